Context: an optimization exercise on an open-source flow, tuned for small area. The choices shown serve that exercise and are no tape-out recipe.
At most, simulation tests tie the RTL to the original design; equivalence was not proved.
Runs are listed by start time; runs that overlapped did not see each other's results, and the first one shown may already differ from the original design.
The series may have gaps, and a smaller design here may also do less where the tests do not look.
Function not checked in runs 9 and 10: the RTL went through the layout flow alone.

==> design/flow/design.v <==
module Naddr(a,b,s,ci,co);
parameter N=8;
input[N-1:0] a;
input[N-1:0] b;
output[N-1:0] s;
input ci;
output co;
assign {co,s} = a + b + {{(N-1){1'b0}},ci};
endmodule
module boothEncode(A,d);
input[2:0] A;
output reg[2:0] d;
always @(*)
begin
	case(A)
		3'B000: d = 3'b000;
		3'B001: d = 3'b001;
		3'B010: d = 3'b001;
		3'B011: d = 3'b010;
		3'B100: d = 3'b110;
		3'B101: d = 3'b111;
		3'B110: d = 3'b111;
		3'B111: d = 3'b000;
	endcase
end
endmodule
module subMultiply(B,d,P);
input[15:0] B;
input[2:0] d;
output reg[17:0] P;
always @(*)
begin
	case(d)
		3'b000: P = 18'b0;
		default: P = 18'b0;
		3'b001: P = {B[15],B[15],B};
		3'b010: begin
			P = {B[15],B[15],B}<<1;
		end
		3'b110:begin
			P = ((~{B[15],B[15],B})+1)<<1;
		end
		3'b111:begin
			P = (~{B[15],B[15],B})+1;
		end
	endcase
end
endmodule
module subSum(P7,P6,P5,P4,P3,P2,P1,P0,P);
input[17:0] P7,P6,P5,P4,P3,P2,P1,P0;
output[31:0] P;
wire[19:0] P01,P23,P45,P67;
Naddr #(.N(20)) Naddr0(.a({P0[17],P0[17],P0}),.b({P1,2'b0}),.s(P01),.ci(1'b0),.co());
Naddr #(.N(20)) Naddr1(.a({P2[17],P2[17],P2}),.b({P3,2'b0}),.s(P23),.ci(1'b0),.co());
Naddr #(.N(20)) Naddr2(.a({P4[17],P4[17],P4}),.b({P5,2'b0}),.s(P45),.ci(1'b0),.co());
Naddr #(.N(20)) Naddr3(.a({P6[17],P6[17],P6}),.b({P7,2'b0}),.s(P67),.ci(1'b0),.co());
wire[23:0] P0123,P4567;
Naddr #(.N(24)) Naddr4(.a({P01[19],P01[19],P01[19],P01[19],P01}),.b({P23,4'b0}),.s(P0123),.ci(1'b0),.co());
Naddr #(.N(24)) Naddr5(.a({P45[19],P45[19],P45[19],P45[19],P45}),.b({P67,4'b0}),.s(P4567),.ci(1'b0),.co());
Naddr #(.N(32)) Naddr6(.a({{8{P0123[23]}},P0123}),.b({P4567,8'b0}),.s(P),.ci(1'b0),.co());
endmodule
module booth_multiplier(A,B,P);
	input[15:0] A,B;
	output[31:0] P;
	wire[2:0] d0,d1,d2,d3,d4,d5,d6,d7;
	boothEncode boothEncode0(.A({A[1],A[0],1'b0}),.d(d0));
	boothEncode boothEncode1(.A({A[3],A[2],A[1]}),.d(d1));
	boothEncode boothEncode2(.A({A[5],A[4],A[3]}),.d(d2));
	boothEncode boothEncode3(.A({A[7],A[6],A[5]}),.d(d3));
	boothEncode boothEncode4(.A({A[9],A[8],A[7]}),.d(d4));
	boothEncode boothEncode5(.A({A[11],A[10],A[9]}),.d(d5));
	boothEncode boothEncode6(.A({A[13],A[12],A[11]}),.d(d6));
	boothEncode boothEncode7(.A({A[15],A[14],A[13]}),.d(d7));
	wire[17:0] P7,P6,P5,P4,P3,P2,P1,P0;
	subMultiply subMultiply0(.B(B),.d(d0),.P(P0));
	subMultiply subMultiply1(.B(B),.d(d1),.P(P1));
	subMultiply subMultiply2(.B(B),.d(d2),.P(P2));
	subMultiply subMultiply3(.B(B),.d(d3),.P(P3));
	subMultiply subMultiply4(.B(B),.d(d4),.P(P4));
	subMultiply subMultiply5(.B(B),.d(d5),.P(P5));
	subMultiply subMultiply6(.B(B),.d(d6),.P(P6));
	subMultiply subMultiply7(.B(B),.d(d7),.P(P7));
	subSum subSum0(.P7(P7),.P6(P6),.P5(P5),.P4(P4),.P3(P3),.P2(P2),.P1(P1),.P0(P0),.P(P));
endmodule
module counterT(clk,en,r,q,co);
parameter n=2;
parameter counter_bits = 1;
input clk,en,r;
output reg[counter_bits:1] q;
output co;
assign co = (q==(n-1))&&en;
always @(posedge clk)
begin
	if(r) q<=0;
	else if(en)
	begin
		if(q==(n-1)) q<=0;
		else q<=q+1;
	end
	else q<=q;
end
endmodule
module dffre(d,en,r,clk,q);
parameter WIDTH = 1;
input en,r,clk;
input[WIDTH-1:0] d;
output reg[WIDTH-1:0] q;
always @(posedge clk)
begin
	if(r) q <= {WIDTH{1'b0}};
	else if(en) q<=d;
	else q <= q;
end
endmodule
module firControl(sample,reset,co,clk,oe,clr);
input sample,reset,clk,co;
output reg clr,oe;
parameter RESET = 0,MAC= 1,DATAOUT=2;
reg[2:0] state,nextstate;
always @(posedge clk) if(reset) state <= RESET;else state <= nextstate;
always @(*)begin
	clr = 0;oe = 0;
	case(state)
		RESET :begin
			clr = 1;
			oe = 0;
			if(sample)
			begin
				nextstate = MAC;
			end
			else begin
				nextstate = RESET;
			end
		end
		MAC: begin
			clr = 0;
			oe = 0;
			if(co) begin
				nextstate = DATAOUT;
			end
			else begin
				nextstate = MAC;
			end
		end
		DATAOUT : begin
			clr = 0;
			oe = 1;
			nextstate = RESET;
		end
		default : begin
			clr = 0;
			oe = 0;
			nextstate = RESET;
		end
	endcase
end
endmodule
module h_rom_h(addr,dout,mode);
input mode;
input[4:0] addr;
output reg[15:0] dout;
always @(*)begin
		if(mode) begin
		case(addr)
		5'b00000: dout = 16'b1111111111110010;
                    5'b00001: dout = 16'b0000000000010001;
                    5'b00010: dout = 16'b0000000001000000;
                    5'b00011: dout = 16'b0000000010000011;
                    5'b00100: dout = 16'b0000000011000011;
                    5'b00101: dout = 16'b0000000011010000;
                    5'b00110: dout = 16'b0000000001101100;
                    5'b00111: dout = 16'b1111111101101011;
                    5'b01000: dout = 16'b1111110111010110;
                    5'b01001: dout = 16'b1111110000001000;
                    5'b01010: dout = 16'b1111101010110000;
                    5'b01011: dout = 16'b1111101010111101;
                    5'b01100: dout = 16'b1111110101010010;
                    5'b01101: dout = 16'b0000001111111001;
                    5'b01110: dout = 16'b0001001011001101;
                    5'b01111: dout = 16'b0100111010000110;
                    5'b10000: dout = 16'b1011000101111010;
                    5'b10001: dout = 16'b1110110100110011;
                    5'b10010: dout = 16'b1111110000000111;
                    5'b10011: dout = 16'b0000001010101110;
                    5'b10100: dout = 16'b0000010101000011;
                    5'b10101: dout = 16'b0000010101010000;
                    5'b10110: dout = 16'b0000001111111000;
                    5'b10111: dout = 16'b0000001000101010;
                    5'b11000: dout = 16'b0000000010010101;
                    5'b11001: dout = 16'b1111111110010100;
                    5'b11010: dout = 16'b1111111100110000;
                    5'b11011: dout = 16'b1111111100111101;
                    5'b11100: dout = 16'b1111111101111101;
                    5'b11101: dout = 16'b1111111111000000;
                    5'b11110: dout = 16'b1111111111101111;
                    5'b11111: dout = 16'b0000000000001110;
endcase
		end
		else begin
		case(addr)
			5'b00000: dout = 16'b0000000000110001;
5'b00001: dout = 16'b0000000000111100;
5'b00010: dout = 16'b0000000001010101;
5'b00011: dout = 16'b0000000010000000;
5'b00100: dout = 16'b0000000011000001;
5'b00101: dout = 16'b0000000100011100;
5'b00110: dout = 16'b0000000110010101;
5'b00111: dout = 16'b0000001000110011;
5'b01000: dout = 16'b0000001100000000;
5'b01001: dout = 16'b0000010000001100;
5'b01010: dout = 16'b0000010101110010;
5'b01011: dout = 16'b0000011101100011;
5'b01100: dout = 16'b0000101001001110;
5'b01101: dout = 16'b0000111101010011;
5'b01110: dout = 16'b0001101010010010;
5'b01111: dout = 16'b0101000101001010;
5'b10000: dout = 16'b1010111010110110;
5'b10001: dout = 16'b1110010101101110;
5'b10010: dout = 16'b1111000010101101;
5'b10011: dout = 16'b1111010110110010;
5'b10100: dout = 16'b1111100010011101;
5'b10101: dout = 16'b1111101010001110;
5'b10110: dout = 16'b1111101111110100;
5'b10111: dout = 16'b1111110100000000;
5'b11000: dout = 16'b1111110111001101;
5'b11001: dout = 16'b1111111001101011;
5'b11010: dout = 16'b1111111011100100;
5'b11011: dout = 16'b1111111100111111;
5'b11100: dout = 16'b1111111110000000;
5'b11101: dout = 16'b1111111110101011;
5'b11110: dout = 16'b1111111111000100;
5'b11111: dout = 16'b1111111111001111;
			endcase
		end
end
endmodule
module fir_H(xIn,sample,clk,reset,yOut,mode);
input mode;
input sample, clk, reset;
	input[15:0] xIn;
	output[15:0] yOut;
	reg [511:0] x_temp;
	reg [15:0] x_out;
   	wire[4:0] q;
	always @(posedge clk) 
	begin
	   if (reset)
	      x_temp <= 512'b0;
		else if (sample)
			x_temp <= {xIn, x_temp[511:16]};
	end
	always @(*) 
	begin
		case (q)
			5'b00000: x_out=x_temp[15:0];
			5'b00001: x_out=x_temp[31:16];
			5'b00010: x_out=x_temp[47:32];
			5'b00011: x_out=x_temp[63:48];
			5'b00100: x_out=x_temp[79:64];
			5'b00101: x_out=x_temp[95:80];
			5'b00110: x_out=x_temp[111:96];
			5'b00111: x_out=x_temp[127:112];
			5'b01000: x_out=x_temp[143:128];
			5'b01001: x_out=x_temp[159:144];
			5'b01010: x_out=x_temp[175:160];
			5'b01011: x_out=x_temp[191:176];
			5'b01100: x_out=x_temp[207:192];
			5'b01101: x_out=x_temp[223:208];
			5'b01110: x_out=x_temp[239:224];
			5'b01111: x_out=x_temp[255:240];
			5'b10000: x_out=x_temp[271:256];
			5'b10001: x_out=x_temp[287:272];
			5'b10010: x_out=x_temp[303:288];
			5'b10011: x_out=x_temp[319:304];
			5'b10100: x_out=x_temp[335:320];
			5'b10101: x_out=x_temp[351:336];
			5'b10110: x_out=x_temp[367:352];
			5'b10111: x_out=x_temp[383:368];
			5'b11000: x_out=x_temp[399:384];
			5'b11001: x_out=x_temp[415:400];
			5'b11010: x_out=x_temp[431:416];
			5'b11011: x_out=x_temp[447:432];
			5'b11100: x_out=x_temp[463:448];
			5'b11101: x_out=x_temp[479:464];
			5'b11110: x_out=x_temp[495:480];
			5'b11111: x_out=x_temp[511:496];
		endcase
	end
	wire[31:0] p, raw_y;
	wire oe, clr, co;
	firControl firControl0(.reset(reset), .sample(sample), 
			.clk(clk), .co(co), .clr(clr), .oe(oe));
	counterT #(.n(5'b1111_1),.counter_bits(5)) counter(.r(clr), .clk(clk), .q(q), .co(co), .en(1'b1));
	wire[15:0] b;
	h_rom_h h(.addr(~q+1),.dout(b),.mode(mode));
	booth_multiplier mu(.A(x_out), .B(b), .P(p));
	wire[32:0] temp_s;
	wire[31:0] s;
	Naddr  #(.N(33)) adder_32(.a({raw_y[31],raw_y}), .b({p[31],p}), .ci(1'b0), .s(temp_s), .co());
	assign s = (temp_s[32] == temp_s[31])? temp_s[31:0]:(temp_s[32]? 32'h8000_0000:32'h7fff_fff);
	dffre #(.WIDTH(32)) D_32(.d(s),.clk(clk), .r(clr), .q(raw_y), .en(1'b1));
	wire[15:0] temp_y;
	assign temp_y = raw_y[31]? (raw_y[30]? raw_y[30:15]:16'h8000)
			:(raw_y[30]? 16'h7fff:raw_y[30:15]);
	dffre #(.WIDTH(16)) D_y(.d(temp_y), .clk(clk), .r(reset), .q(yOut), .en(oe));
endmodule
==> design/flow/run.sh <==
#!/bin/bash
# synth_recipe.tcl (not shown) runs the flow's synth.tcl, then flattens the netlist and writes it again
# the make line also repeats each setting of config.mk as NAME=value (left out here)
make -C /OpenROAD-flow-scripts/flow DESIGN_CONFIG=/design/flow/config.mk WORK_HOME=/design/flow/orfs CLKGATE_MAP_FILE= SYNTH_SCRIPT=/design/flow/synth_recipe.tcl finish
==> design/flow/config.mk <==
export PLATFORM = sky130hd
export DESIGN_NAME = fir_H
export DESIGN_NICKNAME = fir_H
export VERILOG_FILES = /design/flow/design.v
export SDC_FILE = /design/flow/constraint.sdc
export NUM_CORES = 4
export LEC_CHECK = 0
export CAP_MARGIN = 20
export CORE_MARGIN = 2
export CORE_UTILIZATION = 40
export SLEW_MARGIN = 20
==> design/flow/constraint.sdc <==
create_clock -name core_clock -period 25.0 [get_ports {clk}]
set_input_delay 5.0000 -clock core_clock [delete_from_list [all_inputs] [get_ports {clk}]]
set_output_delay 5.0000 -clock core_clock [all_outputs]
set_load 0.01 [all_outputs]
==> flow_summary.ini, run 1 <==
[synth]
syn-cell-area_um2 = 35500
async_flop_share = 0
yosysWarnings = 9
ys_types = 101
ys_top_cells_by_area = dfxtp_1, mux2i_1, nor2_1
ys_seq_area_frac = 0.319
synth_area_leader_cell = dfxtp_1
synth.most_common_cell = nor2_1
synth_top_area_frac = 0.319
avgSynthCellArea_um2 = 8.47
ys_ff_latch = 567
yosys-top-cells-count = nor2_1, dfxtp_1, mux2i_1
synth_edf_count = 0
ys.flop_type = dfxtp_1
syn_inst = 4198

[sta]
rsz0062_at_grt = no
skew_ns = 0.0298
setup_tns_ns = 0
slew_viol_final = 0
timing.fmax_ghz = 0.0569
worstMarginPinSlew_ns = 1.05
final-hold-violation-count = 0
relSlewSlack = 0.299
final.period_utilization = 0.703
fin_crit_ns = 17.58
finalSetupViolCount = 0

[run]
drv_cap = 0

[global_route]
antenna_found_initial = 4
use_met3 = 0.0317
grt_busiest_layer = met2
grt_max_degree = 143
grtUsageTotal = 0.243
use_met1 = 0.358
grt_pass1_vias = 29200
met2_usage = 0.366
grt_pass1_wl_mm = 175
overflow = 0

[detailed_routing]
routedWlPerCell_um = 21.6
vias_per_cell = 6.04
postRouteAntennaNets = 0
vias = 31900
drc = 0
wirelength_mm = 114
drt_iter0_markers = 3601
drtPass1Iterations = 6

[worst_setup_path]
critPathMaxStageDelay_ns = 0.81
cp.required_ns = 25.48
worstPathArrival_ns = 18.07
crit_path_end_kind = flip-flop
critPathMaxFanout = 22
cpMaxStageDelayCell = o211ai_1
worstRegToRegCells = 53
crit_top_cell = a21oi_1
crit_type = primary input to flip-flop
worstSetupStartpointType = primary input

[die]
rows = 109
start_util = 0.403
ios = 36
chipWidth_um = 302
core_area_um2 = 88200
dieArea_um2 = 91300
die_h_um = 302

[placement]
io_buffers = 35
routabilityCongestion = 0.928
dp_hpwl_mm = 74.1

[clock_tree]
post_cts_buffers = 0
htree_levels = 2
root_buffer = clkbuf_16
cts_tree = yes
insertion_delay_ns = 0.65
hold_buffers = 0
cts_buffers = 60
ctsLongestPathBuffers = 3
cts_sinks = 567
clkSlewWorstSetupHoldPaths_ns = 0.06
cts_resized = 0

[cells_and_area]
fin_nets = 4286
synthToLayoutAreaGrowth_pct = 9.53
drive_gt1_frac = 0.0646

[run_status]
status = complete, no violations

[min_path]
whs_path_depth = 2
hp-class = flip-flop to flip-flop
final timing paths:
kind                    end  slack [ns]    startpoint
setup / recovery  D_32.q[7]        7.42          mode
hold / removal    D_y.q[15]        0.46     D_y.q[15]
setup reg to reg  D_32.q[7]        9.47  counter.q[3]
hold reg to reg   D_y.q[15]        0.46     D_y.q[15]
per-stage QoR:
| step | area, µm² | util | setup WS, ns | std cells | hold slack (ns) |
|---|---|---|---|---|---|
| after floorplan | 35500 | - | 8.98 | 4198 | 0.456 |
| after global placement | 36900 | 0.418 | 7.29 | 5171 | 0.447 |
| after detailed placement | 36900 | 0.418 | 7.02 | 5171 | 0.452 |
| after CTS | 38900 | 0.441 | 7.65 | 5283 | 0.460 |
| after global routing | 38900 | 0.441 | 6.36 | 5284 | 0.528 |
| final | 38900 | 0.441 | 7.42 | 5284 | 0.465 |
metal layers:
metal  vias up  share of wire  routed length [µm]
met5         -              0                   0
met4         0          0.030                3450
met3       192          0.075                8550
met2      1288           0.43               49000
met1     15300           0.47               53400
li1      15100              -                   -
registers in the layout, indices dropped and copies added, names as in the netlist:
signal             count
D_y.q                 16
firControl0.state      2
counter.q              5
D_32.q                32
x_temp               512
critical path, delay by kind of cell:
family,cells,cell delay [ns]
AND/OR/NAND/NOR,7,2.04
adder cells (fa/ha/maj),5,1.71
AO/OA/AOI/OAI,25,5.65
buffers and inverters,6,1.82
XOR/XNOR,4,1.80
layout by cell type (no fill, tap or decap), types with 61 or more instances in the layout:
cell and instances:
nor2_1 714, dfxtp_1 566, mux2i_1 548, a21oi_1 257, ha_1 190, o21ai_0 151, nand2_1 150, a22oi_1 138
a221oi_1 133, xnor2_1 111, inv_1 94, buf_4 87, clkbuf_16 61
layout make-up:
cell class	count	area (µm²)
Antenna cell	1	2.50
Clock buffer	89	1790
Clock inverter	23	248
Fill cell	8716	49300
Inverter	100	375
Multi-Input combinational cell	3215	22600
Sequential cell	567	11400
Tap cell	1165	1460
Timing Repair Buffer	124	1050
logic make-up after synthesis:
| kind of cell | Yosys count | synth area share |
|---|---|---|
| xor+xnor | 154 | 0.0391 |
| fa+ha+maj | 198 | 0.0714 |
| mux | 557 | 0.157 |
| compound gates | 1092 | 0.215 |
| buf+inv | 416 | 0.0465 |
| flops | 567 | 0.319 |
| simple gates | 1214 | 0.152 |
Power of run 1 is not shown: default switching activity piles up to over one toggle a cycle in this logic, so the estimate is an artifact.
==> inputs of run 2 (changes only) <==
==> design/flow/design.v (replaced) <==
module fa(a,b,ci,s,co);
input a,b,ci;
output s,co;
assign s = a ^ b ^ ci;
assign co = (a & b) | (ci & (a ^ b));
endmodule
module mac(h,acc,one,two,neg,s);
input[15:0] h;
input[31:0] acc;
input[7:0] one,two,neg;
output[32:0] s;
wire pp0_0;
wire pp0_1;
wire pp0_2;
wire pp0_3;
wire pp0_4;
wire pp0_5;
wire pp0_6;
wire pp0_7;
wire pp0_8;
wire pp0_9;
wire pp0_10;
wire pp0_11;
wire pp0_12;
wire pp0_13;
wire pp0_14;
wire pp0_15;
wire pp0_16;
wire pp1_0;
wire pp1_1;
wire pp1_2;
wire pp1_3;
wire pp1_4;
wire pp1_5;
wire pp1_6;
wire pp1_7;
wire pp1_8;
wire pp1_9;
wire pp1_10;
wire pp1_11;
wire pp1_12;
wire pp1_13;
wire pp1_14;
wire pp1_15;
wire pp1_16;
wire pp2_0;
wire pp2_1;
wire pp2_2;
wire pp2_3;
wire pp2_4;
wire pp2_5;
wire pp2_6;
wire pp2_7;
wire pp2_8;
wire pp2_9;
wire pp2_10;
wire pp2_11;
wire pp2_12;
wire pp2_13;
wire pp2_14;
wire pp2_15;
wire pp2_16;
wire pp3_0;
wire pp3_1;
wire pp3_2;
wire pp3_3;
wire pp3_4;
wire pp3_5;
wire pp3_6;
wire pp3_7;
wire pp3_8;
wire pp3_9;
wire pp3_10;
wire pp3_11;
wire pp3_12;
wire pp3_13;
wire pp3_14;
wire pp3_15;
wire pp3_16;
wire pp4_0;
wire pp4_1;
wire pp4_2;
wire pp4_3;
wire pp4_4;
wire pp4_5;
wire pp4_6;
wire pp4_7;
wire pp4_8;
wire pp4_9;
wire pp4_10;
wire pp4_11;
wire pp4_12;
wire pp4_13;
wire pp4_14;
wire pp4_15;
wire pp4_16;
wire pp5_0;
wire pp5_1;
wire pp5_2;
wire pp5_3;
wire pp5_4;
wire pp5_5;
wire pp5_6;
wire pp5_7;
wire pp5_8;
wire pp5_9;
wire pp5_10;
wire pp5_11;
wire pp5_12;
wire pp5_13;
wire pp5_14;
wire pp5_15;
wire pp5_16;
wire pp6_0;
wire pp6_1;
wire pp6_2;
wire pp6_3;
wire pp6_4;
wire pp6_5;
wire pp6_6;
wire pp6_7;
wire pp6_8;
wire pp6_9;
wire pp6_10;
wire pp6_11;
wire pp6_12;
wire pp6_13;
wire pp6_14;
wire pp6_15;
wire pp6_16;
wire pp7_0;
wire pp7_1;
wire pp7_2;
wire pp7_3;
wire pp7_4;
wire pp7_5;
wire pp7_6;
wire pp7_7;
wire pp7_8;
wire pp7_9;
wire pp7_10;
wire pp7_11;
wire pp7_12;
wire pp7_13;
wire pp7_14;
wire pp7_15;
wire pp7_16;
wire s0, c0;
wire s1, c1;
wire s2, c2;
wire s3, c3;
wire s4, c4;
wire s5, c5;
wire s6, c6;
wire s7, c7;
wire s8, c8;
wire s9, c9;
wire s10, c10;
wire s11, c11;
wire s12, c12;
wire s13, c13;
wire s14, c14;
wire s15, c15;
wire s16, c16;
wire s17, c17;
wire s18, c18;
wire s19, c19;
wire s20, c20;
wire s21, c21;
wire s22, c22;
wire s23, c23;
wire s24, c24;
wire s25, c25;
wire s26, c26;
wire s27, c27;
wire s28, c28;
wire s29, c29;
wire s30, c30;
wire s31, c31;
wire s32, c32;
wire s33, c33;
wire s34, c34;
wire s35, c35;
wire s36, c36;
wire s37, c37;
wire s38, c38;
wire s39, c39;
wire s40, c40;
wire s41, c41;
wire s42, c42;
wire s43, c43;
wire s44, c44;
wire s45, c45;
wire s46, c46;
wire s47, c47;
wire s48, c48;
wire s49, c49;
wire s50, c50;
wire s51, c51;
wire s52, c52;
wire s53, c53;
wire s54, c54;
wire s55, c55;
wire s56, c56;
wire s57, c57;
wire s58, c58;
wire s59, c59;
wire s60, c60;
wire s61, c61;
wire s62, c62;
wire s63, c63;
wire s64, c64;
wire s65, c65;
wire s66, c66;
wire s67, c67;
wire s68, c68;
wire s69, c69;
wire s70, c70;
wire s71, c71;
wire s72, c72;
wire s73, c73;
wire s74, c74;
wire s75, c75;
wire s76, c76;
wire s77, c77;
wire s78, c78;
wire s79, c79;
wire s80, c80;
wire s81, c81;
wire s82, c82;
wire s83, c83;
wire s84, c84;
wire s85, c85;
wire s86, c86;
wire s87, c87;
wire s88, c88;
wire s89, c89;
wire s90, c90;
wire s91, c91;
wire s92, c92;
wire s93, c93;
wire s94, c94;
wire s95, c95;
wire s96, c96;
wire s97, c97;
wire s98, c98;
wire s99, c99;
wire s100, c100;
wire s101, c101;
wire s102, c102;
wire s103, c103;
wire s104, c104;
wire s105, c105;
wire s106, c106;
wire s107, c107;
wire s108, c108;
wire s109, c109;
wire s110, c110;
wire s111, c111;
wire s112, c112;
wire s113, c113;
wire s114, c114;
wire s115, c115;
wire s116, c116;
wire s117, c117;
wire s118, c118;
wire s119, c119;
wire s120, c120;
wire s121, c121;
wire s122, c122;
wire s123, c123;
wire s124, c124;
wire s125, c125;
wire s126, c126;
wire s127, c127;
wire s128, c128;
wire s129, c129;
wire s130, c130;
wire s131, c131;
wire s132, c132;
wire s133, c133;
wire s134, c134;
wire s135, c135;
wire s136, c136;
wire s137, c137;
wire s138, c138;
wire s139, c139;
wire s140, c140;
wire s141, c141;
wire s142, c142;
wire s143, c143;
wire s144, c144;
wire s145, c145;
wire s146, c146;
wire s147, c147;
wire s148, c148;
wire s149, c149;
wire s150, c150;
wire s151, c151;
wire s152, c152;
wire s153, c153;
wire s154, c154;
wire s155, c155;
wire s156, c156;
wire s157, c157;
wire s158, c158;
wire s159, c159;
assign pp0_0 = (one[0] & h[0]) ^ neg[0];
assign pp0_1 = ((one[0] & h[1]) | (two[0] & h[0])) ^ neg[0];
assign pp0_2 = ((one[0] & h[2]) | (two[0] & h[1])) ^ neg[0];
assign pp0_3 = ((one[0] & h[3]) | (two[0] & h[2])) ^ neg[0];
assign pp0_4 = ((one[0] & h[4]) | (two[0] & h[3])) ^ neg[0];
assign pp0_5 = ((one[0] & h[5]) | (two[0] & h[4])) ^ neg[0];
assign pp0_6 = ((one[0] & h[6]) | (two[0] & h[5])) ^ neg[0];
assign pp0_7 = ((one[0] & h[7]) | (two[0] & h[6])) ^ neg[0];
assign pp0_8 = ((one[0] & h[8]) | (two[0] & h[7])) ^ neg[0];
assign pp0_9 = ((one[0] & h[9]) | (two[0] & h[8])) ^ neg[0];
assign pp0_10 = ((one[0] & h[10]) | (two[0] & h[9])) ^ neg[0];
assign pp0_11 = ((one[0] & h[11]) | (two[0] & h[10])) ^ neg[0];
assign pp0_12 = ((one[0] & h[12]) | (two[0] & h[11])) ^ neg[0];
assign pp0_13 = ((one[0] & h[13]) | (two[0] & h[12])) ^ neg[0];
assign pp0_14 = ((one[0] & h[14]) | (two[0] & h[13])) ^ neg[0];
assign pp0_15 = ((one[0] & h[15]) | (two[0] & h[14])) ^ neg[0];
assign pp0_16 = ~(((one[0] | two[0]) & h[15]) ^ neg[0]);
assign pp1_0 = (one[1] & h[0]) ^ neg[1];
assign pp1_1 = ((one[1] & h[1]) | (two[1] & h[0])) ^ neg[1];
assign pp1_2 = ((one[1] & h[2]) | (two[1] & h[1])) ^ neg[1];
assign pp1_3 = ((one[1] & h[3]) | (two[1] & h[2])) ^ neg[1];
assign pp1_4 = ((one[1] & h[4]) | (two[1] & h[3])) ^ neg[1];
assign pp1_5 = ((one[1] & h[5]) | (two[1] & h[4])) ^ neg[1];
assign pp1_6 = ((one[1] & h[6]) | (two[1] & h[5])) ^ neg[1];
assign pp1_7 = ((one[1] & h[7]) | (two[1] & h[6])) ^ neg[1];
assign pp1_8 = ((one[1] & h[8]) | (two[1] & h[7])) ^ neg[1];
assign pp1_9 = ((one[1] & h[9]) | (two[1] & h[8])) ^ neg[1];
assign pp1_10 = ((one[1] & h[10]) | (two[1] & h[9])) ^ neg[1];
assign pp1_11 = ((one[1] & h[11]) | (two[1] & h[10])) ^ neg[1];
assign pp1_12 = ((one[1] & h[12]) | (two[1] & h[11])) ^ neg[1];
assign pp1_13 = ((one[1] & h[13]) | (two[1] & h[12])) ^ neg[1];
assign pp1_14 = ((one[1] & h[14]) | (two[1] & h[13])) ^ neg[1];
assign pp1_15 = ((one[1] & h[15]) | (two[1] & h[14])) ^ neg[1];
assign pp1_16 = ~(((one[1] | two[1]) & h[15]) ^ neg[1]);
assign pp2_0 = (one[2] & h[0]) ^ neg[2];
assign pp2_1 = ((one[2] & h[1]) | (two[2] & h[0])) ^ neg[2];
assign pp2_2 = ((one[2] & h[2]) | (two[2] & h[1])) ^ neg[2];
assign pp2_3 = ((one[2] & h[3]) | (two[2] & h[2])) ^ neg[2];
assign pp2_4 = ((one[2] & h[4]) | (two[2] & h[3])) ^ neg[2];
assign pp2_5 = ((one[2] & h[5]) | (two[2] & h[4])) ^ neg[2];
assign pp2_6 = ((one[2] & h[6]) | (two[2] & h[5])) ^ neg[2];
assign pp2_7 = ((one[2] & h[7]) | (two[2] & h[6])) ^ neg[2];
assign pp2_8 = ((one[2] & h[8]) | (two[2] & h[7])) ^ neg[2];
assign pp2_9 = ((one[2] & h[9]) | (two[2] & h[8])) ^ neg[2];
assign pp2_10 = ((one[2] & h[10]) | (two[2] & h[9])) ^ neg[2];
assign pp2_11 = ((one[2] & h[11]) | (two[2] & h[10])) ^ neg[2];
assign pp2_12 = ((one[2] & h[12]) | (two[2] & h[11])) ^ neg[2];
assign pp2_13 = ((one[2] & h[13]) | (two[2] & h[12])) ^ neg[2];
assign pp2_14 = ((one[2] & h[14]) | (two[2] & h[13])) ^ neg[2];
assign pp2_15 = ((one[2] & h[15]) | (two[2] & h[14])) ^ neg[2];
assign pp2_16 = ~(((one[2] | two[2]) & h[15]) ^ neg[2]);
assign pp3_0 = (one[3] & h[0]) ^ neg[3];
assign pp3_1 = ((one[3] & h[1]) | (two[3] & h[0])) ^ neg[3];
assign pp3_2 = ((one[3] & h[2]) | (two[3] & h[1])) ^ neg[3];
assign pp3_3 = ((one[3] & h[3]) | (two[3] & h[2])) ^ neg[3];
assign pp3_4 = ((one[3] & h[4]) | (two[3] & h[3])) ^ neg[3];
assign pp3_5 = ((one[3] & h[5]) | (two[3] & h[4])) ^ neg[3];
assign pp3_6 = ((one[3] & h[6]) | (two[3] & h[5])) ^ neg[3];
assign pp3_7 = ((one[3] & h[7]) | (two[3] & h[6])) ^ neg[3];
assign pp3_8 = ((one[3] & h[8]) | (two[3] & h[7])) ^ neg[3];
assign pp3_9 = ((one[3] & h[9]) | (two[3] & h[8])) ^ neg[3];
assign pp3_10 = ((one[3] & h[10]) | (two[3] & h[9])) ^ neg[3];
assign pp3_11 = ((one[3] & h[11]) | (two[3] & h[10])) ^ neg[3];
assign pp3_12 = ((one[3] & h[12]) | (two[3] & h[11])) ^ neg[3];
assign pp3_13 = ((one[3] & h[13]) | (two[3] & h[12])) ^ neg[3];
assign pp3_14 = ((one[3] & h[14]) | (two[3] & h[13])) ^ neg[3];
assign pp3_15 = ((one[3] & h[15]) | (two[3] & h[14])) ^ neg[3];
assign pp3_16 = ~(((one[3] | two[3]) & h[15]) ^ neg[3]);
assign pp4_0 = (one[4] & h[0]) ^ neg[4];
assign pp4_1 = ((one[4] & h[1]) | (two[4] & h[0])) ^ neg[4];
assign pp4_2 = ((one[4] & h[2]) | (two[4] & h[1])) ^ neg[4];
assign pp4_3 = ((one[4] & h[3]) | (two[4] & h[2])) ^ neg[4];
assign pp4_4 = ((one[4] & h[4]) | (two[4] & h[3])) ^ neg[4];
assign pp4_5 = ((one[4] & h[5]) | (two[4] & h[4])) ^ neg[4];
assign pp4_6 = ((one[4] & h[6]) | (two[4] & h[5])) ^ neg[4];
assign pp4_7 = ((one[4] & h[7]) | (two[4] & h[6])) ^ neg[4];
assign pp4_8 = ((one[4] & h[8]) | (two[4] & h[7])) ^ neg[4];
assign pp4_9 = ((one[4] & h[9]) | (two[4] & h[8])) ^ neg[4];
assign pp4_10 = ((one[4] & h[10]) | (two[4] & h[9])) ^ neg[4];
assign pp4_11 = ((one[4] & h[11]) | (two[4] & h[10])) ^ neg[4];
assign pp4_12 = ((one[4] & h[12]) | (two[4] & h[11])) ^ neg[4];
assign pp4_13 = ((one[4] & h[13]) | (two[4] & h[12])) ^ neg[4];
assign pp4_14 = ((one[4] & h[14]) | (two[4] & h[13])) ^ neg[4];
assign pp4_15 = ((one[4] & h[15]) | (two[4] & h[14])) ^ neg[4];
assign pp4_16 = ~(((one[4] | two[4]) & h[15]) ^ neg[4]);
assign pp5_0 = (one[5] & h[0]) ^ neg[5];
assign pp5_1 = ((one[5] & h[1]) | (two[5] & h[0])) ^ neg[5];
assign pp5_2 = ((one[5] & h[2]) | (two[5] & h[1])) ^ neg[5];
assign pp5_3 = ((one[5] & h[3]) | (two[5] & h[2])) ^ neg[5];
assign pp5_4 = ((one[5] & h[4]) | (two[5] & h[3])) ^ neg[5];
assign pp5_5 = ((one[5] & h[5]) | (two[5] & h[4])) ^ neg[5];
assign pp5_6 = ((one[5] & h[6]) | (two[5] & h[5])) ^ neg[5];
assign pp5_7 = ((one[5] & h[7]) | (two[5] & h[6])) ^ neg[5];
assign pp5_8 = ((one[5] & h[8]) | (two[5] & h[7])) ^ neg[5];
assign pp5_9 = ((one[5] & h[9]) | (two[5] & h[8])) ^ neg[5];
assign pp5_10 = ((one[5] & h[10]) | (two[5] & h[9])) ^ neg[5];
assign pp5_11 = ((one[5] & h[11]) | (two[5] & h[10])) ^ neg[5];
assign pp5_12 = ((one[5] & h[12]) | (two[5] & h[11])) ^ neg[5];
assign pp5_13 = ((one[5] & h[13]) | (two[5] & h[12])) ^ neg[5];
assign pp5_14 = ((one[5] & h[14]) | (two[5] & h[13])) ^ neg[5];
assign pp5_15 = ((one[5] & h[15]) | (two[5] & h[14])) ^ neg[5];
assign pp5_16 = ~(((one[5] | two[5]) & h[15]) ^ neg[5]);
assign pp6_0 = (one[6] & h[0]) ^ neg[6];
assign pp6_1 = ((one[6] & h[1]) | (two[6] & h[0])) ^ neg[6];
assign pp6_2 = ((one[6] & h[2]) | (two[6] & h[1])) ^ neg[6];
assign pp6_3 = ((one[6] & h[3]) | (two[6] & h[2])) ^ neg[6];
assign pp6_4 = ((one[6] & h[4]) | (two[6] & h[3])) ^ neg[6];
assign pp6_5 = ((one[6] & h[5]) | (two[6] & h[4])) ^ neg[6];
assign pp6_6 = ((one[6] & h[6]) | (two[6] & h[5])) ^ neg[6];
assign pp6_7 = ((one[6] & h[7]) | (two[6] & h[6])) ^ neg[6];
assign pp6_8 = ((one[6] & h[8]) | (two[6] & h[7])) ^ neg[6];
assign pp6_9 = ((one[6] & h[9]) | (two[6] & h[8])) ^ neg[6];
assign pp6_10 = ((one[6] & h[10]) | (two[6] & h[9])) ^ neg[6];
assign pp6_11 = ((one[6] & h[11]) | (two[6] & h[10])) ^ neg[6];
assign pp6_12 = ((one[6] & h[12]) | (two[6] & h[11])) ^ neg[6];
assign pp6_13 = ((one[6] & h[13]) | (two[6] & h[12])) ^ neg[6];
assign pp6_14 = ((one[6] & h[14]) | (two[6] & h[13])) ^ neg[6];
assign pp6_15 = ((one[6] & h[15]) | (two[6] & h[14])) ^ neg[6];
assign pp6_16 = ~(((one[6] | two[6]) & h[15]) ^ neg[6]);
assign pp7_0 = (one[7] & h[0]) ^ neg[7];
assign pp7_1 = ((one[7] & h[1]) | (two[7] & h[0])) ^ neg[7];
assign pp7_2 = ((one[7] & h[2]) | (two[7] & h[1])) ^ neg[7];
assign pp7_3 = ((one[7] & h[3]) | (two[7] & h[2])) ^ neg[7];
assign pp7_4 = ((one[7] & h[4]) | (two[7] & h[3])) ^ neg[7];
assign pp7_5 = ((one[7] & h[5]) | (two[7] & h[4])) ^ neg[7];
assign pp7_6 = ((one[7] & h[6]) | (two[7] & h[5])) ^ neg[7];
assign pp7_7 = ((one[7] & h[7]) | (two[7] & h[6])) ^ neg[7];
assign pp7_8 = ((one[7] & h[8]) | (two[7] & h[7])) ^ neg[7];
assign pp7_9 = ((one[7] & h[9]) | (two[7] & h[8])) ^ neg[7];
assign pp7_10 = ((one[7] & h[10]) | (two[7] & h[9])) ^ neg[7];
assign pp7_11 = ((one[7] & h[11]) | (two[7] & h[10])) ^ neg[7];
assign pp7_12 = ((one[7] & h[12]) | (two[7] & h[11])) ^ neg[7];
assign pp7_13 = ((one[7] & h[13]) | (two[7] & h[12])) ^ neg[7];
assign pp7_14 = ((one[7] & h[14]) | (two[7] & h[13])) ^ neg[7];
assign pp7_15 = ((one[7] & h[15]) | (two[7] & h[14])) ^ neg[7];
assign pp7_16 = ~(((one[7] | two[7]) & h[15]) ^ neg[7]);
fa fa1(.a(acc[0]), .b(neg[0]), .ci(pp0_0), .s(s0), .co(c0));
fa fa2(.a(acc[1]), .b(pp0_1), .ci(c0), .s(s1), .co(c1));
fa fa3(.a(acc[2]), .b(neg[1]), .ci(pp0_2), .s(s2), .co(c2));
fa fa4(.a(pp1_0), .b(s2), .ci(c1), .s(s3), .co(c3));
fa fa5(.a(acc[3]), .b(pp0_3), .ci(pp1_1), .s(s4), .co(c4));
fa fa6(.a(c2), .b(s4), .ci(c3), .s(s5), .co(c5));
fa fa7(.a(acc[4]), .b(neg[2]), .ci(pp0_4), .s(s6), .co(c6));
fa fa8(.a(pp1_2), .b(pp2_0), .ci(c4), .s(s7), .co(c7));
fa fa9(.a(s6), .b(s7), .ci(c5), .s(s8), .co(c8));
fa fa10(.a(acc[5]), .b(pp0_5), .ci(pp1_3), .s(s9), .co(c9));
fa fa11(.a(pp2_1), .b(c6), .ci(s9), .s(s10), .co(c10));
fa fa12(.a(c7), .b(s10), .ci(c8), .s(s11), .co(c11));
fa fa13(.a(acc[6]), .b(neg[3]), .ci(pp0_6), .s(s12), .co(c12));
fa fa14(.a(pp1_4), .b(pp2_2), .ci(pp3_0), .s(s13), .co(c13));
fa fa15(.a(c9), .b(s12), .ci(s13), .s(s14), .co(c14));
fa fa16(.a(c10), .b(s14), .ci(c11), .s(s15), .co(c15));
fa fa17(.a(acc[7]), .b(pp0_7), .ci(pp1_5), .s(s16), .co(c16));
fa fa18(.a(pp2_3), .b(pp3_1), .ci(c12), .s(s17), .co(c17));
fa fa19(.a(c13), .b(s16), .ci(c14), .s(s18), .co(c18));
fa fa20(.a(s17), .b(s18), .ci(c15), .s(s19), .co(c19));
fa fa21(.a(acc[8]), .b(neg[4]), .ci(pp0_8), .s(s20), .co(c20));
fa fa22(.a(pp1_6), .b(pp2_4), .ci(pp3_2), .s(s21), .co(c21));
fa fa23(.a(pp4_0), .b(c16), .ci(s20), .s(s22), .co(c22));
fa fa24(.a(s21), .b(c17), .ci(s22), .s(s23), .co(c23));
fa fa25(.a(c18), .b(s23), .ci(c19), .s(s24), .co(c24));
fa fa26(.a(acc[9]), .b(pp0_9), .ci(pp1_7), .s(s25), .co(c25));
fa fa27(.a(pp2_5), .b(pp3_3), .ci(pp4_1), .s(s26), .co(c26));
fa fa28(.a(c20), .b(c21), .ci(s25), .s(s27), .co(c27));
fa fa29(.a(s26), .b(c22), .ci(s27), .s(s28), .co(c28));
fa fa30(.a(c23), .b(s28), .ci(c24), .s(s29), .co(c29));
fa fa31(.a(acc[10]), .b(neg[5]), .ci(pp0_10), .s(s30), .co(c30));
fa fa32(.a(pp1_8), .b(pp2_6), .ci(pp3_4), .s(s31), .co(c31));
fa fa33(.a(pp4_2), .b(pp5_0), .ci(c25), .s(s32), .co(c32));
fa fa34(.a(c26), .b(s30), .ci(s31), .s(s33), .co(c33));
fa fa35(.a(c27), .b(s32), .ci(s33), .s(s34), .co(c34));
fa fa36(.a(c28), .b(s34), .ci(c29), .s(s35), .co(c35));
fa fa37(.a(acc[11]), .b(pp0_11), .ci(pp1_9), .s(s36), .co(c36));
fa fa38(.a(pp2_7), .b(pp3_5), .ci(pp4_3), .s(s37), .co(c37));
fa fa39(.a(pp5_1), .b(c30), .ci(c31), .s(s38), .co(c38));
fa fa40(.a(s36), .b(s37), .ci(c32), .s(s39), .co(c39));
fa fa41(.a(c33), .b(s38), .ci(c34), .s(s40), .co(c40));
fa fa42(.a(s39), .b(s40), .ci(c35), .s(s41), .co(c41));
fa fa43(.a(acc[12]), .b(neg[6]), .ci(pp0_12), .s(s42), .co(c42));
fa fa44(.a(pp1_10), .b(pp2_8), .ci(pp3_6), .s(s43), .co(c43));
fa fa45(.a(pp4_4), .b(pp5_2), .ci(pp6_0), .s(s44), .co(c44));
fa fa46(.a(c36), .b(c37), .ci(s42), .s(s45), .co(c45));
fa fa47(.a(s43), .b(s44), .ci(c38), .s(s46), .co(c46));
fa fa48(.a(s45), .b(c39), .ci(s46), .s(s47), .co(c47));
fa fa49(.a(c40), .b(s47), .ci(c41), .s(s48), .co(c48));
fa fa50(.a(acc[13]), .b(pp0_13), .ci(pp1_11), .s(s49), .co(c49));
fa fa51(.a(pp2_9), .b(pp3_7), .ci(pp4_5), .s(s50), .co(c50));
fa fa52(.a(pp5_3), .b(pp6_1), .ci(c42), .s(s51), .co(c51));
fa fa53(.a(c43), .b(c44), .ci(s49), .s(s52), .co(c52));
fa fa54(.a(s50), .b(c45), .ci(s51), .s(s53), .co(c53));
fa fa55(.a(s52), .b(c46), .ci(s53), .s(s54), .co(c54));
fa fa56(.a(c47), .b(s54), .ci(c48), .s(s55), .co(c55));
fa fa57(.a(acc[14]), .b(neg[7]), .ci(pp0_14), .s(s56), .co(c56));
fa fa58(.a(pp1_12), .b(pp2_10), .ci(pp3_8), .s(s57), .co(c57));
fa fa59(.a(pp4_6), .b(pp5_4), .ci(pp6_2), .s(s58), .co(c58));
fa fa60(.a(pp7_0), .b(c49), .ci(c50), .s(s59), .co(c59));
fa fa61(.a(s56), .b(s57), .ci(s58), .s(s60), .co(c60));
fa fa62(.a(c51), .b(c52), .ci(s59), .s(s61), .co(c61));
fa fa63(.a(s60), .b(c53), .ci(s61), .s(s62), .co(c62));
fa fa64(.a(c54), .b(s62), .ci(c55), .s(s63), .co(c63));
fa fa65(.a(acc[15]), .b(pp0_15), .ci(pp1_13), .s(s64), .co(c64));
fa fa66(.a(pp2_11), .b(pp3_9), .ci(pp4_7), .s(s65), .co(c65));
fa fa67(.a(pp5_5), .b(pp6_3), .ci(pp7_1), .s(s66), .co(c66));
fa fa68(.a(c56), .b(c57), .ci(c58), .s(s67), .co(c67));
fa fa69(.a(s64), .b(s65), .ci(s66), .s(s68), .co(c68));
fa fa70(.a(c59), .b(c60), .ci(s67), .s(s69), .co(c69));
fa fa71(.a(s68), .b(c61), .ci(s69), .s(s70), .co(c70));
fa fa72(.a(c62), .b(s70), .ci(c63), .s(s71), .co(c71));
fa fa73(.a(1'b1), .b(acc[16]), .ci(pp0_16), .s(s72), .co(c72));
fa fa74(.a(pp1_14), .b(pp2_12), .ci(pp3_10), .s(s73), .co(c73));
fa fa75(.a(pp4_8), .b(pp5_6), .ci(pp6_4), .s(s74), .co(c74));
fa fa76(.a(pp7_2), .b(c64), .ci(c65), .s(s75), .co(c75));
fa fa77(.a(c66), .b(s72), .ci(s73), .s(s76), .co(c76));
fa fa78(.a(s74), .b(c67), .ci(c68), .s(s77), .co(c77));
fa fa79(.a(s75), .b(s76), .ci(c69), .s(s78), .co(c78));
fa fa80(.a(s77), .b(c70), .ci(s78), .s(s79), .co(c79));
assign s80 = c71 ^ s79;
assign c80 = c71 & s79;
fa fa82(.a(1'b1), .b(acc[17]), .ci(pp1_15), .s(s81), .co(c81));
fa fa83(.a(pp2_13), .b(pp3_11), .ci(pp4_9), .s(s82), .co(c82));
fa fa84(.a(pp5_7), .b(pp6_5), .ci(pp7_3), .s(s83), .co(c83));
fa fa85(.a(c72), .b(c73), .ci(c74), .s(s84), .co(c84));
fa fa86(.a(s81), .b(s82), .ci(s83), .s(s85), .co(c85));
fa fa87(.a(c75), .b(c76), .ci(s84), .s(s86), .co(c86));
fa fa88(.a(s85), .b(c77), .ci(s86), .s(s87), .co(c87));
fa fa89(.a(c78), .b(s87), .ci(c79), .s(s88), .co(c88));
assign s89 = c80 ^ s88;
assign c89 = c80 & s88;
fa fa91(.a(acc[18]), .b(pp1_16), .ci(pp2_14), .s(s90), .co(c90));
fa fa92(.a(pp3_12), .b(pp4_10), .ci(pp5_8), .s(s91), .co(c91));
fa fa93(.a(pp6_6), .b(pp7_4), .ci(c81), .s(s92), .co(c92));
fa fa94(.a(c82), .b(c83), .ci(s90), .s(s93), .co(c93));
fa fa95(.a(s91), .b(c84), .ci(c85), .s(s94), .co(c94));
fa fa96(.a(s92), .b(s93), .ci(c86), .s(s95), .co(c95));
fa fa97(.a(s94), .b(c87), .ci(s95), .s(s96), .co(c96));
fa fa98(.a(s96), .b(c88), .ci(c89), .s(s97), .co(c97));
fa fa99(.a(1'b1), .b(acc[19]), .ci(pp2_15), .s(s98), .co(c98));
fa fa100(.a(pp3_13), .b(pp4_11), .ci(pp5_9), .s(s99), .co(c99));
fa fa101(.a(pp6_7), .b(pp7_5), .ci(c90), .s(s100), .co(c100));
fa fa102(.a(c91), .b(s98), .ci(s99), .s(s101), .co(c101));
fa fa103(.a(c92), .b(c93), .ci(s100), .s(s102), .co(c102));
fa fa104(.a(s101), .b(c94), .ci(s102), .s(s103), .co(c103));
fa fa105(.a(c95), .b(s103), .ci(c96), .s(s104), .co(c104));
assign s105 = c97 ^ s104;
assign c105 = c97 & s104;
fa fa107(.a(acc[20]), .b(pp2_16), .ci(pp3_14), .s(s106), .co(c106));
fa fa108(.a(pp4_12), .b(pp5_10), .ci(pp6_8), .s(s107), .co(c107));
fa fa109(.a(pp7_6), .b(c98), .ci(c99), .s(s108), .co(c108));
fa fa110(.a(s106), .b(s107), .ci(c100), .s(s109), .co(c109));
fa fa111(.a(c101), .b(s108), .ci(c102), .s(s110), .co(c110));
fa fa112(.a(s109), .b(c103), .ci(s110), .s(s111), .co(c111));
fa fa113(.a(s111), .b(c104), .ci(c105), .s(s112), .co(c112));
fa fa114(.a(1'b1), .b(acc[21]), .ci(pp3_15), .s(s113), .co(c113));
fa fa115(.a(pp4_13), .b(pp5_11), .ci(pp6_9), .s(s114), .co(c114));
fa fa116(.a(pp7_7), .b(c106), .ci(c107), .s(s115), .co(c115));
fa fa117(.a(s113), .b(s114), .ci(c108), .s(s116), .co(c116));
fa fa118(.a(s115), .b(c109), .ci(s116), .s(s117), .co(c117));
fa fa119(.a(c110), .b(s117), .ci(c111), .s(s118), .co(c118));
assign s119 = c112 ^ s118;
assign c119 = c112 & s118;
fa fa121(.a(acc[22]), .b(pp3_16), .ci(pp4_14), .s(s120), .co(c120));
fa fa122(.a(pp5_12), .b(pp6_10), .ci(pp7_8), .s(s121), .co(c121));
fa fa123(.a(c113), .b(c114), .ci(s120), .s(s122), .co(c122));
fa fa124(.a(s121), .b(c115), .ci(s122), .s(s123), .co(c123));
fa fa125(.a(c116), .b(s123), .ci(c117), .s(s124), .co(c124));
fa fa126(.a(s124), .b(c118), .ci(c119), .s(s125), .co(c125));
fa fa127(.a(1'b1), .b(acc[23]), .ci(pp4_15), .s(s126), .co(c126));
fa fa128(.a(pp5_13), .b(pp6_11), .ci(pp7_9), .s(s127), .co(c127));
fa fa129(.a(c120), .b(c121), .ci(s126), .s(s128), .co(c128));
fa fa130(.a(s127), .b(c122), .ci(s128), .s(s129), .co(c129));
fa fa131(.a(c123), .b(s129), .ci(c124), .s(s130), .co(c130));
assign s131 = c125 ^ s130;
assign c131 = c125 & s130;
fa fa133(.a(acc[24]), .b(pp4_16), .ci(pp5_14), .s(s132), .co(c132));
fa fa134(.a(pp6_12), .b(pp7_10), .ci(c126), .s(s133), .co(c133));
fa fa135(.a(c127), .b(s132), .ci(c128), .s(s134), .co(c134));
fa fa136(.a(s133), .b(c129), .ci(s134), .s(s135), .co(c135));
fa fa137(.a(s135), .b(c130), .ci(c131), .s(s136), .co(c136));
fa fa138(.a(1'b1), .b(acc[25]), .ci(pp5_15), .s(s137), .co(c137));
fa fa139(.a(pp6_13), .b(pp7_11), .ci(c132), .s(s138), .co(c138));
fa fa140(.a(s137), .b(c133), .ci(s138), .s(s139), .co(c139));
fa fa141(.a(c134), .b(s139), .ci(c135), .s(s140), .co(c140));
assign s141 = c136 ^ s140;
assign c141 = c136 & s140;
fa fa143(.a(acc[26]), .b(pp5_16), .ci(pp6_14), .s(s142), .co(c142));
fa fa144(.a(pp7_12), .b(c137), .ci(s142), .s(s143), .co(c143));
fa fa145(.a(c138), .b(s143), .ci(c139), .s(s144), .co(c144));
fa fa146(.a(s144), .b(c140), .ci(c141), .s(s145), .co(c145));
fa fa147(.a(1'b1), .b(acc[27]), .ci(pp6_15), .s(s146), .co(c146));
fa fa148(.a(pp7_13), .b(c142), .ci(s146), .s(s147), .co(c147));
fa fa149(.a(c143), .b(s147), .ci(c144), .s(s148), .co(c148));
assign s149 = c145 ^ s148;
assign c149 = c145 & s148;
fa fa151(.a(acc[28]), .b(pp6_16), .ci(pp7_14), .s(s150), .co(c150));
fa fa152(.a(c146), .b(s150), .ci(c147), .s(s151), .co(c151));
fa fa153(.a(s151), .b(c148), .ci(c149), .s(s152), .co(c152));
fa fa154(.a(1'b1), .b(acc[29]), .ci(pp7_15), .s(s153), .co(c153));
fa fa155(.a(c150), .b(s153), .ci(c151), .s(s154), .co(c154));
assign s155 = c152 ^ s154;
assign c155 = c152 & s154;
fa fa157(.a(acc[30]), .b(pp7_16), .ci(c153), .s(s156), .co(c156));
fa fa158(.a(s156), .b(c154), .ci(c155), .s(s157), .co(c157));
fa fa159(.a(~acc[31]), .b(c156), .ci(c157), .s(s158), .co(c158));
assign s159 = 1'b1 ^ c158;
assign s = {s159, s158, s157, s155, s152, s149, s145, s141, s136, s131, s125, s119, s112, s105, s97, s89, s80, s71, s63, s55, s48, s41, s35, s29, s24, s19, s15, s11, s8, s5, s3, s1, s0};
endmodule
module h_rom_h(addr,mode,one,two,neg);
input mode;
input[4:0] addr;
output reg[7:0] one, two, neg;
always @(*) begin
	case({mode,addr})
		6'd0: begin one = 8'b00001101; two = 8'b00000000; neg = 8'b00000100; end  
		6'd1: begin one = 8'b00001101; two = 8'b00000000; neg = 8'b00001001; end  
		6'd2: begin one = 8'b00001010; two = 8'b00000000; neg = 8'b00001000; end  
		6'd3: begin one = 8'b00001111; two = 8'b00000000; neg = 8'b00001111; end  
		6'd4: begin one = 8'b00000000; two = 8'b00001000; neg = 8'b00001000; end  
		6'd5: begin one = 8'b00011001; two = 8'b00000000; neg = 8'b00010001; end  
		6'd6: begin one = 8'b00010010; two = 8'b00000100; neg = 8'b00010100; end  
		6'd7: begin one = 8'b00000111; two = 8'b00011000; neg = 8'b00010111; end  
		6'd8: begin one = 8'b00101111; two = 8'b00010000; neg = 8'b00101010; end  
		6'd9: begin one = 8'b00110000; two = 8'b00000000; neg = 8'b00100000; end  
		6'd10: begin one = 8'b00100110; two = 8'b00000000; neg = 8'b00100100; end  
		6'd11: begin one = 8'b00110100; two = 8'b00001001; neg = 8'b00111001; end  
		6'd12: begin one = 8'b00010011; two = 8'b00101100; neg = 8'b00101010; end  
		6'd13: begin one = 8'b01101110; two = 8'b00010001; neg = 8'b01001101; end  
		6'd14: begin one = 8'b01011111; two = 8'b00000000; neg = 8'b01001110; end  
		6'd15: begin one = 8'b00110100; two = 8'b01001001; neg = 8'b01000101; end  
		6'd16: begin one = 8'b11011100; two = 8'b00000011; neg = 8'b11011101; end  
		6'd17: begin one = 8'b11011110; two = 8'b00000001; neg = 8'b00000011; end  
		6'd18: begin one = 8'b00110110; two = 8'b01001001; neg = 8'b00111001; end  
		6'd19: begin one = 8'b01011111; two = 8'b00000000; neg = 8'b00010001; end  
		6'd20: begin one = 8'b01101100; two = 8'b00010001; neg = 8'b00110001; end  
		6'd21: begin one = 8'b00010011; two = 8'b00101100; neg = 8'b00010101; end  
		6'd22: begin one = 8'b00110110; two = 8'b00001001; neg = 8'b00000101; end  
		6'd23: begin one = 8'b00100110; two = 8'b00000000; neg = 8'b00000010; end  
		6'd24: begin one = 8'b00110000; two = 8'b00000000; neg = 8'b00010000; end  
		6'd25: begin one = 8'b00101111; two = 8'b00010000; neg = 8'b00010101; end  
		6'd26: begin one = 8'b00000111; two = 8'b00011000; neg = 8'b00001000; end  
		6'd27: begin one = 8'b00010010; two = 8'b00000100; neg = 8'b00000010; end  
		6'd28: begin one = 8'b00011001; two = 8'b00000000; neg = 8'b00001000; end  
		6'd29: begin one = 8'b00010000; two = 8'b00001000; neg = 8'b00001000; end  
		6'd30: begin one = 8'b00001111; two = 8'b00000000; neg = 8'b00000000; end  
		6'd31: begin one = 8'b00001010; two = 8'b00000000; neg = 8'b00000010; end  
		6'd32: begin one = 8'b00000110; two = 8'b00000001; neg = 8'b00000101; end  
		6'd33: begin one = 8'b00000100; two = 8'b00000001; neg = 8'b00000001; end  
		6'd34: begin one = 8'b00000101; two = 8'b00000000; neg = 8'b00000101; end  
		6'd35: begin one = 8'b00001000; two = 8'b00000000; neg = 8'b00001000; end  
		6'd36: begin one = 8'b00010011; two = 8'b00001000; neg = 8'b00010010; end  
		6'd37: begin one = 8'b00011011; two = 8'b00000000; neg = 8'b00010010; end  
		6'd38: begin one = 8'b00011100; two = 8'b00000000; neg = 8'b00010100; end  
		6'd39: begin one = 8'b00000110; two = 8'b00001000; neg = 8'b00001000; end  
		6'd40: begin one = 8'b00010111; two = 8'b00001000; neg = 8'b00001000; end  
		6'd41: begin one = 8'b00101110; two = 8'b00010001; neg = 8'b00010111; end  
		6'd42: begin one = 8'b00100000; two = 8'b00000010; neg = 8'b00000010; end  
		6'd43: begin one = 8'b00111100; two = 8'b00000000; neg = 8'b00000000; end  
		6'd44: begin one = 8'b00111011; two = 8'b00000000; neg = 8'b00000001; end  
		6'd45: begin one = 8'b00111100; two = 8'b00000001; neg = 8'b00011101; end  
		6'd46: begin one = 8'b00100001; two = 8'b00000010; neg = 8'b00100001; end  
		6'd47: begin one = 8'b01111111; two = 8'b00000000; neg = 8'b01100101; end  
		6'd48: begin one = 8'b11010010; two = 8'b00001001; neg = 8'b11000011; end  
		6'd49: begin one = 8'b11010000; two = 8'b00001011; neg = 8'b00011001; end  
		6'd50: begin one = 8'b01111111; two = 8'b00000000; neg = 8'b00011010; end  
		6'd51: begin one = 8'b00100001; two = 8'b00000010; neg = 8'b00000010; end  
		6'd52: begin one = 8'b00111110; two = 8'b00000001; neg = 8'b00100001; end  
		6'd53: begin one = 8'b00111011; two = 8'b00000000; neg = 8'b00111010; end  
		6'd54: begin one = 8'b00111100; two = 8'b00000000; neg = 8'b00111100; end  
		6'd55: begin one = 8'b00100100; two = 8'b00000010; neg = 8'b00100010; end  
		6'd56: begin one = 8'b00101100; two = 8'b00010011; neg = 8'b00101001; end  
		6'd57: begin one = 8'b00010111; two = 8'b00001000; neg = 8'b00010111; end  
		6'd58: begin one = 8'b00000110; two = 8'b00001000; neg = 8'b00000110; end  
		6'd59: begin one = 8'b00011100; two = 8'b00000000; neg = 8'b00001000; end  
		6'd60: begin one = 8'b00011011; two = 8'b00000000; neg = 8'b00001001; end  
		6'd61: begin one = 8'b00010011; two = 8'b00001000; neg = 8'b00001001; end  
		6'd62: begin one = 8'b00001000; two = 8'b00000000; neg = 8'b00000000; end  
		6'd63: begin one = 8'b00000101; two = 8'b00000000; neg = 8'b00000000; end  
		default: begin one = 8'b0; two = 8'b0; neg = 8'b0; end
	endcase
end
endmodule
module fir_H(xIn,sample,clk,reset,yOut,mode);
input mode;
input sample, clk, reset;
input[15:0] xIn;
output reg[15:0] yOut;
	reg [495:0] ring;           
	reg [4:0] ph;               
	reg [4:0] u;                
	reg [31:0] acc;
	wire start = sample & ~reset & (ph == 5'd0);
	wire busy = (ph != 5'd0);
	wire [15:0] fb = busy ? ring[15:0] : xIn;
	always @(posedge clk)
		if (start | busy) ring <= {fb, ring[495:16]};
	always @(posedge clk)
		if (reset) ph <= 5'd0;
		else if (start | busy) ph <= ph + 5'd1;
	always @(posedge clk)
		if (reset) u <= 5'd31;
		else if (ph == 5'd31 && u != 5'd0) u <= u - 5'd1;
	wire [7:0] one, two, neg;
	h_rom_h rom(.addr(ph), .mode(mode), .one(one), .two(two), .neg(neg));
	wire [32:0] s;
	mac mac0(.h(ring[15:0]), .acc(acc), .one(one), .two(two), .neg(neg), .s(s));
	wire [31:0] sat = (s[32] == s[31]) ? s[31:0] : (s[32] ? 32'h8000_0000 : 32'h07ff_ffff);
	wire clr = reset | (ph == 5'd31) | (~busy & ~sample) | (ph < u);
	always @(posedge clk)
		acc <= clr ? 32'd0 : sat;
	wire [15:0] y = acc[31] ? (acc[30] ? acc[30:15] : 16'h8000)
	                        : (acc[30] ? 16'h7fff : acc[30:15]);
	always @(posedge clk)
		if (reset) yOut <= 16'd0;
		else if (ph == 5'd31) yOut <= y;
endmodule
==> run 2 against run 1 <==
Net effect: critical path type unchanged; largest cell class is now registers; die area fell by 29%; critical path depth rose by 14; still clean; clock-buffer cell count fell by 24; first-iteration DRC count fell by 69%; critical endpoint is now acc[0].
==> flow_summary.ini, run 2 <==
[synth]
yosys-top-cells-count = edfxtp_1, inv_1, fa_1
ys_ff_latch = 554
ys_seq_area_frac = 0.642
async_flop_share = 0
synth.most_common_cell = edfxtp_1
syn_inst = 1698
synth_top_area_frac = 0.596
ys_top_cells_by_area = edfxtp_1, fa_1, dfxtp_1
syn-cell-area_um2 = 25000
ys_types = 71
yosysWarnings = 2
synth_edf_count = 496
synth_area_leader_cell = edfxtp_1
ys.flop_type = edfxtp_1
avgSynthCellArea_um2 = 14.7

[min_path]
hp-class = flip-flop to flip-flop
worstHoldStart = ring[82]
whs_path_depth = 0
hold_path_end = ring[66]

[cells_and_area]
mostFrequentLayoutCell = edfxtp_1
layoutNonFillerInstCount = 2610
drive_gt1_frac = 0.0914
fin_nets = 1920
final_cell_mix = edfxtp_1, inv_1, fa_1
reg_top3 = ring: 496 flops, acc: 32 flops, yOut: 16 flops
synthToLayoutAreaGrowth_pct = 12.5
regMostFlops = ring
fillers = 5477
largest_reg_flops = 496
antennaDiodeCount = 0
final_cell_area_um2 = 28100

[worst_setup_path]
worstRegToRegCells = 60
reg2reg_slack_ns = 11.14
crit_path_end_kind = flip-flop
worstReg2RegEnd = acc[0]
critPathMaxStageDelay_ns = 0.73
cpMaxStageDelayCell = or4b_4
crit_type = primary input to flip-flop
worstPathArrival_ns = 17.74
reg2reg_from = ph[0]
cp.required_ns = 25.52
critPathMaxFanout = 40
worstSetupStartpointType = primary input
crit_top_cell = fa_1

[die]
chipWidth_um = 254
die_h_um = 254
rows = 91
start_util = 0.405
core_area_um2 = 61700
ios = 36
dieArea_um2 = 64500

[sta]
final.period_utilization = 0.689
worstMarginPinSlew_ns = 1.05
finalSetupViolCount = 0
fin_crit_ns = 17.22
final-hold-violation-count = 0
slew_viol_final = 0
timing.fmax_ghz = 0.0581
skew_ns = 0.0267
relSlewSlack = 0.298
rsz0062_at_grt = no
setup_tns_ns = 0

[clock_tree]
insertion_delay_ns = 0.61
hold_buffers = 0
cts_tree = yes
ctsLongestPathBuffers = 3
cts_resized = 0
post_cts_buffers = 0
clkSlewWorstSetupHoldPaths_ns = 0.07
cts_buffers = 56
cts_sinks = 554
root_buffer = clkbuf_16
htree_levels = 2

[placement]
dpl.cell_count = 2503
routabilityCongestion = 0.845
dpl-instance-area_um2 = 26200
dp_hpwl_mm = 31.8
io_buffers = 35

[detailed_routing]
drt_iter0_markers = 1115
drtPass1Iterations = 5
routedWlPerCell_um = 19.6
drc = 0
postRouteAntennaNets = 0
vias_per_cell = 5.14
wirelength_mm = 51.1
vias = 13400

[run]
drv_cap = 0

[global_route]
grt_max_degree = 202
grtUsageTotal = 0.160
antenna_found_initial = 0
grt_pass1_vias = 13700
grt_pass1_wl_mm = 79.5
overflow = 0

[run_status]
status = complete, no violations
-- run 2: cell count changes after synthesis, sizes merged, moves of 65 or more --
cell    change
nor2      -641
ha        -157
fa        +134
clkbuf    -176
edfxtp    +496
a221oi    -130
a21oi     -202
mux2i     -546
inv        +65
dfxtp     -509
o21ai      -96
-- run 2: how the worst max path moves through the flow --
| stage | start | endpoint | cells past startpoint |
|---|---|---|---|
| final | mode | acc[0] | 61 |
| after global routing | mode | acc[30] | 61 |
| after CTS | mode | acc[30] | 61 |
| after detailed placement | mode | acc[0] | 61 |
| after global placement | mode | acc[0] | 61 |
| after floorplan | reset | ring[0] | 2 |
-- run 2: logic make-up after synthesis --
group,count (synthesis),share of synthesized area
DFF,554,0.642
AOI/OAI and AO/OA,306,0.0817
buffers and inverters,266,0.0437
and+or+nand+nor,248,0.0480
adders and majority gates,175,0.130
xor gates and xnor gates,139,0.0487
muxes,10,0.00570
-- run 2: final cells by class --
| cell class | instances | area (µm²) | share of cell area |
|---|---|---|---|
| clock buffers | 65 | 1460 | 0.0518 |
| clock inverters | 41 | 428 | 0.0152 |
| inverters | 163 | 612 | 0.0217 |
| multi-input cells | 878 | 7880 | 0.280 |
| flip-flops and latches | 554 | 16100 | 0.571 |
| well taps | 837 | 1050 | 0.0372 |
| repair buffers | 72 | 653 | 0.0232 |
-- run 2: per-stage QoR --
stage / worst slack, ns / utilization / hold slack (ns)
finish: 7.78 / 0.456 / 0.399
global route: 6.93 / 0.456 / 0.386
CTS: 7.78 / 0.456 / 0.393
detailed placement: 7.14 / 0.425 / 0.405
global placement: 7.18 / 0.425 / 0.400
floorplan: 6.26 / - / 0.400
-- run 2: worst max-delay path: cells and delay by family --
family	cells	cell delay, ns
buffers and inverters	21	1.75
AND/OR/NAND/NOR	4	1.79
AO/OA/AOI/OAI	4	0.96
XOR/XNOR	1	0.12
adder cells (fa/ha/maj)	31	8.04
-- run 2: layer usage --
metal | GRT usage | part of all wire
met4 | 0.0561 | 0.029
met5 | 0 | 0
met2 | 0.249 | 0.46
met1 | 0.227 | 0.46
met3 | 0.0283 | 0.053
Power of run 2 is left out for the same reason.
==> inputs of run 3 (changes only) <==
--- a/design/flow/config.mk
+++ b/design/flow/config.mk
@@ -7,5 +7,7 @@
 export LEC_CHECK = 0
 export CAP_MARGIN = 20
 export CORE_MARGIN = 2
-export CORE_UTILIZATION = 40
+export CORE_UTILIZATION = 60
+export CTS_BUF_LIST = sky130_fd_sc_hd__clkbuf_4
+export CTS_CLUSTER_SIZE = 20
 export SLEW_MARGIN = 20
==> run 3 against run 2 <==
Net effect: still clean on timing, DRC and antenna; worst hold slack got worse by 0.0088 ns; critical path depth unchanged; via count increased by 3.3%; setup slack improved by 0.068 ns.
==> flow_summary.ini, run 3 <==
[run_status]
status = complete, no violations

[cells_and_area]
fin_nets = 2001
final-seq-area_um2 = 16100
largest_reg_flops = 496
drive_gt1_frac = 0.149
mostFrequentLayoutCell = edfxtp_1
synthToLayoutAreaGrowth_pct = 10.2
reg_top3 = ring: 496 flops, acc: 32 flops, yOut: 16 flops
final_cell_area_um2 = 27600
regMostFlops = ring
final_cell_mix = edfxtp_1, clkbuf_4, inv_1
multi_input_area_um2 = 7890
fillers = 2885

[synth]
async_flop_share = 0
ys_types = 71
synth.most_common_cell = edfxtp_1
avgSynthCellArea_um2 = 14.7
yosys-top-cells-count = edfxtp_1, inv_1, fa_1
syn_inst = 1698
ys.flop_type = edfxtp_1
synth_edf_count = 496
ys_top_cells_by_area = edfxtp_1, fa_1, dfxtp_1
synth_area_leader_cell = edfxtp_1
yosysWarnings = 2
ys_seq_area_frac = 0.642
ys_ff_latch = 554
syn-cell-area_um2 = 25000
synth_top_area_frac = 0.596

[sta]
relSlewSlack = 0.291
fin_crit_ns = 17.16
setup_tns_ns = 0
hold_ws_ns = 0.390
final-hold-violation-count = 0
timing.final.ws_setup_ns = 7.84
finalSetupViolCount = 0
worstMarginPinSlew_ns = 1.06
final.period_utilization = 0.686
rsz0062_at_grt = no
skew_ns = 0.0467
slew_viol_final = 0
timing.fmax_ghz = 0.0583

[worst_setup_path]
worstRegToRegCells = 62
crit_top_cell = fa_1
worstSetupStartpointType = primary input
worstPathArrival_ns = 17.97
critPathMaxFanout = 40
reg2reg_slack_ns = 11.18
cpMaxStageDelayCell = and3_1
cp.required_ns = 25.81
crit_type = primary input to flip-flop
crit_path_end_kind = flip-flop
critPathMaxStageDelay_ns = 0.74

[die]
start_util = 0.610
rows = 74
chipWidth_um = 208
ios = 36
die_h_um = 208
core_area_um2 = 41000
dieArea_um2 = 43300

[detailed_routing]
routedWlPerCell_um = 20.3
vias = 13900
postRouteAntennaNets = 0
drc = 0
vias_per_cell = 5.70
drt_iter0_markers = 1312
wirelength_mm = 49.5
drtPass1Iterations = 7

[clock_tree]
ctsLongestPathBuffers = 3
hold_buffers = 0
root_buffer = clkbuf_4
clkSlewWorstSetupHoldPaths_ns = 0.06
insertion_delay_ns = 0.92
cts_sinks = 554
cts_resized = 0
htree_levels = 4
post_cts_buffers = 0
cts_buffers = 139
cts_tree = yes

[run]
drv_cap = 0

[global_route]
antenna_found_initial = 2
grt_pass1_wl_mm = 77.8
grt_pass1_vias = 14200
grtUsageTotal = 0.237
grt_max_degree = 212
overflow = 0

[min_path]
hp-class = flip-flop to flip-flop
whs_path_depth = 0

[placement]
place_ws_ns = 6.99
io_buffers = 35
dpl-instance-area_um2 = 25800
routabilityCongestion = 0.866
dp_hpwl_mm = 30.1
[run 3: cell counts after synthesis]
Identical to the previous run, type by type.
[run 3: logic make-up (layout without fill, tap and decap cells)]
group | count (synthesis) | after routing | share of synthesized area
flops | 554 | 554 | 0.642
compound gates | 306 | 306 | 0.0817
buf+inv | 266 | 464 | 0.0437
simple gates | 248 | 248 | 0.0480
fa+ha+maj | 175 | 175 | 0.130
xor+xnor | 139 | 139 | 0.0487
mux | 10 | 10 | 0.00570
other cells | 0 | 5 | 0
[run 3: critical path: cells and delay by family]
| kind | cells | cell delay (ns) |
|---|---|---|
| AND/OR/NAND/NOR | 4 | 2.00 |
| buffers and inverters | 21 | 1.95 |
| AO/OA/AOI/OAI | 4 | 0.74 |
| XOR/XNOR | 1 | 0.20 |
| adder cells (fa/ha/maj) | 31 | 8.09 |
[run 3: layer usage]
layer	GRT usage	wire, µm
met1	0.346	23100
met2	0.340	21800
met3	0.0580	3420
met4	0.111	1250
met5	0	13
[run 3: area by class of cell]
class,count,share of cell area
repair buffers,70,0.0228
well taps,532,0.0242
inverters,163,0.0222
diodes,5,0.000454
flip-flops and latches,554,0.583
clock buffers,190,0.0518
multi-input cells,878,0.286
clock inverters,41,0.00981
[run 3: metrics by stage]
stage / util / cells
6_report: 0.672 / 2433
5_1_grt: 0.672 / 2429
4_1_cts: 0.672 / 2428
3_5_place_dp: 0.630 / 2197
3_3_place_gp: 0.630 / 2197
2_1_floorplan: - / 1698
[run 3: path summary, 6_finish.rpt]
check,startpoint,to
max,mode,acc[28]
min,ring[77],ring[61]
max reg2reg,ph[0],acc[28]
min reg2reg,ring[77],ring[61]
Power of run 3 is left out for the same reason.
==> inputs of run 4 (changes only) <==
==> design/flow/design.v (replaced) <==
module fa(a,b,ci,s,co);           
input a,b,ci;
output s,co;
assign s = a ^ b ^ ci;
assign co = (a & b) | (ci & (a ^ b));
endmodule
module ha(a,b,s,co);              
input a,b;
output s,co;
assign s = a ^ b;
assign co = a & b;
endmodule
module fa1(a,b,s,co);             
input a,b;
output s,co;
assign s = ~(a ^ b);
assign co = a | b;
endmodule
module aoi222(a1,a2,b1,b2,c1,c2,y);
input a1,a2,b1,b2,c1,c2;
output y;
assign y = ~((a1 & a2) | (b1 & b2) | (c1 & c2));
endmodule
module nand2(a,b,y);
input a,b;
output y;
assign y = ~(a & b);
endmodule
module nand3(a,b,c,y);
input a,b,c;
output y;
assign y = ~(a & b & c);
endmodule
module nand4(a,b,c,d,y);
input a,b,c,d;
output y;
assign y = ~(a & b & c & d);
endmodule
module nor3(a,b,c,y);
input a,b,c;
output y;
assign y = ~(a | b | c);
endmodule
module bsel(onen,twon,hn,hn1,neg,pp);
input onen,twon,hn,hn1,neg;
output pp;
assign pp = ~((hn | onen) & (hn1 | twon)) ^ neg;
endmodule
module bsel0(onen,hn,neg,pp);
input onen,hn,neg;
output pp;
assign pp = ~(hn | onen) ^ neg;
endmodule
module mac(hn,acc,onen,twon,neg,s);
input[15:0] hn;
input[31:0] acc;
input[7:0] onen,twon,neg;
output[32:0] s;
wire [7:0] negn = ~neg;
wire accn31 = ~acc[31];
wire pp0_0;
wire pp0_1;
wire pp0_2;
wire pp0_3;
wire pp0_4;
wire pp0_5;
wire pp0_6;
wire pp0_7;
wire pp0_8;
wire pp0_9;
wire pp0_10;
wire pp0_11;
wire pp0_12;
wire pp0_13;
wire pp0_14;
wire pp0_15;
wire pp0_16;
wire pp1_0;
wire pp1_1;
wire pp1_2;
wire pp1_3;
wire pp1_4;
wire pp1_5;
wire pp1_6;
wire pp1_7;
wire pp1_8;
wire pp1_9;
wire pp1_10;
wire pp1_11;
wire pp1_12;
wire pp1_13;
wire pp1_14;
wire pp1_15;
wire pp1_16;
wire pp2_0;
wire pp2_1;
wire pp2_2;
wire pp2_3;
wire pp2_4;
wire pp2_5;
wire pp2_6;
wire pp2_7;
wire pp2_8;
wire pp2_9;
wire pp2_10;
wire pp2_11;
wire pp2_12;
wire pp2_13;
wire pp2_14;
wire pp2_15;
wire pp2_16;
wire pp3_0;
wire pp3_1;
wire pp3_2;
wire pp3_3;
wire pp3_4;
wire pp3_5;
wire pp3_6;
wire pp3_7;
wire pp3_8;
wire pp3_9;
wire pp3_10;
wire pp3_11;
wire pp3_12;
wire pp3_13;
wire pp3_14;
wire pp3_15;
wire pp3_16;
wire pp4_0;
wire pp4_1;
wire pp4_2;
wire pp4_3;
wire pp4_4;
wire pp4_5;
wire pp4_6;
wire pp4_7;
wire pp4_8;
wire pp4_9;
wire pp4_10;
wire pp4_11;
wire pp4_12;
wire pp4_13;
wire pp4_14;
wire pp4_15;
wire pp4_16;
wire pp5_0;
wire pp5_1;
wire pp5_2;
wire pp5_3;
wire pp5_4;
wire pp5_5;
wire pp5_6;
wire pp5_7;
wire pp5_8;
wire pp5_9;
wire pp5_10;
wire pp5_11;
wire pp5_12;
wire pp5_13;
wire pp5_14;
wire pp5_15;
wire pp5_16;
wire pp6_0;
wire pp6_1;
wire pp6_2;
wire pp6_3;
wire pp6_4;
wire pp6_5;
wire pp6_6;
wire pp6_7;
wire pp6_8;
wire pp6_9;
wire pp6_10;
wire pp6_11;
wire pp6_12;
wire pp6_13;
wire pp6_14;
wire pp6_15;
wire pp6_16;
wire pp7_0;
wire pp7_1;
wire pp7_2;
wire pp7_3;
wire pp7_4;
wire pp7_5;
wire pp7_6;
wire pp7_7;
wire pp7_8;
wire pp7_9;
wire pp7_10;
wire pp7_11;
wire pp7_12;
wire pp7_13;
wire pp7_14;
wire pp7_15;
wire pp7_16;
wire s1, c1;
wire s2, c2;
wire s3, c3;
wire s4, c4;
wire s5, c5;
wire s6, c6;
wire s7, c7;
wire s8, c8;
wire s9, c9;
wire s10, c10;
wire s11, c11;
wire s12, c12;
wire s13, c13;
wire s14, c14;
wire s15, c15;
wire s16, c16;
wire s17, c17;
wire s18, c18;
wire s19, c19;
wire s20, c20;
wire s21, c21;
wire s22, c22;
wire s23, c23;
wire s24, c24;
wire s25, c25;
wire s26, c26;
wire s27, c27;
wire s28, c28;
wire s29, c29;
wire s30, c30;
wire s31, c31;
wire s32, c32;
wire s33, c33;
wire s34, c34;
wire s35, c35;
wire s36, c36;
wire s37, c37;
wire s38, c38;
wire s39, c39;
wire s40, c40;
wire s41, c41;
wire s42, c42;
wire s43, c43;
wire s44, c44;
wire s45, c45;
wire s46, c46;
wire s47, c47;
wire s48, c48;
wire s49, c49;
wire s50, c50;
wire s51, c51;
wire s52, c52;
wire s53, c53;
wire s54, c54;
wire s55, c55;
wire s56, c56;
wire s57, c57;
wire s58, c58;
wire s59, c59;
wire s60, c60;
wire s61, c61;
wire s62, c62;
wire s63, c63;
wire s64, c64;
wire s65, c65;
wire s66, c66;
wire s67, c67;
wire s68, c68;
wire s69, c69;
wire s70, c70;
wire s71, c71;
wire s72, c72;
wire s73, c73;
wire s74, c74;
wire s75, c75;
wire s76, c76;
wire s77, c77;
wire s78, c78;
wire s79, c79;
wire s80, c80;
wire s81, c81;
wire s82, c82;
wire s83, c83;
wire s84, c84;
wire s85, c85;
wire s86, c86;
wire s87, c87;
wire s88, c88;
wire s89, c89;
wire s90, c90;
wire s91, c91;
wire s92, c92;
wire s93, c93;
wire s94, c94;
wire s95, c95;
wire s96, c96;
wire s97, c97;
wire s98, c98;
wire s99, c99;
wire s100, c100;
wire s101, c101;
wire s102, c102;
wire s103, c103;
wire s104, c104;
wire s105, c105;
wire s106, c106;
wire s107, c107;
wire s108, c108;
wire s109, c109;
wire s110, c110;
wire s111, c111;
wire s112, c112;
wire s113, c113;
wire s114, c114;
wire s115, c115;
wire s116, c116;
wire s117, c117;
wire s118, c118;
wire s119, c119;
wire s120, c120;
wire s121, c121;
wire s122, c122;
wire s123, c123;
wire s124, c124;
wire s125, c125;
wire s126, c126;
wire s127, c127;
wire s128, c128;
wire s129, c129;
wire s130, c130;
wire s131, c131;
wire s132, c132;
wire s133, c133;
wire s134, c134;
wire s135, c135;
wire s136, c136;
wire s137, c137;
wire s138, c138;
wire s139, c139;
wire s140, c140;
wire s141, c141;
wire s142, c142;
wire s143, c143;
wire s144, c144;
wire s145, c145;
wire s146, c146;
wire s147, c147;
wire s148, c148;
wire s149, c149;
wire s150, c150;
wire s151, c151;
wire s152, c152;
wire s153, c153;
wire s154, c154;
wire s155, c155;
wire s156, c156;
wire s157, c157;
wire s158, c158;
wire s159, c159;
bsel0 b0_0(.onen(onen[0]), .hn(hn[0]), .neg(neg[0]), .pp(pp0_0));
bsel b0_1(.onen(onen[0]), .twon(twon[0]), .hn(hn[1]), .hn1(hn[0]), .neg(neg[0]), .pp(pp0_1));
bsel b0_2(.onen(onen[0]), .twon(twon[0]), .hn(hn[2]), .hn1(hn[1]), .neg(neg[0]), .pp(pp0_2));
bsel b0_3(.onen(onen[0]), .twon(twon[0]), .hn(hn[3]), .hn1(hn[2]), .neg(neg[0]), .pp(pp0_3));
bsel b0_4(.onen(onen[0]), .twon(twon[0]), .hn(hn[4]), .hn1(hn[3]), .neg(neg[0]), .pp(pp0_4));
bsel b0_5(.onen(onen[0]), .twon(twon[0]), .hn(hn[5]), .hn1(hn[4]), .neg(neg[0]), .pp(pp0_5));
bsel b0_6(.onen(onen[0]), .twon(twon[0]), .hn(hn[6]), .hn1(hn[5]), .neg(neg[0]), .pp(pp0_6));
bsel b0_7(.onen(onen[0]), .twon(twon[0]), .hn(hn[7]), .hn1(hn[6]), .neg(neg[0]), .pp(pp0_7));
bsel b0_8(.onen(onen[0]), .twon(twon[0]), .hn(hn[8]), .hn1(hn[7]), .neg(neg[0]), .pp(pp0_8));
bsel b0_9(.onen(onen[0]), .twon(twon[0]), .hn(hn[9]), .hn1(hn[8]), .neg(neg[0]), .pp(pp0_9));
bsel b0_10(.onen(onen[0]), .twon(twon[0]), .hn(hn[10]), .hn1(hn[9]), .neg(neg[0]), .pp(pp0_10));
bsel b0_11(.onen(onen[0]), .twon(twon[0]), .hn(hn[11]), .hn1(hn[10]), .neg(neg[0]), .pp(pp0_11));
bsel b0_12(.onen(onen[0]), .twon(twon[0]), .hn(hn[12]), .hn1(hn[11]), .neg(neg[0]), .pp(pp0_12));
bsel b0_13(.onen(onen[0]), .twon(twon[0]), .hn(hn[13]), .hn1(hn[12]), .neg(neg[0]), .pp(pp0_13));
bsel b0_14(.onen(onen[0]), .twon(twon[0]), .hn(hn[14]), .hn1(hn[13]), .neg(neg[0]), .pp(pp0_14));
bsel b0_15(.onen(onen[0]), .twon(twon[0]), .hn(hn[15]), .hn1(hn[14]), .neg(neg[0]), .pp(pp0_15));
bsel b0_16(.onen(onen[0]), .twon(twon[0]), .hn(hn[15]), .hn1(hn[15]), .neg(negn[0]), .pp(pp0_16));
bsel0 b1_0(.onen(onen[1]), .hn(hn[0]), .neg(neg[1]), .pp(pp1_0));
bsel b1_1(.onen(onen[1]), .twon(twon[1]), .hn(hn[1]), .hn1(hn[0]), .neg(neg[1]), .pp(pp1_1));
bsel b1_2(.onen(onen[1]), .twon(twon[1]), .hn(hn[2]), .hn1(hn[1]), .neg(neg[1]), .pp(pp1_2));
bsel b1_3(.onen(onen[1]), .twon(twon[1]), .hn(hn[3]), .hn1(hn[2]), .neg(neg[1]), .pp(pp1_3));
bsel b1_4(.onen(onen[1]), .twon(twon[1]), .hn(hn[4]), .hn1(hn[3]), .neg(neg[1]), .pp(pp1_4));
bsel b1_5(.onen(onen[1]), .twon(twon[1]), .hn(hn[5]), .hn1(hn[4]), .neg(neg[1]), .pp(pp1_5));
bsel b1_6(.onen(onen[1]), .twon(twon[1]), .hn(hn[6]), .hn1(hn[5]), .neg(neg[1]), .pp(pp1_6));
bsel b1_7(.onen(onen[1]), .twon(twon[1]), .hn(hn[7]), .hn1(hn[6]), .neg(neg[1]), .pp(pp1_7));
bsel b1_8(.onen(onen[1]), .twon(twon[1]), .hn(hn[8]), .hn1(hn[7]), .neg(neg[1]), .pp(pp1_8));
bsel b1_9(.onen(onen[1]), .twon(twon[1]), .hn(hn[9]), .hn1(hn[8]), .neg(neg[1]), .pp(pp1_9));
bsel b1_10(.onen(onen[1]), .twon(twon[1]), .hn(hn[10]), .hn1(hn[9]), .neg(neg[1]), .pp(pp1_10));
bsel b1_11(.onen(onen[1]), .twon(twon[1]), .hn(hn[11]), .hn1(hn[10]), .neg(neg[1]), .pp(pp1_11));
bsel b1_12(.onen(onen[1]), .twon(twon[1]), .hn(hn[12]), .hn1(hn[11]), .neg(neg[1]), .pp(pp1_12));
bsel b1_13(.onen(onen[1]), .twon(twon[1]), .hn(hn[13]), .hn1(hn[12]), .neg(neg[1]), .pp(pp1_13));
bsel b1_14(.onen(onen[1]), .twon(twon[1]), .hn(hn[14]), .hn1(hn[13]), .neg(neg[1]), .pp(pp1_14));
bsel b1_15(.onen(onen[1]), .twon(twon[1]), .hn(hn[15]), .hn1(hn[14]), .neg(neg[1]), .pp(pp1_15));
bsel b1_16(.onen(onen[1]), .twon(twon[1]), .hn(hn[15]), .hn1(hn[15]), .neg(negn[1]), .pp(pp1_16));
bsel0 b2_0(.onen(onen[2]), .hn(hn[0]), .neg(neg[2]), .pp(pp2_0));
bsel b2_1(.onen(onen[2]), .twon(twon[2]), .hn(hn[1]), .hn1(hn[0]), .neg(neg[2]), .pp(pp2_1));
bsel b2_2(.onen(onen[2]), .twon(twon[2]), .hn(hn[2]), .hn1(hn[1]), .neg(neg[2]), .pp(pp2_2));
bsel b2_3(.onen(onen[2]), .twon(twon[2]), .hn(hn[3]), .hn1(hn[2]), .neg(neg[2]), .pp(pp2_3));
bsel b2_4(.onen(onen[2]), .twon(twon[2]), .hn(hn[4]), .hn1(hn[3]), .neg(neg[2]), .pp(pp2_4));
bsel b2_5(.onen(onen[2]), .twon(twon[2]), .hn(hn[5]), .hn1(hn[4]), .neg(neg[2]), .pp(pp2_5));
bsel b2_6(.onen(onen[2]), .twon(twon[2]), .hn(hn[6]), .hn1(hn[5]), .neg(neg[2]), .pp(pp2_6));
bsel b2_7(.onen(onen[2]), .twon(twon[2]), .hn(hn[7]), .hn1(hn[6]), .neg(neg[2]), .pp(pp2_7));
bsel b2_8(.onen(onen[2]), .twon(twon[2]), .hn(hn[8]), .hn1(hn[7]), .neg(neg[2]), .pp(pp2_8));
bsel b2_9(.onen(onen[2]), .twon(twon[2]), .hn(hn[9]), .hn1(hn[8]), .neg(neg[2]), .pp(pp2_9));
bsel b2_10(.onen(onen[2]), .twon(twon[2]), .hn(hn[10]), .hn1(hn[9]), .neg(neg[2]), .pp(pp2_10));
bsel b2_11(.onen(onen[2]), .twon(twon[2]), .hn(hn[11]), .hn1(hn[10]), .neg(neg[2]), .pp(pp2_11));
bsel b2_12(.onen(onen[2]), .twon(twon[2]), .hn(hn[12]), .hn1(hn[11]), .neg(neg[2]), .pp(pp2_12));
bsel b2_13(.onen(onen[2]), .twon(twon[2]), .hn(hn[13]), .hn1(hn[12]), .neg(neg[2]), .pp(pp2_13));
bsel b2_14(.onen(onen[2]), .twon(twon[2]), .hn(hn[14]), .hn1(hn[13]), .neg(neg[2]), .pp(pp2_14));
bsel b2_15(.onen(onen[2]), .twon(twon[2]), .hn(hn[15]), .hn1(hn[14]), .neg(neg[2]), .pp(pp2_15));
bsel b2_16(.onen(onen[2]), .twon(twon[2]), .hn(hn[15]), .hn1(hn[15]), .neg(negn[2]), .pp(pp2_16));
bsel0 b3_0(.onen(onen[3]), .hn(hn[0]), .neg(neg[3]), .pp(pp3_0));
bsel b3_1(.onen(onen[3]), .twon(twon[3]), .hn(hn[1]), .hn1(hn[0]), .neg(neg[3]), .pp(pp3_1));
bsel b3_2(.onen(onen[3]), .twon(twon[3]), .hn(hn[2]), .hn1(hn[1]), .neg(neg[3]), .pp(pp3_2));
bsel b3_3(.onen(onen[3]), .twon(twon[3]), .hn(hn[3]), .hn1(hn[2]), .neg(neg[3]), .pp(pp3_3));
bsel b3_4(.onen(onen[3]), .twon(twon[3]), .hn(hn[4]), .hn1(hn[3]), .neg(neg[3]), .pp(pp3_4));
bsel b3_5(.onen(onen[3]), .twon(twon[3]), .hn(hn[5]), .hn1(hn[4]), .neg(neg[3]), .pp(pp3_5));
bsel b3_6(.onen(onen[3]), .twon(twon[3]), .hn(hn[6]), .hn1(hn[5]), .neg(neg[3]), .pp(pp3_6));
bsel b3_7(.onen(onen[3]), .twon(twon[3]), .hn(hn[7]), .hn1(hn[6]), .neg(neg[3]), .pp(pp3_7));
bsel b3_8(.onen(onen[3]), .twon(twon[3]), .hn(hn[8]), .hn1(hn[7]), .neg(neg[3]), .pp(pp3_8));
bsel b3_9(.onen(onen[3]), .twon(twon[3]), .hn(hn[9]), .hn1(hn[8]), .neg(neg[3]), .pp(pp3_9));
bsel b3_10(.onen(onen[3]), .twon(twon[3]), .hn(hn[10]), .hn1(hn[9]), .neg(neg[3]), .pp(pp3_10));
bsel b3_11(.onen(onen[3]), .twon(twon[3]), .hn(hn[11]), .hn1(hn[10]), .neg(neg[3]), .pp(pp3_11));
bsel b3_12(.onen(onen[3]), .twon(twon[3]), .hn(hn[12]), .hn1(hn[11]), .neg(neg[3]), .pp(pp3_12));
bsel b3_13(.onen(onen[3]), .twon(twon[3]), .hn(hn[13]), .hn1(hn[12]), .neg(neg[3]), .pp(pp3_13));
bsel b3_14(.onen(onen[3]), .twon(twon[3]), .hn(hn[14]), .hn1(hn[13]), .neg(neg[3]), .pp(pp3_14));
bsel b3_15(.onen(onen[3]), .twon(twon[3]), .hn(hn[15]), .hn1(hn[14]), .neg(neg[3]), .pp(pp3_15));
bsel b3_16(.onen(onen[3]), .twon(twon[3]), .hn(hn[15]), .hn1(hn[15]), .neg(negn[3]), .pp(pp3_16));
bsel0 b4_0(.onen(onen[4]), .hn(hn[0]), .neg(neg[4]), .pp(pp4_0));
bsel b4_1(.onen(onen[4]), .twon(twon[4]), .hn(hn[1]), .hn1(hn[0]), .neg(neg[4]), .pp(pp4_1));
bsel b4_2(.onen(onen[4]), .twon(twon[4]), .hn(hn[2]), .hn1(hn[1]), .neg(neg[4]), .pp(pp4_2));
bsel b4_3(.onen(onen[4]), .twon(twon[4]), .hn(hn[3]), .hn1(hn[2]), .neg(neg[4]), .pp(pp4_3));
bsel b4_4(.onen(onen[4]), .twon(twon[4]), .hn(hn[4]), .hn1(hn[3]), .neg(neg[4]), .pp(pp4_4));
bsel b4_5(.onen(onen[4]), .twon(twon[4]), .hn(hn[5]), .hn1(hn[4]), .neg(neg[4]), .pp(pp4_5));
bsel b4_6(.onen(onen[4]), .twon(twon[4]), .hn(hn[6]), .hn1(hn[5]), .neg(neg[4]), .pp(pp4_6));
bsel b4_7(.onen(onen[4]), .twon(twon[4]), .hn(hn[7]), .hn1(hn[6]), .neg(neg[4]), .pp(pp4_7));
bsel b4_8(.onen(onen[4]), .twon(twon[4]), .hn(hn[8]), .hn1(hn[7]), .neg(neg[4]), .pp(pp4_8));
bsel b4_9(.onen(onen[4]), .twon(twon[4]), .hn(hn[9]), .hn1(hn[8]), .neg(neg[4]), .pp(pp4_9));
bsel b4_10(.onen(onen[4]), .twon(twon[4]), .hn(hn[10]), .hn1(hn[9]), .neg(neg[4]), .pp(pp4_10));
bsel b4_11(.onen(onen[4]), .twon(twon[4]), .hn(hn[11]), .hn1(hn[10]), .neg(neg[4]), .pp(pp4_11));
bsel b4_12(.onen(onen[4]), .twon(twon[4]), .hn(hn[12]), .hn1(hn[11]), .neg(neg[4]), .pp(pp4_12));
bsel b4_13(.onen(onen[4]), .twon(twon[4]), .hn(hn[13]), .hn1(hn[12]), .neg(neg[4]), .pp(pp4_13));
bsel b4_14(.onen(onen[4]), .twon(twon[4]), .hn(hn[14]), .hn1(hn[13]), .neg(neg[4]), .pp(pp4_14));
bsel b4_15(.onen(onen[4]), .twon(twon[4]), .hn(hn[15]), .hn1(hn[14]), .neg(neg[4]), .pp(pp4_15));
bsel b4_16(.onen(onen[4]), .twon(twon[4]), .hn(hn[15]), .hn1(hn[15]), .neg(negn[4]), .pp(pp4_16));
bsel0 b5_0(.onen(onen[5]), .hn(hn[0]), .neg(neg[5]), .pp(pp5_0));
bsel b5_1(.onen(onen[5]), .twon(twon[5]), .hn(hn[1]), .hn1(hn[0]), .neg(neg[5]), .pp(pp5_1));
bsel b5_2(.onen(onen[5]), .twon(twon[5]), .hn(hn[2]), .hn1(hn[1]), .neg(neg[5]), .pp(pp5_2));
bsel b5_3(.onen(onen[5]), .twon(twon[5]), .hn(hn[3]), .hn1(hn[2]), .neg(neg[5]), .pp(pp5_3));
bsel b5_4(.onen(onen[5]), .twon(twon[5]), .hn(hn[4]), .hn1(hn[3]), .neg(neg[5]), .pp(pp5_4));
bsel b5_5(.onen(onen[5]), .twon(twon[5]), .hn(hn[5]), .hn1(hn[4]), .neg(neg[5]), .pp(pp5_5));
bsel b5_6(.onen(onen[5]), .twon(twon[5]), .hn(hn[6]), .hn1(hn[5]), .neg(neg[5]), .pp(pp5_6));
bsel b5_7(.onen(onen[5]), .twon(twon[5]), .hn(hn[7]), .hn1(hn[6]), .neg(neg[5]), .pp(pp5_7));
bsel b5_8(.onen(onen[5]), .twon(twon[5]), .hn(hn[8]), .hn1(hn[7]), .neg(neg[5]), .pp(pp5_8));
bsel b5_9(.onen(onen[5]), .twon(twon[5]), .hn(hn[9]), .hn1(hn[8]), .neg(neg[5]), .pp(pp5_9));
bsel b5_10(.onen(onen[5]), .twon(twon[5]), .hn(hn[10]), .hn1(hn[9]), .neg(neg[5]), .pp(pp5_10));
bsel b5_11(.onen(onen[5]), .twon(twon[5]), .hn(hn[11]), .hn1(hn[10]), .neg(neg[5]), .pp(pp5_11));
bsel b5_12(.onen(onen[5]), .twon(twon[5]), .hn(hn[12]), .hn1(hn[11]), .neg(neg[5]), .pp(pp5_12));
bsel b5_13(.onen(onen[5]), .twon(twon[5]), .hn(hn[13]), .hn1(hn[12]), .neg(neg[5]), .pp(pp5_13));
bsel b5_14(.onen(onen[5]), .twon(twon[5]), .hn(hn[14]), .hn1(hn[13]), .neg(neg[5]), .pp(pp5_14));
bsel b5_15(.onen(onen[5]), .twon(twon[5]), .hn(hn[15]), .hn1(hn[14]), .neg(neg[5]), .pp(pp5_15));
bsel b5_16(.onen(onen[5]), .twon(twon[5]), .hn(hn[15]), .hn1(hn[15]), .neg(negn[5]), .pp(pp5_16));
bsel0 b6_0(.onen(onen[6]), .hn(hn[0]), .neg(neg[6]), .pp(pp6_0));
bsel b6_1(.onen(onen[6]), .twon(twon[6]), .hn(hn[1]), .hn1(hn[0]), .neg(neg[6]), .pp(pp6_1));
bsel b6_2(.onen(onen[6]), .twon(twon[6]), .hn(hn[2]), .hn1(hn[1]), .neg(neg[6]), .pp(pp6_2));
bsel b6_3(.onen(onen[6]), .twon(twon[6]), .hn(hn[3]), .hn1(hn[2]), .neg(neg[6]), .pp(pp6_3));
bsel b6_4(.onen(onen[6]), .twon(twon[6]), .hn(hn[4]), .hn1(hn[3]), .neg(neg[6]), .pp(pp6_4));
bsel b6_5(.onen(onen[6]), .twon(twon[6]), .hn(hn[5]), .hn1(hn[4]), .neg(neg[6]), .pp(pp6_5));
bsel b6_6(.onen(onen[6]), .twon(twon[6]), .hn(hn[6]), .hn1(hn[5]), .neg(neg[6]), .pp(pp6_6));
bsel b6_7(.onen(onen[6]), .twon(twon[6]), .hn(hn[7]), .hn1(hn[6]), .neg(neg[6]), .pp(pp6_7));
bsel b6_8(.onen(onen[6]), .twon(twon[6]), .hn(hn[8]), .hn1(hn[7]), .neg(neg[6]), .pp(pp6_8));
bsel b6_9(.onen(onen[6]), .twon(twon[6]), .hn(hn[9]), .hn1(hn[8]), .neg(neg[6]), .pp(pp6_9));
bsel b6_10(.onen(onen[6]), .twon(twon[6]), .hn(hn[10]), .hn1(hn[9]), .neg(neg[6]), .pp(pp6_10));
bsel b6_11(.onen(onen[6]), .twon(twon[6]), .hn(hn[11]), .hn1(hn[10]), .neg(neg[6]), .pp(pp6_11));
bsel b6_12(.onen(onen[6]), .twon(twon[6]), .hn(hn[12]), .hn1(hn[11]), .neg(neg[6]), .pp(pp6_12));
bsel b6_13(.onen(onen[6]), .twon(twon[6]), .hn(hn[13]), .hn1(hn[12]), .neg(neg[6]), .pp(pp6_13));
bsel b6_14(.onen(onen[6]), .twon(twon[6]), .hn(hn[14]), .hn1(hn[13]), .neg(neg[6]), .pp(pp6_14));
bsel b6_15(.onen(onen[6]), .twon(twon[6]), .hn(hn[15]), .hn1(hn[14]), .neg(neg[6]), .pp(pp6_15));
bsel b6_16(.onen(onen[6]), .twon(twon[6]), .hn(hn[15]), .hn1(hn[15]), .neg(negn[6]), .pp(pp6_16));
bsel0 b7_0(.onen(onen[7]), .hn(hn[0]), .neg(neg[7]), .pp(pp7_0));
bsel b7_1(.onen(onen[7]), .twon(twon[7]), .hn(hn[1]), .hn1(hn[0]), .neg(neg[7]), .pp(pp7_1));
bsel b7_2(.onen(onen[7]), .twon(twon[7]), .hn(hn[2]), .hn1(hn[1]), .neg(neg[7]), .pp(pp7_2));
bsel b7_3(.onen(onen[7]), .twon(twon[7]), .hn(hn[3]), .hn1(hn[2]), .neg(neg[7]), .pp(pp7_3));
bsel b7_4(.onen(onen[7]), .twon(twon[7]), .hn(hn[4]), .hn1(hn[3]), .neg(neg[7]), .pp(pp7_4));
bsel b7_5(.onen(onen[7]), .twon(twon[7]), .hn(hn[5]), .hn1(hn[4]), .neg(neg[7]), .pp(pp7_5));
bsel b7_6(.onen(onen[7]), .twon(twon[7]), .hn(hn[6]), .hn1(hn[5]), .neg(neg[7]), .pp(pp7_6));
bsel b7_7(.onen(onen[7]), .twon(twon[7]), .hn(hn[7]), .hn1(hn[6]), .neg(neg[7]), .pp(pp7_7));
bsel b7_8(.onen(onen[7]), .twon(twon[7]), .hn(hn[8]), .hn1(hn[7]), .neg(neg[7]), .pp(pp7_8));
bsel b7_9(.onen(onen[7]), .twon(twon[7]), .hn(hn[9]), .hn1(hn[8]), .neg(neg[7]), .pp(pp7_9));
bsel b7_10(.onen(onen[7]), .twon(twon[7]), .hn(hn[10]), .hn1(hn[9]), .neg(neg[7]), .pp(pp7_10));
bsel b7_11(.onen(onen[7]), .twon(twon[7]), .hn(hn[11]), .hn1(hn[10]), .neg(neg[7]), .pp(pp7_11));
bsel b7_12(.onen(onen[7]), .twon(twon[7]), .hn(hn[12]), .hn1(hn[11]), .neg(neg[7]), .pp(pp7_12));
bsel b7_13(.onen(onen[7]), .twon(twon[7]), .hn(hn[13]), .hn1(hn[12]), .neg(neg[7]), .pp(pp7_13));
bsel b7_14(.onen(onen[7]), .twon(twon[7]), .hn(hn[14]), .hn1(hn[13]), .neg(neg[7]), .pp(pp7_14));
bsel b7_15(.onen(onen[7]), .twon(twon[7]), .hn(hn[15]), .hn1(hn[14]), .neg(neg[7]), .pp(pp7_15));
bsel b7_16(.onen(onen[7]), .twon(twon[7]), .hn(hn[15]), .hn1(hn[15]), .neg(negn[7]), .pp(pp7_16));
fa f1(.a(acc[0]), .b(neg[0]), .ci(pp0_0), .s(s1), .co(c1));
fa f2(.a(acc[1]), .b(pp0_1), .ci(c1), .s(s2), .co(c2));
fa f3(.a(acc[2]), .b(neg[1]), .ci(pp0_2), .s(s3), .co(c3));
fa f4(.a(pp1_0), .b(s3), .ci(c2), .s(s4), .co(c4));
fa f5(.a(acc[3]), .b(pp0_3), .ci(pp1_1), .s(s5), .co(c5));
fa f6(.a(c3), .b(s5), .ci(c4), .s(s6), .co(c6));
fa f7(.a(acc[4]), .b(neg[2]), .ci(pp0_4), .s(s7), .co(c7));
fa f8(.a(pp1_2), .b(pp2_0), .ci(c5), .s(s8), .co(c8));
fa f9(.a(s7), .b(s8), .ci(c6), .s(s9), .co(c9));
fa f10(.a(acc[5]), .b(pp0_5), .ci(pp1_3), .s(s10), .co(c10));
fa f11(.a(pp2_1), .b(c7), .ci(s10), .s(s11), .co(c11));
fa f12(.a(c8), .b(s11), .ci(c9), .s(s12), .co(c12));
fa f13(.a(acc[6]), .b(neg[3]), .ci(pp0_6), .s(s13), .co(c13));
fa f14(.a(pp1_4), .b(pp2_2), .ci(pp3_0), .s(s14), .co(c14));
fa f15(.a(c10), .b(s13), .ci(s14), .s(s15), .co(c15));
fa f16(.a(c11), .b(s15), .ci(c12), .s(s16), .co(c16));
fa f17(.a(acc[7]), .b(pp0_7), .ci(pp1_5), .s(s17), .co(c17));
fa f18(.a(pp2_3), .b(pp3_1), .ci(c13), .s(s18), .co(c18));
fa f19(.a(c14), .b(s17), .ci(c15), .s(s19), .co(c19));
fa f20(.a(s18), .b(s19), .ci(c16), .s(s20), .co(c20));
fa f21(.a(acc[8]), .b(neg[4]), .ci(pp0_8), .s(s21), .co(c21));
fa f22(.a(pp1_6), .b(pp2_4), .ci(pp3_2), .s(s22), .co(c22));
fa f23(.a(pp4_0), .b(c17), .ci(s21), .s(s23), .co(c23));
fa f24(.a(s22), .b(c18), .ci(s23), .s(s24), .co(c24));
fa f25(.a(c19), .b(s24), .ci(c20), .s(s25), .co(c25));
fa f26(.a(acc[9]), .b(pp0_9), .ci(pp1_7), .s(s26), .co(c26));
fa f27(.a(pp2_5), .b(pp3_3), .ci(pp4_1), .s(s27), .co(c27));
fa f28(.a(c21), .b(c22), .ci(s26), .s(s28), .co(c28));
fa f29(.a(s27), .b(c23), .ci(s28), .s(s29), .co(c29));
fa f30(.a(c24), .b(s29), .ci(c25), .s(s30), .co(c30));
fa f31(.a(acc[10]), .b(neg[5]), .ci(pp0_10), .s(s31), .co(c31));
fa f32(.a(pp1_8), .b(pp2_6), .ci(pp3_4), .s(s32), .co(c32));
fa f33(.a(pp4_2), .b(pp5_0), .ci(c26), .s(s33), .co(c33));
fa f34(.a(c27), .b(s31), .ci(s32), .s(s34), .co(c34));
fa f35(.a(c28), .b(s33), .ci(s34), .s(s35), .co(c35));
fa f36(.a(c29), .b(s35), .ci(c30), .s(s36), .co(c36));
fa f37(.a(acc[11]), .b(pp0_11), .ci(pp1_9), .s(s37), .co(c37));
fa f38(.a(pp2_7), .b(pp3_5), .ci(pp4_3), .s(s38), .co(c38));
fa f39(.a(pp5_1), .b(c31), .ci(c32), .s(s39), .co(c39));
fa f40(.a(s37), .b(s38), .ci(c33), .s(s40), .co(c40));
fa f41(.a(c34), .b(s39), .ci(c35), .s(s41), .co(c41));
fa f42(.a(s40), .b(s41), .ci(c36), .s(s42), .co(c42));
fa f43(.a(acc[12]), .b(neg[6]), .ci(pp0_12), .s(s43), .co(c43));
fa f44(.a(pp1_10), .b(pp2_8), .ci(pp3_6), .s(s44), .co(c44));
fa f45(.a(pp4_4), .b(pp5_2), .ci(pp6_0), .s(s45), .co(c45));
fa f46(.a(c37), .b(c38), .ci(s43), .s(s46), .co(c46));
fa f47(.a(s44), .b(s45), .ci(c39), .s(s47), .co(c47));
fa f48(.a(s46), .b(c40), .ci(s47), .s(s48), .co(c48));
fa f49(.a(c41), .b(s48), .ci(c42), .s(s49), .co(c49));
fa f50(.a(acc[13]), .b(pp0_13), .ci(pp1_11), .s(s50), .co(c50));
fa f51(.a(pp2_9), .b(pp3_7), .ci(pp4_5), .s(s51), .co(c51));
fa f52(.a(pp5_3), .b(pp6_1), .ci(c43), .s(s52), .co(c52));
fa f53(.a(c44), .b(c45), .ci(s50), .s(s53), .co(c53));
fa f54(.a(s51), .b(c46), .ci(s52), .s(s54), .co(c54));
fa f55(.a(s53), .b(c47), .ci(s54), .s(s55), .co(c55));
fa f56(.a(c48), .b(s55), .ci(c49), .s(s56), .co(c56));
fa f57(.a(acc[14]), .b(neg[7]), .ci(pp0_14), .s(s57), .co(c57));
fa f58(.a(pp1_12), .b(pp2_10), .ci(pp3_8), .s(s58), .co(c58));
fa f59(.a(pp4_6), .b(pp5_4), .ci(pp6_2), .s(s59), .co(c59));
fa f60(.a(pp7_0), .b(c50), .ci(c51), .s(s60), .co(c60));
fa f61(.a(s57), .b(s58), .ci(s59), .s(s61), .co(c61));
fa f62(.a(c52), .b(c53), .ci(s60), .s(s62), .co(c62));
fa f63(.a(s61), .b(c54), .ci(s62), .s(s63), .co(c63));
fa f64(.a(c55), .b(s63), .ci(c56), .s(s64), .co(c64));
fa f65(.a(acc[15]), .b(pp0_15), .ci(pp1_13), .s(s65), .co(c65));
fa f66(.a(pp2_11), .b(pp3_9), .ci(pp4_7), .s(s66), .co(c66));
fa f67(.a(pp5_5), .b(pp6_3), .ci(pp7_1), .s(s67), .co(c67));
fa f68(.a(c57), .b(c58), .ci(c59), .s(s68), .co(c68));
fa f69(.a(s65), .b(s66), .ci(s67), .s(s69), .co(c69));
fa f70(.a(c60), .b(c61), .ci(s68), .s(s70), .co(c70));
fa f71(.a(s69), .b(c62), .ci(s70), .s(s71), .co(c71));
fa f72(.a(c63), .b(s71), .ci(c64), .s(s72), .co(c72));
fa1 f73(.a(acc[16]), .b(pp0_16), .s(s73), .co(c73));
fa f74(.a(pp1_14), .b(pp2_12), .ci(pp3_10), .s(s74), .co(c74));
fa f75(.a(pp4_8), .b(pp5_6), .ci(pp6_4), .s(s75), .co(c75));
fa f76(.a(pp7_2), .b(c65), .ci(c66), .s(s76), .co(c76));
fa f77(.a(c67), .b(s73), .ci(s74), .s(s77), .co(c77));
fa f78(.a(s75), .b(c68), .ci(c69), .s(s78), .co(c78));
fa f79(.a(s76), .b(s77), .ci(c70), .s(s79), .co(c79));
fa f80(.a(s78), .b(c71), .ci(s79), .s(s80), .co(c80));
ha f81(.a(c72), .b(s80), .s(s81), .co(c81));
fa1 f82(.a(acc[17]), .b(pp1_15), .s(s82), .co(c82));
fa f83(.a(pp2_13), .b(pp3_11), .ci(pp4_9), .s(s83), .co(c83));
fa f84(.a(pp5_7), .b(pp6_5), .ci(pp7_3), .s(s84), .co(c84));
fa f85(.a(c73), .b(c74), .ci(c75), .s(s85), .co(c85));
fa f86(.a(s82), .b(s83), .ci(s84), .s(s86), .co(c86));
fa f87(.a(c76), .b(c77), .ci(s85), .s(s87), .co(c87));
fa f88(.a(s86), .b(c78), .ci(s87), .s(s88), .co(c88));
fa f89(.a(c79), .b(s88), .ci(c80), .s(s89), .co(c89));
ha f90(.a(c81), .b(s89), .s(s90), .co(c90));
fa f91(.a(acc[18]), .b(pp1_16), .ci(pp2_14), .s(s91), .co(c91));
fa f92(.a(pp3_12), .b(pp4_10), .ci(pp5_8), .s(s92), .co(c92));
fa f93(.a(pp6_6), .b(pp7_4), .ci(c82), .s(s93), .co(c93));
fa f94(.a(c83), .b(c84), .ci(s91), .s(s94), .co(c94));
fa f95(.a(s92), .b(c85), .ci(c86), .s(s95), .co(c95));
fa f96(.a(s93), .b(s94), .ci(c87), .s(s96), .co(c96));
fa f97(.a(s95), .b(c88), .ci(s96), .s(s97), .co(c97));
fa f98(.a(s97), .b(c89), .ci(c90), .s(s98), .co(c98));
fa1 f99(.a(acc[19]), .b(pp2_15), .s(s99), .co(c99));
fa f100(.a(pp3_13), .b(pp4_11), .ci(pp5_9), .s(s100), .co(c100));
fa f101(.a(pp6_7), .b(pp7_5), .ci(c91), .s(s101), .co(c101));
fa f102(.a(c92), .b(s100), .ci(s99), .s(s102), .co(c102));
fa f103(.a(c93), .b(c94), .ci(s101), .s(s103), .co(c103));
fa f104(.a(s102), .b(c95), .ci(s103), .s(s104), .co(c104));
fa f105(.a(c96), .b(s104), .ci(c97), .s(s105), .co(c105));
ha f106(.a(c98), .b(s105), .s(s106), .co(c106));
fa f107(.a(acc[20]), .b(pp2_16), .ci(pp3_14), .s(s107), .co(c107));
fa f108(.a(pp4_12), .b(pp5_10), .ci(pp6_8), .s(s108), .co(c108));
fa f109(.a(pp7_6), .b(c100), .ci(c99), .s(s109), .co(c109));
fa f110(.a(s107), .b(s108), .ci(c101), .s(s110), .co(c110));
fa f111(.a(c102), .b(s109), .ci(c103), .s(s111), .co(c111));
fa f112(.a(s110), .b(c104), .ci(s111), .s(s112), .co(c112));
fa f113(.a(s112), .b(c105), .ci(c106), .s(s113), .co(c113));
fa1 f114(.a(acc[21]), .b(pp3_15), .s(s114), .co(c114));
fa f115(.a(pp4_13), .b(pp5_11), .ci(pp6_9), .s(s115), .co(c115));
fa f116(.a(pp7_7), .b(c107), .ci(c108), .s(s116), .co(c116));
fa f117(.a(s114), .b(s115), .ci(c109), .s(s117), .co(c117));
fa f118(.a(s116), .b(c110), .ci(s117), .s(s118), .co(c118));
fa f119(.a(c111), .b(s118), .ci(c112), .s(s119), .co(c119));
ha f120(.a(c113), .b(s119), .s(s120), .co(c120));
fa f121(.a(acc[22]), .b(pp3_16), .ci(pp4_14), .s(s121), .co(c121));
fa f122(.a(pp5_12), .b(pp6_10), .ci(pp7_8), .s(s122), .co(c122));
fa f123(.a(c114), .b(c115), .ci(s121), .s(s123), .co(c123));
fa f124(.a(s122), .b(c116), .ci(s123), .s(s124), .co(c124));
fa f125(.a(c117), .b(s124), .ci(c118), .s(s125), .co(c125));
fa f126(.a(s125), .b(c119), .ci(c120), .s(s126), .co(c126));
fa1 f127(.a(acc[23]), .b(pp4_15), .s(s127), .co(c127));
fa f128(.a(pp5_13), .b(pp6_11), .ci(pp7_9), .s(s128), .co(c128));
fa f129(.a(c121), .b(c122), .ci(s127), .s(s129), .co(c129));
fa f130(.a(s128), .b(c123), .ci(s129), .s(s130), .co(c130));
fa f131(.a(c124), .b(s130), .ci(c125), .s(s131), .co(c131));
ha f132(.a(c126), .b(s131), .s(s132), .co(c132));
fa f133(.a(acc[24]), .b(pp4_16), .ci(pp5_14), .s(s133), .co(c133));
fa f134(.a(pp6_12), .b(pp7_10), .ci(c127), .s(s134), .co(c134));
fa f135(.a(c128), .b(s133), .ci(c129), .s(s135), .co(c135));
fa f136(.a(s134), .b(c130), .ci(s135), .s(s136), .co(c136));
fa f137(.a(s136), .b(c131), .ci(c132), .s(s137), .co(c137));
fa1 f138(.a(acc[25]), .b(pp5_15), .s(s138), .co(c138));
fa f139(.a(pp6_13), .b(pp7_11), .ci(c133), .s(s139), .co(c139));
fa f140(.a(s138), .b(c134), .ci(s139), .s(s140), .co(c140));
fa f141(.a(c135), .b(s140), .ci(c136), .s(s141), .co(c141));
ha f142(.a(c137), .b(s141), .s(s142), .co(c142));
fa f143(.a(acc[26]), .b(pp5_16), .ci(pp6_14), .s(s143), .co(c143));
fa f144(.a(pp7_12), .b(c138), .ci(s143), .s(s144), .co(c144));
fa f145(.a(c139), .b(s144), .ci(c140), .s(s145), .co(c145));
fa f146(.a(s145), .b(c141), .ci(c142), .s(s146), .co(c146));
fa1 f147(.a(acc[27]), .b(pp6_15), .s(s147), .co(c147));
fa f148(.a(pp7_13), .b(c143), .ci(s147), .s(s148), .co(c148));
fa f149(.a(c144), .b(s148), .ci(c145), .s(s149), .co(c149));
ha f150(.a(c146), .b(s149), .s(s150), .co(c150));
fa f151(.a(acc[28]), .b(pp6_16), .ci(pp7_14), .s(s151), .co(c151));
fa f152(.a(c147), .b(s151), .ci(c148), .s(s152), .co(c152));
fa f153(.a(s152), .b(c149), .ci(c150), .s(s153), .co(c153));
fa1 f154(.a(acc[29]), .b(pp7_15), .s(s154), .co(c154));
fa f155(.a(c151), .b(s154), .ci(c152), .s(s155), .co(c155));
ha f156(.a(c153), .b(s155), .s(s156), .co(c156));
fa f157(.a(acc[30]), .b(pp7_16), .ci(c154), .s(s157), .co(c157));
fa f158(.a(s157), .b(c155), .ci(c156), .s(s158), .co(c158));
fa f159(.a(accn31), .b(c157), .ci(c158), .s(s159), .co(c159));
assign s = {~c159, s159, s158, s156, s153, s150, s146, s142, s137, s132, s126, s120, s113, s106, s98, s90, s81, s72, s64, s56, s49, s42, s36, s30, s25, s20, s16, s12, s9, s6, s4, s2, s1};
endmodule
module rmux(d,sel,yn);
input[30:0] d;
input[30:0] sel;
output yn;
wire [10:0] t;
wire [2:0] o;
aoi222 a0(.a1(d[0]), .a2(sel[0]), .b1(d[1]), .b2(sel[1]), .c1(d[2]), .c2(sel[2]), .y(t[0]));
aoi222 a1(.a1(d[3]), .a2(sel[3]), .b1(d[4]), .b2(sel[4]), .c1(d[5]), .c2(sel[5]), .y(t[1]));
aoi222 a2(.a1(d[6]), .a2(sel[6]), .b1(d[7]), .b2(sel[7]), .c1(d[8]), .c2(sel[8]), .y(t[2]));
aoi222 a3(.a1(d[9]), .a2(sel[9]), .b1(d[10]), .b2(sel[10]), .c1(d[11]), .c2(sel[11]), .y(t[3]));
aoi222 a4(.a1(d[12]), .a2(sel[12]), .b1(d[13]), .b2(sel[13]), .c1(d[14]), .c2(sel[14]), .y(t[4]));
aoi222 a5(.a1(d[15]), .a2(sel[15]), .b1(d[16]), .b2(sel[16]), .c1(d[17]), .c2(sel[17]), .y(t[5]));
aoi222 a6(.a1(d[18]), .a2(sel[18]), .b1(d[19]), .b2(sel[19]), .c1(d[20]), .c2(sel[20]), .y(t[6]));
aoi222 a7(.a1(d[21]), .a2(sel[21]), .b1(d[22]), .b2(sel[22]), .c1(d[23]), .c2(sel[23]), .y(t[7]));
aoi222 a8(.a1(d[24]), .a2(sel[24]), .b1(d[25]), .b2(sel[25]), .c1(d[26]), .c2(sel[26]), .y(t[8]));
aoi222 a9(.a1(d[27]), .a2(sel[27]), .b1(d[28]), .b2(sel[28]), .c1(d[29]), .c2(sel[29]), .y(t[9]));
nand2 a10(.a(d[30]), .b(sel[30]), .y(t[10]));
nand4 o0(.a(t[0]), .b(t[1]), .c(t[2]), .d(t[3]), .y(o[0]));
nand4 o1(.a(t[4]), .b(t[5]), .c(t[6]), .d(t[7]), .y(o[1]));
nand3 o2(.a(t[8]), .b(t[9]), .c(t[10]), .y(o[2]));
nor3 o3(.a(o[0]), .b(o[1]), .c(o[2]), .y(yn));
endmodule
module h_rom_h(addr,mode,onen,twon,neg);
input mode;
input[4:0] addr;
output[7:0] onen, twon, neg;
wire [4:0] k = 5'd0 - addr;
wire [3:0] kk = k[4] ? ~k[3:0] : k[3:0];
reg [7:0] one, two, sg;
always @(*) begin
	case({mode,kk})
		5'd0: begin one = 8'b00001101; two = 8'b00000000; sg = 8'b00000100; end  
		5'd1: begin one = 8'b00001010; two = 8'b00000000; sg = 8'b00000010; end  
		5'd2: begin one = 8'b00001111; two = 8'b00000000; sg = 8'b00000000; end  
		5'd3: begin one = 8'b00010000; two = 8'b00001000; sg = 8'b00001000; end  
		5'd4: begin one = 8'b00011001; two = 8'b00000000; sg = 8'b00001000; end  
		5'd5: begin one = 8'b00010010; two = 8'b00000100; sg = 8'b00000010; end  
		5'd6: begin one = 8'b00000111; two = 8'b00011000; sg = 8'b00001000; end  
		5'd7: begin one = 8'b00101111; two = 8'b00010000; sg = 8'b00010101; end  
		5'd8: begin one = 8'b00110000; two = 8'b00000000; sg = 8'b00010000; end  
		5'd9: begin one = 8'b00100110; two = 8'b00000000; sg = 8'b00000010; end  
		5'd10: begin one = 8'b00110110; two = 8'b00001001; sg = 8'b00000101; end  
		5'd11: begin one = 8'b00010011; two = 8'b00101100; sg = 8'b00010101; end  
		5'd12: begin one = 8'b01101100; two = 8'b00010001; sg = 8'b00110001; end  
		5'd13: begin one = 8'b01011111; two = 8'b00000000; sg = 8'b00010001; end  
		5'd14: begin one = 8'b00110110; two = 8'b01001001; sg = 8'b00111001; end  
		5'd15: begin one = 8'b11011110; two = 8'b00000001; sg = 8'b00000011; end  
		5'd16: begin one = 8'b00000110; two = 8'b00000001; sg = 8'b00000101; end  
		5'd17: begin one = 8'b00000101; two = 8'b00000000; sg = 8'b00000000; end  
		5'd18: begin one = 8'b00001000; two = 8'b00000000; sg = 8'b00000000; end  
		5'd19: begin one = 8'b00010011; two = 8'b00001000; sg = 8'b00001001; end  
		5'd20: begin one = 8'b00011011; two = 8'b00000000; sg = 8'b00001001; end  
		5'd21: begin one = 8'b00011100; two = 8'b00000000; sg = 8'b00001000; end  
		5'd22: begin one = 8'b00000110; two = 8'b00001000; sg = 8'b00000110; end  
		5'd23: begin one = 8'b00010111; two = 8'b00001000; sg = 8'b00010111; end  
		5'd24: begin one = 8'b00101100; two = 8'b00010011; sg = 8'b00101001; end  
		5'd25: begin one = 8'b00100100; two = 8'b00000010; sg = 8'b00100010; end  
		5'd26: begin one = 8'b00111100; two = 8'b00000000; sg = 8'b00111100; end  
		5'd27: begin one = 8'b00111011; two = 8'b00000000; sg = 8'b00111010; end  
		5'd28: begin one = 8'b00111110; two = 8'b00000001; sg = 8'b00100001; end  
		5'd29: begin one = 8'b00100001; two = 8'b00000010; sg = 8'b00000010; end  
		5'd30: begin one = 8'b01111111; two = 8'b00000000; sg = 8'b00011010; end  
		5'd31: begin one = 8'b11010000; two = 8'b00001011; sg = 8'b00011001; end  
		default: begin one = 8'b0; two = 8'b0; sg = 8'b0; end
	endcase
end
assign onen = ~one;
assign twon = ~two;
assign neg = sg ^ {8{k[4]}};
endmodule
module fir_H(xIn,sample,clk,reset,yOut,mode);
input mode;
input sample, clk, reset;
input[15:0] xIn;
output reg[15:0] yOut;
	reg [495:0] ring;           
	reg [4:0] r;                
	reg [15:0] xb;              
	reg [4:0] ph;               
	reg [4:0] u;                
	reg [31:0] acc;
	wire start = sample & ~reset & (ph == 5'd0);
	wire busy = (ph != 5'd0);
	wire ins = busy & ((ph == r) | ((ph == 5'd31) & (r == 5'd0)));
	wire [15:0] fb = ins ? xb : ring[15:0];
	always @(posedge clk)
		ring <= {fb, ring[495:16]};
	always @(posedge clk)
		if (!busy) xb <= xIn;
	always @(posedge clk)
		if (reset) r <= 5'd0;
		else if (!(start | busy)) r <= (r == 5'd0) ? 5'd30 : r - 5'd1;
	wire [15:0] hn;
	wire [30:0] sel;
	genvar g;
	generate for (g = 0; g < 31; g = g + 1) begin : rd
		assign sel[g] = (r == g);
	end
	for (g = 0; g < 16; g = g + 1) begin : rb
		wire [30:0] d;
		genvar w;
		for (w = 0; w < 31; w = w + 1) begin : dw
			assign d[w] = ring[16*w + g];
		end
		rmux m(.d(d), .sel(sel), .yn(hn[g]));
	end endgenerate
	always @(posedge clk)
		if (reset) ph <= 5'd0;
		else if (start | busy) ph <= ph + 5'd1;
	always @(posedge clk)
		if (reset) u <= 5'd31;
		else if (ph == 5'd31 && u != 5'd0) u <= u - 5'd1;
	wire [7:0] onen, twon, neg;
	h_rom_h rom(.addr(ph), .mode(mode), .onen(onen), .twon(twon), .neg(neg));
	wire [32:0] s;
	mac mac0(.hn(hn), .acc(acc), .onen(onen), .twon(twon), .neg(neg), .s(s));
	wire [31:0] sat = (s[32] == s[31]) ? s[31:0] : (s[32] ? 32'h8000_0000 : 32'h07ff_ffff);
	wire clr = reset | (ph == 5'd31) | (~busy & ~sample) | (ph < u);
	always @(posedge clk)
		acc <= clr ? 32'd0 : sat;
	wire [15:0] y = acc[31] ? (acc[30] ? acc[30:15] : 16'h8000)
	                        : (acc[30] ? 16'h7fff : acc[30:15]);
	always @(posedge clk)
		if (reset) yOut <= 16'd0;
		else if (ph == 5'd31) yOut <= y;
endmodule
--- a/design/flow/config.mk
+++ b/design/flow/config.mk
@@ -8,6 +8,5 @@
 export CAP_MARGIN = 20
 export CORE_MARGIN = 2
 export CORE_UTILIZATION = 60
-export CTS_BUF_LIST = sky130_fd_sc_hd__clkbuf_4
-export CTS_CLUSTER_SIZE = 20
 export SLEW_MARGIN = 20
+export SYNTH_HIERARCHICAL = 1
==> run 4 against run 3 <==
Net effect: first-iteration DRC count is 52% higher; fmax is 12% lower; critical endpoint is now acc[9]; synthesized cell count is 15% higher; register-to-register slack worse by 4.4 ns; die area is 3.5% lower; flip-flop and latch count is 21 higher; global-route usage is 6.8 points higher; clock-buffer cell count is 117 lower; final cell count is 6.4% higher.
==> flow_summary.ini, run 4 <==
[synth]
ys.flop_type = dfxtp_1
synth_top_area_frac = 0.464
syn-cell-area_um2 = 24100
synth.most_common_cell = dfxtp_1
ys_ff_latch = 575
synth_area_leader_cell = dfxtp_1
ys_types = 77
async_flop_share = 0
ys_top_cells_by_area = dfxtp_1, fa_1, o22ai_2
synth_edf_count = 16
ys_seq_area_frac = 0.484
yosys-top-cells-count = dfxtp_1, a222oi_1, fa_1
syn_inst = 1952
avgSynthCellArea_um2 = 12.4
yosysWarnings = 8

[detailed_routing]
drc = 0
routedWlPerCell_um = 24.3
wirelength_mm = 63.0
postRouteAntennaNets = 0
drtPass1Iterations = 13
vias_per_cell = 6.38
vias = 16500
drt_iter0_markers = 1995

[worst_setup_path]
worstReg2RegEnd = acc[9]
crit_top_cell = fa_1
worstSetupStartpointType = primary input
cpMaxStageDelayCell = nor2_2
crit_type = primary input to flip-flop
critPathMaxStageDelay_ns = 1.05
worstRegToRegCells = 50
reg2reg_slack_ns = 6.74
worstPathArrival_ns = 20.11
reg2reg_from = ph[0]
cp.required_ns = 25.52
critPathMaxFanout = 32
crit_path_end_kind = flip-flop

[cells_and_area]
reg_top3 = ring: 496 flops, acc: 32 flops
final_cell_mix = dfxtp_1, a222oi_1, fa_1
multi_input_area_um2 = 11800
final-seq-area_um2 = 11700
largest_reg_flops = 496
fillers = 2930
synthToLayoutAreaGrowth_pct = 13.0
antennaDiodeCount = 0
regMostFlops = ring
mostFrequentLayoutCell = dfxtp_1
fin_nets = 2223
drive_gt1_frac = 0.195
layoutNonFillerInstCount = 2588

[global_route]
grt_pass1_wl_mm = 97.8
overflow = 0
antenna_found_initial = 0
grt_pass1_vias = 16700
grt_max_degree = 45
grtUsageTotal = 0.305

[clock_tree]
root_buffer = clkbuf_16
insertion_delay_ns = 0.62
cts_resized = 0
htree_levels = 2
cts_sinks = 575
cts_buffers = 55
post_cts_buffers = 0
cts_tree = yes
ctsLongestPathBuffers = 3
hold_buffers = 0
clkSlewWorstSetupHoldPaths_ns = 0.07

[sta]
worstMarginPinSlew_ns = 1.13
final.period_utilization = 0.783
hold_ws_ns = 0.338
relSlewSlack = 0.248
setup_tns_ns = 0
slew_viol_final = 0
timing.fmax_ghz = 0.0511
rsz0062_at_grt = no
fin_crit_ns = 19.59
final-hold-violation-count = 0
finalSetupViolCount = 0
skew_ns = 0.0231

[die]
chipWidth_um = 205
die_h_um = 205
start_util = 0.607
core_area_um2 = 39700
dieArea_um2 = 41800
rows = 73
ios = 36

[run]
drv_cap = 0

[min_path]
hp-class = flip-flop to flip-flop
worstHoldStart = ring[256]
whs_path_depth = 0
hold_path_end = ring[240]

[placement]
routabilityCongestion = 0.911
dpl.cell_count = 2487
dp_hpwl_mm = 41.6
io_buffers = 35

[run_status]
status = complete, no violations
[run 4: changes by cell type in the layout (fill, tap and decap cells not counted), sizes merged, moves of 67 or more]
cell,delta
xor2,+67
edfxtp,-480
inv,-82
o22ai,+110
a22oi,-89
nor3,+69
clkbuf,-117
a222oi,+159
dfxtp,+501
[run 4: critical path, delay by kind of cell]
kind                       cells  cell delay (ns)
adders and majority gates     32            11.60
and+or+nand+nor                3             1.32
AOI/OAI and AO/OA              3             1.15
buffers and inverters          3             0.80
xor gates and xnor gates       1             0.20
[run 4: cell type report]
| class | instances | area share |
|---|---|---|
| Clock buffer | 73 | 0.0571 |
| Clock inverter | 28 | 0.0139 |
| Inverter | 83 | 0.0115 |
| Multi-Input combinational cell | 1197 | 0.433 |
| Sequential cell | 575 | 0.428 |
| Tap cell | 525 | 0.0241 |
| Timing Repair Buffer | 107 | 0.0327 |
[run 4: metal layers]
layer	vias to the layer above	global-route usage	share of wire
met2	608	0.513	0.49
met1	8363	0.403	0.42
met4	0	0.110	0.033
met5	-	0	0
met3	116	0.0415	0.062
li1	7423	-	-
[run 4: cell families (layout without fill, tap and decap cells)]
family,count (synthesis),after routing,synth area share
AOI/OAI and AO/OA,484,484,0.190
xor gates and xnor gates,159,159,0.0618
adders and majority gates,184,184,0.140
buffers and inverters,180,291,0.0384
DFF,575,575,0.484
muxes,7,7,0.00296
other,1,1,0.000155
and+or+nand+nor,362,362,0.0832
[run 4: worst max path at each step]
stage | cells past startpoint | endpoint | start | slack (ns)
2_1_floorplan | 45 | acc[10] | mode | 5.83
3_3_place_gp | 43 | acc[25] | mode | 4.81
3_5_place_dp | 43 | acc[6] | mode | 4.57
4_1_cts | 43 | acc[6] | mode | 5.19
5_1_grt | 43 | acc[9] | mode | 4.75
6_report | 42 | acc[9] | mode | 5.41
[run 4: per-module statistics from Yosys, one instance, submodules excluded, a selection]
module   copies in the design  area [µm²]  cells  flip-flops and latches
fir_H                       1       14200    989                     575
h_rom_h                     1        1510    218                       0
mac                         1         278     42                       0
fa1                         8        27.5      5                       0
bsel                      128        21.3      2                       0
fa                        143        20.0      1                       0
bsel0                       8        12.5      2                       0
ha                          8        12.5      1                       0
aoi222                    160        10.0      1                       0
nor3                       16        10.0      1                       0
nand4                      32        6.26      1                       0
nand3                      16        5.00      1                       0
nand2                      16        3.75      1                       0
[run 4: per-stage QoR]
stage	util	instance area (µm²)	setup WS, ns
final	0.686	27300	5.41
after global routing	0.686	27300	4.75
after CTS	0.686	27300	5.19
after detailed placement	0.637	25300	4.57
after global placement	0.637	25300	4.81
after floorplan	-	24100	5.83
Power of run 4 is left out for the same reason.
==> inputs of run 5 (changes only) <==
==> design/flow/flow/run.sh (new file) <==
#!/bin/bash
# Layout flow: the standard ORFS flow (standard.sh), with
#  - clock tree synthesis without dummy loads (CTS_ARGS), and
#  - power recovery in global routing, which downsizes gates that have slack.
set -euo pipefail
export CTS_ARGS="-sink_clustering_enable -repair_clock_nets -dont_use_dummy_load"
export RECOVER_POWER=100
bash standard.sh > standard.log 2>&1
==> design/flow/standard.sh (new file) <==
#!/bin/bash
# synth_recipe.tcl (not shown) runs the flow's synth.tcl, then flattens the netlist and writes it again
# the make line also repeats each setting of config.mk as NAME=value (left out here)
make -C /OpenROAD-flow-scripts/flow DESIGN_CONFIG=/design/flow/config.mk WORK_HOME=/design/flow/orfs CLKGATE_MAP_FILE= SYNTH_SCRIPT=/design/flow/synth_recipe.tcl "${@:-finish}"
removed: design/flow/run.sh
==> run 5 against run 4 <==
Net effect: the layout now fails its checks (max-capacitance violations, max-slew violations); register-to-register slack got worse by 0.97 ns; design area is 2.2% lower; setup slack worse by 1.7 ns; wire length down 0.26%; sequential share of layout area rose by 0.97 points; synthesized area unchanged; fmax down 7.9%; first-iteration DRC count is 8.3% lower; flip-flop and latch count is the same; highest routed layer unchanged.
==> flow_summary.ini, run 5 <==
[die]
dieArea_um2 = 41800
die_h_um = 205
core_area_um2 = 39700
ios = 36
start_util = 0.607
chipWidth_um = 205
rows = 73

[cells_and_area]
largest_reg_flops = 496
final_cell_mix = dfxtp_1, a222oi_1, fa_1
drive_gt1_frac = 0.176
fin_nets = 2223
regMostFlops = ring
mostFrequentLayoutCell = dfxtp_1
reg_top3 = ring: 496 flops, acc: 32 flops
synthToLayoutAreaGrowth_pct = 10.5
antennaDiodeCount = 0

[global_route]
grtUsageTotal = 0.304
grt_max_degree = 45
grt_pass1_wl_mm = 97.4
antenna_found_initial = 0
grt_pass1_vias = 16600
overflow = 0

[worst_setup_path]
crit_type = primary input to flip-flop
crit_top_cell = fa_1
reg2reg_slack_ns = 5.77
reg2reg_from = ph[0]
crit_path_end_kind = flip-flop
worstPathArrival_ns = 21.75
cpMaxStageDelayCell = a21oi_1
cp-startpoint = mode
worstSetupStartpointType = primary input
worstReg2RegEnd = acc[6]
critPathMaxFanout = 32
cp.required_ns = 25.47
worstRegToRegCells = 50
critPathMaxStageDelay_ns = 1.50

[clock_tree]
insertion_delay_ns = 0.62
cts_resized = 0
root_buffer = clkbuf_16
hold_buffers = 0
cts_buffers = 55
post_cts_buffers = 0
htree_levels = 2
clkSlewWorstSetupHoldPaths_ns = 0.06
cts_sinks = 575
cts_tree = yes
ctsLongestPathBuffers = 3

[synth]
synth.most_common_cell = dfxtp_1
async_flop_share = 0
synth_area_leader_cell = dfxtp_1
ys_seq_area_frac = 0.484
ys.flop_type = dfxtp_1
ys_types = 77
synth_edf_count = 16
avgSynthCellArea_um2 = 12.4
syn-cell-area_um2 = 24100
syn_inst = 1952
ys_ff_latch = 575
yosysWarnings = 8
synth_top_area_frac = 0.464
ys_top_cells_by_area = dfxtp_1, fa_1, o22ai_2
yosys-top-cells-count = dfxtp_1, a222oi_1, fa_1

[detailed_routing]
wirelength_mm = 62.8
postRouteAntennaNets = 0
vias = 16400
routedWlPerCell_um = 24.7
drc = 0
drtPass1Iterations = 9
drt_iter0_markers = 1829
vias_per_cell = 6.47

[sta]
final-hold-violation-count = 0
worstMarginPinSlew_ns = 1.94
timing.final.ws_setup_ns = 3.73
timing.fmax_ghz = 0.0470
finalSetupViolCount = 0
relSlewSlack = -0.294
rsz0062_at_grt = no
skew_ns = 0.0683
fin_crit_ns = 21.27
final.period_utilization = 0.851
slew_viol_final = 86
setup_tns_ns = 0

[min_path]
whs_path_depth = 0
hp-class = flip-flop to flip-flop
worstHoldStart = ring[453]
hold_path_end = ring[437]

[placement]
io_buffers = 35
dp_hpwl_mm = 41.6
place_ws_ns = 4.57
routabilityCongestion = 0.911

[run_status]
violations = max-capacitance violations, max-slew violations
status = complete, but fails checks

[run]
drv_cap = 3
[run 5: changes by cell type in the layout (fill, tap and decap cells not counted), sizes merged]
| cell | delta |
|---|---|
| inv | -6 |
| clkbuf | -15 |
| bufinv | -6 |
| clkinvlp | -4 |
| buf | -3 |
| clkinv | -12 |
| dlygate4sd3 | +34 |
| clkdlybuf4s50 | -34 |
[run 5: worst max-delay path by stage]
stage,cells after the start,endpoint,slack (ns)
global placement,43,acc[25],4.81
floorplan,45,acc[10],5.83
detailed placement,43,acc[6],4.57
CTS,43,acc[6],5.14
finish,43,acc[6],3.73
global route,43,acc[9],2.87
[run 5: layout make-up]
| type | instances | area (µm²) |
|---|---|---|
| fillers | 3009 | 13100 |
| multi-input cells | 1197 | 11800 |
| flip-flops and latches | 575 | 11700 |
| clock buffers | 55 | 1380 |
| repair buffers | 107 | 880 |
| well taps | 525 | 657 |
| inverters | 83 | 314 |
[run 5: cells by family (layout without fill, tap and decap cells)]
logic type                 count (synthesis)  after routing  share of synthesized area
AOI/OAI and AO/OA                        484            484                      0.190
xor gates and xnor gates                 159            159                     0.0618
adders and majority gates                184            184                      0.140
buffers and inverters                    180            245                     0.0384
DFF                                      575            575                      0.484
muxes                                      7              7                    0.00296
other                                      1              1                   0.000155
and+or+nand+nor                          362            362                     0.0832
[run 5: per-layer routing]
layer  track usage  routed length (µm)
met1         0.404               26300
met2         0.515               30900
met3        0.0455                3800
met4        0.0947                1790
met5             0                   0
[run 5: metrics by stage]
step / cell area [µm²] / cells / util / hold WS [ns]
3_3_place_gp: 25300 / 2487 / 0.637 / 0.333
5_1_grt: 26700 / 2542 / 0.671 / 0.302
4_1_cts: 26700 / 2542 / 0.672 / 0.304
3_5_place_dp: 25300 / 2487 / 0.637 / 0.336
2_1_floorplan: 24100 / 1952 / - / 0.330
6_report: 26700 / 2542 / 0.671 / 0.295
[run 5: modules after synthesis, one instance, submodules excluded, excerpt]
module	cells	area, µm²	flip-flops and latches	copies in the design
fir_H	989	14200	575	1
nand3	1	5.00	0	16
ha	1	12.5	0	8
aoi222	1	10.0	0	160
nor3	1	10.0	0	16
h_rom_h	218	1510	0	1
fa1	5	27.5	0	8
fa	1	20.0	0	143
nand4	1	6.26	0	32
nand2	1	3.75	0	16
bsel	2	21.3	0	128
[run 5: critical path: cells and delay by family]
kind / cells / cell delay (ns)
AOI/OAI and AO/OA: 3 / 1.71
xor gates and xnor gates: 1 / 0.23
adders and majority gates: 33 / 11.90
buffers and inverters: 3 / 1.48
and+or+nand+nor: 3 / 1.36
Power of run 5 is left out for the same reason.
==> inputs of run 6 (changes only) <==
==> design/flow/flow/run.sh (replaced) <==
#!/bin/bash
# Layout flow: the standard ORFS flow (standard.sh) with two changes:
#  - before the resizer's repair_design, every cell is set to its smallest
#    drive strength (flow/downsize.tcl); repair_design sizes up what needs it;
#  - clock tree synthesis without dummy loads (CTS_ARGS).
# make's output goes to standard.log; ORFS keeps each step's log in orfs/logs.
set -euo pipefail
here=$(pwd)
export PRE_RESIZE_TCL=$here/flow/downsize.tcl
export CTS_ARGS="-sink_clustering_enable -repair_clock_nets -dont_use_dummy_load"
bash standard.sh > standard.log 2>&1
==> design/flow/flow/downsize.tcl (new file) <==
# Before the resizer's repair_design (PRE_RESIZE hook): give every cell the
# smallest drive strength of its function.  Synthesis sizes cells for speed
# that this design, with its long clock period, does not need; repair_design
# then upsizes or buffers wherever slew, capacitance or fanout need it.
set db [ord::get_db]
set block [ord::get_db_block]
set dont_use $::env(DONT_USE_CELLS)
set count 0
foreach inst [$block getInsts] {
  set m [$inst getMaster]
  set name [$m getName]
  if { ![regexp {^(sky130_fd_sc_hd__[a-z0-9]+)_([0-9]+)$} $name -> base drive] } { continue }
  if { [$inst isFixed] } { continue }
  set best $m
  foreach d {0 1 2 3 4 6 8 12 16} {
    set cname ${base}_$d
    if { [lsearch -exact $dont_use $cname] >= 0 } { continue }
    set c [$db findMaster $cname]
    if { $c == "NULL" || $c == "" } { continue }
    if { [$c getWidth] < [$best getWidth] } { set best $c }
  }
  if { $best != $m } {
    set p1 [lsort [lmap t [$m getMTerms] {$t getName}]]
    set p2 [lsort [lmap t [$best getMTerms] {$t getName}]]
    if { $p1 eq $p2 } {
      $inst swapMaster $best
      incr count
    }
  }
}
puts "downsize: $count instances set to their smallest drive strength"
==> run 6 against run 5 <==
Net effect: the run now finishes clean; setup slack better by 1.6 ns; flip-flop and latch count unchanged; clock skew up 0.0060 ns; die area unchanged; first-iteration DRC count up 11%; clock-buffer cell count down 2; critical path depth unchanged; wire length down 1.8%; sequential share of layout area up 2.8 points; utilization down 4.0 points; via count down 0.60%; synthesized cell count unchanged; highest routed layer unchanged.
==> flow_summary.ini, run 6 <==
[synth]
ys_ff_latch = 575
ys_seq_area_frac = 0.484
synth_top_area_frac = 0.464
ys_top_cells_by_area = dfxtp_1, fa_1, o22ai_2
synth_simple_gate_area_frac = 0.0832
synth_compound_area_frac = 0.190
ys.flop_type = dfxtp_1
synth_xor_area_frac = 0.0618
synth.most_common_cell = dfxtp_1
synth_top_family_by_area = compound AO/OA/AOI/OAI gates
synth_edf_count = 16
synth_area_leader_cell = dfxtp_1
yosysWarnings = 8
synth_mux_area_frac = 0.00296
avgSynthCellArea_um2 = 12.4
yosys-top-cells-count = dfxtp_1, a222oi_1, fa_1
syn_inst = 1952
async_flop_share = 0
ys_types = 77
yosys.area_share.adder = 0.140
syn-cell-area_um2 = 24100

[global_route]
grtUsageTotal = 0.299
grt_pass1_wl_mm = 95.9
grt_pass1_vias = 16300
overflow = 0
antenna_found_initial = 0
grt_max_degree = 38

[min_path]
hp-class = flip-flop to flip-flop
whs_path_depth = 0
worstHoldStart = ring[430]
hold_path_end = ring[414]

[clock_tree]
root_buffer = clkbuf_16
htree_levels = 2
hold_buffers = 0
cts_resized = 0
post_cts_buffers = 0
ctsLongestPathBuffers = 3
insertion_delay_ns = 0.61
cts_buffers = 53
cts_sinks = 575
cts_tree = yes
clkSlewWorstSetupHoldPaths_ns = 0.07

[worst_setup_path]
cpMaxStageDelayCell = ha_1
path_delay_family = adder cells
worstSetupStartpointType = primary input
critPathBufInv = 6
reg2reg_from = ph[0]
worstPathArrival_ns = 20.09
crit_path_end_kind = flip-flop
critPathMaxFanout = 32
worstRegToRegCells = 52
worstReg2RegEnd = acc[6]
critPathMaxStageDelay_ns = 0.71
crit_type = primary input to flip-flop
cp.required_ns = 25.44
reg2reg_slack_ns = 7.00
crit_top_cell = fa_1

[run]
drv_cap = 0

[sta]
setup_tns_ns = 0
finalSetupViolCount = 0
final.period_utilization = 0.786
hold_ws_ns = 0.302
fin_crit_ns = 19.65
slew_viol_final = 0
timing.final.ws_setup_ns = 5.35
final-hold-violation-count = 0
worstMarginPinSlew_ns = 1.28
relSlewSlack = 0.149
skew_ns = 0.0743
rsz0062_at_grt = no
timing.fmax_ghz = 0.0509

[cells_and_area]
mostFrequentLayoutCell = dfxtp_1
fin_nets = 2230
layoutNonFillerInstCount = 2549
drive_gt1_frac = 0.0474
antennaDiodeCount = 0
fillers = 3210
synthToLayoutAreaGrowth_pct = 3.92
regMostFlops = ring
final_cell_mix = dfxtp_1, a222oi_1, fa_1
reg_top3 = ring: 496 flops, acc: 32 flops
largest_reg_flops = 496

[placement]
place_ws_ns = 4.00
routabilityCongestion = 0.911
dpl.cell_count = 2496
io_buffers = 35
dp_hpwl_mm = 41.2

[die]
chipWidth_um = 205
ios = 36
die_h_um = 205
core_area_um2 = 39700
start_util = 0.607
dieArea_um2 = 41800
rows = 73

[detailed_routing]
wirelength_mm = 61.7
routedWlPerCell_um = 24.2
drt_iter0_markers = 2030
vias_per_cell = 6.41
postRouteAntennaNets = 0
drc = 0
vias = 16300
drtPass1Iterations = 10

[run_status]
status = complete, no violations
==> run 6: worst max-delay path by stage <==
| stage | start | endpoint | slack (ns) | cells after the start |
|---|---|---|---|---|
| global placement | mode | acc[25] | 4.81 | 43 |
| finish | mode | acc[6] | 5.35 | 43 |
| detailed placement | mode | acc[6] | 4.00 | 45 |
| floorplan | mode | acc[10] | 5.83 | 45 |
| CTS | mode | acc[6] | 4.56 | 45 |
| global route | mode | acc[3] | 4.74 | 43 |
==> run 6: cells by family after synthesis <==
family | Yosys count
buf+inv | 180
flops | 575
xor+xnor | 159
mux | 7
fa+ha+maj | 184
simple gates | 362
compound gates | 484
other cells | 1
==> run 6: final cells by class <==
type / count / area, µm² / share of cell area
inverters: 83 / 312 / 0.0124
clock buffers: 53 / 1330 / 0.0529
well taps: 525 / 657 / 0.0262
multi-input cells: 1197 / 10300 / 0.412
flip-flops and latches: 575 / 11700 / 0.466
repair buffers: 116 / 782 / 0.0312
==> run 6: Yosys stat by module (local to each module, per instance), excerpt <==
module	cells	cell area, µm²	flops+latches	times used
h_rom_h	218	1510	0	1
mac	42	278	0	1
fa1	5	27.5	0	8
bsel	2	21.3	0	128
fa	1	20.0	0	143
ha	1	12.5	0	8
bsel0	2	12.5	0	8
aoi222	1	10.0	0	160
nor3	1	10.0	0	16
nand4	1	6.26	0	32
nand2	1	3.75	0	16
==> run 6: metal layers <==
layer	vias to the layer above	GRT usage	part of all wire
li1	7402	-	-
met1	8164	0.404	0.42
met2	642	0.495	0.48
met3	131	0.0377	0.059
met4	0	0.113	0.037
met5	-	0	0
==> run 6: metrics by stage <==
step	util	area (µm²)
after floorplan	-	24100
after global placement	0.637	25300
after detailed placement	0.597	23700
after CTS	0.631	25100
after global routing	0.631	25100
final	0.631	25100
Power of run 6 is left out for the same reason.
==> inputs of run 7 (changes only) <==
--- a/design/flow/design.v
+++ b/design/flow/design.v
@@ -473,22 +473,22 @@
 bsel b6_15(.onen(onen[6]), .twon(twon[6]), .hn(hn[15]), .hn1(hn[14]), .neg(neg[6]), .pp(pp6_15));
 bsel b6_16(.onen(onen[6]), .twon(twon[6]), .hn(hn[15]), .hn1(hn[15]), .neg(negn[6]), .pp(pp6_16));
 bsel0 b7_0(.onen(onen[7]), .hn(hn[0]), .neg(neg[7]), .pp(pp7_0));
-bsel b7_1(.onen(onen[7]), .twon(twon[7]), .hn(hn[1]), .hn1(hn[0]), .neg(neg[7]), .pp(pp7_1));
-bsel b7_2(.onen(onen[7]), .twon(twon[7]), .hn(hn[2]), .hn1(hn[1]), .neg(neg[7]), .pp(pp7_2));
-bsel b7_3(.onen(onen[7]), .twon(twon[7]), .hn(hn[3]), .hn1(hn[2]), .neg(neg[7]), .pp(pp7_3));
-bsel b7_4(.onen(onen[7]), .twon(twon[7]), .hn(hn[4]), .hn1(hn[3]), .neg(neg[7]), .pp(pp7_4));
-bsel b7_5(.onen(onen[7]), .twon(twon[7]), .hn(hn[5]), .hn1(hn[4]), .neg(neg[7]), .pp(pp7_5));
-bsel b7_6(.onen(onen[7]), .twon(twon[7]), .hn(hn[6]), .hn1(hn[5]), .neg(neg[7]), .pp(pp7_6));
-bsel b7_7(.onen(onen[7]), .twon(twon[7]), .hn(hn[7]), .hn1(hn[6]), .neg(neg[7]), .pp(pp7_7));
-bsel b7_8(.onen(onen[7]), .twon(twon[7]), .hn(hn[8]), .hn1(hn[7]), .neg(neg[7]), .pp(pp7_8));
-bsel b7_9(.onen(onen[7]), .twon(twon[7]), .hn(hn[9]), .hn1(hn[8]), .neg(neg[7]), .pp(pp7_9));
-bsel b7_10(.onen(onen[7]), .twon(twon[7]), .hn(hn[10]), .hn1(hn[9]), .neg(neg[7]), .pp(pp7_10));
-bsel b7_11(.onen(onen[7]), .twon(twon[7]), .hn(hn[11]), .hn1(hn[10]), .neg(neg[7]), .pp(pp7_11));
-bsel b7_12(.onen(onen[7]), .twon(twon[7]), .hn(hn[12]), .hn1(hn[11]), .neg(neg[7]), .pp(pp7_12));
-bsel b7_13(.onen(onen[7]), .twon(twon[7]), .hn(hn[13]), .hn1(hn[12]), .neg(neg[7]), .pp(pp7_13));
-bsel b7_14(.onen(onen[7]), .twon(twon[7]), .hn(hn[14]), .hn1(hn[13]), .neg(neg[7]), .pp(pp7_14));
-bsel b7_15(.onen(onen[7]), .twon(twon[7]), .hn(hn[15]), .hn1(hn[14]), .neg(neg[7]), .pp(pp7_15));
-bsel b7_16(.onen(onen[7]), .twon(twon[7]), .hn(hn[15]), .hn1(hn[15]), .neg(negn[7]), .pp(pp7_16));
+bsel0 b7_1(.onen(onen[7]), .hn(hn[1]), .neg(neg[7]), .pp(pp7_1));
+bsel0 b7_2(.onen(onen[7]), .hn(hn[2]), .neg(neg[7]), .pp(pp7_2));
+bsel0 b7_3(.onen(onen[7]), .hn(hn[3]), .neg(neg[7]), .pp(pp7_3));
+bsel0 b7_4(.onen(onen[7]), .hn(hn[4]), .neg(neg[7]), .pp(pp7_4));
+bsel0 b7_5(.onen(onen[7]), .hn(hn[5]), .neg(neg[7]), .pp(pp7_5));
+bsel0 b7_6(.onen(onen[7]), .hn(hn[6]), .neg(neg[7]), .pp(pp7_6));
+bsel0 b7_7(.onen(onen[7]), .hn(hn[7]), .neg(neg[7]), .pp(pp7_7));
+bsel0 b7_8(.onen(onen[7]), .hn(hn[8]), .neg(neg[7]), .pp(pp7_8));
+bsel0 b7_9(.onen(onen[7]), .hn(hn[9]), .neg(neg[7]), .pp(pp7_9));
+bsel0 b7_10(.onen(onen[7]), .hn(hn[10]), .neg(neg[7]), .pp(pp7_10));
+bsel0 b7_11(.onen(onen[7]), .hn(hn[11]), .neg(neg[7]), .pp(pp7_11));
+bsel0 b7_12(.onen(onen[7]), .hn(hn[12]), .neg(neg[7]), .pp(pp7_12));
+bsel0 b7_13(.onen(onen[7]), .hn(hn[13]), .neg(neg[7]), .pp(pp7_13));
+bsel0 b7_14(.onen(onen[7]), .hn(hn[14]), .neg(neg[7]), .pp(pp7_14));
+bsel0 b7_15(.onen(onen[7]), .hn(hn[15]), .neg(neg[7]), .pp(pp7_15));
+bsel0 b7_16(.onen(onen[7]), .hn(hn[15]), .neg(negn[7]), .pp(pp7_16));
 fa f1(.a(acc[0]), .b(neg[0]), .ci(pp0_0), .s(s1), .co(c1));
 fa f2(.a(acc[1]), .b(pp0_1), .ci(c1), .s(s2), .co(c2));
 fa f3(.a(acc[2]), .b(neg[1]), .ci(pp0_2), .s(s3), .co(c3));
@@ -681,7 +681,7 @@
 reg [7:0] one, two, sg;
 always @(*) begin
 	case({mode,kk})
-		5'd0: begin one = 8'b00001101; two = 8'b00000000; sg = 8'b00000100; end  
+		5'd0: begin one = 8'b00001101; two = 8'b00000000; sg = 8'b00100100; end  
 		5'd1: begin one = 8'b00001010; two = 8'b00000000; sg = 8'b00000010; end  
 		5'd2: begin one = 8'b00001111; two = 8'b00000000; sg = 8'b00000000; end  
 		5'd3: begin one = 8'b00010000; two = 8'b00001000; sg = 8'b00001000; end  
@@ -690,27 +690,27 @@
 		5'd6: begin one = 8'b00000111; two = 8'b00011000; sg = 8'b00001000; end  
 		5'd7: begin one = 8'b00101111; two = 8'b00010000; sg = 8'b00010101; end  
 		5'd8: begin one = 8'b00110000; two = 8'b00000000; sg = 8'b00010000; end  
-		5'd9: begin one = 8'b00100110; two = 8'b00000000; sg = 8'b00000010; end  
+		5'd9: begin one = 8'b00100110; two = 8'b00000000; sg = 8'b00000011; end  
 		5'd10: begin one = 8'b00110110; two = 8'b00001001; sg = 8'b00000101; end  
 		5'd11: begin one = 8'b00010011; two = 8'b00101100; sg = 8'b00010101; end  
 		5'd12: begin one = 8'b01101100; two = 8'b00010001; sg = 8'b00110001; end  
 		5'd13: begin one = 8'b01011111; two = 8'b00000000; sg = 8'b00010001; end  
 		5'd14: begin one = 8'b00110110; two = 8'b01001001; sg = 8'b00111001; end  
 		5'd15: begin one = 8'b11011110; two = 8'b00000001; sg = 8'b00000011; end  
-		5'd16: begin one = 8'b00000110; two = 8'b00000001; sg = 8'b00000101; end  
-		5'd17: begin one = 8'b00000101; two = 8'b00000000; sg = 8'b00000000; end  
+		5'd16: begin one = 8'b00000110; two = 8'b00000001; sg = 8'b00100101; end  
+		5'd17: begin one = 8'b00000101; two = 8'b00000000; sg = 8'b00001000; end  
 		5'd18: begin one = 8'b00001000; two = 8'b00000000; sg = 8'b00000000; end  
 		5'd19: begin one = 8'b00010011; two = 8'b00001000; sg = 8'b00001001; end  
 		5'd20: begin one = 8'b00011011; two = 8'b00000000; sg = 8'b00001001; end  
-		5'd21: begin one = 8'b00011100; two = 8'b00000000; sg = 8'b00001000; end  
+		5'd21: begin one = 8'b00011100; two = 8'b00000000; sg = 8'b00001010; end  
 		5'd22: begin one = 8'b00000110; two = 8'b00001000; sg = 8'b00000110; end  
 		5'd23: begin one = 8'b00010111; two = 8'b00001000; sg = 8'b00010111; end  
 		5'd24: begin one = 8'b00101100; two = 8'b00010011; sg = 8'b00101001; end  
-		5'd25: begin one = 8'b00100100; two = 8'b00000010; sg = 8'b00100010; end  
+		5'd25: begin one = 8'b00100000; two = 8'b00000010; sg = 8'b00100000; end  
 		5'd26: begin one = 8'b00111100; two = 8'b00000000; sg = 8'b00111100; end  
 		5'd27: begin one = 8'b00111011; two = 8'b00000000; sg = 8'b00111010; end  
 		5'd28: begin one = 8'b00111110; two = 8'b00000001; sg = 8'b00100001; end  
-		5'd29: begin one = 8'b00100001; two = 8'b00000010; sg = 8'b00000010; end  
+		5'd29: begin one = 8'b00100001; two = 8'b00000010; sg = 8'b00001010; end  
 		5'd30: begin one = 8'b01111111; two = 8'b00000000; sg = 8'b00011010; end  
 		5'd31: begin one = 8'b11010000; two = 8'b00001011; sg = 8'b00011001; end  
 		default: begin one = 8'b0; two = 8'b0; sg = 8'b0; end
--- a/design/flow/flow/run.sh
+++ b/design/flow/flow/run.sh
@@ -7,5 +7,5 @@
 set -euo pipefail
 here=$(pwd)
 export PRE_RESIZE_TCL=$here/flow/downsize.tcl
-export CTS_ARGS="-sink_clustering_enable -repair_clock_nets -dont_use_dummy_load"
+export CTS_ARGS="-sink_clustering_enable -repair_clock_nets -dont_use_dummy_load -sink_clustering_size 28 -sink_clustering_max_diameter 100"
 bash standard.sh > standard.log 2>&1
==> run 7 against run 6 <==
Net effect: first-iteration DRC count increased by 14%; critical endpoint is now acc[7]; setup slack got worse by 0.43 ns; die area increased by 0.62%; final cell count increased by 0.63%; sequential share of layout area increased by 0.86 points; critical path depth unchanged; synthesized cell count increased by 2.2%; via count increased by 0.64%; design area decreased by 1.8%.
==> flow_summary.ini, run 7 <==
[run_status]
status = complete, no violations

[die]
core_area_um2 = 39800
dieArea_um2 = 42100
chipWidth_um = 205
rows = 73
ios = 36
start_util = 0.610
die_h_um = 205

[clock_tree]
hold_buffers = 0
cts_resized = 0
cts_tree = yes
htree_levels = 1
cts_sinks = 575
insertion_delay_ns = 0.61
root_buffer = clkbuf_16
ctsLongestPathBuffers = 3
clkSlewWorstSetupHoldPaths_ns = 0.11
post_cts_buffers = 0
cts_buffers = 27

[cells_and_area]
layoutNonFillerInstCount = 2565
final_cell_area_um2 = 24600
reg_top3 = ring: 496 flops, acc: 32 flops
drive_gt1_frac = 0.0358
final_cell_mix = dfxtp_1, a222oi_1, fa_1
fin_nets = 2246
antennaDiodeCount = 0
synthToLayoutAreaGrowth_pct = 1.39
mostFrequentLayoutCell = dfxtp_1
largest_reg_flops = 496
regMostFlops = ring

[detailed_routing]
postRouteAntennaNets = 0
drt_iter0_markers = 2312
drtPass1Iterations = 13
vias = 16400
routedWlPerCell_um = 24.1
vias_per_cell = 6.41
drc = 0
wirelength_mm = 61.9

[worst_setup_path]
worstPathArrival_ns = 20.48
reg2reg_from = ph[0]
critPathBufInv = 5
critPathMaxStageDelay_ns = 0.99
crit_top_cell = fa_1
cp.required_ns = 25.40
crit_type = primary input to flip-flop
critPathMaxFanout = 32
worstSetupStartpointType = primary input
crit_path_end_kind = flip-flop
cpMaxStageDelayCell = ha_1
path_delay_family = adder cells
cp-startpoint = mode

[sta]
finalSetupViolCount = 0
setup_tns_ns = 0
timing.final.ws_setup_ns = 4.92
relSlewSlack = 0.213
timing.fmax_ghz = 0.0498
worstMarginPinSlew_ns = 1.18
fin_crit_ns = 20.08
final.period_utilization = 0.803
slew_viol_final = 0
final-hold-violation-count = 0
skew_ns = 0.0701
rsz0062_at_grt = no

[placement]
routabilityCongestion = 0.878
dpl-instance-area_um2 = 23900
place_ws_ns = 4.02
dp_hpwl_mm = 41.8
io_buffers = 35
dpl.cell_count = 2536

[synth]
syn_inst = 1995
yosysWarnings = 8
syn-cell-area_um2 = 24300
avgSynthCellArea_um2 = 12.2

[global_route]
grt_pass1_vias = 16500
grt_pass1_wl_mm = 95.8
grt_max_degree = 43
antenna_found_initial = 1
overflow = 0
grtUsageTotal = 0.297

[min_path]
worstHoldStart = ring[161]
hp-class = flip-flop to flip-flop

[run]
drv_cap = 0
-- run 7: cell types whose count changed in the layout (fill, tap and decap cells not counted), moves of 6 or more --
| cell | previous run | this run |
|---|---|---|
| a31oi_1 | 5 | 12 |
| o22ai_1 | 130 | 114 |
| nor2_1 | 85 | 95 |
| clkbuf_16 | 53 | 27 |
| o21ai_0 | 23 | 29 |
| buf_6 | 6 | 0 |
| o211ai_1 | 39 | 45 |
-- run 7: layer usage --
layer	global-route usage	wire length [µm]	up-vias
li1	-	-	7514
met1	0.397	26100	8222
met2	0.500	30100	609
met3	0.0395	3710	99
met4	0.0958	2000	0
met5	0	0	-
-- run 7: path summary, 6_finish.rpt --
path	cells past startpoint	slack [ns]	to
max	43	4.92	acc[7]
min	0	0.31	ring[145]
max reg2reg	54	6.09	acc[7]
min reg2reg	0	0.31	ring[145]
-- run 7: final cells by class --
class	count	area, µm²
Fill cell	3292	15200
Sequential cell	575	11700
Multi-Input combinational cell	1231	10500
Timing Repair Buffer	120	777
Clock buffer	27	676
Tap cell	525	657
Inverter	87	327
-- run 7: stage by stage --
| stage | hold slack [ns] | utilization |
|---|---|---|
| floorplan | 0.330 | - |
| global placement | 0.333 | 0.636 |
| detailed placement | 0.337 | 0.600 |
| CTS | 0.313 | 0.617 |
| global route | 0.306 | 0.618 |
| finish | 0.312 | 0.618 |
Power of run 7 is left out for the same reason.
==> inputs of run 8 (changes only) <==
--- a/design/flow/flow/run.sh
+++ b/design/flow/flow/run.sh
@@ -7,5 +7,6 @@
 set -euo pipefail
 here=$(pwd)
 export PRE_RESIZE_TCL=$here/flow/downsize.tcl
+export REMOVE_ABC_BUFFERS=1
 export CTS_ARGS="-sink_clustering_enable -repair_clock_nets -dont_use_dummy_load -sink_clustering_size 28 -sink_clustering_max_diameter 100"
 bash standard.sh > standard.log 2>&1
==> run 8 against run 7 <==
Net effect: synthesized cell count is the same; utilization shrank 0.19 points; final cell count shrank 0.16%; still clean on timing, DRC and antenna; clock-buffer cell count shrank 1.
==> flow_summary.ini, run 8 <==
[sta]
rsz0062_at_grt = no
final-hold-violation-count = 0
slew_viol_final = 0
timing.fmax_ghz = 0.0511
worstMarginPinSlew_ns = 1.12
skew_ns = 0.0806
relSlewSlack = 0.251
final.period_utilization = 0.782
setup_tns_ns = 0
timing.final.ws_setup_ns = 5.44
fin_crit_ns = 19.56
finalSetupViolCount = 0

[worst_setup_path]
worstSetupStartpointType = primary input
cp-startpoint = mode
critPathMaxStageDelay_ns = 0.73
crit_path_end_kind = flip-flop
critPathBufInv = 5
worstPathArrival_ns = 20.00
cp.required_ns = 25.44
cpMaxStageDelayCell = ha_1
reg2reg_from = ph[0]
path_delay_family = adder cells
crit_type = primary input to flip-flop
crit_top_cell = fa_1
critPathMaxFanout = 32

[synth]
avgSynthCellArea_um2 = 12.2
yosysWarnings = 8
syn-cell-area_um2 = 24300
syn_inst = 1995

[cells_and_area]
regMostFlops = ring
reg_top3 = ring: 496 flops, acc: 32 flops
drive_gt1_frac = 0.0334
fillers = 3345
mostFrequentLayoutCell = dfxtp_1
postLayoutCoreUtil = 0.616
fin_nets = 2241
final_cell_mix = dfxtp_1, a222oi_1, fa_1
synthToLayoutAreaGrowth_pct = 1.08
final_cell_area_um2 = 24500
largest_reg_flops = 496

[global_route]
grt_pass1_vias = 15900
antenna_found_initial = 0
overflow = 0
grt_max_degree = 43
grt_pass1_wl_mm = 94.4
grtUsageTotal = 0.292

[die]
dieArea_um2 = 42100
die_h_um = 205
core_area_um2 = 39800
ios = 36
start_util = 0.610
chipWidth_um = 205
rows = 73

[detailed_routing]
postRouteAntennaNets = 0
drtPass1Iterations = 8
vias_per_cell = 6.41
vias = 16400
drt_iter0_markers = 2112
wirelength_mm = 60.3
drc = 0
routedWlPerCell_um = 23.5

[clock_tree]
cts_buffers = 26
hold_buffers = 0
insertion_delay_ns = 0.60
cts_resized = 0
post_cts_buffers = 0
cts_tree = yes
cts_sinks = 575
htree_levels = 1
ctsLongestPathBuffers = 3
root_buffer = clkbuf_16
clkSlewWorstSetupHoldPaths_ns = 0.10

[placement]
dp_hpwl_mm = 41.5
io_buffers = 35
place_ws_ns = 3.97
routabilityCongestion = 0.880
dpl-instance-area_um2 = 23900

[min_path]
hp-class = flip-flop to flip-flop
worstHoldStart = ring[432]

[run_status]
status = complete, no violations

[run]
drv_cap = 0
## run 8: final cells by class
class | instances | area, µm² | area share
inverters | 87 | 327 | 0.0133
multi-input cells | 1231 | 10500 | 0.428
repair buffers | 116 | 721 | 0.0294
well taps | 525 | 657 | 0.0268
flip-flops and latches | 575 | 11700 | 0.476
diodes | 1 | 2.50 | 0.000102
clock buffers | 26 | 651 | 0.0265
## run 8: worst paths after layout
path	to	slack [ns]	cells after the start
max	acc[10]	5.44	44
min	ring[416]	0.29	0
max reg2reg	acc[10]	6.09	48
min reg2reg	ring[416]	0.29	0
## run 8: stage by stage
| stage | instances | hold WS, ns |
|---|---|---|
| floorplan | 1893 | 0.330 |
| global placement | 2529 | 0.332 |
| detailed placement | 2534 | 0.334 |
| CTS | 2560 | 0.299 |
| global route | 2560 | 0.305 |
| finish | 2561 | 0.295 |
## run 8: per-layer routing
| layer | share of wire | global-route usage |
|---|---|---|
| met5 | 0 | 0 |
| met3 | 0.070 | 0.0401 |
| met4 | 0.020 | 0.0704 |
| met1 | 0.47 | 0.439 |
| met2 | 0.44 | 0.445 |
Power of run 8 is left out for the same reason.
==> inputs of run 9 (changes only) <==
--- a/design/flow/design.v
+++ b/design/flow/design.v
@@ -10,11 +10,15 @@
 assign s = a ^ b;
 assign co = a & b;
 endmodule
-module fa1(a,b,s,co);             
+module xnor2(a,b,y);              
 input a,b;
-output s,co;
-assign s = ~(a ^ b);
-assign co = a | b;
+output y;
+assign y = ~(a ^ b);
+endmodule
+module or2(a,b,y);
+input a,b;
+output y;
+assign y = a | b;
 endmodule
 module aoi222(a1,a2,b1,b2,c1,c2,y);
 input a1,a2,b1,b2,c1,c2;
@@ -561,7 +565,8 @@
 fa f70(.a(c60), .b(c61), .ci(s68), .s(s70), .co(c70));
 fa f71(.a(s69), .b(c62), .ci(s70), .s(s71), .co(c71));
 fa f72(.a(c63), .b(s71), .ci(c64), .s(s72), .co(c72));
-fa1 f73(.a(acc[16]), .b(pp0_16), .s(s73), .co(c73));
+xnor2 f73(.a(acc[16]), .b(pp0_16), .y(s73));
+or2 g73(.a(acc[16]), .b(pp0_16), .y(c73));
 fa f74(.a(pp1_14), .b(pp2_12), .ci(pp3_10), .s(s74), .co(c74));
 fa f75(.a(pp4_8), .b(pp5_6), .ci(pp6_4), .s(s75), .co(c75));
 fa f76(.a(pp7_2), .b(c65), .ci(c66), .s(s76), .co(c76));
@@ -570,7 +575,8 @@
 fa f79(.a(s76), .b(s77), .ci(c70), .s(s79), .co(c79));
 fa f80(.a(s78), .b(c71), .ci(s79), .s(s80), .co(c80));
 ha f81(.a(c72), .b(s80), .s(s81), .co(c81));
-fa1 f82(.a(acc[17]), .b(pp1_15), .s(s82), .co(c82));
+xnor2 f82(.a(acc[17]), .b(pp1_15), .y(s82));
+or2 g82(.a(acc[17]), .b(pp1_15), .y(c82));
 fa f83(.a(pp2_13), .b(pp3_11), .ci(pp4_9), .s(s83), .co(c83));
 fa f84(.a(pp5_7), .b(pp6_5), .ci(pp7_3), .s(s84), .co(c84));
 fa f85(.a(c73), .b(c74), .ci(c75), .s(s85), .co(c85));
@@ -587,7 +593,8 @@
 fa f96(.a(s93), .b(s94), .ci(c87), .s(s96), .co(c96));
 fa f97(.a(s95), .b(c88), .ci(s96), .s(s97), .co(c97));
 fa f98(.a(s97), .b(c89), .ci(c90), .s(s98), .co(c98));
-fa1 f99(.a(acc[19]), .b(pp2_15), .s(s99), .co(c99));
+xnor2 f99(.a(acc[19]), .b(pp2_15), .y(s99));
+or2 g99(.a(acc[19]), .b(pp2_15), .y(c99));
 fa f100(.a(pp3_13), .b(pp4_11), .ci(pp5_9), .s(s100), .co(c100));
 fa f101(.a(pp6_7), .b(pp7_5), .ci(c91), .s(s101), .co(c101));
 fa f102(.a(c92), .b(s100), .ci(s99), .s(s102), .co(c102));
@@ -602,7 +609,8 @@
 fa f111(.a(c102), .b(s109), .ci(c103), .s(s111), .co(c111));
 fa f112(.a(s110), .b(c104), .ci(s111), .s(s112), .co(c112));
 fa f113(.a(s112), .b(c105), .ci(c106), .s(s113), .co(c113));
-fa1 f114(.a(acc[21]), .b(pp3_15), .s(s114), .co(c114));
+xnor2 f114(.a(acc[21]), .b(pp3_15), .y(s114));
+or2 g114(.a(acc[21]), .b(pp3_15), .y(c114));
 fa f115(.a(pp4_13), .b(pp5_11), .ci(pp6_9), .s(s115), .co(c115));
 fa f116(.a(pp7_7), .b(c107), .ci(c108), .s(s116), .co(c116));
 fa f117(.a(s114), .b(s115), .ci(c109), .s(s117), .co(c117));
@@ -615,7 +623,8 @@
 fa f124(.a(s122), .b(c116), .ci(s123), .s(s124), .co(c124));
 fa f125(.a(c117), .b(s124), .ci(c118), .s(s125), .co(c125));
 fa f126(.a(s125), .b(c119), .ci(c120), .s(s126), .co(c126));
-fa1 f127(.a(acc[23]), .b(pp4_15), .s(s127), .co(c127));
+xnor2 f127(.a(acc[23]), .b(pp4_15), .y(s127));
+or2 g127(.a(acc[23]), .b(pp4_15), .y(c127));
 fa f128(.a(pp5_13), .b(pp6_11), .ci(pp7_9), .s(s128), .co(c128));
 fa f129(.a(c121), .b(c122), .ci(s127), .s(s129), .co(c129));
 fa f130(.a(s128), .b(c123), .ci(s129), .s(s130), .co(c130));
@@ -626,7 +635,8 @@
 fa f135(.a(c128), .b(s133), .ci(c129), .s(s135), .co(c135));
 fa f136(.a(s134), .b(c130), .ci(s135), .s(s136), .co(c136));
 fa f137(.a(s136), .b(c131), .ci(c132), .s(s137), .co(c137));
-fa1 f138(.a(acc[25]), .b(pp5_15), .s(s138), .co(c138));
+xnor2 f138(.a(acc[25]), .b(pp5_15), .y(s138));
+or2 g138(.a(acc[25]), .b(pp5_15), .y(c138));
 fa f139(.a(pp6_13), .b(pp7_11), .ci(c133), .s(s139), .co(c139));
 fa f140(.a(s138), .b(c134), .ci(s139), .s(s140), .co(c140));
 fa f141(.a(c135), .b(s140), .ci(c136), .s(s141), .co(c141));
@@ -635,14 +645,16 @@
 fa f144(.a(pp7_12), .b(c138), .ci(s143), .s(s144), .co(c144));
 fa f145(.a(c139), .b(s144), .ci(c140), .s(s145), .co(c145));
 fa f146(.a(s145), .b(c141), .ci(c142), .s(s146), .co(c146));
-fa1 f147(.a(acc[27]), .b(pp6_15), .s(s147), .co(c147));
+xnor2 f147(.a(acc[27]), .b(pp6_15), .y(s147));
+or2 g147(.a(acc[27]), .b(pp6_15), .y(c147));
 fa f148(.a(pp7_13), .b(c143), .ci(s147), .s(s148), .co(c148));
 fa f149(.a(c144), .b(s148), .ci(c145), .s(s149), .co(c149));
 ha f150(.a(c146), .b(s149), .s(s150), .co(c150));
 fa f151(.a(acc[28]), .b(pp6_16), .ci(pp7_14), .s(s151), .co(c151));
 fa f152(.a(c147), .b(s151), .ci(c148), .s(s152), .co(c152));
 fa f153(.a(s152), .b(c149), .ci(c150), .s(s153), .co(c153));
-fa1 f154(.a(acc[29]), .b(pp7_15), .s(s154), .co(c154));
+xnor2 f154(.a(acc[29]), .b(pp7_15), .y(s154));
+or2 g154(.a(acc[29]), .b(pp7_15), .y(c154));
 fa f155(.a(c151), .b(s154), .ci(c152), .s(s155), .co(c155));
 ha f156(.a(c153), .b(s155), .s(s156), .co(c156));
 fa f157(.a(acc[30]), .b(pp7_16), .ci(c154), .s(s157), .co(c157));
@@ -681,7 +693,7 @@
 reg [7:0] one, two, sg;
 always @(*) begin
 	case({mode,kk})
-		5'd0: begin one = 8'b00001101; two = 8'b00000000; sg = 8'b00100100; end  
+		5'd0: begin one = 8'b00001101; two = 8'b00000000; sg = 8'b00000100; end  
 		5'd1: begin one = 8'b00001010; two = 8'b00000000; sg = 8'b00000010; end  
 		5'd2: begin one = 8'b00001111; two = 8'b00000000; sg = 8'b00000000; end  
 		5'd3: begin one = 8'b00010000; two = 8'b00001000; sg = 8'b00001000; end  
@@ -690,27 +702,27 @@
 		5'd6: begin one = 8'b00000111; two = 8'b00011000; sg = 8'b00001000; end  
 		5'd7: begin one = 8'b00101111; two = 8'b00010000; sg = 8'b00010101; end  
 		5'd8: begin one = 8'b00110000; two = 8'b00000000; sg = 8'b00010000; end  
-		5'd9: begin one = 8'b00100110; two = 8'b00000000; sg = 8'b00000011; end  
+		5'd9: begin one = 8'b00100110; two = 8'b00000000; sg = 8'b00000010; end  
 		5'd10: begin one = 8'b00110110; two = 8'b00001001; sg = 8'b00000101; end  
 		5'd11: begin one = 8'b00010011; two = 8'b00101100; sg = 8'b00010101; end  
 		5'd12: begin one = 8'b01101100; two = 8'b00010001; sg = 8'b00110001; end  
 		5'd13: begin one = 8'b01011111; two = 8'b00000000; sg = 8'b00010001; end  
 		5'd14: begin one = 8'b00110110; two = 8'b01001001; sg = 8'b00111001; end  
 		5'd15: begin one = 8'b11011110; two = 8'b00000001; sg = 8'b00000011; end  
-		5'd16: begin one = 8'b00000110; two = 8'b00000001; sg = 8'b00100101; end  
-		5'd17: begin one = 8'b00000101; two = 8'b00000000; sg = 8'b00001000; end  
+		5'd16: begin one = 8'b00000110; two = 8'b00000001; sg = 8'b00000101; end  
+		5'd17: begin one = 8'b00000101; two = 8'b00000000; sg = 8'b00000000; end  
 		5'd18: begin one = 8'b00001000; two = 8'b00000000; sg = 8'b00000000; end  
 		5'd19: begin one = 8'b00010011; two = 8'b00001000; sg = 8'b00001001; end  
 		5'd20: begin one = 8'b00011011; two = 8'b00000000; sg = 8'b00001001; end  
-		5'd21: begin one = 8'b00011100; two = 8'b00000000; sg = 8'b00001010; end  
+		5'd21: begin one = 8'b00011100; two = 8'b00000000; sg = 8'b00001000; end  
 		5'd22: begin one = 8'b00000110; two = 8'b00001000; sg = 8'b00000110; end  
 		5'd23: begin one = 8'b00010111; two = 8'b00001000; sg = 8'b00010111; end  
 		5'd24: begin one = 8'b00101100; two = 8'b00010011; sg = 8'b00101001; end  
-		5'd25: begin one = 8'b00100000; two = 8'b00000010; sg = 8'b00100000; end  
+		5'd25: begin one = 8'b00100100; two = 8'b00000010; sg = 8'b00100010; end  
 		5'd26: begin one = 8'b00111100; two = 8'b00000000; sg = 8'b00111100; end  
 		5'd27: begin one = 8'b00111011; two = 8'b00000000; sg = 8'b00111010; end  
 		5'd28: begin one = 8'b00111110; two = 8'b00000001; sg = 8'b00100001; end  
-		5'd29: begin one = 8'b00100001; two = 8'b00000010; sg = 8'b00001010; end  
+		5'd29: begin one = 8'b00100001; two = 8'b00000010; sg = 8'b00000010; end  
 		5'd30: begin one = 8'b01111111; two = 8'b00000000; sg = 8'b00011010; end  
 		5'd31: begin one = 8'b11010000; two = 8'b00001011; sg = 8'b00011001; end  
 		default: begin one = 8'b0; two = 8'b0; sg = 8'b0; end
--- a/design/flow/flow/run.sh
+++ b/design/flow/flow/run.sh
@@ -8,5 +8,6 @@
 here=$(pwd)
 export PRE_RESIZE_TCL=$here/flow/downsize.tcl
 export REMOVE_ABC_BUFFERS=1
+export BUFFER_PORTS_ARGS="-buffer_cell sky130_fd_sc_hd__buf_1"
 export CTS_ARGS="-sink_clustering_enable -repair_clock_nets -dont_use_dummy_load -sink_clustering_size 28 -sink_clustering_max_diameter 100"
 bash standard.sh > standard.log 2>&1
==> run 9 against run 8 <==
Net effect: still clean; via count down 3.5%; design area down 1.9%; critical path depth down 1; utilization down 0.64 points; wire length down 3.4%; non-clock buffer count down 1; clock-buffer cell count unchanged; die area down 1.6%; sequential share of layout area up 0.94 points; synthesized cell count down 3.5%; fmax up 3.4%; global-route usage down 0.76 points; critical path type unchanged; critical endpoint is now acc[11].
==> flow_summary.ini, run 9 <==
[clock_tree]
insertion_delay_ns = 0.61
root_buffer = clkbuf_16
ctsLongestPathBuffers = 3
htree_levels = 1
cts_resized = 0
post_cts_buffers = 0
cts_buffers = 26
cts_sinks = 575
cts_tree = yes
clkSlewWorstSetupHoldPaths_ns = 0.10
hold_buffers = 0

[sta]
final-hold-violation-count = 0
setup_tns_ns = 0
hold_ws_ns = 0.300
relSlewSlack = 0.191
finalSetupViolCount = 0
skew_ns = 0.114
timing.fmax_ghz = 0.0529
worstMarginPinSlew_ns = 1.21
rsz0062_at_grt = no
fin_crit_ns = 18.91
final.period_utilization = 0.756
slew_viol_final = 0

[detailed_routing]
postRouteAntennaNets = 0
vias_per_cell = 6.35
wirelength_mm = 58.2
drtPass1Iterations = 9
drt_iter0_markers = 1786
drc = 0
routedWlPerCell_um = 23.3
vias = 15800

[worst_setup_path]
critPathMaxFanout = 32
cp.required_ns = 25.44
crit_path_end_kind = flip-flop
reg2reg_from = ph[0]
crit_top_cell = fa_1
worstSetupEndpoint = acc[11]
cpMaxStageDelayCell = fa_1
worstPathArrival_ns = 19.35
worstSetupStartpointType = primary input
cp-startpoint = mode
critPathBufInv = 6
worstRegToRegCells = 51
worstReg2RegEnd = acc[11]
crit_type = primary input to flip-flop
critPathMaxStageDelay_ns = 0.56
path_delay_family = adder cells
reg2reg_slack_ns = 7.69
worstSetupPathDepth = 43

[run]
drv_cap = 0

[synth]
syn-cell-area_um2 = 23900
avgSynthCellArea_um2 = 12.4
yosysWarnings = 8
syn_inst = 1926

[die]
core_area_um2 = 39500
rows = 73
dieArea_um2 = 41400
ios = 36
start_util = 0.605
chipWidth_um = 203
die_h_um = 203

[run_status]
status = complete, no violations

[cells_and_area]
fillers = 3311
largest_reg_flops = 496
drive_gt1_frac = 0.0365
antennaDiodeCount = 0
mostFrequentLayoutCell = dfxtp_1
regMostFlops = ring
final_cell_mix = dfxtp_1, a222oi_1, fa_1
reg_top3 = ring: 496 flops, acc: 32 flops
fin_nets = 2169
synthToLayoutAreaGrowth_pct = 0.786

[global_route]
grt_pass1_wl_mm = 91.4
grt_max_degree = 38
overflow = 0
antenna_found_initial = 1
grt_pass1_vias = 15600
grtUsageTotal = 0.284

[min_path]
hp-class = flip-flop to flip-flop

[placement]
dp_hpwl_mm = 41.2
routabilityCongestion = 0.872
io_buffers = 35
[run 9: cell count changes in the layout (fill, tap and decap cells not counted), moves of 6 or more]
cell,previous run,this run
clkbuf_2,8,2
buf_1,57,91
o21ai_0,29,23
clkdlybuf4s50_1,35,0
xnor2_1,11,22
inv_1,83,48
or2_1,2,8
ha_1,41,32
o211ai_1,45,39
a31oi_1,12,5
[run 9: worst min path at each step]
stage / startpoint / endpoint / slack (ns) / depth (start not counted)
floorplan: ring[144] / ring[128] / 0.33 / 0
global placement: ring[126] / ring[110] / 0.33 / 0
detailed placement: ring[336] / ring[320] / 0.34 / 0
CTS: ring[252] / ring[236] / 0.30 / 0
global route: ring[252] / ring[236] / 0.30 / 0
finish: ring[252] / ring[236] / 0.30 / 0
[run 9: final cells by class]
type,instances,area [µm²],area share
sequential,575,11700,0.485
multi-input combinational,1204,10300,0.428
tap,525,657,0.0273
clock buffer,26,651,0.0270
timing repair buffer,115,582,0.0242
inverter,51,191,0.00796
[run 9: per-layer routing]
metal  up-vias  share of wire  GRT usage
met5         -              0          0
met4         0          0.024     0.0662
met3        84          0.067     0.0387
met2       561           0.45      0.443
met1      7921           0.46      0.422
li1       7283              -          -
[run 9: metrics by stage]
step | cell area [µm²] | cells | setup WS, ns | util
after floorplan | 23300 | 1830 | 5.56 | -
after global placement | 24700 | 2458 | 5.19 | 0.626
after detailed placement | 23400 | 2469 | 4.71 | 0.592
after CTS | 24000 | 2495 | 5.26 | 0.609
after global routing | 24100 | 2496 | 5.46 | 0.610
final | 24100 | 2496 | 6.09 | 0.610
[run 9: worst reg2reg max path: cells and delay by family, from the launching register on]
kind,cells,cell delay [ns]
flip-flops,1,0.54
AND/OR/NAND/NOR,3,1.26
AO/OA/AOI/OAI,6,1.06
buffers and inverters,5,1.21
XOR/XNOR,3,0.85
adder cells (fa/ha/maj),34,12.29
Power of run 9 is left out for the same reason.
==> inputs of run 10 (changes only) <==
--- a/design/flow/config.mk
+++ b/design/flow/config.mk
@@ -7,6 +7,7 @@
 export LEC_CHECK = 0
 export CAP_MARGIN = 20
 export CORE_MARGIN = 2
-export CORE_UTILIZATION = 60
+export CORE_UTILIZATION = 70
+export GPL_TIMING_DRIVEN = 0
 export SLEW_MARGIN = 20
 export SYNTH_HIERARCHICAL = 1
==> run 10 against run 9 <==
Net effect: sequential share of layout area shrank 0.54 points; utilization increased by 12 points; critical path type unchanged; setup slack lost 0.023 ns; first-iteration DRC count is 8.7% higher.
==> flow_summary.ini, run 10 <==
[synth]
yosysWarnings = 8
avgSynthCellArea_um2 = 12.4
syn_inst = 1926
syn-cell-area_um2 = 23900

[detailed_routing]
drtPass1Iterations = 9
vias = 16100
drc = 0
routedWlPerCell_um = 23.5
wirelength_mm = 56.3
drt_iter0_markers = 1942
postRouteAntennaNets = 0
vias_per_cell = 6.70

[worst_setup_path]
path_delay_family = adder cells
cp.required_ns = 25.39
crit_path_end_kind = flip-flop
cpMaxStageDelayCell = ha_2
worstSetupPathDepth = 44
crit_type = primary input to flip-flop
critPathMaxFanout = 32
critPathBufInv = 4
worstSetupStartpointType = primary input
worstPathArrival_ns = 19.32
crit_top_cell = fa_1
critPathMaxStageDelay_ns = 0.73
worstRegToRegCells = 51

[clock_tree]
ctsLongestPathBuffers = 3
insertion_delay_ns = 0.60
cts_sinks = 575
cts_resized = 0
htree_levels = 1
root_buffer = clkbuf_16
hold_buffers = 0
cts_tree = yes
clkSlewWorstSetupHoldPaths_ns = 0.11
post_cts_buffers = 0
cts_buffers = 25

[sta]
finalSetupViolCount = 0
final.period_utilization = 0.757
relSlewSlack = 0.258
final-hold-violation-count = 0
worstMarginPinSlew_ns = 1.11
fin_crit_ns = 18.93
rsz0062_at_grt = no
slew_viol_final = 0
timing.fmax_ghz = 0.0528
setup_tns_ns = 0
skew_ns = 0.0725

[global_route]
grt_busiest_layer = met2
met2_usage = 0.501
grt_pass1_vias = 16200
grt_max_degree = 38
grt_pass1_wl_mm = 90.6
use_met3 = 0.0410
grtUsageTotal = 0.323
use_met1 = 0.478
overflow = 0
antenna_found_initial = 2

[cells_and_area]
reg_top3 = ring: 496 flops, acc: 32 flops
drive_gt1_frac = 0.0835
synthToLayoutAreaGrowth_pct = 1.93
regMostFlops = ring
mostFrequentLayoutCell = dfxtp_1
fin_nets = 2150
final_cell_mix = dfxtp_1, a222oi_1, fa_1
largest_reg_flops = 496
fillers = 2403

[die]
core_area_um2 = 33500
ios = 36
dieArea_um2 = 35600
chipWidth_um = 189
start_util = 0.712
rows = 67
die_h_um = 189

[min_path]
hp-class = flip-flop to flip-flop
whs_path_depth = 0

[placement]
io_buffers = 35
routabilityCongestion = 0.881
dp_hpwl_mm = 40.5

[run]
drv_cap = 0

[run_status]
status = complete, no violations
==> run 10: through the flow <==
step            util  hold WS (ns)  cell area, µm²  cells  setup slack [ns]
2_1_floorplan      -         0.330           23300   1830              5.56
3_3_place_gp   0.714         0.332           24000   2313              3.04
3_5_place_dp   0.706         0.336           23700   2374              5.11
4_1_cts        0.725         0.314           24300   2399              5.69
5_1_grt        0.725         0.322           24300   2400              5.54
6_report       0.726         0.308           24300   2402              6.07
==> run 10: final timing paths <==
path              startpoint        to  slack (ns)
setup / recovery        mode    acc[4]        6.07
hold / removal      ring[32]  ring[16]        0.31
setup reg to reg       ph[0]    acc[4]        7.20
hold reg to reg     ring[32]  ring[16]        0.31
==> run 10: area by class of cell <==
cell class,count,area [µm²],share of cell area
Multi-Input combinational cell,1204,10500,0.433
Sequential cell,575,11700,0.480
Timing Repair Buffer,97,744,0.0306
Clock buffer,25,626,0.0257
Antenna cell,2,5.00,0.000206
Inverter,51,191,0.00787
Tap cell,448,561,0.0230
==> run 10: worst register-to-register path: cells and delay by family, from the launching register on <==
kind | cells | cell delay, ns
buffers and inverters | 5 | 0.85
adder cells (fa/ha/maj) | 35 | 12.77
XOR/XNOR | 4 | 1.88
AO/OA/AOI/OAI | 3 | 0.57
flip-flops | 1 | 0.80
AND/OR/NAND/NOR | 4 | 0.70
==> run 10: per-layer routing <==
layer	share of wire	vias to the layer above	routed length [µm]
met5	0	-	0
met3	0.078	122	4400
met2	0.45	676	25600
met4	0.028	0	1550
li1	-	7236	-
met1	0.44	8065	24800
Power of run 10 is left out for the same reason.
==> inputs of run 11 (changes only) <==
--- a/design/flow/design.v
+++ b/design/flow/design.v
@@ -40,6 +40,16 @@
 output y;
 assign y = ~(a & b & c & d);
 endmodule
+module nor2(a,b,y);
+input a,b;
+output y;
+assign y = ~(a | b);
+endmodule
+module nor4(a,b,c,d,y);
+input a,b,c,d;
+output y;
+assign y = ~(a | b | c | d);
+endmodule
 module nor3(a,b,c,y);
 input a,b,c;
 output y;
@@ -689,48 +699,213 @@
 input[4:0] addr;
 output[7:0] onen, twon, neg;
 wire [4:0] k = 5'd0 - addr;
+wire k4 = k[4];
 wire [3:0] kk = k[4] ? ~k[3:0] : k[3:0];
-reg [7:0] one, two, sg;
-always @(*) begin
-	case({mode,kk})
-		5'd0: begin one = 8'b00001101; two = 8'b00000000; sg = 8'b00000100; end  
-		5'd1: begin one = 8'b00001010; two = 8'b00000000; sg = 8'b00000010; end  
-		5'd2: begin one = 8'b00001111; two = 8'b00000000; sg = 8'b00000000; end  
-		5'd3: begin one = 8'b00010000; two = 8'b00001000; sg = 8'b00001000; end  
-		5'd4: begin one = 8'b00011001; two = 8'b00000000; sg = 8'b00001000; end  
-		5'd5: begin one = 8'b00010010; two = 8'b00000100; sg = 8'b00000010; end  
-		5'd6: begin one = 8'b00000111; two = 8'b00011000; sg = 8'b00001000; end  
-		5'd7: begin one = 8'b00101111; two = 8'b00010000; sg = 8'b00010101; end  
-		5'd8: begin one = 8'b00110000; two = 8'b00000000; sg = 8'b00010000; end  
-		5'd9: begin one = 8'b00100110; two = 8'b00000000; sg = 8'b00000010; end  
-		5'd10: begin one = 8'b00110110; two = 8'b00001001; sg = 8'b00000101; end  
-		5'd11: begin one = 8'b00010011; two = 8'b00101100; sg = 8'b00010101; end  
-		5'd12: begin one = 8'b01101100; two = 8'b00010001; sg = 8'b00110001; end  
-		5'd13: begin one = 8'b01011111; two = 8'b00000000; sg = 8'b00010001; end  
-		5'd14: begin one = 8'b00110110; two = 8'b01001001; sg = 8'b00111001; end  
-		5'd15: begin one = 8'b11011110; two = 8'b00000001; sg = 8'b00000011; end  
-		5'd16: begin one = 8'b00000110; two = 8'b00000001; sg = 8'b00000101; end  
-		5'd17: begin one = 8'b00000101; two = 8'b00000000; sg = 8'b00000000; end  
-		5'd18: begin one = 8'b00001000; two = 8'b00000000; sg = 8'b00000000; end  
-		5'd19: begin one = 8'b00010011; two = 8'b00001000; sg = 8'b00001001; end  
-		5'd20: begin one = 8'b00011011; two = 8'b00000000; sg = 8'b00001001; end  
-		5'd21: begin one = 8'b00011100; two = 8'b00000000; sg = 8'b00001000; end  
-		5'd22: begin one = 8'b00000110; two = 8'b00001000; sg = 8'b00000110; end  
-		5'd23: begin one = 8'b00010111; two = 8'b00001000; sg = 8'b00010111; end  
-		5'd24: begin one = 8'b00101100; two = 8'b00010011; sg = 8'b00101001; end  
-		5'd25: begin one = 8'b00100100; two = 8'b00000010; sg = 8'b00100010; end  
-		5'd26: begin one = 8'b00111100; two = 8'b00000000; sg = 8'b00111100; end  
-		5'd27: begin one = 8'b00111011; two = 8'b00000000; sg = 8'b00111010; end  
-		5'd28: begin one = 8'b00111110; two = 8'b00000001; sg = 8'b00100001; end  
-		5'd29: begin one = 8'b00100001; two = 8'b00000010; sg = 8'b00000010; end  
-		5'd30: begin one = 8'b01111111; two = 8'b00000000; sg = 8'b00011010; end  
-		5'd31: begin one = 8'b11010000; two = 8'b00001011; sg = 8'b00011001; end  
-		default: begin one = 8'b0; two = 8'b0; sg = 8'b0; end
-	endcase
-end
-assign onen = ~one;
-assign twon = ~two;
-assign neg = sg ^ {8{k[4]}};
+wire [3:0] kn = ~kk;
+wire moden = ~mode;
+wire [3:0] an;
+wire [7:0] bn;
+wire [31:0] L;
+nand2 pa0(.a(kn[0]), .b(kn[1]), .y(an[0]));
+nand2 pa1(.a(kk[0]), .b(kn[1]), .y(an[1]));
+nand2 pa2(.a(kn[0]), .b(kk[1]), .y(an[2]));
+nand2 pa3(.a(kk[0]), .b(kk[1]), .y(an[3]));
+nand3 pb0(.a(kn[2]), .b(kn[3]), .c(moden), .y(bn[0]));
+nand3 pb1(.a(kk[2]), .b(kn[3]), .c(moden), .y(bn[1]));
+nand3 pb2(.a(kn[2]), .b(kk[3]), .c(moden), .y(bn[2]));
+nand3 pb3(.a(kk[2]), .b(kk[3]), .c(moden), .y(bn[3]));
+nand3 pb4(.a(kn[2]), .b(kn[3]), .c(mode), .y(bn[4]));
+nand3 pb5(.a(kk[2]), .b(kn[3]), .c(mode), .y(bn[5]));
+nand3 pb6(.a(kn[2]), .b(kk[3]), .c(mode), .y(bn[6]));
+nand3 pb7(.a(kk[2]), .b(kk[3]), .c(mode), .y(bn[7]));
+nor2 l0(.a(an[0]), .b(bn[0]), .y(L[0]));
+nor2 l1(.a(an[1]), .b(bn[0]), .y(L[1]));
+nor2 l2(.a(an[2]), .b(bn[0]), .y(L[2]));
+nor2 l3(.a(an[3]), .b(bn[0]), .y(L[3]));
+nor2 l4(.a(an[0]), .b(bn[1]), .y(L[4]));
+nor2 l5(.a(an[1]), .b(bn[1]), .y(L[5]));
+nor2 l6(.a(an[2]), .b(bn[1]), .y(L[6]));
+nor2 l7(.a(an[3]), .b(bn[1]), .y(L[7]));
+nor2 l8(.a(an[0]), .b(bn[2]), .y(L[8]));
+nor2 l9(.a(an[1]), .b(bn[2]), .y(L[9]));
+nor2 l10(.a(an[2]), .b(bn[2]), .y(L[10]));
+nor2 l11(.a(an[3]), .b(bn[2]), .y(L[11]));
+nor2 l12(.a(an[0]), .b(bn[3]), .y(L[12]));
+nor2 l13(.a(an[1]), .b(bn[3]), .y(L[13]));
+nor2 l14(.a(an[2]), .b(bn[3]), .y(L[14]));
+nor2 l15(.a(an[3]), .b(bn[3]), .y(L[15]));
+nor2 l16(.a(an[0]), .b(bn[4]), .y(L[16]));
+nor2 l17(.a(an[1]), .b(bn[4]), .y(L[17]));
+nor2 l18(.a(an[2]), .b(bn[4]), .y(L[18]));
+nor2 l19(.a(an[3]), .b(bn[4]), .y(L[19]));
+nor2 l20(.a(an[0]), .b(bn[5]), .y(L[20]));
+nor2 l21(.a(an[1]), .b(bn[5]), .y(L[21]));
+nor2 l22(.a(an[2]), .b(bn[5]), .y(L[22]));
+nor2 l23(.a(an[3]), .b(bn[5]), .y(L[23]));
+nor2 l24(.a(an[0]), .b(bn[6]), .y(L[24]));
+nor2 l25(.a(an[1]), .b(bn[6]), .y(L[25]));
+nor2 l26(.a(an[2]), .b(bn[6]), .y(L[26]));
+nor2 l27(.a(an[3]), .b(bn[6]), .y(L[27]));
+nor2 l28(.a(an[0]), .b(bn[7]), .y(L[28]));
+nor2 l29(.a(an[1]), .b(bn[7]), .y(L[29]));
+nor2 l30(.a(an[2]), .b(bn[7]), .y(L[30]));
+nor2 l31(.a(an[3]), .b(bn[7]), .y(L[31]));
+wire t1;
+nor4 u1(.a(L[0]), .b(L[2]), .c(L[4]), .d(L[6]), .y(t1));
+wire t2;
+nor4 u2(.a(L[7]), .b(L[11]), .c(L[13]), .d(L[17]), .y(t2));
+wire t3;
+nor4 u3(.a(L[19]), .b(L[20]), .c(L[23]), .d(L[27]), .y(t3));
+wire t4;
+nor2 u4(.a(L[29]), .b(L[30]), .y(t4));
+wire t5;
+nand4 u5(.a(t1), .b(t2), .c(t3), .d(t4), .y(t5));
+wire t6;
+assign t6 = ~t5;
+wire t7;
+nor4 u7(.a(L[10]), .b(L[12]), .c(L[14]), .d(L[15]), .y(t7));
+wire t8;
+nor4 u8(.a(L[16]), .b(L[24]), .c(L[28]), .d(L[31]), .y(t8));
+wire t9;
+nand2 u9(.a(t7), .b(t8), .y(t9));
+wire t10;
+assign t10 = ~t9;
+wire t11;
+nor4 u11(.a(L[0]), .b(L[2]), .c(L[4]), .d(L[6]), .y(t11));
+wire t12;
+nor4 u12(.a(L[17]), .b(L[26]), .c(L[27]), .d(L[29]), .y(t12));
+wire t13;
+nor2 u13(.a(L[30]), .b(L[31]), .y(t13));
+wire t14;
+nand3 u14(.a(t11), .b(t12), .c(t13), .y(t14));
+wire t15;
+nor4 u15(.a(L[0]), .b(L[3]), .c(L[4]), .d(L[8]), .y(t15));
+wire t16;
+nor4 u16(.a(L[12]), .b(L[17]), .c(L[18]), .d(L[21]), .y(t16));
+wire t17;
+nor4 u17(.a(L[24]), .b(L[25]), .c(L[26]), .d(L[29]), .y(t17));
+wire t18;
+nand3 u18(.a(t15), .b(t16), .c(t17), .y(t18));
+wire t19;
+nor3 u19(.a(L[24]), .b(L[25]), .c(L[29]), .y(t19));
+wire t20;
+nor4 u20(.a(L[1]), .b(L[5]), .c(L[9]), .d(L[15]), .y(t20));
+wire t21;
+nor4 u21(.a(L[22]), .b(L[23]), .c(L[27]), .d(L[30]), .y(t21));
+wire t22;
+nand2 u22(.a(t20), .b(t21), .y(t22));
+wire t23;
+nor4 u23(.a(L[1]), .b(L[3]), .c(L[4]), .d(L[5]), .y(t23));
+wire t24;
+nor4 u24(.a(L[8]), .b(L[11]), .c(L[18]), .d(L[19]), .y(t24));
+wire t25;
+nor4 u25(.a(L[20]), .b(L[25]), .c(L[27]), .d(L[31]), .y(t25));
+wire t26;
+nand3 u26(.a(t23), .b(t24), .c(t25), .y(t26));
+wire t27;
+nor2 u27(.a(L[5]), .b(L[11]), .y(t27));
+wire t28;
+nor4 u28(.a(L[0]), .b(L[5]), .c(L[7]), .d(L[10]), .y(t28));
+wire t29;
+nor4 u29(.a(L[16]), .b(L[22]), .c(L[23]), .d(L[26]), .y(t29));
+wire t30;
+assign t30 = ~L[29];
+wire t31;
+nand3 u31(.a(t28), .b(t29), .c(t30), .y(t31));
+wire t32;
+nor4 u32(.a(L[3]), .b(L[6]), .c(L[8]), .d(L[9]), .y(t32));
+wire t33;
+nor4 u33(.a(L[10]), .b(L[14]), .c(L[16]), .d(L[17]), .y(t33));
+wire t34;
+nor4 u34(.a(L[19]), .b(L[22]), .c(L[23]), .d(L[25]), .y(t34));
+wire t35;
+nor2 u35(.a(L[29]), .b(L[31]), .y(t35));
+wire t36;
+nand4 u36(.a(t32), .b(t33), .c(t34), .d(t35), .y(t36));
+wire t37;
+nor4 u37(.a(L[3]), .b(L[6]), .c(L[10]), .d(L[14]), .y(t37));
+wire t38;
+nor4 u38(.a(L[19]), .b(L[22]), .c(L[23]), .d(L[31]), .y(t38));
+wire t39;
+nand2 u39(.a(t37), .b(t38), .y(t39));
+wire t40;
+assign t40 = ~t39;
+wire t41;
+nor4 u41(.a(L[3]), .b(L[4]), .c(L[19]), .d(L[20]), .y(t41));
+wire t42;
+nor4 u42(.a(L[21]), .b(L[22]), .c(L[24]), .d(L[26]), .y(t42));
+wire t43;
+nor3 u43(.a(L[27]), .b(L[30]), .c(L[31]), .y(t43));
+wire t44;
+nand3 u44(.a(t41), .b(t42), .c(t43), .y(t44));
+wire t45;
+nor4 u45(.a(L[0]), .b(L[1]), .c(L[2]), .d(L[7]), .y(t45));
+wire t46;
+nor4 u46(.a(L[9]), .b(L[12]), .c(L[14]), .d(L[16]), .y(t46));
+wire t47;
+nor4 u47(.a(L[17]), .b(L[18]), .c(L[24]), .d(L[25]), .y(t47));
+wire t48;
+assign t48 = ~L[29];
+wire t49;
+nand4 u49(.a(t45), .b(t46), .c(t47), .d(t48), .y(t49));
+wire t50;
+nor4 u50(.a(L[7]), .b(L[12]), .c(L[14]), .d(L[24]), .y(t50));
+wire t51;
+nor4 u51(.a(L[8]), .b(L[11]), .c(L[13]), .d(L[23]), .y(t51));
+wire t52;
+nor4 u52(.a(L[24]), .b(L[26]), .c(L[27]), .d(L[30]), .y(t52));
+wire t53;
+assign t53 = ~L[31];
+wire t54;
+nand3 u54(.a(t51), .b(t52), .c(t53), .y(t54));
+wire t55;
+nor4 u55(.a(L[8]), .b(L[9]), .c(L[10]), .d(L[25]), .y(t55));
+wire t56;
+nor4 u56(.a(L[26]), .b(L[27]), .c(L[28]), .d(L[29]), .y(t56));
+wire t57;
+assign t57 = ~L[30];
+wire t58;
+nand3 u58(.a(t55), .b(t56), .c(t57), .y(t58));
+wire t59;
+assign t59 = ~t58;
+wire t60;
+nor3 u60(.a(L[11]), .b(L[12]), .c(L[14]), .y(t60));
+wire t61;
+nor4 u61(.a(L[25]), .b(L[26]), .c(L[27]), .d(L[28]), .y(t61));
+wire t62;
+nor4 u62(.a(L[13]), .b(L[14]), .c(L[15]), .d(L[30]), .y(t62));
+wire t63;
+assign t63 = ~L[31];
+wire t64;
+nand2 u64(.a(t62), .b(t63), .y(t64));
+wire t65;
+assign t65 = ~t64;
+wire t66;
+nor2 u66(.a(L[15]), .b(L[31]), .y(t66));
+assign onen[0] = t6;
+assign twon[0] = t10;
+assign neg[0] = ~(t14 ^ k4);
+assign onen[1] = t18;
+assign twon[1] = t19;
+assign neg[1] = t22 ^ k4;
+assign onen[2] = t26;
+assign twon[2] = t27;
+assign neg[2] = t31 ^ k4;
+assign onen[3] = t36;
+assign twon[3] = t40;
+assign neg[3] = t44 ^ k4;
+assign onen[4] = t49;
+assign twon[4] = t50;
+assign neg[4] = t54 ^ k4;
+assign onen[5] = t59;
+assign twon[5] = t60;
+assign neg[5] = ~(t61 ^ k4);
+assign onen[6] = t65;
+assign twon[6] = 1'b1;
+assign neg[6] = 1'b0 ^ k4;
+assign onen[7] = t66;
+assign twon[7] = 1'b1;
+assign neg[7] = 1'b0 ^ k4;
 endmodule
 module fir_H(xIn,sample,clk,reset,yOut,mode);
 input mode;
--- a/design/flow/config.mk
+++ b/design/flow/config.mk
@@ -7,7 +7,6 @@
 export LEC_CHECK = 0
 export CAP_MARGIN = 20
 export CORE_MARGIN = 2
-export CORE_UTILIZATION = 70
-export GPL_TIMING_DRIVEN = 0
+export CORE_UTILIZATION = 60
 export SLEW_MARGIN = 20
 export SYNTH_HIERARCHICAL = 1
==> run 11 against run 10 <==
Net effect: wire length down 1.5%; non-clock buffer count up 11; clock skew is 0.0023 ns higher; first-iteration DRC count down 6.0%; design area shrank 3.8%; synthesized cell count down 3.2%; die area up 14%; fmax fell by 2.3%; utilization decreased by 12 points; register-to-register slack improved by 1.2 ns; clock-buffer cell count is 1 higher; worst hold slack worse by 0.0099 ns.
==> flow_summary.ini, run 11 <==
[run_status]
status = complete, no violations

[run]
drv_cap = 0

[die]
chipWidth_um = 202
start_util = 0.607
rows = 72
dieArea_um2 = 40700
die_h_um = 202
core_area_um2 = 38600
ios = 36

[global_route]
antenna_found_initial = 0
grtUsageTotal = 0.275
grt_pass1_vias = 15100
grt_max_degree = 38
grt_pass1_wl_mm = 88.2
overflow = 0

[worst_setup_path]
crit_path_end_kind = flip-flop
cp-startpoint = mode
critPathMaxFanout = 32
worstPathArrival_ns = 19.77
crit_top_cell = fa_1
worstSetupStartpointType = primary input
reg2reg_from = r[0]
cpMaxStageDelayCell = ha_1
cp.required_ns = 25.38
crit_type = primary input to flip-flop
critPathMaxStageDelay_ns = 0.97

[sta]
worstMarginPinSlew_ns = 1.17
timing.fmax_ghz = 0.0516
slew_viol_final = 0
relSlewSlack = 0.223
final-hold-violation-count = 0
hold_ws_ns = 0.298
finalSetupViolCount = 0
final.period_utilization = 0.776
fin_crit_ns = 19.39
rsz0062_at_grt = no
skew_ns = 0.0747
setup_tns_ns = 0

[cells_and_area]
fin_nets = 2098
synthToLayoutAreaGrowth_pct = -0.240
final-seq-area_um2 = 11700
final_cell_mix = dfxtp_1, a222oi_1, xor2_1
multi_input_area_um2 = 9760
layoutNonFillerInstCount = 2427
reg_top3 = ring: 496 flops, acc: 32 flops
fillers = 3182
largest_reg_flops = 496
regMostFlops = ring
mostFrequentLayoutCell = dfxtp_1
postLayoutCoreUtil = 0.606
drive_gt1_frac = 0.0257

[clock_tree]
htree_levels = 1
cts_tree = yes
clkSlewWorstSetupHoldPaths_ns = 0.10
root_buffer = clkbuf_16
cts_sinks = 575
ctsLongestPathBuffers = 3
insertion_delay_ns = 0.60
cts_buffers = 26
post_cts_buffers = 0
hold_buffers = 0
cts_resized = 0

[synth]
yosysWarnings = 7
syn-cell-area_um2 = 23500
avgSynthCellArea_um2 = 12.6
syn_inst = 1864

[detailed_routing]
postRouteAntennaNets = 0
vias_per_cell = 6.29
wirelength_mm = 55.5
drc = 0
drt_iter0_markers = 1825
routedWlPerCell_um = 22.9
vias = 15300
drtPass1Iterations = 9

[min_path]
hp-class = flip-flop to flip-flop
worstHoldStart = ring[232]

[placement]
dpl.cell_count = 2400
routabilityCongestion = 0.850
dp_hpwl_mm = 39.0
io_buffers = 35
## run 11: worst paths after layout
| kind | endpoint | slack [ns] | cells past startpoint |
|---|---|---|---|
| worst max register to register | acc[2] | 8.40 | 49 |
| worst min register to register | ring[216] | 0.30 | 0 |
| worst max-delay path | acc[2] | 5.61 | 46 |
| worst min-delay path | ring[216] | 0.30 | 0 |
## run 11: area by class of cell
cell class              instances  share of cell area
flip-flops and latches        575               0.499
multi-input cells            1144               0.417
clock buffers                  26              0.0278
well taps                     518              0.0277
repair buffers                108              0.0199
inverters                      55             0.00882
diodes                          1            0.000107
## run 11: routing by layer
metal	share of wire	routed length (µm)	up-vias	track usage
met2	0.44	24700	514	0.424
li1	-	-	7011	-
met4	0.021	1180	0	0.0670
met3	0.065	3580	69	0.0394
met5	0	0	-	0
met1	0.47	26100	7664	0.412
## run 11: stage by stage
step | setup slack [ns] | cell area, µm²
detailed placement | 5.08 | 22700
global route | 4.94 | 23400
CTS | 5.63 | 23400
global placement | 4.55 | 24300
finish | 5.61 | 23400
floorplan | 5.14 | 22900
## run 11: worst max-delay path, delay by kind of cell
family | cells | cell delay (ns)
AO/OA/AOI/OAI | 1 | 0.14
XOR/XNOR | 2 | 0.69
adder cells (fa/ha/maj) | 33 | 12.06
buffers and inverters | 4 | 0.67
AND/OR/NAND/NOR | 6 | 1.20
Power of run 11 is left out for the same reason.
==> inputs of run 12 (changes only) <==
--- a/design/flow/flow/downsize.tcl
+++ b/design/flow/flow/downsize.tcl
@@ -2,6 +2,17 @@
 # smallest drive strength of its function.  Synthesis sizes cells for speed
 # that this design, with its long clock period, does not need; repair_design
 # then upsizes or buffers wherever slew, capacitance or fanout need it.
+# Buffers that timing-driven global placement inserted are removed first.
+set pbufs {}
+foreach inst [[ord::get_db_block] getInsts] {
+  if { [string match "place*" [$inst getName]] && [[$inst getMaster] getName] != "" } {
+    lappend pbufs [sta::find_instance [$inst getName]]
+  }
+}
+if { [llength $pbufs] > 0 } {
+  remove_buffers $pbufs
+}
+puts "downsize: removed [llength $pbufs] placement buffers"
 set db [ord::get_db]
 set block [ord::get_db_block]
 set dont_use $::env(DONT_USE_CELLS)
==> run 12 against run 11 <==
Net effect: fmax up 1.6%; clock skew up 0.015 ns; flip-flop and latch count is the same; global-route usage up 0.30 points; critical path depth is 1 lower; synthesized area did not move; synthesized cell count unchanged; first-iteration DRC count fell by 3.4%; design area increased by 1.9%; wire length increased by 1.3%; setup slack better by 0.30 ns; final cell count fell by 2.1%.
==> flow_summary.ini, run 12 <==
[run_status]
status = complete, no violations

[detailed_routing]
wirelength_mm = 56.2
postRouteAntennaNets = 0
drt_iter0_markers = 1763
routedWlPerCell_um = 23.7
vias_per_cell = 6.44
drc = 0
drtPass1Iterations = 8
vias = 15300

[cells_and_area]
fin_nets = 2047
synthToLayoutAreaGrowth_pct = 1.67
drive_gt1_frac = 0.0781
final_cell_mix = dfxtp_1, a222oi_1, fa_1
final-seq-area_um2 = 11700
multi_input_area_um2 = 10000
fillers = 3105
reg_top3 = ring: 496 flops, acc: 32 flops
final_cell_area_um2 = 23900
mostFrequentLayoutCell = dfxtp_1
largest_reg_flops = 496
regMostFlops = ring

[clock_tree]
cts_buffers = 26
root_buffer = clkbuf_16
post_cts_buffers = 0
cts_sinks = 575
ctsLongestPathBuffers = 3
hold_buffers = 0
htree_levels = 1
clkSlewWorstSetupHoldPaths_ns = 0.10
cts_resized = 0
insertion_delay_ns = 0.61
cts_tree = yes

[die]
dieArea_um2 = 40700
die_h_um = 202
chipWidth_um = 202
rows = 72
core_area_um2 = 38600
ios = 36
start_util = 0.607

[placement]
dpl-instance-area_um2 = 23200
routabilityCongestion = 0.850
io_buffers = 35
dp_hpwl_mm = 40.9

[global_route]
grt_pass1_vias = 15300
grt_pass1_wl_mm = 88.4
grtUsageTotal = 0.278
antenna_found_initial = 2
grt_max_degree = 38
overflow = 0

[worst_setup_path]
reg2reg_from = ph[0]
crit_top_cell = fa_1
crit_path_end_kind = flip-flop
worstRegToRegCells = 49
worstPathArrival_ns = 19.46
critPathMaxStageDelay_ns = 0.98
reg2reg_slack_ns = 8.39
critPathBufInv = 3
worstReg2RegEnd = acc[5]
critPathMaxFanout = 32
crit_type = primary input to flip-flop
cpMaxStageDelayCell = ha_1
cp.required_ns = 25.37
worstSetupStartpointType = primary input
path_delay_family = adder cells
worstSetupPathDepth = 45

[sta]
slew_viol_final = 0
worstMarginPinSlew_ns = 1.13
setup_tns_ns = 0
final.period_utilization = 0.763
timing.fmax_ghz = 0.0524
rsz0062_at_grt = no
final-hold-violation-count = 0
relSlewSlack = 0.246
fin_crit_ns = 19.08
finalSetupViolCount = 0
skew_ns = 0.0901

[synth]
syn_inst = 1864
avgSynthCellArea_um2 = 12.6
yosysWarnings = 7
syn-cell-area_um2 = 23500

[min_path]
hp-class = flip-flop to flip-flop
hold_path_end = ring[267]
whs_path_depth = 0
worstHoldStart = ring[283]

[run]
drv_cap = 0
[run 12: layout make-up]
type / count / share of cell area
Tap cell: 518 / 0.0272
Sequential cell: 575 / 0.489
Antenna cell: 1 / 0.000105
Clock buffer: 26 / 0.0273
Timing Repair Buffer: 57 / 0.0265
Multi-Input combinational cell: 1144 / 0.421
Inverter: 55 / 0.00866
[run 12: routing by layer]
| layer | GRT usage | vias to the layer above | share of wire |
|---|---|---|---|
| met3 | 0.0337 | 100 | 0.065 |
| met2 | 0.422 | 546 | 0.44 |
| met1 | 0.413 | 7747 | 0.46 |
| met4 | 0.0987 | 0 | 0.033 |
| met5 | 0 | - | 0 |
| li1 | - | 6900 | - |
[run 12: worst max path at each step]
stage	startpoint	end	slack (ns)
finish	mode	acc[5]	5.92
floorplan	mode	acc[0]	5.14
detailed placement	mode	acc[12]	5.37
CTS	mode	acc[5]	5.93
global route	mode	acc[12]	5.22
global placement	mode	acc[25]	4.55
[run 12: per-stage QoR]
step | hold WS [ns] | cells | utilization | setup WS (ns)
after global routing | 0.294 | 2375 | 0.617 | 5.22
final | 0.292 | 2376 | 0.617 | 5.92
after CTS | 0.294 | 2374 | 0.617 | 5.93
after floorplan | 0.330 | 1774 | - | 5.14
after global placement | 0.332 | 2396 | 0.628 | 4.55
after detailed placement | 0.336 | 2348 | 0.600 | 5.37
[run 12: worst reg2reg max path, delay by kind of cell, from the launching register on]
family / cells / cell delay (ns)
buffers and inverters: 3 / 0.42
and+or+nand+nor: 7 / 1.52
AOI/OAI and AO/OA: 1 / 0.16
xor gates and xnor gates: 4 / 1.47
DFF: 1 / 0.54
adders and majority gates: 34 / 12.29
Power of run 12 is left out for the same reason.
==> inputs of run 13 (changes only) <==
--- a/design/flow/flow/downsize.tcl
+++ b/design/flow/flow/downsize.tcl
@@ -2,17 +2,6 @@
 # smallest drive strength of its function.  Synthesis sizes cells for speed
 # that this design, with its long clock period, does not need; repair_design
 # then upsizes or buffers wherever slew, capacitance or fanout need it.
-# Buffers that timing-driven global placement inserted are removed first.
-set pbufs {}
-foreach inst [[ord::get_db_block] getInsts] {
-  if { [string match "place*" [$inst getName]] && [[$inst getMaster] getName] != "" } {
-    lappend pbufs [sta::find_instance [$inst getName]]
-  }
-}
-if { [llength $pbufs] > 0 } {
-  remove_buffers $pbufs
-}
-puts "downsize: removed [llength $pbufs] placement buffers"
 set db [ord::get_db]
 set block [ord::get_db_block]
 set dont_use $::env(DONT_USE_CELLS)
--- a/design/flow/config.mk
+++ b/design/flow/config.mk
@@ -8,5 +8,6 @@
 export CAP_MARGIN = 20
 export CORE_MARGIN = 2
 export CORE_UTILIZATION = 60
+export GPL_TIMING_DRIVEN = 0
 export SLEW_MARGIN = 20
 export SYNTH_HIERARCHICAL = 1
==> run 13 against run 12 <==
Net effect: still clean on timing, DRC and antenna; synthesized area unchanged; worst hold slack better by 0.027 ns; clock-buffer cell count unchanged; clock skew down 0.049 ns; utilization up 0.73 points; setup slack worse by 0.34 ns; die area unchanged; synthesized cell count unchanged; wire length down 0.89%; flip-flop and latch count unchanged; design area up 1.2%; register-to-register slack worse by 0.05 ns.
==> flow_summary.ini, run 13 <==
[run_status]
status = complete, no violations

[worst_setup_path]
crit_path_end_kind = flip-flop
path_delay_family = adder cells
worstSetupPathDepth = 46
worstSetupStartpointType = primary input
reg2reg_slack_ns = 8.34
cpMaxStageDelayCell = nor2_4
critPathBufInv = 4
critPathMaxFanout = 32
crit_top_cell = fa_1
worstPathArrival_ns = 19.88
critPathMaxStageDelay_ns = 0.69
worstRegToRegCells = 50
cp-startpoint = mode
worstSetupEndpoint = acc[9]
crit_type = primary input to flip-flop
cp.required_ns = 25.45
worstReg2RegEnd = acc[9]
reg2reg_from = ph[0]

[global_route]
use_met1 = 0.423
overflow = 0
grt_pass1_vias = 15300
grt_pass1_wl_mm = 89.1
grt_max_degree = 38
grtUsageTotal = 0.278
antenna_found_initial = 0
use_met3 = 0.0376
met2_usage = 0.423
grt_busiest_layer = met1

[detailed_routing]
vias = 15300
routedWlPerCell_um = 23.0
wirelength_mm = 55.7
drt_iter0_markers = 1616
drc = 0
vias_per_cell = 6.32
drtPass1Iterations = 9
postRouteAntennaNets = 0

[clock_tree]
htree_levels = 1
cts_buffers = 26
clkSlewWorstSetupHoldPaths_ns = 0.11
cts_resized = 0
root_buffer = clkbuf_16
post_cts_buffers = 0
cts_sinks = 575
insertion_delay_ns = 0.57
hold_buffers = 0
ctsLongestPathBuffers = 3
cts_tree = yes

[placement]
io_buffers = 35
dp_hpwl_mm = 40.9
routabilityCongestion = 0.907
dpl-instance-area_um2 = 23500

[sta]
rsz0062_at_grt = no
setup_tns_ns = 0
fin_crit_ns = 19.43
relSlewSlack = 0.268
worstMarginPinSlew_ns = 1.09
hold_ws_ns = 0.318
final.period_utilization = 0.777
timing.fmax_ghz = 0.0515
slew_viol_final = 0
finalSetupViolCount = 0
skew_ns = 0.0413
final-hold-violation-count = 0

[cells_and_area]
mostFrequentLayoutCell = dfxtp_1
final_cell_area_um2 = 24100
synthToLayoutAreaGrowth_pct = 2.87
largest_reg_flops = 496
regMostFlops = ring
drive_gt1_frac = 0.0832
fin_nets = 2090
reg_top3 = ring: 496 flops, acc: 32 flops
final_cell_mix = dfxtp_1, a222oi_1, fa_1
postLayoutCoreUtil = 0.624

[die]
ios = 36
chipWidth_um = 202
start_util = 0.607
core_area_um2 = 38600
die_h_um = 202
dieArea_um2 = 40700
rows = 72

[synth]
syn-cell-area_um2 = 23500
yosysWarnings = 7
avgSynthCellArea_um2 = 12.6
syn_inst = 1864

[min_path]
hp-class = flip-flop to flip-flop

[run]
drv_cap = 0
-- run 13: cell count changes in the layout (fill, tap and decap cells not counted), sizes merged --
cell | previous run | this run
buf | 57 | 100
diode | 1 | 2
-- run 13: worst min-delay path by stage --
| stage | startpoint | to | cells after the start |
|---|---|---|---|
| 3_3_place_gp | ring[126] | ring[110] | 0 |
| 3_5_place_dp | ring[443] | ring[427] | 0 |
| 5_1_grt | ring[171] | ring[155] | 0 |
| 2_1_floorplan | ring[144] | ring[128] | 0 |
| 6_report | ring[171] | ring[155] | 0 |
| 4_1_cts | ring[171] | ring[155] | 0 |
-- run 13: per-layer routing --
layer / share of wire / up-vias
met5: 0 / -
met4: 0.023 / 0
met3: 0.068 / 75
met2: 0.44 / 556
met1: 0.47 / 7667
li1: - / 7001
-- run 13: area by class of cell --
type / instances / area (µm²)
Tap cell: 518 / 648
Fill cell: 3104 / 14500
Sequential cell: 575 / 11700
Timing Repair Buffer: 100 / 897
Antenna cell: 2 / 5.00
Multi-Input combinational cell: 1144 / 10100
Inverter: 55 / 206
Clock buffer: 26 / 651
-- run 13: per-stage QoR --
step | setup WS, ns | cells
after floorplan | 5.14 | 1774
after CTS | 5.33 | 2418
after detailed placement | 4.76 | 2392
after global placement | 2.21 | 2327
final | 5.57 | 2420
after global routing | 4.94 | 2418
Power of run 13 is left out for the same reason.
==> inputs of run 14 (changes only) <==
==> design/flow/config.mk (replaced) <==
export PLATFORM = sky130hd
export DESIGN_NAME = fir_H
export DESIGN_NICKNAME = fir_H
export VERILOG_FILES = /design/flow/design.v
export SDC_FILE = /design/flow/constraint.sdc
export NUM_CORES = 4
export LEC_CHECK = 0
export CAP_MARGIN = 5
export CORE_MARGIN = 2
export CORE_UTILIZATION = 60
export SLEW_MARGIN = 5
export SYNTH_HIERARCHICAL = 1
==> run 14 against run 13 <==
Net effect: final cell count rose by 0.29%; critical path depth fell by 1; critical endpoint is now acc[4]; non-clock buffer count rose by 8; fmax fell by 0.60%; setup slack got worse by 0.12 ns; largest cell class unchanged.
==> flow_summary.ini, run 14 <==
[worst_setup_path]
critPathMaxStageDelay_ns = 0.97
crit_path_end_kind = flip-flop
crit_top_cell = fa_1
crit_type = primary input to flip-flop
worstSetupStartpointType = primary input
cp.required_ns = 25.37
worstPathArrival_ns = 19.91
cpMaxStageDelayCell = buf_1
critPathMaxFanout = 32

[synth]
yosysWarnings = 7
syn-cell-area_um2 = 23500
avgSynthCellArea_um2 = 12.6
syn_inst = 1864

[clock_tree]
insertion_delay_ns = 0.61
cts_resized = 0
post_cts_buffers = 0
cts_sinks = 575
cts_buffers = 26
root_buffer = clkbuf_16
htree_levels = 1
ctsLongestPathBuffers = 3
hold_buffers = 0
clkSlewWorstSetupHoldPaths_ns = 0.10
cts_tree = yes

[placement]
dp_hpwl_mm = 38.9
io_buffers = 35
dpl-instance-area_um2 = 22700
dpl.cell_count = 2399
place_ws_ns = 4.90
routabilityCongestion = 0.850

[global_route]
overflow = 0
use_met3 = 0.0421
grt_busiest_layer = met2
met2_usage = 0.422
grt_pass1_wl_mm = 88.3
antenna_found_initial = 3
grtUsageTotal = 0.277
use_met1 = 0.412
grt_pass1_vias = 15000
grt_max_degree = 38

[cells_and_area]
drive_gt1_frac = 0.0236
largest_reg_flops = 496
fin_nets = 2098
fillers = 3199
regMostFlops = ring
mostFrequentLayoutCell = dfxtp_1
synthToLayoutAreaGrowth_pct = -0.251
final_cell_area_um2 = 23400
final_cell_mix = dfxtp_1, a222oi_1, xor2_1
layoutNonFillerInstCount = 2427
final-seq-area_um2 = 11700
reg_top3 = ring: 496 flops, acc: 32 flops
multi_input_area_um2 = 9760

[detailed_routing]
vias_per_cell = 6.30
postRouteAntennaNets = 0
drt_iter0_markers = 1815
vias = 15300
drc = 0
drtPass1Iterations = 10
wirelength_mm = 55.7
routedWlPerCell_um = 23.0

[die]
chipWidth_um = 202
die_h_um = 202
ios = 36
core_area_um2 = 38600
rows = 72
dieArea_um2 = 40700
start_util = 0.607

[sta]
timing.final.ws_setup_ns = 5.45
worstMarginPinSlew_ns = 1.31
relSlewSlack = 0.130
rsz0062_at_grt = no
slew_viol_final = 0
fin_crit_ns = 19.55
finalSetupViolCount = 0
skew_ns = 0.0843
timing.fmax_ghz = 0.0512
final-hold-violation-count = 0
final.period_utilization = 0.782
setup_tns_ns = 0

[min_path]
hp-class = flip-flop to flip-flop

[run_status]
status = complete, no violations

[run]
drv_cap = 0
run 14: cell type report:
type,count,area share
inverters,55,0.00882
clock buffers,26,0.0278
diodes,1,0.000107
repair buffers,108,0.0199
flip-flops and latches,575,0.499
well taps,518,0.0277
multi-input cells,1144,0.417
run 14: through the flow:
step	hold WS, ns	util
detailed placement	0.336	0.588
finish	0.296	0.606
CTS	0.296	0.605
floorplan	0.330	-
global route	0.295	0.605
global placement	0.332	0.628
run 14: final timing paths:
path             start        end  slack, ns  cells past startpoint
max               mode     acc[4]       5.45                     45
max reg2reg      ph[0]     acc[4]       8.13                     49
min          ring[232]  ring[216]       0.30                      0
min reg2reg  ring[232]  ring[216]       0.30                      0
run 14: critical path: cells and delay by family:
family	cells	cell delay, ns
buf+inv	5	1.60
simple gates	6	1.12
xor+xnor	1	0.16
compound gates	1	0.13
fa+ha+maj	32	11.88
run 14: layer usage:
layer	routed length, µm	vias to the layer above
met4	1360	0
met3	3740	80
li1	-	7016
met2	24700	555
met1	25900	7640
met5	0	-
Power of run 14 is left out for the same reason.
==> inputs of run 15 (changes only) <==
==> design/flow/config.mk (replaced) <==
export PLATFORM = sky130hd
export DESIGN_NAME = fir_H
export DESIGN_NICKNAME = fir_H
export VERILOG_FILES = /design/flow/design.v
export SDC_FILE = /design/flow/constraint.sdc
export NUM_CORES = 4
export LEC_CHECK = 0
export CAP_MARGIN = 20
export CORE_MARGIN = 2
export CORE_UTILIZATION = 50
export SLEW_MARGIN = 20
export SYNTH_HIERARCHICAL = 1
==> run 15 against run 14 <==
Net effect: still clean; final cell count up 3.7%; design area grew 0.48%; via count about the same; critical endpoint is now acc[15].
==> flow_summary.ini, run 15 <==
[cells_and_area]
final-seq-area_um2 = 11700
mostFrequentLayoutCell = dfxtp_1
multi_input_area_um2 = 9750
regMostFlops = ring
drive_gt1_frac = 0.0257
fillers = 4185
reg_top3 = ring: 496 flops, acc: 32 flops
fin_nets = 2099
synthToLayoutAreaGrowth_pct = 0.229
final_cell_mix = dfxtp_1, a222oi_1, xor2_1
largest_reg_flops = 496

[sta]
rsz0062_at_grt = no
final-hold-violation-count = 0
skew_ns = 0.0945
worstMarginPinSlew_ns = 1.16
setup_tns_ns = 0
timing.fmax_ghz = 0.0513
fin_crit_ns = 19.49
relSlewSlack = 0.224
slew_viol_final = 0
final.period_utilization = 0.780
finalSetupViolCount = 0

[synth]
syn-cell-area_um2 = 23500
syn_inst = 1864
avgSynthCellArea_um2 = 12.6
yosysWarnings = 7

[clock_tree]
cts_sinks = 575
hold_buffers = 0
cts_buffers = 27
insertion_delay_ns = 0.61
clkSlewWorstSetupHoldPaths_ns = 0.10
cts_tree = yes
cts_resized = 0
post_cts_buffers = 0
htree_levels = 1
ctsLongestPathBuffers = 3
root_buffer = clkbuf_16

[worst_setup_path]
crit_path_end_kind = flip-flop
crit_top_cell = fa_1
reg2reg_from = ph[0]
worstPathArrival_ns = 19.86
critPathMaxFanout = 32
cp.required_ns = 25.37
worstSetupStartpointType = primary input
critPathMaxStageDelay_ns = 1.01
cpMaxStageDelayCell = ha_1
critPathBufInv = 5
cp-startpoint = mode
path_delay_family = adder cells
crit_type = primary input to flip-flop

[global_route]
grtUsageTotal = 0.239
grt_max_degree = 38
antenna_found_initial = 2
overflow = 0
grt_pass1_wl_mm = 89.2
grt_pass1_vias = 14800

[detailed_routing]
drtPass1Iterations = 9
wirelength_mm = 57.7
wl_met3_mm = 3.16
vias = 15300
drc = 0
routed.top_layer = met4
drt_iter0_markers = 1970
vias_per_cell = 6.07
routed-wl-met2_mm = 25.2
routedWlPerCell_um = 22.9
met1_length_mm = 27.9
postRouteAntennaNets = 0

[die]
dieArea_um2 = 48700
chipWidth_um = 221
rows = 79
ios = 36
die_h_um = 221
core_area_um2 = 46500
start_util = 0.505

[placement]
io_buffers = 35
dp_hpwl_mm = 40.6
routabilityCongestion = 0.857

[run_status]
status = complete, no violations

[min_path]
hp-class = flip-flop to flip-flop
worstHoldStart = ring[302]

[run]
drv_cap = 0
-- run 15: area by class of cell --
type                       instances  area share
sequential                       575       0.496
multi-input combinational       1144       0.415
tap                              607      0.0323
clock buffer                      27      0.0287
timing repair buffer             108      0.0189
inverter                          55     0.00878
antenna                            2    0.000213
-- run 15: worst register-to-register path, delay by kind of cell (launching register included) --
kind,cells,cell delay [ns]
compound gates,1,0.15
xor+xnor,4,0.75
fa+ha+maj,34,12.39
simple gates,7,1.39
flops,1,0.54
buf+inv,5,1.53
-- run 15: final timing paths --
| check | cells past startpoint | slack, ns | end |
|---|---|---|---|
| worst max-delay path | 47 | 5.51 | acc[15] |
| worst min-delay path | 0 | 0.32 | ring[286] |
| worst max register to register | 51 | 8.09 | acc[15] |
| worst min register to register | 0 | 0.32 | ring[286] |
-- run 15: per-stage QoR --
stage                     setup slack, ns  instance area, µm²  hold WS, ns  cells   util
final                                5.51               23500        0.316   2518  0.506
after global routing                 4.86               23500        0.318   2516  0.506
after CTS                            5.10               23500        0.317   2516  0.506
after detailed placement             4.51               22800        0.336   2489  0.491
after global placement               4.85               24400        0.332   2487  0.525
after floorplan                      5.14               22900        0.330   1774      -
-- run 15: per-layer routing --
layer	vias up	GRT usage
li1	7014	-
met1	7723	0.363
met2	474	0.362
met3	70	0.0257
met4	0	0.0651
met5	-	0
Power of run 15 is left out for the same reason.
==> inputs of run 16 (changes only) <==
--- a/design/flow/flow/run.sh
+++ b/design/flow/flow/run.sh
@@ -9,5 +9,5 @@
 export PRE_RESIZE_TCL=$here/flow/downsize.tcl
 export REMOVE_ABC_BUFFERS=1
 export BUFFER_PORTS_ARGS="-buffer_cell sky130_fd_sc_hd__buf_1"
-export CTS_ARGS="-sink_clustering_enable -repair_clock_nets -dont_use_dummy_load -sink_clustering_size 28 -sink_clustering_max_diameter 100"
+export CTS_ARGS="-sink_clustering_enable -repair_clock_nets -dont_use_dummy_load -sink_clustering_size 30 -sink_clustering_max_diameter 90"
 bash standard.sh > standard.log 2>&1
--- a/design/flow/config.mk
+++ b/design/flow/config.mk
@@ -7,6 +7,6 @@
 export LEC_CHECK = 0
 export CAP_MARGIN = 20
 export CORE_MARGIN = 2
-export CORE_UTILIZATION = 50
+export CORE_UTILIZATION = 60
 export SLEW_MARGIN = 20
 export SYNTH_HIERARCHICAL = 1
==> run 16 against run 15 <==
Net effect: die area is 16% lower; clock skew rose by 0.0041 ns; synthesized area is the same; clock-buffer cell count decreased by 1; via count increased by 0.20%; setup slack improved by 0.095 ns; fmax rose by 0.49%; global-route usage grew 3.7 points; wire length is 3.3% lower; final cell count shrank 3.5%; critical path type unchanged; largest cell class unchanged.
==> flow_summary.ini, run 16 <==
[sta]
worstMarginPinSlew_ns = 1.16
relSlewSlack = 0.224
skew_ns = 0.0986
setup_tns_ns = 0
finalSetupViolCount = 0
final-hold-violation-count = 0
slew_viol_final = 0
rsz0062_at_grt = no
final.period_utilization = 0.776
fin_crit_ns = 19.40
timing.fmax_ghz = 0.0516
timing.final.ws_setup_ns = 5.60

[cells_and_area]
drive_gt1_frac = 0.0257
mostFrequentLayoutCell = dfxtp_1
synthToLayoutAreaGrowth_pct = -0.219
largest_reg_flops = 496
final_cell_area_um2 = 23400
fin_nets = 2098
reg_top3 = ring: 496 flops, acc: 32 flops
regMostFlops = ring
final_cell_mix = dfxtp_1, a222oi_1, xor2_1

[detailed_routing]
drt_iter0_markers = 1846
postRouteAntennaNets = 0
vias = 15300
vias_per_cell = 6.30
drc = 0
routedWlPerCell_um = 23.0
wirelength_mm = 55.8
drtPass1Iterations = 10

[die]
chipWidth_um = 202
die_h_um = 202
rows = 72
dieArea_um2 = 40700
start_util = 0.607
ios = 36
core_area_um2 = 38600

[global_route]
overflow = 0
grtUsageTotal = 0.276
antenna_found_initial = 0
grt_busiest_layer = met2
grt_pass1_wl_mm = 88.2
grt_max_degree = 38
use_met3 = 0.0342
grt_pass1_vias = 15000
met2_usage = 0.425
use_met1 = 0.416

[placement]
dp_hpwl_mm = 39.0
io_buffers = 35
routabilityCongestion = 0.850
place_ws_ns = 5.08
dpl-instance-area_um2 = 22700

[worst_setup_path]
critPathMaxFanout = 32
crit_path_end_kind = flip-flop
crit_type = primary input to flip-flop
worstPathArrival_ns = 19.82
worstSetupStartpointType = primary input
cp.required_ns = 25.42
cpMaxStageDelayCell = ha_1
reg2reg_slack_ns = 8.43
crit_top_cell = fa_1
critPathMaxStageDelay_ns = 0.70

[clock_tree]
root_buffer = clkbuf_16
hold_buffers = 0
cts_tree = yes
post_cts_buffers = 0
cts_resized = 0
cts_buffers = 26
cts_sinks = 575
ctsLongestPathBuffers = 3
htree_levels = 1
insertion_delay_ns = 0.61
clkSlewWorstSetupHoldPaths_ns = 0.10

[synth]
avgSynthCellArea_um2 = 12.6
syn_inst = 1864
syn-cell-area_um2 = 23500
yosysWarnings = 7

[run_status]
status = complete, no violations

[min_path]
hp-class = flip-flop to flip-flop

[run]
drv_cap = 0
run 16: cell types whose count changed in the layout (fill, tap and decap cells not counted), sizes merged:
| cell | change |
|---|---|
| diode | +1 |
| buf | +2 |
| clkbuf | -3 |
run 16: final timing paths:
| check | startpoint | to | cells past startpoint |
|---|---|---|---|
| setup reg to reg | r[0] | acc[12] | 49 |
| hold / removal | ring[292] | ring[276] | 0 |
| setup / recovery | mode | acc[12] | 46 |
| hold reg to reg | ring[292] | ring[276] | 0 |
run 16: area by class of cell:
class | count | area, µm²
antenna | 3 | 7.51
timing repair buffer | 108 | 467
multi-input combinational | 1144 | 9760
fill | 3190 | 15200
clock buffer | 26 | 651
tap | 518 | 648
sequential | 575 | 11700
inverter | 55 | 206
run 16: layer usage:
metal	vias up	share of wire
met5	-	0
met4	0	0.019
met3	54	0.060
met2	519	0.45
met1	7723	0.47
li1	7016	-
run 16: per-stage QoR:
stage / std cells / utilization / hold slack [ns]
floorplan: 1774 / - / 0.330
global placement: 2396 / 0.628 / 0.332
detailed placement: 2400 / 0.589 / 0.336
CTS: 2426 / 0.605 / 0.292
global route: 2426 / 0.606 / 0.290
finish: 2429 / 0.606 / 0.297
run 16: worst max-delay path, delay by kind of cell:
family,cells,cell delay (ns)
fa+ha+maj,33,11.79
compound gates,1,0.06
simple gates,6,1.57
xor+xnor,2,0.69
buf+inv,4,0.68
Power of run 16 is left out for the same reason.
==> inputs of run 17 (changes only) <==
--- a/design/flow/flow/run.sh
+++ b/design/flow/flow/run.sh
@@ -9,5 +9,5 @@
 export PRE_RESIZE_TCL=$here/flow/downsize.tcl
 export REMOVE_ABC_BUFFERS=1
 export BUFFER_PORTS_ARGS="-buffer_cell sky130_fd_sc_hd__buf_1"
-export CTS_ARGS="-sink_clustering_enable -repair_clock_nets -dont_use_dummy_load -sink_clustering_size 30 -sink_clustering_max_diameter 90"
+export CTS_ARGS="-sink_clustering_enable -repair_clock_nets -dont_use_dummy_load -sink_clustering_size 32 -sink_clustering_max_diameter 100"
 bash standard.sh > standard.log 2>&1
==> run 17 against run 16 <==
Net effect: design area down 0.31%; still clean; largest cell class unchanged; first-iteration DRC count down 2.1%; critical endpoint is now acc[2]; die area unchanged; clock-buffer cell count down 3.
==> flow_summary.ini, run 17 <==
[cells_and_area]
multi_input_area_um2 = 9760
regMostFlops = ring
final_cell_area_um2 = 23300
mostFrequentLayoutCell = dfxtp_1
largest_reg_flops = 496
final-seq-area_um2 = 11700
final_cell_mix = dfxtp_1, a222oi_1, xor2_1
synthToLayoutAreaGrowth_pct = -0.528
fin_nets = 2095
fillers = 3200
drive_gt1_frac = 0.0241
reg_top3 = ring: 496 flops, acc: 32 flops

[placement]
dp_hpwl_mm = 39.0
routabilityCongestion = 0.850
dpl-instance-area_um2 = 22700
io_buffers = 35

[worst_setup_path]
reg2reg_from = r[0]
path_delay_family = adder cells
crit_top_cell = fa_1
worstPathArrival_ns = 19.76
crit_path_end_kind = flip-flop
cpMaxStageDelayCell = ha_1
crit_type = primary input to flip-flop
worstSetupStartpointType = primary input
critPathMaxFanout = 32
worstRegToRegCells = 49
critPathBufInv = 4
reg2reg_slack_ns = 8.43
cp.required_ns = 25.36
worstReg2RegEnd = acc[2]
critPathMaxStageDelay_ns = 0.97

[clock_tree]
cts_tree = yes
cts_resized = 0
ctsLongestPathBuffers = 3
hold_buffers = 0
clkSlewWorstSetupHoldPaths_ns = 0.11
cts_sinks = 575
root_buffer = clkbuf_16
htree_levels = 1
cts_buffers = 23
post_cts_buffers = 0
insertion_delay_ns = 0.59

[sta]
slew_viol_final = 0
timing.fmax_ghz = 0.0516
final-hold-violation-count = 0
relSlewSlack = 0.211
worstMarginPinSlew_ns = 1.18
setup_tns_ns = 0
finalSetupViolCount = 0
final.period_utilization = 0.776
skew_ns = 0.0913
fin_crit_ns = 19.40
rsz0062_at_grt = no

[die]
chipWidth_um = 202
die_h_um = 202
rows = 72
ios = 36
core_area_um2 = 38600
dieArea_um2 = 40700
start_util = 0.607

[detailed_routing]
wirelength_mm = 55.5
drtPass1Iterations = 11
drt_iter0_markers = 1808
routedWlPerCell_um = 22.9
drc = 0
postRouteAntennaNets = 0
vias_per_cell = 6.31
vias = 15300

[global_route]
grt_max_degree = 38
grt_pass1_vias = 15100
overflow = 0
antenna_found_initial = 0
grtUsageTotal = 0.275
grt_pass1_wl_mm = 88.1

[run_status]
status = complete, no violations

[min_path]
hp-class = flip-flop to flip-flop
worstHoldStart = ring[299]
whs_path_depth = 0
hold_path_end = ring[283]

[synth]
syn-cell-area_um2 = 23500
yosysWarnings = 7
avgSynthCellArea_um2 = 12.6
syn_inst = 1864

[run]
drv_cap = 0
[run 17: routing by layer]
| metal | vias to the layer above | GRT usage | routed length [µm] |
|---|---|---|---|
| li1 | 7008 | - | - |
| met1 | 7701 | 0.414 | 26100 |
| met2 | 548 | 0.428 | 24900 |
| met3 | 64 | 0.0319 | 3510 |
| met4 | 0 | 0.0630 | 1050 |
| met5 | - | 0 | 0 |
[run 17: worst max-delay path by stage]
| stage | from | to | slack, ns | depth (start not counted) |
|---|---|---|---|---|
| 2_1_floorplan | mode | acc[0] | 5.14 | 44 |
| 3_3_place_gp | mode | acc[25] | 4.55 | 45 |
| 4_1_cts | mode | acc[4] | 5.61 | 46 |
| 3_5_place_dp | mode | acc[12] | 5.08 | 46 |
| 5_1_grt | mode | acc[12] | 4.92 | 46 |
| 6_report | mode | acc[2] | 5.60 | 46 |
[run 17: stage by stage]
| stage | hold slack (ns) | util | cells | setup slack, ns |
|---|---|---|---|---|
| final | 0.300 | 0.604 | 2427 | 5.60 |
| after global routing | 0.301 | 0.604 | 2423 | 4.92 |
| after CTS | 0.303 | 0.604 | 2423 | 5.61 |
| after detailed placement | 0.336 | 0.589 | 2400 | 5.08 |
| after global placement | 0.332 | 0.628 | 2396 | 4.55 |
| after floorplan | 0.330 | - | 1774 | 5.14 |
[run 17: cell type report]
class,instances,share of cell area
clock buffers,23,0.0247
multi-input cells,1144,0.418
repair buffers,108,0.0200
inverters,55,0.00885
flip-flops and latches,575,0.500
well taps,518,0.0278
diodes,4,0.000429
[run 17: worst reg2reg max path: cells and delay by family (launching register included)]
family	cells	cell delay, ns
XOR/XNOR	1	0.19
adder cells (fa/ha/maj)	34	12.34
buffers and inverters	5	1.54
flip-flops	1	0.49
AND/OR/NAND/NOR	7	1.14
AO/OA/AOI/OAI	2	0.69
Power of run 17 is left out for the same reason.
==> inputs of run 18 (changes only) <==
--- a/design/flow/design.v
+++ b/design/flow/design.v
@@ -694,6 +694,54 @@
 nand3 o2(.a(t[8]), .b(t[9]), .c(t[10]), .y(o[2]));
 nor3 o3(.a(o[0]), .b(o[1]), .c(o[2]), .y(yn));
 endmodule
+module inc5(a,y);                 
+input[4:0] a;
+output[4:0] y;
+assign y[0] = ~a[0];
+assign y[1] = a[1] ^ a[0];
+assign y[2] = a[2] ^ (a[1] & a[0]);
+assign y[3] = a[3] ^ (a[2] & a[1] & a[0]);
+assign y[4] = a[4] ^ (a[3] & a[2] & a[1] & a[0]);
+endmodule
+module dec5(a,y);                 
+input[4:0] a;
+output[4:0] y;
+assign y[0] = ~a[0];
+assign y[1] = a[1] ^ ~a[0];
+assign y[2] = a[2] ^ ~(a[1] | a[0]);
+assign y[3] = a[3] ^ ~(a[2] | a[1] | a[0]);
+assign y[4] = a[4] ^ ~(a[3] | a[2] | a[1] | a[0]);
+endmodule
+module eq5(a,b,y);                
+input[4:0] a,b;
+output y;
+assign y = ~|(a ^ b);
+endmodule
+module lt5(a,b,y);                
+input[4:0] a,b;
+output y;
+assign y = a < b;
+endmodule
+module mux2(a,b,s,y);             
+input a,b,s;
+output y;
+assign y = s ? b : a;
+endmodule
+module ao21(a1,a2,b1,y);
+input a1,a2,b1;
+output y;
+assign y = (a1 & a2) | b1;
+endmodule
+module and2(a,b,y);
+input a,b;
+output y;
+assign y = a & b;
+endmodule
+module ybit(a,a31n,sat,rst,y);    
+input a,a31n,sat,rst;
+output y;
+assign y = ~rst & (sat ? a31n : a);
+endmodule
 module h_rom_h(addr,mode,onen,twon,neg);
 input mode;
 input[4:0] addr;
@@ -918,24 +966,41 @@
 	reg [4:0] ph;               
 	reg [4:0] u;                
 	reg [31:0] acc;
-	wire start = sample & ~reset & (ph == 5'd0);
-	wire busy = (ph != 5'd0);
-	wire ins = busy & ((ph == r) | ((ph == 5'd31) & (r == 5'd0)));
-	wire [15:0] fb = ins ? xb : ring[15:0];
+	wire busy = |ph;            
+	wire ld = &ph;              
+	wire rest = ~busy & ~sample;    
+	wire [4:0] rn = ~r;
+	wire [3:0] an;
+	wire [7:0] bn;
+	wire [30:0] sel;
+	genvar g;
+	generate for (g = 0; g < 4; g = g + 1) begin : pa
+		nand2 p(.a(g & 1 ? r[0] : rn[0]), .b(g & 2 ? r[1] : rn[1]), .y(an[g]));
+	end
+	for (g = 0; g < 8; g = g + 1) begin : pb
+		nand3 p(.a(g & 1 ? r[2] : rn[2]), .b(g & 2 ? r[3] : rn[3]), .c(g & 4 ? r[4] : rn[4]), .y(bn[g]));
+	end
+	for (g = 0; g < 31; g = g + 1) begin : dl
+		nor2 l(.a(an[g % 4]), .b(bn[g / 4]), .y(sel[g]));
+	end endgenerate
+	wire eq;
+	eq5 cmp_ins(.a(ph), .b(r), .y(eq));
+	wire ins = busy & (eq | (ld & sel[0]));
+	wire [15:0] fb;
+	generate for (g = 0; g < 16; g = g + 1) begin : fbm
+		mux2 m(.a(ring[g]), .b(xb[g]), .s(ins), .y(fb[g]));
+	end endgenerate
 	always @(posedge clk)
 		ring <= {fb, ring[495:16]};
 	always @(posedge clk)
 		if (!busy) xb <= xIn;
+	wire [4:0] rdec;
+	dec5 rd(.a(r), .y(rdec));
+	wire [4:0] rnext = {rdec[4:1], rdec[0] & ~sel[0]} & {5{~reset}};
 	always @(posedge clk)
-		if (reset) r <= 5'd0;
-		else if (!(start | busy)) r <= (r == 5'd0) ? 5'd30 : r - 5'd1;
+		if (reset | rest) r <= rnext;
 	wire [15:0] hn;
-	wire [30:0] sel;
-	genvar g;
-	generate for (g = 0; g < 31; g = g + 1) begin : rd
-		assign sel[g] = (r == g);
-	end
-	for (g = 0; g < 16; g = g + 1) begin : rb
+	generate for (g = 0; g < 16; g = g + 1) begin : rb
 		wire [30:0] d;
 		genvar w;
 		for (w = 0; w < 31; w = w + 1) begin : dw
@@ -943,23 +1008,42 @@
 		end
 		rmux m(.d(d), .sel(sel), .yn(hn[g]));
 	end endgenerate
+	wire [4:0] phinc;
+	inc5 pi(.a(ph), .y(phinc));
+	wire cnt = ~reset & (sample | busy);
 	always @(posedge clk)
-		if (reset) ph <= 5'd0;
-		else if (start | busy) ph <= ph + 5'd1;
+		ph <= phinc & {5{cnt}};
+	wire [4:0] udec;
+	dec5 ud(.a(u), .y(udec));
 	always @(posedge clk)
-		if (reset) u <= 5'd31;
-		else if (ph == 5'd31 && u != 5'd0) u <= u - 5'd1;
+		if (reset | (ld & (|u))) u <= udec | {5{reset}};
 	wire [7:0] onen, twon, neg;
 	h_rom_h rom(.addr(ph), .mode(mode), .onen(onen), .twon(twon), .neg(neg));
 	wire [32:0] s;
 	mac mac0(.hn(hn), .acc(acc), .onen(onen), .twon(twon), .neg(neg), .s(s));
-	wire [31:0] sat = (s[32] == s[31]) ? s[31:0] : (s[32] ? 32'h8000_0000 : 32'h07ff_ffff);
-	wire clr = reset | (ph == 5'd31) | (~busy & ~sample) | (ph < u);
+	wire lt;
+	lt5 cmp_u(.a(ph), .b(u), .y(lt));
+	wire clr = reset | ld | rest | lt;
+	wire ovp = ~s[32] & s[31];      
+	wire ovn = s[32] & ~s[31];      
+	wire keep = ~(clr | ovp | ovn);
+	wire setp = ~clr & ovp;
+	wire setn = ~clr & ovn;
+	wire [31:0] accd;
+	generate for (g = 0; g < 32; g = g + 1) begin : ab
+		if (g < 27) ao21 a(.a1(s[g]), .a2(keep), .b1(setp), .y(accd[g]));
+		else if (g < 31) and2 a(.a(s[g]), .b(keep), .y(accd[g]));
+		else ao21 a(.a1(s[g]), .a2(keep), .b1(setn), .y(accd[g]));
+	end endgenerate
 	always @(posedge clk)
-		acc <= clr ? 32'd0 : sat;
-	wire [15:0] y = acc[31] ? (acc[30] ? acc[30:15] : 16'h8000)
-	                        : (acc[30] ? 16'h7fff : acc[30:15]);
+		acc <= accd;
+	wire sat = acc[31] ^ acc[30];
+	wire a31n = ~acc[31];
+	wire [15:0] yd;
+	generate for (g = 0; g < 15; g = g + 1) begin : yb
+		ybit b(.a(acc[15+g]), .a31n(a31n), .sat(sat), .rst(reset), .y(yd[g]));
+	end endgenerate
+	assign yd[15] = acc[31] & ~reset;
 	always @(posedge clk)
-		if (reset) yOut <= 16'd0;
-		else if (ph == 5'd31) yOut <= y;
+		if (reset | ld) yOut <= yd;
 endmodule
--- a/design/flow/flow/run.sh
+++ b/design/flow/flow/run.sh
@@ -9,5 +9,5 @@
 export PRE_RESIZE_TCL=$here/flow/downsize.tcl
 export REMOVE_ABC_BUFFERS=1
 export BUFFER_PORTS_ARGS="-buffer_cell sky130_fd_sc_hd__buf_1"
-export CTS_ARGS="-sink_clustering_enable -repair_clock_nets -dont_use_dummy_load -sink_clustering_size 32 -sink_clustering_max_diameter 100"
+export CTS_ARGS="-sink_clustering_enable -repair_clock_nets -dont_use_dummy_load -sink_clustering_size 28 -sink_clustering_max_diameter 100"
 bash standard.sh > standard.log 2>&1
==> run 18 against run 17 <==
Net effect: non-clock buffer count down 1; setup slack improved by 0.39 ns; synthesized area shrank 3.5%; worst hold slack got worse by 0.015 ns; register-to-register slack improved by 0.28 ns; clock-buffer cell count grew 3; global-route usage rose by 1.4 points; fmax is 2.1% higher.
==> flow_summary.ini, run 18 <==
[cells_and_area]
reg_top3 = ring: 496 flops, acc: 32 flops
synthToLayoutAreaGrowth_pct = 1.17
layoutNonFillerInstCount = 2256
mostFrequentLayoutCell = dfxtp_1
regMostFlops = ring
final_cell_mix = dfxtp_1, a222oi_1, xor2_1
postLayoutCoreUtil = 0.612
fillers = 3038
largest_reg_flops = 496
drive_gt1_frac = 0.0292
fin_nets = 1925

[clock_tree]
clkSlewWorstSetupHoldPaths_ns = 0.10
post_cts_buffers = 0
insertion_delay_ns = 0.62
hold_buffers = 0
cts_sinks = 575
cts_tree = yes
ctsLongestPathBuffers = 3
cts_buffers = 26
htree_levels = 1
root_buffer = clkbuf_16
cts_resized = 0

[placement]
routabilityCongestion = 0.875
dpl.cell_count = 2229
dp_hpwl_mm = 37.5
io_buffers = 35

[sta]
relSlewSlack = 0.189
rsz0062_at_grt = no
final.period_utilization = 0.760
finalSetupViolCount = 0
fin_crit_ns = 19.00
setup_tns_ns = 0
worstMarginPinSlew_ns = 1.22
final-hold-violation-count = 0
slew_viol_final = 0
timing.fmax_ghz = 0.0526
skew_ns = 0.0804

[global_route]
antenna_found_initial = 2
overflow = 0
grt_pass1_vias = 14300
grt_max_degree = 30
grt_pass1_wl_mm = 85.8
grtUsageTotal = 0.290

[detailed_routing]
drt_iter0_markers = 1843
wirelength_mm = 55.5
vias_per_cell = 6.24
drc = 0
drtPass1Iterations = 13
vias = 14100
routedWlPerCell_um = 24.6
postRouteAntennaNets = 0

[synth]
syn-cell-area_um2 = 22600
avgSynthCellArea_um2 = 13.6
yosysWarnings = 7
syn_inst = 1661

[run]
drv_cap = 0

[die]
core_area_um2 = 37400
start_util = 0.605
die_h_um = 198
chipWidth_um = 198
ios = 36
dieArea_um2 = 39300
rows = 71

[worst_setup_path]
critPathMaxStageDelay_ns = 0.53
path_delay_family = adder cells
worstPathArrival_ns = 19.49
worstSetupStartpointType = primary input
cpMaxStageDelayCell = fa_1
crit_top_cell = fa_1
critPathBufInv = 4
critPathMaxFanout = 26
cp.required_ns = 25.49
crit_type = primary input to flip-flop
crit_path_end_kind = flip-flop

[min_path]
hp-class = flip-flop to flip-flop

[run_status]
status = complete, no violations
## run 18: final timing paths
check	from	end	slack (ns)	cells past startpoint
max	mode	acc[11]	6.00	45
min	ring[58]	ring[42]	0.29	0
max reg2reg	ph[1]	acc[11]	8.71	48
min reg2reg	ring[58]	ring[42]	0.29	0
## run 18: per-stage QoR
| stage | area [µm²] | setup WS (ns) | hold slack [ns] |
|---|---|---|---|
| floorplan | 22300 | 4.77 | 0.330 |
| global placement | 23700 | 5.75 | 0.332 |
| detailed placement | 22200 | 5.04 | 0.336 |
| CTS | 22900 | 5.61 | 0.288 |
| global route | 22900 | 5.45 | 0.288 |
| finish | 22900 | 6.00 | 0.285 |
## run 18: cell type report
type	instances	area [µm²]	area share
Sequential cell	575	11900	0.521
Tap cell	511	639	0.0279
Inverter	41	154	0.00672
Clock buffer	26	651	0.0284
Antenna cell	1	2.50	0.000109
Multi-Input combinational cell	995	9080	0.396
Timing Repair Buffer	107	450	0.0197
## run 18: layer usage
layer  wire length, µm  up-vias  share of wire  global-route usage
met1             25300     7092           0.46               0.433
met5                 0        -              0                   0
met3              5100       69          0.092              0.0640
li1                  -     6352              -                   -
met4              1050        0          0.019              0.0666
met2             24000      567           0.43               0.430
## run 18: worst reg2reg max path, delay by kind of cell, from the launching register on
kind | cells | cell delay [ns]
buffers and inverters | 3 | 1.07
DFF | 1 | 0.67
and+or+nand+nor | 7 | 1.62
AOI/OAI and AO/OA | 1 | 0.22
adders and majority gates | 33 | 11.50
xor gates and xnor gates | 4 | 1.13
Power of run 18 is not shown: the default activity estimate is doubtful for this run.
==> inputs of run 19 (changes only) <==
--- a/design/flow/design.v
+++ b/design/flow/design.v
@@ -720,7 +720,13 @@
 module lt5(a,b,y);                
 input[4:0] a,b;
 output y;
-assign y = a < b;
+wire [4:0] l;
+assign l[0] = ~a[0] & b[0];
+genvar i;
+generate for (i = 1; i < 5; i = i + 1) begin : bw
+	assign l[i] = (~a[i] & b[i]) | (~a[i] & l[i-1]) | (b[i] & l[i-1]);
+end endgenerate
+assign y = l[4];
 endmodule
 module mux2(a,b,s,y);             
 input a,b,s;
--- a/design/flow/flow/run.sh
+++ b/design/flow/flow/run.sh
@@ -9,5 +9,5 @@
 export PRE_RESIZE_TCL=$here/flow/downsize.tcl
 export REMOVE_ABC_BUFFERS=1
 export BUFFER_PORTS_ARGS="-buffer_cell sky130_fd_sc_hd__buf_1"
-export CTS_ARGS="-sink_clustering_enable -repair_clock_nets -dont_use_dummy_load -sink_clustering_size 28 -sink_clustering_max_diameter 100"
+export CTS_ARGS="-sink_clustering_enable -repair_clock_nets -dont_use_dummy_load -sink_clustering_size 32 -sink_clustering_max_diameter 100"
 bash standard.sh > standard.log 2>&1
==> run 19 against run 18 <==
Net effect: utilization down 0.12 points; register-to-register slack better by 0.08 ns; sequential share of layout area up 0.10 points; wire length down 1.4%; largest cell class unchanged.
==> flow_summary.ini, run 19 <==
[clock_tree]
clkSlewWorstSetupHoldPaths_ns = 0.11
cts_resized = 0
htree_levels = 1
cts_tree = yes
post_cts_buffers = 0
cts_buffers = 24
root_buffer = clkbuf_16
cts_sinks = 575
insertion_delay_ns = 0.60
ctsLongestPathBuffers = 3
hold_buffers = 0

[cells_and_area]
drive_gt1_frac = 0.0339
reg_top3 = ring: 496 flops, acc: 32 flops
largest_reg_flops = 496
synthToLayoutAreaGrowth_pct = 1.08
regMostFlops = ring
final_cell_mix = dfxtp_1, a222oi_1, xor2_1
fin_nets = 1918
antennaDiodeCount = 0
mostFrequentLayoutCell = dfxtp_1

[detailed_routing]
postRouteAntennaNets = 0
drt_iter0_markers = 1665
drc = 0
wirelength_mm = 54.8
vias = 14000
vias_per_cell = 6.24
routedWlPerCell_um = 24.3
drtPass1Iterations = 10

[die]
rows = 71
dieArea_um2 = 39300
start_util = 0.605
core_area_um2 = 37400
die_h_um = 198
chipWidth_um = 198
ios = 36

[sta]
final-hold-violation-count = 0
worstMarginPinSlew_ns = 1.18
final.period_utilization = 0.762
rsz0062_at_grt = no
skew_ns = 0.0760
fin_crit_ns = 19.04
relSlewSlack = 0.213
hold_ws_ns = 0.275
setup_tns_ns = 0
slew_viol_final = 0
timing.fmax_ghz = 0.0525
finalSetupViolCount = 0

[synth]
syn-cell-area_um2 = 22600
avgSynthCellArea_um2 = 13.6
syn_inst = 1657
yosysWarnings = 7

[global_route]
grt_pass1_vias = 14300
grtUsageTotal = 0.286
grt_max_degree = 33
overflow = 0
grt_pass1_wl_mm = 84.6
antenna_found_initial = 0

[worst_setup_path]
worstSetupStartpointType = primary input
critPathBufInv = 4
path_delay_family = adder cells
cpMaxStageDelayCell = fa_1
crit_top_cell = fa_1
cp.required_ns = 25.47
critPathMaxFanout = 29
crit_path_end_kind = flip-flop
crit_type = primary input to flip-flop
worstPathArrival_ns = 19.51
critPathMaxStageDelay_ns = 0.53

[min_path]
hp-class = flip-flop to flip-flop

[run_status]
status = complete, no violations

[run]
drv_cap = 0

[placement]
routabilityCongestion = 0.831
io_buffers = 35
dp_hpwl_mm = 37.5
run 19: layout make-up:
| cell class | instances | area, µm² |
|---|---|---|
| well taps | 511 | 639 |
| clock buffers | 24 | 601 |
| multi-input cells | 992 | 9050 |
| inverters | 40 | 150 |
| fillers | 3057 | 14500 |
| flip-flops and latches | 575 | 11900 |
| repair buffers | 110 | 489 |
run 19: through the flow:
step                setup WS [ns]  area (µm²)  cells  utilization
floorplan                    4.77       22200   1607            -
global placement             5.89       23700   2225        0.633
detailed placement           4.99       22200   2227        0.594
CTS                          5.57       22800   2251        0.611
global route                 5.35       22900   2252        0.611
finish                       5.96       22900   2252        0.611
run 19: per-layer routing:
layer / track usage / wire, µm / up-vias
li1: - / - / 6342
met1: 0.411 / 24400 / 7100
met2: 0.444 / 24500 / 544
met3: 0.0669 / 4900 / 54
met4: 0.0602 / 841 / 2
met5: 0 / 50 / -
run 19: final timing paths:
check | start | end | slack, ns | depth (start not counted)
max reg2reg | ph[0] | acc[20] | 8.79 | 49
max | mode | acc[20] | 5.96 | 45
min | ring[268] | ring[252] | 0.27 | 0
min reg2reg | ring[268] | ring[252] | 0.27 | 0
Power of run 19 is not shown: the default activity estimate is doubtful for this run.
==> inputs of run 20 (changes only) <==
--- a/design/flow/config.mk
+++ b/design/flow/config.mk
@@ -8,5 +8,6 @@
 export CAP_MARGIN = 20
 export CORE_MARGIN = 2
 export CORE_UTILIZATION = 60
+export PLACE_DENSITY = 0.8
 export SLEW_MARGIN = 20
 export SYNTH_HIERARCHICAL = 1
==> run 20 against run 19 <==
Net effect: synthesized cell count unchanged; critical path depth decreased by 1; sequential share of layout area increased by 0.066 points; clock-buffer cell count unchanged; wire length decreased by 2.4%; synthesized area unchanged; register-to-register slack about the same; worst hold slack improved by 0.023 ns; highest routed layer is now met4.
==> flow_summary.ini, run 20 <==
[worst_setup_path]
worstSetupPathDepth = 44
critPathMaxFanout = 32
worstReg2RegEnd = acc[10]
crit_top_cell = fa_1
cp.required_ns = 25.48
cpMaxStageDelayCell = and4b_2
worstPathArrival_ns = 19.29
reg2reg_from = ph[0]
critPathBufInv = 3
crit_type = primary input to flip-flop
path_delay_family = adder cells
worstRegToRegCells = 47
worstSetupStartpointType = primary input
crit_path_end_kind = flip-flop
reg2reg_slack_ns = 8.80
critPathMaxStageDelay_ns = 0.66

[global_route]
grt_pass1_wl_mm = 82.6
grtUsageTotal = 0.276
overflow = 0
antenna_found_initial = 0
grt_pass1_vias = 14400
grt_max_degree = 33

[die]
chipWidth_um = 198
die_h_um = 198
ios = 36
start_util = 0.605
dieArea_um2 = 39300
core_area_um2 = 37400
rows = 71

[clock_tree]
cts_resized = 0
htree_levels = 1
ctsLongestPathBuffers = 3
clkSlewWorstSetupHoldPaths_ns = 0.11
cts_sinks = 575
cts_tree = yes
cts_buffers = 24
insertion_delay_ns = 0.61
hold_buffers = 0
root_buffer = clkbuf_16
post_cts_buffers = 0

[detailed_routing]
vias_per_cell = 6.28
postRouteAntennaNets = 0
wirelength_mm = 53.4
met1_length_mm = 23.0
wl_met3_mm = 3.91
routedWlPerCell_um = 23.7
drt_iter0_markers = 1824
routed.top_layer = met4
drtPass1Iterations = 10
vias = 14100
routed-wl-met2_mm = 24.9
drc = 0

[sta]
rsz0062_at_grt = no
finalSetupViolCount = 0
timing.fmax_ghz = 0.0531
final-hold-violation-count = 0
skew_ns = 0.0888
relSlewSlack = 0.230
setup_tns_ns = 0
final.period_utilization = 0.753
worstMarginPinSlew_ns = 1.15
slew_viol_final = 0
hold_ws_ns = 0.298
fin_crit_ns = 18.82

[min_path]
hp-class = flip-flop to flip-flop
whs_path_depth = 0
hold_path_end = ring[294]
worstHoldStart = ring[310]

[placement]
routabilityCongestion = 0.894
dpl.cell_count = 2230
dp_hpwl_mm = 36.9
io_buffers = 35

[cells_and_area]
reg_top3 = ring: 496 flops, acc: 32 flops
fillers = 2921
synthToLayoutAreaGrowth_pct = 0.957
mostFrequentLayoutCell = dfxtp_1
layoutNonFillerInstCount = 2254
drive_gt1_frac = 0.0258
largest_reg_flops = 496
regMostFlops = ring
final_cell_mix = dfxtp_1, a222oi_1, xor2_1
fin_nets = 1920
antennaDiodeCount = 0
postLayoutCoreUtil = 0.610

[synth]
syn-cell-area_um2 = 22600
syn_inst = 1657
avgSynthCellArea_um2 = 13.6
yosysWarnings = 7

[run_status]
status = complete, no violations

[run]
drv_cap = 0
run 20: cell count changes in the layout (fill, tap and decap cells not counted):
cell,delta
buf_6,+1
and4b_2,+1
buf_8,-1
and4b_1,-1
buf_2,-7
buf_1,+17
buf_12,-1
clkbuf_2,-7
run 20: metrics by stage:
stage,instance area (µm²),worst slack (ns)
after floorplan,22200,4.77
after global routing,22800,5.59
after global placement,23700,5.37
after detailed placement,22200,5.36
after CTS,22800,5.89
final,22800,6.18
run 20: how the worst max path moves through the flow:
stage / startpoint / slack, ns / to
after detailed placement: mode / 5.36 / acc[27]
after global placement: mode / 5.37 / acc[30]
after global routing: mode / 5.59 / acc[3]
final: mode / 6.18 / acc[10]
after CTS: mode / 5.89 / acc[27]
after floorplan: mode / 4.77 / acc[0]
run 20: layer usage:
metal / vias to the layer above / track usage
met3: 109 / 0.0439
met2: 536 / 0.443
met4: 0 / 0.0897
met1: 7147 / 0.384
met5: - / 0
li1: 6352 / -
run 20: area by class of cell:
type	count	area, µm²	share of cell area
Inverter	40	150	0.00658
Timing Repair Buffer	112	459	0.0201
Multi-Input combinational cell	992	9050	0.396
Tap cell	511	639	0.0280
Clock buffer	24	601	0.0263
Sequential cell	575	11900	0.523
Power of run 20 is not shown: the default activity estimate is doubtful for this run.
==> inputs of run 21 (changes only) <==
--- a/design/flow/flow/run.sh
+++ b/design/flow/flow/run.sh
@@ -9,5 +9,5 @@
 export PRE_RESIZE_TCL=$here/flow/downsize.tcl
 export REMOVE_ABC_BUFFERS=1
 export BUFFER_PORTS_ARGS="-buffer_cell sky130_fd_sc_hd__buf_1"
-export CTS_ARGS="-sink_clustering_enable -repair_clock_nets -dont_use_dummy_load -sink_clustering_size 32 -sink_clustering_max_diameter 100"
+export CTS_ARGS="-sink_clustering_enable -repair_clock_nets -dont_use_dummy_load -sink_clustering_size 16 -sink_clustering_max_diameter 60 -buf_list sky130_fd_sc_hd__clkbuf_8"
 bash standard.sh > standard.log 2>&1
--- a/design/flow/config.mk
+++ b/design/flow/config.mk
@@ -8,6 +8,5 @@
 export CAP_MARGIN = 20
 export CORE_MARGIN = 2
 export CORE_UTILIZATION = 60
-export PLACE_DENSITY = 0.8
 export SLEW_MARGIN = 20
 export SYNTH_HIERARCHICAL = 1
==> run 21 against run 20 <==
Net effect: wire length grew 3.5%; non-clock buffer count shrank 2; utilization grew 0.24 points; still clean on timing, DRC and antenna; die area is the same; synthesized area is the same; final cell count grew 0.98%; setup slack lost 0.21 ns; fmax shrank 1.1%; highest routed layer is now met5.
==> flow_summary.ini, run 21 <==
[cells_and_area]
largest_reg_flops = 496
mostFrequentLayoutCell = dfxtp_1
synthToLayoutAreaGrowth_pct = 1.35
fillers = 3059
final_cell_area_um2 = 22900
antennaDiodeCount = 0
reg_top3 = ring: 496 flops, acc: 32 flops
final_cell_mix = dfxtp_1, a222oi_1, xor2_1
fin_nets = 1942
regMostFlops = ring
drive_gt1_frac = 0.0470

[worst_setup_path]
critPathMaxStageDelay_ns = 0.53
crit_top_cell = fa_1
worstReg2RegEnd = acc[20]
crit_type = primary input to flip-flop
cpMaxStageDelayCell = fa_1
worstRegToRegCells = 50
reg2reg_from = ph[0]
crit_path_end_kind = flip-flop
worstPathArrival_ns = 19.52
cp.required_ns = 25.49
reg2reg_slack_ns = 8.76
worstSetupStartpointType = primary input
critPathMaxFanout = 29

[sta]
rsz0062_at_grt = no
slew_viol_final = 0
final-hold-violation-count = 0
finalSetupViolCount = 0
worstMarginPinSlew_ns = 1.17
final.period_utilization = 0.761
skew_ns = 0.121
setup_tns_ns = 0
timing.final.ws_setup_ns = 5.98
fin_crit_ns = 19.02
relSlewSlack = 0.219
timing.fmax_ghz = 0.0526

[clock_tree]
cts_buffers = 48
insertion_delay_ns = 0.67
clkSlewWorstSetupHoldPaths_ns = 0.09
cts_sinks = 575
htree_levels = 2
hold_buffers = 0
post_cts_buffers = 0
cts_tree = yes
cts_resized = 0
root_buffer = clkbuf_8
ctsLongestPathBuffers = 3

[detailed_routing]
drtPass1Iterations = 10
vias_per_cell = 6.21
drt_iter0_markers = 1669
routed.top_layer = met5
routedWlPerCell_um = 24.3
routed-wl-met2_mm = 24.5
vias = 14100
postRouteAntennaNets = 0
wirelength_mm = 55.3
drc = 0
met1_length_mm = 24.7
wl_met3_mm = 5.03

[synth]
avgSynthCellArea_um2 = 13.6
syn_inst = 1657
syn-cell-area_um2 = 22600
yosysWarnings = 7

[min_path]
hp-class = flip-flop to flip-flop
whs_path_depth = 0
worstHoldStart = ring[286]
hold_path_end = ring[270]

[placement]
io_buffers = 35
dpl-instance-area_um2 = 22200
place_ws_ns = 4.99
dp_hpwl_mm = 37.5
routabilityCongestion = 0.831

[run]
drv_cap = 0

[die]
ios = 36
dieArea_um2 = 39300
rows = 71
die_h_um = 198
core_area_um2 = 37400
chipWidth_um = 198
start_util = 0.605

[global_route]
overflow = 0
grt_pass1_wl_mm = 85.6
grt_max_degree = 30
grt_pass1_vias = 14600
antenna_found_initial = 0
grtUsageTotal = 0.291

[run_status]
status = complete, no violations
==> run 21: worst max path at each step <==
stage / start / end / slack [ns]
3_3_place_gp: mode / acc[28] / 5.89
6_report: mode / acc[20] / 5.98
4_1_cts: mode / acc[20] / 5.62
2_1_floorplan: mode / acc[0] / 4.77
3_5_place_dp: mode / acc[28] / 4.99
5_1_grt: mode / acc[20] / 5.39
==> run 21: layer usage <==
| metal | vias up | track usage |
|---|---|---|
| met5 | - | 0 |
| met4 | 2 | 0.0730 |
| met3 | 79 | 0.0756 |
| met2 | 558 | 0.446 |
| met1 | 7130 | 0.414 |
| li1 | 6375 | - |
==> run 21: through the flow <==
| step | hold WS (ns) | std cells | utilization |
|---|---|---|---|
| global route | 0.265 | 2276 | 0.613 |
| global placement | 0.332 | 2225 | 0.633 |
| floorplan | 0.330 | 1607 | - |
| finish | 0.279 | 2276 | 0.613 |
| detailed placement | 0.336 | 2227 | 0.594 |
| CTS | 0.259 | 2275 | 0.612 |
==> run 21: critical path, delay by kind of cell <==
| kind | cells | cell delay, ns |
|---|---|---|
| adder cells (fa/ha/maj) | 32 | 11.26 |
| XOR/XNOR | 2 | 0.34 |
| AO/OA/AOI/OAI | 1 | 0.20 |
| buffers and inverters | 4 | 1.28 |
| AND/OR/NAND/NOR | 6 | 1.39 |
==> run 21: final cells by class <==
class / instances / area (µm²) / share of cell area
Inverter: 40 / 150 / 0.00655
Multi-Input combinational cell: 992 / 9050 / 0.395
Timing Repair Buffer: 110 / 489 / 0.0213
Sequential cell: 575 / 11900 / 0.521
Clock buffer: 48 / 661 / 0.0288
Tap cell: 511 / 639 / 0.0279
Power of run 21 is not shown: the default activity estimate is doubtful for this run.
==> inputs of run 22 (changes only) <==
--- a/design/flow/flow/run.sh
+++ b/design/flow/flow/run.sh
@@ -9,5 +9,5 @@
 export PRE_RESIZE_TCL=$here/flow/downsize.tcl
 export REMOVE_ABC_BUFFERS=1
 export BUFFER_PORTS_ARGS="-buffer_cell sky130_fd_sc_hd__buf_1"
-export CTS_ARGS="-sink_clustering_enable -repair_clock_nets -dont_use_dummy_load -sink_clustering_size 16 -sink_clustering_max_diameter 60 -buf_list sky130_fd_sc_hd__clkbuf_8"
+export CTS_ARGS="-sink_clustering_enable -repair_clock_nets -dont_use_dummy_load -sink_clustering_size 20 -sink_clustering_max_diameter 70 -buf_list sky130_fd_sc_hd__clkbuf_8"
 bash standard.sh > standard.log 2>&1
==> run 22 against run 21 <==
Net effect: critical path type unchanged; non-clock buffer count is 1 lower; critical path depth stayed put; synthesized area stayed put; largest cell class unchanged.
==> flow_summary.ini, run 22 <==
[run_status]
status = complete, no violations

[sta]
worstMarginPinSlew_ns = 1.26
final.period_utilization = 0.762
setup_tns_ns = 0
timing.final.ws_setup_ns = 5.96
skew_ns = 0.122
fin_crit_ns = 19.04
finalSetupViolCount = 0
final-hold-violation-count = 0
relSlewSlack = 0.159
timing.fmax_ghz = 0.0525
hold_ws_ns = 0.294
rsz0062_at_grt = no
slew_viol_final = 0

[placement]
dp_hpwl_mm = 37.5
place_ws_ns = 4.99
routabilityCongestion = 0.831
io_buffers = 35

[cells_and_area]
reg_top3 = ring: 496 flops, acc: 32 flops
drive_gt1_frac = 0.0416
fillers = 3065
regMostFlops = ring
synthToLayoutAreaGrowth_pct = 0.791
mostFrequentLayoutCell = dfxtp_1
largest_reg_flops = 496
antennaDiodeCount = 0
final-seq-area_um2 = 11900
final_cell_mix = dfxtp_1, a222oi_1, xor2_1
fin_nets = 1933
multi_input_area_um2 = 9050

[worst_setup_path]
worstPathArrival_ns = 19.52
crit_path_end_kind = flip-flop
crit_top_cell = fa_1
worstSetupStartpointType = primary input
worstReg2RegEnd = acc[15]
cp.required_ns = 25.48
critPathBufInv = 4
crit_type = primary input to flip-flop
cpMaxStageDelayCell = fa_1
path_delay_family = adder cells
reg2reg_from = ph[0]
worstRegToRegCells = 50
critPathMaxStageDelay_ns = 0.53
critPathMaxFanout = 29
reg2reg_slack_ns = 8.77

[run]
drv_cap = 0

[synth]
syn_inst = 1657
syn-cell-area_um2 = 22600
avgSynthCellArea_um2 = 13.6
yosysWarnings = 7

[min_path]
whs_path_depth = 0
hp-class = flip-flop to flip-flop
worstHoldStart = ring[438]
hold_path_end = ring[422]

[clock_tree]
root_buffer = clkbuf_8
ctsLongestPathBuffers = 3
cts_buffers = 40
cts_sinks = 575
cts_resized = 0
post_cts_buffers = 0
htree_levels = 2
clkSlewWorstSetupHoldPaths_ns = 0.11
insertion_delay_ns = 0.66
cts_tree = yes
hold_buffers = 0

[detailed_routing]
vias = 14100
drtPass1Iterations = 9
wirelength_mm = 55.2
drt_iter0_markers = 1758
postRouteAntennaNets = 0
routedWlPerCell_um = 24.3
drc = 0
vias_per_cell = 6.24

[die]
rows = 71
core_area_um2 = 37400
ios = 36
chipWidth_um = 198
start_util = 0.605
dieArea_um2 = 39300
die_h_um = 198

[global_route]
grt_max_degree = 30
antenna_found_initial = 0
grt_busiest_layer = met2
grtUsageTotal = 0.290
use_met3 = 0.0794
overflow = 0
grt_pass1_vias = 14400
met2_usage = 0.445
grt_pass1_wl_mm = 85.3
use_met1 = 0.413
-- run 22: final cells by class --
| type | count | area share |
|---|---|---|
| Inverter | 40 | 0.00659 |
| Timing Repair Buffer | 109 | 0.0207 |
| Tap cell | 511 | 0.0281 |
| Clock buffer | 40 | 0.0242 |
| Multi-Input combinational cell | 992 | 0.397 |
| Sequential cell | 575 | 0.523 |
-- run 22: stage by stage --
stage / area (µm²) / util / cells
final: 22800 / 0.609 / 2267
after global routing: 22800 / 0.609 / 2267
after CTS: 22800 / 0.609 / 2267
after detailed placement: 22200 / 0.594 / 2227
after global placement: 23700 / 0.633 / 2225
after floorplan: 22200 / - / 1607
-- run 22: layer usage --
metal | wire length [µm] | up-vias | share of wire
li1 | - | 6362 | -
met5 | 0 | - | 0
met3 | 5060 | 75 | 0.092
met1 | 24600 | 7145 | 0.45
met4 | 936 | 0 | 0.017
met2 | 24500 | 556 | 0.44
-- run 22: worst max path at each step --
stage | cells after the start | to | from | slack [ns]
floorplan | 42 | acc[0] | mode | 4.77
global placement | 45 | acc[28] | mode | 5.89
detailed placement | 45 | acc[28] | mode | 4.99
CTS | 45 | acc[15] | mode | 5.60
global route | 45 | acc[15] | mode | 5.37
finish | 45 | acc[15] | mode | 5.96
-- run 22: worst register-to-register path, delay by kind of cell, from the launching register on --
kind                       cells  cell delay (ns)
buffers and inverters          5             1.47
and+or+nand+nor                7             1.63
AOI/OAI and AO/OA              1             0.22
adders and majority gates     33            11.51
DFF                            1             0.64
xor gates and xnor gates       4             0.59
Power of run 22 is not shown: the default activity estimate is doubtful for this run.
==> inputs of run 23 (changes only) <==
--- a/design/flow/flow/run.sh
+++ b/design/flow/flow/run.sh
@@ -2,7 +2,8 @@
 # Layout flow: the standard ORFS flow (standard.sh) with two changes:
 #  - before the resizer's repair_design, every cell is set to its smallest
 #    drive strength (flow/downsize.tcl); repair_design sizes up what needs it;
-#  - clock tree synthesis without dummy loads (CTS_ARGS).
+#  - clock tree synthesis without dummy loads, with clkbuf_8 buffers and
+#    sink clusters of up to 20 flip-flops (CTS_ARGS).
 # make's output goes to standard.log; ORFS keeps each step's log in orfs/logs.
 set -euo pipefail
 here=$(pwd)
==> run 23 against run 22 <==
Net effect: non-clock buffer count unchanged; final cell count unchanged; wire length stayed put; clock-buffer cell count did not move; clock skew stayed put; critical path depth did not move; highest routed layer unchanged.
==> flow_summary.ini, run 23 <==
[cells_and_area]
antennaDiodeCount = 0
synthToLayoutAreaGrowth_pct = 0.791
reg_top3 = ring: 496 flops, acc: 32 flops
drive_gt1_frac = 0.0416
largest_reg_flops = 496
regMostFlops = ring
final_cell_mix = dfxtp_1, a222oi_1, xor2_1
fin_nets = 1933
mostFrequentLayoutCell = dfxtp_1

[sta]
rsz0062_at_grt = no
slew_viol_final = 0
final-hold-violation-count = 0
finalSetupViolCount = 0
final.period_utilization = 0.762
worstMarginPinSlew_ns = 1.26
setup_tns_ns = 0
timing.final.ws_setup_ns = 5.96
skew_ns = 0.122
fin_crit_ns = 19.04
timing.fmax_ghz = 0.0525
relSlewSlack = 0.159

[placement]
dp_hpwl_mm = 37.5
place_ws_ns = 4.99
io_buffers = 35
routabilityCongestion = 0.831

[die]
die_h_um = 198
start_util = 0.605
core_area_um2 = 37400
rows = 71
ios = 36
chipWidth_um = 198
dieArea_um2 = 39300

[clock_tree]
htree_levels = 2
cts_sinks = 575
root_buffer = clkbuf_8
clkSlewWorstSetupHoldPaths_ns = 0.11
cts_tree = yes
post_cts_buffers = 0
cts_buffers = 40
cts_resized = 0
hold_buffers = 0
ctsLongestPathBuffers = 3
insertion_delay_ns = 0.66

[worst_setup_path]
critPathMaxFanout = 29
cpMaxStageDelayCell = fa_1
crit_path_end_kind = flip-flop
crit_top_cell = fa_1
reg2reg_slack_ns = 8.77
crit_type = primary input to flip-flop
critPathMaxStageDelay_ns = 0.53
worstReg2RegEnd = acc[15]
worstPathArrival_ns = 19.52
reg2reg_from = ph[0]
worstRegToRegCells = 50
worstSetupStartpointType = primary input
cp.required_ns = 25.48

[global_route]
grt_pass1_vias = 14400
overflow = 0
grt_pass1_wl_mm = 85.3
grt_max_degree = 30
grtUsageTotal = 0.290
antenna_found_initial = 0

[detailed_routing]
drt_iter0_markers = 1758
routedWlPerCell_um = 24.3
postRouteAntennaNets = 0
drtPass1Iterations = 9
drc = 0
vias = 14100
wirelength_mm = 55.2
vias_per_cell = 6.24

[min_path]
hold_path_end = ring[422]
hp-class = flip-flop to flip-flop
whs_path_depth = 0
worstHoldStart = ring[438]

[synth]
syn-cell-area_um2 = 22600
syn_inst = 1657
yosysWarnings = 7
avgSynthCellArea_um2 = 13.6

[run]
drv_cap = 0

[run_status]
status = complete, no violations
-- run 23: cell counts in the layout (fill, tap and decap cells not counted) --
No cell type changed its count.
-- run 23: worst max path at each step --
stage	startpoint	end	slack, ns	cells past startpoint
finish	mode	acc[15]	5.96	45
global placement	mode	acc[28]	5.89	45
CTS	mode	acc[15]	5.60	45
global route	mode	acc[15]	5.37	45
detailed placement	mode	acc[28]	4.99	45
floorplan	mode	acc[0]	4.77	42
-- run 23: metrics by stage --
step	std cells	utilization	hold slack, ns	area [µm²]
6_report	2267	0.609	0.294	22800
5_1_grt	2267	0.609	0.290	22800
4_1_cts	2267	0.609	0.273	22800
3_5_place_dp	2227	0.594	0.336	22200
3_3_place_gp	2225	0.633	0.332	23700
2_1_floorplan	1607	-	0.330	22200
-- run 23: layout make-up --
cell class              instances  area (µm²)
fillers                      3065       14600
flip-flops and latches        575       11900
well taps                     511         639
multi-input cells             992        9050
clock buffers                  40         551
inverters                      40         150
repair buffers                109         473
-- run 23: layer usage --
metal / vias to the layer above / part of all wire / global-route usage
li1: 6362 / - / -
met1: 7145 / 0.45 / 0.413
met2: 556 / 0.44 / 0.445
met3: 75 / 0.092 / 0.0794
met4: 0 / 0.017 / 0.0627
met5: - / 0 / 0
-- run 23: worst max-delay path, delay by kind of cell --
kind	cells	cell delay (ns)
fa+ha+maj	32	11.24
xor+xnor	2	0.35
buf+inv	4	1.29
simple gates	6	1.39
compound gates	1	0.20
Power of run 23 is not shown: the default activity estimate is doubtful for this run.

==> static timing again, ports no longer ideal <==
How much do the figures lean on ideal ports? The routed layouts below were timed once more, with nothing changed but the port constraints.
Step 1 assumes that a clkbuf_16 drives the clock port and a buf_2 every other input.
Step 2 adds t to the input delays and takes it off the output delays; t is the mean of the earliest and latest rising clock arrival at the registers after step 1. Input paths then give back, and output paths get back, about the clock's delay inside the block.
Three values: ideal ports, drivers, drivers and shift; two values: the first two.
run	shift t [ns]	setup slack, ns	worst setup path at the end	clock arrival spread, ns	slew at the worst register clock pin (ns)
run 1	0.702	7.416 / 7.346 / 6.644	input to register	0.035 / 0.035	0.08 / 0.08
run 2	0.655	7.777 / 7.814 / 7.159	input to register	0.028 / 0.028	0.07 / 0.07
run 3	0.949	7.845 / 7.874 / 6.925	input to register	0.049 / 0.049	0.08 / 0.08
run 4	0.665	5.413 / 5.433 / 4.769	input to register	0.026 / 0.025	0.07 / 0.07
run 5	0.640	3.726 / 3.752 / 3.112	input to register	0.071 / 0.072	0.06 / 0.06
run 6	0.630	5.351 / 5.373 / 4.743	input to register	0.074 / 0.074	0.07 / 0.07
run 7	0.629	4.923 / 4.946 / 4.317	input to register	0.071 / 0.070	0.11 / 0.11
run 8	0.619	5.439 / 5.473 / 4.853	input to register	0.080 / 0.081	0.11 / 0.11
run 9	0.613	6.089 / 6.122 / 5.510	input to register	0.115 / 0.115	0.11 / 0.11
run 10	0.623	6.066 / 6.099 / 5.476	input to register	0.072 / 0.073	0.11 / 0.11
run 11	0.618	5.611 / 5.638 / 5.020	input to register	0.075 / 0.074	0.11 / 0.11
run 12	0.620	5.915 / 5.843 / 5.223	input to register	0.091 / 0.090	0.10 / 0.10
run 13	0.611	5.572 / 5.605 / 4.994	input to register	0.042 / 0.042	0.11 / 0.11
run 14	0.624	5.454 / 5.482 / 4.858	input to register	0.084 / 0.084	0.10 / 0.10
run 15	0.630	5.509 / 5.545 / 4.915	input to register	0.094 / 0.094	0.11 / 0.11
run 16	0.615	5.605 / 5.632 / 5.018	input to register	0.098 / 0.099	0.11 / 0.11
run 17	0.604	5.603 / 5.629 / 5.026	input to register	0.091 / 0.091	0.12 / 0.12
run 18	0.631	5.995 / 6.030 / 5.399	input to register	0.080 / 0.080	0.11 / 0.11
run 19	0.618	5.955 / 5.988 / 5.370	input to register	0.076 / 0.076	0.12 / 0.12
run 20	0.619	6.183 / 6.169 / 5.551	input to register	0.089 / 0.089	0.11 / 0.11
run 21	0.665	5.975 / 6.003 / 5.338	input to register	0.121 / 0.122	0.10 / 0.10
run 22	0.649	5.960 / 5.988 / 5.339	input to register	0.122 / 0.122	0.12 / 0.12
run 23	0.649	5.960 / 5.988 / 5.339	input to register	0.122 / 0.122	0.12 / 0.12
The setup slack of run 3, which loses most, moves by +0.029 ns with the drivers and by -0.920 ns with both steps.
